Context: an optimization exercise on an open-source flow, tuned for small area. The choices shown serve that exercise and are no tape-out recipe. In this exercise RTL edits were held to simulation tests only and were not proved equivalent to the original. The runs stand in the order in which they began. Some may have run side by side, so a run need not build on the results above it, and the first need not be the original design. The series may have gaps, and a smaller design here may also do less where the tests do not look.

==> design.v <==
`timescale 1ns / 1ps
module debouncer #(
    parameter HOLD_BITS = 20
)(
    input  clk,
    input  rst,
    input  raw,         
    output reg db       
);
    reg [HOLD_BITS-1:0] cnt;
    reg raw_prev;
    always @(posedge clk or posedge rst) begin
        if (rst) begin
            cnt <= 0; db <= 0; raw_prev <= 0;
        end else begin
            raw_prev <= raw;
            if (raw != raw_prev)
                cnt <= 0;                           
            else if (&cnt)                          
                db <= raw;                          
            else
                cnt <= cnt + 1;
        end
    end
endmodule
module debouncer_top (
    input        clk,
    input        rst_raw,         
    input        confirm_raw,     
    input  [3:0] key_in,          
    input        valid_in,
    output       db_reset,
    output       db_confirm,
    output [3:0] db_key,
    output       db_valid
);
    debouncer #(.HOLD_BITS(10)) u_rst (
        .clk(clk), .rst(1'b0), .raw(rst_raw), .db(db_reset)
    );
    debouncer #(.HOLD_BITS(10)) u_confirm (
        .clk(clk), .rst(rst_raw), .raw(confirm_raw), .db(db_confirm)
    );
    reg [3:0] db_key_r;
    reg       db_valid_r;
    always @(posedge clk or posedge rst_raw) begin
        if (rst_raw) begin
            db_key_r <= 0; db_valid_r <= 0;
        end else begin
            db_key_r   <= key_in;
            db_valid_r <= valid_in;
        end
    end
    assign db_key   = db_key_r;
    assign db_valid = db_valid_r;
endmodule
`timescale 1ns / 1ps
module hex_keypad_scanner (
    input        clk,
    input        rst,
    input  [3:0] col,         
    output reg [3:0] row,     
    output reg [3:0] key,     
    output reg       valid    
);
    reg [1:0] scan_row;
    reg [19:0] debounce_cnt;
    reg [3:0] col_stable;
    reg scanning;
    always @(*) begin
        case (scan_row)
            2'd0: row = 4'b1110;
            2'd1: row = 4'b1101;
            2'd2: row = 4'b1011;
            2'd3: row = 4'b0111;
        endcase
    end
    localparam [19:0] DB_MAX = 20'h003FF;
    wire key_hit = scanning && (col != 4'b1111) && !(debounce_cnt < DB_MAX);
    always @(posedge clk) begin
        if (!rst && key_hit) begin
            col_stable <= col;
            case ({scan_row, col})
                {2'd0,4'b1110}: key <= 4'h1;
                {2'd0,4'b1101}: key <= 4'h2;
                {2'd0,4'b1011}: key <= 4'h3;
                {2'd0,4'b0111}: key <= 4'hA;
                {2'd1,4'b1110}: key <= 4'h4;
                {2'd1,4'b1101}: key <= 4'h5;
                {2'd1,4'b1011}: key <= 4'h6;
                {2'd1,4'b0111}: key <= 4'hB;
                {2'd2,4'b1110}: key <= 4'h7;
                {2'd2,4'b1101}: key <= 4'h8;
                {2'd2,4'b1011}: key <= 4'h9;
                {2'd2,4'b0111}: key <= 4'hC;
                {2'd3,4'b1110}: key <= 4'hE;
                {2'd3,4'b1101}: key <= 4'h0;
                {2'd3,4'b1011}: key <= 4'hF;
                {2'd3,4'b0111}: key <= 4'hD;
                default:        key <= 4'h0;
            endcase
        end
    end
    always @(posedge clk or posedge rst) begin
        if (rst) begin
            scan_row <= 0; debounce_cnt <= 0;
            valid <= 0; scanning <= 1;
        end else begin
            valid <= 0;
            if (scanning) begin
                if (col != 4'b1111) begin
                    if (debounce_cnt < DB_MAX)
                        debounce_cnt <= debounce_cnt + 1;
                    else begin
                        debounce_cnt <= 0;
                        valid    <= 1;
                        scanning <= 0;  
                    end
                end else begin
                    debounce_cnt <= 0;
                    scan_row <= scan_row + 1;
                end
            end else begin
                if (col == 4'b1111)
                    scanning <= 1;
            end
        end
    end
endmodule
`timescale 1ns / 1ps
module input_buffer (
    input        clk,
    input        rst,            
    input  [3:0] db_key,         
    input        db_valid,       
    input        db_confirm,     
    output reg [7:0] snack_code,    
    output reg       snack_valid,   
    output reg [3:0] digit_l,
    output reg [3:0] digit_r
);
    localparam IDLE      = 3'd0,
               GOT_ONE   = 3'd1,
               GOT_TWO   = 3'd2,
               CONFIRMED = 3'd3,
               WAIT_RST  = 3'd4;
    reg [2:0] state;
    reg [3:0] buf_l, buf_r;
    localparam BLANK = 4'hF;  
    always @(posedge clk or posedge rst) begin
        if (rst) begin
            state       <= IDLE;
            buf_l       <= BLANK;
            buf_r       <= BLANK;
            snack_code  <= 8'h00;
            snack_valid <= 1'b0;
            digit_l     <= BLANK;
            digit_r     <= BLANK;
        end else begin
            snack_valid <= 1'b0;    
            case (state)
                IDLE: begin
                    buf_l <= BLANK;
                    buf_r <= BLANK;
                    if (db_valid) begin
                        buf_r  <= db_key;
                        state  <= GOT_ONE;
                    end
                end
                GOT_ONE: begin
                    digit_l <= BLANK;
                    digit_r <= buf_r;
                    if (db_valid) begin
                        buf_l  <= buf_r;      
                        buf_r  <= db_key;
                        state  <= GOT_TWO;
                    end
                end
                GOT_TWO: begin
                    digit_l <= buf_l;
                    digit_r <= buf_r;
                    if (db_valid) begin
                        buf_l <= buf_r;
                        buf_r <= db_key;
                    end else if (db_confirm) begin
                        snack_code  <= {buf_l, buf_r};
                        snack_valid <= 1'b1;
                        state       <= CONFIRMED;
                    end
                end
                CONFIRMED: begin
                    state <= WAIT_RST;
                end
                WAIT_RST: begin
                end
                default: state <= IDLE;
            endcase
        end
    end
endmodule
`timescale 1ns / 1ps
module cycle_2dig (
    input        clk,
    input        rst,
    input  [3:0] digit_l,     
    input  [3:0] digit_r,    
    output [6:0] seg,
    output reg   dig_sel,      
    output [1:0] anode
);
    reg [15:0] cnt;
    reg [3:0]  disp_val;
    always @(posedge clk or posedge rst) begin
        if (rst) cnt <= 0;
        else cnt <= cnt + 1;
    end
    always @(*) begin
        dig_sel  = cnt[15];
        disp_val = dig_sel ? digit_r : digit_l;
    end
    assign anode = dig_sel ? 2'b10 : 2'b01;
    seg7_encoder enc (.hex(disp_val), .seg(seg));
endmodule
module seg7_encoder (
    input  [3:0] hex,
    output reg [6:0] seg   
);
    always @(*) begin
        case (hex)
            4'h0: seg = 7'b0111111;
            4'h1: seg = 7'b0000110;
            4'h2: seg = 7'b1011011;
            4'h3: seg = 7'b1001111;
            4'h4: seg = 7'b1100110;
            4'h5: seg = 7'b1101101;
            4'h6: seg = 7'b1111101;
            4'h7: seg = 7'b0000111;
            4'h8: seg = 7'b1111111;
            4'h9: seg = 7'b1101111;
            4'hA: seg = 7'b1110111;
            4'hB: seg = 7'b1111100;
            4'hC: seg = 7'b0111001;
            4'hD: seg = 7'b1011110;
            4'hE: seg = 7'b1111001;
            4'hF: seg = 7'b1110001;
            default: seg = 7'b0000000;
        endcase
    end
endmodule
`timescale 1ns / 1ps
module keypad (
    input        clk,
    input        rst,
    input  [7:0] snack_code,     
    input        snack_valid,    
    output reg [5:0] ch0, ch1, ch2, ch3,   
    output reg       is_valid,
    output reg       is_invalid   
);
    localparam [5:0] A=0,B=1,C=2,D=3,E=4,F=5,G=6,H=7,I=8,J=9,
               K=10,L=11,M=12,N=13,O=14,P=15,Q=16,R=17,S=18,
               T=19,U=20,V=21,W=22,X=23,Y=24,Z=25,SPC=26;
    always @(posedge clk or posedge rst) begin
        if (rst) begin
            ch0 <= SPC; ch1 <= SPC; ch2 <= SPC; ch3 <= SPC;
            is_valid <= 0; is_invalid <= 0;
        end else begin
            is_valid   <= 1'b0;
            is_invalid <= 1'b0;
            if (snack_valid) begin
                case (snack_code)
                    8'h1A: begin {ch0,ch1,ch2,ch3} <= {C,H,I,P}; is_valid <= 1; end
                    8'h2A: begin {ch0,ch1,ch2,ch3} <= {B,A,R,SPC}; is_valid <= 1; end
                    8'h3A: begin {ch0,ch1,ch2,ch3} <= {C,H,O,C}; is_valid <= 1; end
                    8'h4B: begin {ch0,ch1,ch2,ch3} <= {N,U,T,S}; is_valid <= 1; end
                    8'h5B: begin {ch0,ch1,ch2,ch3} <= {C,A,K,E}; is_valid <= 1; end
                    8'h6B: begin {ch0,ch1,ch2,ch3} <= {O,R,E,O}; is_valid <= 1; end
                    8'h7C: begin {ch0,ch1,ch2,ch3} <= {C,A,F,E}; is_valid <= 1; end
                    8'h8C: begin {ch0,ch1,ch2,ch3} <= {A,C,A,I}; is_valid <= 1; end
                    8'h9C: begin {ch0,ch1,ch2,ch3} <= {R,A,N,D}; is_valid <= 1; end  
                    default: begin
                        {ch0,ch1,ch2,ch3} <= {SPC,SPC,SPC,SPC};
                        is_invalid <= 1;
                    end
                endcase
            end
        end
    end
endmodule
`timescale 1ns / 1ps
module cycle_4dig (
    input        clk,
    input        rst,
    input  [6:0] seg0,    
    input  [6:0] seg1,
    input  [6:0] seg2,
    input  [6:0] seg3,    
    output reg [6:0] seg,
    output reg [3:0] anode    
);
    reg [15:0] cnt;
    always @(posedge clk or posedge rst) begin
        if (rst) cnt <= 0;
        else     cnt <= cnt + 1;
    end
    always @(*) begin
        case (cnt[15:14])
            2'd0: begin seg = seg0; anode = 4'b1110; end
            2'd1: begin seg = seg1; anode = 4'b1101; end
            2'd2: begin seg = seg2; anode = 4'b1011; end
            2'd3: begin seg = seg3; anode = 4'b0111; end
        endcase
    end
endmodule
module letter_encoder (
    input  [5:0] ch,       
    output reg [6:0] seg
);
    always @(*) begin
        case (ch)
            6'd0:  seg = 7'b1110111;  
            6'd1:  seg = 7'b1111100;  
            6'd2:  seg = 7'b0111001;  
            6'd3:  seg = 7'b1011110;  
            6'd4:  seg = 7'b1111001;  
            6'd5:  seg = 7'b1110001;  
            6'd6:  seg = 7'b0111101;  
            6'd7:  seg = 7'b1110110;  
            6'd8:  seg = 7'b0000110;  
            6'd9:  seg = 7'b0011110;  
            6'd10: seg = 7'b1110101;  
            6'd11: seg = 7'b0111000;  
            6'd12: seg = 7'b0010101;  
            6'd13: seg = 7'b1010100;  
            6'd14: seg = 7'b0111111;  
            6'd15: seg = 7'b1110011;  
            6'd16: seg = 7'b1100111;  
            6'd17: seg = 7'b1010000;  
            6'd18: seg = 7'b1101101;  
            6'd19: seg = 7'b0000111;  
            6'd20: seg = 7'b0111110;  
            6'd21: seg = 7'b0111110;  
            6'd22: seg = 7'b0101010;  
            6'd23: seg = 7'b1110110;  
            6'd24: seg = 7'b1101110;  
            6'd25: seg = 7'b1011011;  
            6'd26: seg = 7'b0000000;  
            6'd27: seg = 7'b1000000;  
            default: seg = 7'b0000000;
        endcase
    end
endmodule
`timescale 1ns / 1ps
module dispenser #(
    parameter CLK_FREQ         = 50_000,
    parameter DISP_HOLD_CYCLES = 50_000,
    parameter SCROLL_STEP      = 12_500
)(
    input        clk,
    input        rst,
    input  [5:0] ch0_in, ch1_in, ch2_in, ch3_in,
    input        is_valid,       
    output [6:0] seg0, seg1, seg2, seg3,   
    output reg   done            
);
    localparam SPC = 26;
    reg [5:0] disp [0:3];    
    reg [5:0] ch0_r, ch1_r, ch2_r, ch3_r;
    wire [6:0] sego [0:3];
    letter_encoder le0 (.ch(disp[0]), .seg(sego[0]));
    letter_encoder le1 (.ch(disp[1]), .seg(sego[1]));
    letter_encoder le2 (.ch(disp[2]), .seg(sego[2]));
    letter_encoder le3 (.ch(disp[3]), .seg(sego[3]));
    assign seg0 = sego[0];
    assign seg1 = sego[1];
    assign seg2 = sego[2];
    assign seg3 = sego[3];
    localparam S_IDLE   = 2'd0,
               S_HOLD   = 2'd1,
               S_SCROLL = 2'd2,
               S_DONE   = 2'd3;
    reg [1:0] state;
    reg [25:0] timer;
    reg [1:0]  scroll_step;
    always @(posedge clk or posedge rst) begin
        if (rst) begin
            state       <= S_IDLE;
            timer       <= 0;
            scroll_step <= 0;
            done        <= 0;
            disp[0] <= SPC; disp[1] <= SPC;
            disp[2] <= SPC; disp[3] <= SPC;
        end else begin
            done <= 0;
            case (state)
                S_IDLE: begin
                    if (is_valid) begin
                        ch0_r <= ch0_in; ch1_r <= ch1_in;
                        ch2_r <= ch2_in; ch3_r <= ch3_in;
                        disp[0] <= ch0_in; disp[1] <= ch1_in;
                        disp[2] <= ch2_in; disp[3] <= ch3_in;
                        timer   <= 0;
                        state   <= S_HOLD;
                    end
                end
                S_HOLD: begin
                    if (timer == DISP_HOLD_CYCLES - 1) begin
                        timer       <= 0;
                        scroll_step <= 0;
                        state       <= S_SCROLL;
                    end else
                        timer <= timer + 1;
                end
                S_SCROLL: begin
                    if (timer == SCROLL_STEP - 1) begin
                        timer <= 0;
                        disp[0] <= disp[1];
                        disp[1] <= disp[2];
                        disp[2] <= disp[3];
                        disp[3] <= SPC;
                        if (scroll_step == 2'd3) begin
                            state <= S_DONE;
                        end else
                            scroll_step <= scroll_step + 1;
                    end else
                        timer <= timer + 1;
                end
                S_DONE: begin
                    disp[0] <= SPC; disp[1] <= SPC;
                    disp[2] <= SPC; disp[3] <= SPC;
                    done  <= 1;
                    state <= S_IDLE;
                end
            endcase
        end
    end
endmodule
module sfx #(
    parameter CLK_FREQ = 50_000
)(
    input  clk,
    input  rst,
    input  is_valid,       
    input  is_invalid,     
    output reg ain,        
    output     gain,       
    output     shutdown_n  
);
    assign gain       = 1'b0;    
    assign shutdown_n = ~rst;    
    reg [7:0] duty;
    reg       tone_active;
    always @(*) begin
        if (!tone_active)
            duty = 8'h80;                            
        else
            duty = phase_acc[23] ? 8'hC0 : 8'h40;   
    end
    reg [7:0] pwm_cnt;
    always @(posedge clk or posedge rst) begin
        if (rst) begin
            pwm_cnt <= 0;
            ain     <= 0;
        end else begin
            pwm_cnt <= pwm_cnt + 1;
            ain     <= (pwm_cnt < duty);
        end
    end
    reg [23:0] phase_acc;
    reg [23:0] phase_step;
    localparam STEP_C6 = 24'd352_187;    
    localparam STEP_G5 = 24'd263_314;    
    localparam STEP_A3 = 24'd73_819;     
    localparam STEP_E4 = 24'd110_728;    
    localparam DUR_SHORT  = CLK_FREQ / 4;    
    localparam DUR_MEDIUM = CLK_FREQ / 2;    
    localparam DUR_RATTLE = CLK_FREQ / 8;    
    localparam S_IDLE     = 3'd0,
               S_VALID_HI = 3'd1,
               S_VALID_LO = 3'd2,
               S_DISPENSE = 3'd3,
               S_INVALID  = 3'd4;
    reg [2:0]  state;
    reg [25:0] dur_cnt;
    reg [1:0]  rattle_cnt;
    always @(posedge clk or posedge rst) begin
        if (rst) begin
            state      <= S_IDLE;
            dur_cnt    <= 0;
            rattle_cnt <= 0;
            phase_step <= 0;
            tone_active <= 0;
            phase_acc  <= 0;
        end else begin
            phase_acc <= phase_acc + phase_step;
            case (state)
                S_IDLE: begin
                    tone_active <= 0;
                    phase_acc   <= 0;
                    dur_cnt     <= 0;
                    rattle_cnt  <= 0;
                    if (is_valid) begin
                        phase_step  <= STEP_C6;
                        tone_active <= 1;
                        state       <= S_VALID_HI;
                    end else if (is_invalid) begin
                        phase_step  <= STEP_E4;
                        tone_active <= 1;
                        state       <= S_INVALID;
                    end
                end
                S_VALID_HI: begin
                    if (dur_cnt == DUR_SHORT - 1) begin
                        dur_cnt     <= 0;
                        phase_step  <= STEP_G5;
                        phase_acc   <= 0;    
                        state       <= S_VALID_LO;
                    end else
                        dur_cnt <= dur_cnt + 1;
                end
                S_VALID_LO: begin
                    if (dur_cnt == DUR_SHORT - 1) begin
                        dur_cnt    <= 0;
                        phase_step <= STEP_A3;
                        phase_acc  <= 0;
                        rattle_cnt <= 0;
                        state      <= S_DISPENSE;
                    end else
                        dur_cnt <= dur_cnt + 1;
                end
                S_DISPENSE: begin
                    tone_active <= ~rattle_cnt[0];
                    if (dur_cnt == DUR_RATTLE - 1) begin
                        dur_cnt <= 0;
                        if (rattle_cnt == 2'd3) begin
                            tone_active <= 0;
                            state       <= S_IDLE;
                        end else begin
                            rattle_cnt <= rattle_cnt + 1;
                            phase_acc  <= 0;
                        end
                    end else
                        dur_cnt <= dur_cnt + 1;
                end
                S_INVALID: begin
                    if (dur_cnt[10:0] == 11'd0 && dur_cnt != 0)
                        phase_step <= phase_step - 24'd800;
                    if (dur_cnt == DUR_MEDIUM - 1) begin
                        tone_active <= 0;
                        state       <= S_IDLE;
                    end else
                        dur_cnt <= dur_cnt + 1;
                end
                default: state <= S_IDLE;
            endcase
        end
    end
endmodule
`timescale 1ns / 1ps
module top (
    input        clk,
    input        rst_raw,  
    input        confirm_raw,  
    input  [3:0] col,
    output [3:0] row,
    output [6:0] seg2,
    output [1:0] anode2,
    output [6:0] seg4,
    output [3:0] anode4,
    output       ain,
    output       gain,
    output       shutdown_n
);
    wire       db_reset, db_confirm;
    wire [3:0] db_key;
    wire       db_valid;
    wire [3:0] key_raw;
    wire       valid_raw;
    hex_keypad_scanner scanner (
        .clk(clk), .rst(db_reset),
        .col(col), .row(row),
        .key(key_raw), .valid(valid_raw)
    );
    debouncer_top deb (
        .clk(clk), .rst_raw(rst_raw), .confirm_raw(confirm_raw),
        .key_in(key_raw), .valid_in(valid_raw),
        .db_reset(db_reset), .db_confirm(db_confirm),
        .db_key(db_key), .db_valid(db_valid)
    );
    wire [7:0] snack_code;
    wire       snack_valid;
    wire [3:0] ibuf_digit_l, ibuf_digit_r;
    input_buffer ibuf (
        .clk(clk), .rst(db_reset),
        .db_key(db_key), .db_valid(db_valid),
        .db_confirm(db_confirm),
        .snack_code(snack_code), .snack_valid(snack_valid),
        .digit_l(ibuf_digit_l), .digit_r(ibuf_digit_r)
    );
    cycle_2dig c2d (
        .clk(clk), .rst(db_reset),
        .digit_l(ibuf_digit_l), .digit_r(ibuf_digit_r),
        .seg(seg2), .anode(anode2)
    );
    wire [5:0] ch0, ch1, ch2, ch3;
    wire       is_valid, is_invalid;
    keypad kp (
        .clk(clk), .rst(db_reset),
        .snack_code(snack_code), .snack_valid(snack_valid),
        .ch0(ch0), .ch1(ch1), .ch2(ch2), .ch3(ch3),
        .is_valid(is_valid), .is_invalid(is_invalid)
    );
    wire [6:0] dseg0, dseg1, dseg2, dseg3;
    wire       disp_done;
    dispenser disp (
        .clk(clk), .rst(db_reset),
        .ch0_in(ch0), .ch1_in(ch1), .ch2_in(ch2), .ch3_in(ch3),
        .is_valid(is_valid),
        .seg0(dseg0), .seg1(dseg1), .seg2(dseg2), .seg3(dseg3),
        .done(disp_done)
    );
    cycle_4dig c4d (
        .clk(clk), .rst(db_reset),
        .seg0(dseg0), .seg1(dseg1), .seg2(dseg2), .seg3(dseg3),
        .seg(seg4), .anode(anode4)
    );
    sfx sound (
        .clk(clk), .rst(db_reset),
        .is_valid(is_valid), .is_invalid(is_invalid),
        .ain(ain), .gain(gain), .shutdown_n(shutdown_n)
    );
endmodule
==> run.sh <==
#!/bin/bash
# synth_recipe.tcl (not shown) runs the flow's synth.tcl, then flattens the netlist and writes it again
# the make line also repeats each setting of config.mk as NAME=value (left out here)
make -C /OpenROAD-flow-scripts/flow DESIGN_CONFIG=/design/flow/config.mk WORK_HOME=/design/flow/orfs CLKGATE_MAP_FILE= SYNTH_SCRIPT=/design/flow/synth_recipe.tcl finish
==> config.mk <==
export PLATFORM = sky130hd
export DESIGN_NAME = top
export DESIGN_NICKNAME = top
export VERILOG_FILES = /design/flow/design.v
export SDC_FILE = /design/flow/constraint.sdc
export NUM_CORES = 4
export LEC_CHECK = 0
export CAP_MARGIN = 20
export CORE_MARGIN = 2
export CORE_UTILIZATION = 40
export SLEW_MARGIN = 20
==> constraint.sdc <==
create_clock -name core_clock -period 10.0 [get_ports {clk}]
set_input_delay 2.0000 -clock core_clock [delete_from_list [all_inputs] [get_ports {clk}]]
set_output_delay 2.0000 -clock core_clock [all_outputs]
set_load 0.01 [all_outputs]
==> flow_summary_export.csv, run 1 <==
group,metric,value,unit
die,pin_count,34,
logic_synthesis,ys.flop_type,"dfrtp_1",
routing,drc_errors,0,
critical_path,path_cells,"inv_1, ha_1, mux4_2, o21ai_0, mux4_2, clkdlybuf4s50_1",
die,fp.dieW,205.3,um
global_route,grt-busiest-layer,"met2",
cells_and_area,num-nets-final,1829,
min_path,hold_path.class,"register to register",
logic_synthesis,synth_nets,1838,
logic_synthesis,syn_avg_cell_area,9.317,sq um
die,core,0.03991,sq mm
die,start_util,0.4062,
critical_path,cp_max_fo,9,
critical_path,path_delay_family,"multiplexers",
timing,fmax,0.1966,GHz
logic_synthesis,synth-seq-cells,276,
logic_synthesis,synth_cell_types,87,
cells_and_area,final_area,0.01806,sq mm
routing,ant_nets,0,
timing,setup-violations-final,0,
logic_synthesis,ys_async_sr_fraction,0.9420,
clock_network,cts_inserted_buffers,34,
routing,vias_per_cell,5.511,
global_route,grt_max_degree,110,
clock_network,clk_latency,0.50,ns
critical_path,crit_path_frequent_cell,"mux4_2",
timing,holdWs,0.3491,ns
status,status,"finished clean",
clock_network,clock_tree.buffer_depth,3,
routing,firstDrtPassIters,5,
logic_synthesis,synth-edff-count,5,
logic_synthesis,yosysSeqAreaShare,0.4273,
clock_network,cts.repair.resized,0,
clock_network,htree_levels,2,
clock_network,path_clk_slew,0.06,ns
routing,routed_wirelength,33860,um
placement,dp.final_hpwl,23090,um
die,num_rows,73,
timing,slew_headroom,0.3525,
timing,slew_violations,0,
critical_path,arrival,3.09,ns
global_route,grt.total_usage,0.1652,
timing,worstMarginPinSlew,0.9442,ns
clock_network,root_buffer,"clkbuf_16",
placement,gp_congestion,0.8375,
global_route,grt_pass1_vias,12190,
die,die_h,205.3,um
placement,placedInstanceArea,0.01692,sq mm
critical_path,critPathLaunchType,"register",
timing,setup_tns,0,ns
timing,rsz0062_at_grt,"false",
clock_network,post-cts-setup-buffers,0,
logic_synthesis,yosys.area.top_type,"dfrtp_1",
critical_path,critPathBufInv,2,
timing,hold_violations,0,
clock_network,cts_sinks,276,
critical_path,crit_required,8.00,ns
logic_synthesis,ys_warn_count,13,
critical_path,cpPeakStageDelay,0.61,ns
clock_network,ctsHoldBuffers,0,
global_route,grt_pass1_wl,59130,um
critical_path,path_class,"register to output port",
logic_synthesis,synthCells,1740,
placement,portBuffers,32,
die,dieArea,0.04216,sq mm
global_route,grtUsageMet3,0.02502,
logic_synthesis,netlist_area,0.01621,sq mm
routing,via_count,12570,
flow_run,maxCapViolCount,0,
routing,drt-initial-drc-count,842,
clock_network,cts_tree,"done",
cells_and_area,final_cell_mix,"dfrtp_1, nor2_1, nand2_1, o21ai_0, a21oi_1",
critical_path,critical_path.slowest_cell,"dfstp_2",
global_route,antenna_found_initial,0,
cells_and_area,areaGrowthSynthToFinish,11.39,%
critical_path,worstSetupEndpointType,"output port",
timing,period_share,0.5085,
global_route,overflow,0,
timing,fin_crit,5.085,ns
cells_and_area,drive_above_1_share,0.08770,
logic_synthesis,yosys-top-cells-area,"dfrtp_1, ha_1, dfstp_2",
timing,skew,0.01877,ns
global_route,met2_usage,0.2630,
cells_and_area,layout_commonest_cell,"dfrtp_1",
routing,wl_per_cell,14.84,um
logic_synthesis,synth_top_cell_area_share,0.3380,
global_route,grt_util_met1,0.2357,
cells_and_area,diodes,0,
==> cells in the mapped netlist (all sizes together), types with 6 or more instances <==
| library cell | count |
|---|---|
| o22a | 22 |
| a21o | 15 |
| a21oi | 99 |
| nand4 | 41 |
| or2 | 6 |
| dfrtp | 219 |
| and3 | 29 |
| o21bai | 7 |
| clkbuf | 70 |
| inv | 71 |
| nand2b | 15 |
| nor3 | 37 |
| mux2i | 22 |
| buf | 16 |
| a31oi | 18 |
| a211oi | 37 |
| mux2 | 22 |
| o211ai | 8 |
| and2 | 10 |
| o22ai | 10 |
| nor2b | 45 |
| dfstp | 41 |
| mux4 | 6 |
| o31ai | 11 |
| o21ai | 111 |
| xnor2 | 69 |
| nand3 | 68 |
| nand2 | 130 |
| and4 | 8 |
| xor2 | 53 |
| nor3b | 9 |
| a221oi | 10 |
| nor4 | 15 |
| dfxtp | 11 |
| a2111oi | 6 |
| nor2 | 187 |
| or3 | 14 |
| ha | 90 |
==> final timing paths <==
path,cells past startpoint,start,endpoint,slack [ns]
max,6,disp.disp[3][1],seg4[0],4.91
min,0,scanner.valid,deb.db_valid_r,0.35
max reg2reg,7,sound.state[1],sound.phase_step[7],6.87
min reg2reg,0,scanner.valid,deb.db_valid_r,0.35
max in group asynchronous,3,deb.u_rst.db,sound.phase_acc[2],7.57
min in group asynchronous,1,deb.u_rst.db,scanner.scan_row[1],0.54
==> worst reg2reg max path, delay by kind of cell (launching register included) <==
| kind | cells | cell delay [ns] |
|---|---|---|
| compound gates | 3 | 0.61 |
| flops | 1 | 0.86 |
| simple gates | 4 | 1.58 |
==> logic make-up after synthesis <==
kind of cell	Yosys count	synth area share
AO/OA/AOI/OAI	407	0.1640
XOR/XNOR	122	0.06591
adder cells (fa/ha/maj)	92	0.07131
buffers and inverters	158	0.03766
flip-flops	276	0.4273
multiplexers	50	0.03743
other	1	0.0002313
AND/OR/NAND/NOR	634	0.1961
==> final cells by class <==
class / count / area (sq um)
clock buffers: 55 / 1074
clock inverters: 6 / 57.56
fillers: 3803 / 21860
inverters: 72 / 277.8
multi-input cells: 1306 / 8673
flip-flops and latches: 276 / 6928
well taps: 525 / 656.9
repair buffers: 41 / 391.6
==> sequential cells by signal, indices dropped and copies added (netlist names), 8 cells and up <==
| name | count |
|---|---|
| c2d.cnt | 16 |
| c4d.cnt | 16 |
| deb.u_confirm.cnt | 10 |
| deb.u_rst.cnt | 10 |
| disp.disp | 20 |
| disp.timer | 26 |
| ibuf.snack_code | 8 |
| scanner.debounce_cnt | 20 |
| sound.dur_cnt | 26 |
| sound.phase_acc | 24 |
| sound.phase_step | 22 |
| sound.pwm_cnt | 8 |
==> per-layer routing <==
layer	vias to the layer above	wire length, um
met5	-	0
met2	215	15350
met4	0	609
met3	48	1279
li1	6213	-
met1	6094	16620
==> stage by stage <==
stage                     std cells  setup slack, ns  utilization
after floorplan                1740            2.612            -
after global placement         2220            5.457       0.4240
after detailed placement       2220            5.424       0.4240
after CTS                      2281            4.894       0.4523
after global routing           2281            4.747       0.4524
final                          2281            4.915       0.4524
Power of run 1 is not shown: the default activity estimate is doubtful for this run.
==> inputs of run 2 (changes only) <==
==> design.v (replaced) <==
module top (
    input        clk,
    input        rst_raw,
    input        confirm_raw,
    input  [3:0] col,
    output [3:0] row,
    output [6:0] seg2,
    output [1:0] anode2,
    output [6:0] seg4,
    output [3:0] anode4,
    output       ain,
    output       gain,
    output       shutdown_n
);
    reg [9:0] rcnt;
    reg       rprev;
    reg       db_reset;
    always @(posedge clk) begin
        rprev <= rst_raw;
        if (rst_raw != rprev)
            rcnt <= 0;
        else if (&rcnt)
            db_reset <= rst_raw;
        else
            rcnt <= rcnt + 1;
    end
    reg [9:0] ccnt;
    reg       cprev;
    reg       db_confirm;
    always @(posedge clk or posedge rst_raw) begin
        if (rst_raw) begin
            ccnt <= 0; cprev <= 0; db_confirm <= 0;
        end else begin
            cprev <= confirm_raw;
            if (confirm_raw != cprev)
                ccnt <= 0;
            else if (&ccnt)
                db_confirm <= confirm_raw;
            else
                ccnt <= ccnt + 1;
        end
    end
    reg [15:0] cnt;
    always @(posedge clk or posedge db_reset) begin
        if (db_reset) cnt <= 0;
        else          cnt <= cnt + 1;
    end
    reg [1:0] scan_row;
    reg [9:0] dcnt;
    reg       scanning;
    wire dfull   = &dcnt;
    wire colany  = (col != 4'b1111);
    wire key_hit = scanning & colany & dfull;
    wire valid   = ~scanning & dfull;
    always @(posedge clk or posedge db_reset) begin
        if (db_reset) begin
            scan_row <= 0; dcnt <= 0; scanning <= 1;
        end else if (scanning) begin
            if (colany) begin
                if (dfull) scanning <= 0;
                else       dcnt <= dcnt + 1;
            end else begin
                dcnt <= 0;
                scan_row <= scan_row + 1;
            end
        end else begin
            dcnt <= 0;
            if (!colany) scanning <= 1;
        end
    end
    assign row = ~(4'b0001 << scan_row);
    reg [3:0] key;
    always @(posedge clk) begin
        if (key_hit) begin
            case ({scan_row, col})
                {2'd0,4'b1110}: key <= 4'h1;
                {2'd0,4'b1101}: key <= 4'h2;
                {2'd0,4'b1011}: key <= 4'h3;
                {2'd0,4'b0111}: key <= 4'hA;
                {2'd1,4'b1110}: key <= 4'h4;
                {2'd1,4'b1101}: key <= 4'h5;
                {2'd1,4'b1011}: key <= 4'h6;
                {2'd1,4'b0111}: key <= 4'hB;
                {2'd2,4'b1110}: key <= 4'h7;
                {2'd2,4'b1101}: key <= 4'h8;
                {2'd2,4'b1011}: key <= 4'h9;
                {2'd2,4'b0111}: key <= 4'hC;
                {2'd3,4'b1110}: key <= 4'hE;
                {2'd3,4'b1101}: key <= 4'h0;
                {2'd3,4'b1011}: key <= 4'hF;
                {2'd3,4'b0111}: key <= 4'hD;
                default:        key <= 4'h0;
            endcase
        end
    end
    reg db_valid;
    always @(posedge clk or posedge rst_raw) begin
        if (rst_raw) db_valid <= 0;
        else         db_valid <= valid;
    end
    reg [1:0] st;
    reg       pend;
    reg [3:0] dl, dr;
    wire post = (st == 2'd3);
    always @(posedge clk or posedge db_reset) begin
        if (db_reset) begin
            st <= 0; pend <= 0; dl <= 4'hF; dr <= 4'hF;
        end else begin
            pend <= db_valid & ~post;
            if (pend) begin
                dl <= dr; dr <= key;
            end
            if (!post) begin
                if (db_valid) begin
                    if (st != 2'd2) st <= st + 1;
                end else if (st == 2'd2 && db_confirm)
                    st <= 2'd3;
            end
        end
    end
    wire [7:0] code = {dl, dr};
    reg        vcode;
    always @(*) begin
        case (code)
            8'h1A, 8'h2A, 8'h3A, 8'h4B, 8'h5B, 8'h6B, 8'h7C, 8'h8C, 8'h9C: vcode = 1'b1;
            default: vcode = 1'b0;
        endcase
    end
    reg [4:0]  H;
    reg [12:0] L;
    wire term = (&L) | (vcode & (L == 13'd6249));
    always @(posedge clk) begin
        if (!post) begin
            H <= 5'd31; L <= 13'd8190;
        end else begin
            L <= term ? 13'd0 : L + 1;
            if (term & ~(H[4] & ~H[0])) H <= H + 1;
        end
    end
    wire [3:0] dsel = cnt[15] ? dr : dl;
    reg  [6:0] s2;
    always @(*) begin
        case (dsel)
            4'h0: s2 = 7'b0111111;
            4'h1: s2 = 7'b0000110;
            4'h2: s2 = 7'b1011011;
            4'h3: s2 = 7'b1001111;
            4'h4: s2 = 7'b1100110;
            4'h5: s2 = 7'b1101101;
            4'h6: s2 = 7'b1111101;
            4'h7: s2 = 7'b0000111;
            4'h8: s2 = 7'b1111111;
            4'h9: s2 = 7'b1101111;
            4'hA: s2 = 7'b1110111;
            4'hB: s2 = 7'b1111100;
            4'hC: s2 = 7'b0111001;
            4'hD: s2 = 7'b1011110;
            4'hE: s2 = 7'b1111001;
            default: s2 = 7'b1110001;
        endcase
    end
    assign seg2   = s2;
    assign anode2 = cnt[15] ? 2'b10 : 2'b01;
    localparam [6:0] LA = 7'b1110111, LB = 7'b1111100, LC = 7'b0111001,
                     LD = 7'b1011110, LE = 7'b1111001, LF = 7'b1110001,
                     LH = 7'b1110110, LI = 7'b0000110, LK = 7'b1110101,
                     LN = 7'b1010100, LO = 7'b0111111, LP = 7'b1110011,
                     LR = 7'b1010000, LS = 7'b1101101, LT = 7'b0000111,
                     LU = 7'b0111110, SP = 7'b0000000;
    wire [1:0] pos   = cnt[15:14];
    wire [1:0] shift = {H[3] & H[2], H[3] & H[1]};
    wire [2:0] idx   = {1'b0, pos} + {1'b0, shift};
    wire       dact  = post & vcode & ~H[4];
    reg  [27:0] name;
    always @(*) begin
        case (code)
            8'h1A: name = {LC, LH, LI, LP};
            8'h2A: name = {LB, LA, LR, SP};
            8'h3A: name = {LC, LH, LO, LC};
            8'h4B: name = {LN, LU, LT, LS};
            8'h5B: name = {LC, LA, LK, LE};
            8'h6B: name = {LO, LR, LE, LO};
            8'h7C: name = {LC, LA, LF, LE};
            8'h8C: name = {LA, LC, LA, LI};
            8'h9C: name = {LR, LA, LN, LD};
            default: name = {SP, SP, SP, SP};
        endcase
    end
    reg [6:0] s4;
    always @(*) begin
        case (idx)
            3'd0: s4 = name[27:21];
            3'd1: s4 = name[20:14];
            3'd2: s4 = name[13:7];
            3'd3: s4 = name[6:0];
            default: s4 = SP;
        endcase
    end
    assign seg4   = dact ? s4 : SP;
    assign anode4 = ~(4'b0001 << pos);
    localparam [23:0] STEP_C6 = 24'd352_187,
                      STEP_G5 = 24'd263_314,
                      STEP_A3 = 24'd73_819;
    wire [3:0] cbase = {H[1:0], L[12:11]};
    wire       bdec  = (L[10:0] == 11'd0) & (cbase != 4'd0);
    wire [3:0] chirp = cbase - {3'd0, bdec};
    reg  [23:0] istep;
    always @(*) begin
        case (chirp)
            4'd0:  istep = 24'd110728;
            4'd1:  istep = 24'd109928;
            4'd2:  istep = 24'd109128;
            4'd3:  istep = 24'd108328;
            4'd4:  istep = 24'd107528;
            4'd5:  istep = 24'd106728;
            4'd6:  istep = 24'd105928;
            4'd7:  istep = 24'd105128;
            4'd8:  istep = 24'd104328;
            4'd9:  istep = 24'd103528;
            4'd10: istep = 24'd102728;
            4'd11: istep = 24'd101928;
            default: istep = 24'd101128;
        endcase
    end
    wire [23:0] vstep = H[2] ? STEP_A3 : (H[1] ? STEP_G5 : STEP_C6);
    wire [23:0] step  = vcode ? vstep : istep;
    reg [23:0] acc;
    wire clr = term & ((H == 5'd31) |
                       (vcode & ((H == 5'd1) | (H == 5'd3) | (H == 5'd4) |
                                 (H == 5'd5) | (H == 5'd6))));
    always @(posedge clk)
        acc <= clr ? 24'd0 : acc + step;
    reg tone;
    wire tone_next = post & (((H == 5'd31) & L[0]) |
                             (vcode ? ((H <= 5'd4) | (H == 5'd6))
                                    : ((H <= 5'd2) | ((H == 5'd3) & (L < 13'd423)))));
    reg ain_r;
    always @(posedge clk or posedge db_reset) begin
        if (db_reset) begin
            tone <= 0; ain_r <= 0;
        end else begin
            tone  <= tone_next;
            ain_r <= tone ? (acc[23] ? ~(cnt[7] & cnt[6]) : ~(cnt[7] | cnt[6]))
                          : ~cnt[7];
        end
    end
    assign ain        = ain_r;
    assign gain       = 1'b0;
    assign shutdown_n = ~db_reset;
endmodule
==> run 2 against run 1 <==
Compared with the run above:
- wire length decreased by 56%
- still clean
- final cell count decreased by 51%
- sequential share of layout area decreased by 7.2 points
- critical path type unchanged
- register-to-register slack got worse by 1.5 ns
- first-iteration DRC count decreased by 61%
- critical path depth increased by 1
- clock-buffer cell count decreased by 36
==> flow_summary_export.csv, run 2 <==
group,metric,value,unit
critical_path,r2r_start,"L[0]",
clock_network,post-cts-setup-buffers,0,
critical_path,worstSetupEndpointType,"output port",
logic_synthesis,synth_nets,910,
cells_and_area,final_cell_mix,"nor2_1, nand2_1, ha_1, dfxtp_1, a21oi_1",
logic_synthesis,synth-edff-count,5,
logic_synthesis,synth_most_common_cell,"nor2_1",
logic_synthesis,ys.flop_type,"dfxtp_1",
status,status,"finished clean",
timing,rsz0062_at_grt,"false",
global_route,grt_max_degree,44,
global_route,grt_pass1_vias,5434,
clock_network,htree_levels,4,
min_path,hold_path.class,"register to async pin",
clock_network,clk_latency,0.42,ns
critical_path,critical_path.slowest_cell,"dfstp_2",
logic_synthesis,syn_avg_cell_area,8.538,sq um
cells_and_area,regMostFlops,"acc",
routing,vias_per_cell,5.263,
timing,period_share,0.5335,
timing,slew_violations,0,
critical_path,reg2reg_depth,18,
critical_path,cp_max_fo,14,
critical_path,critPathLaunchType,"register",
die,fp.dieW,138.5,um
cells_and_area,largest_reg_flops,24,
critical_path,r2r_setup_slack,5.38,ns
timing,skew,0.008901,ns
critical_path,path_cells,"and4bb_1, nand2_1, a21o_1, nand3_2, nand4b_1, a211oi_1, clkdlybuf4s50_1",
clock_network,path_clk_slew,0.05,ns
logic_synthesis,synthCells,847,
die,start_util,0.4054,
clock_network,cts.repair.resized,0,
timing,hold_violations,0,
critical_path,reg2reg_to,"acc[22]",
routing,ant_nets,0,
timing,slew_headroom,0.4024,
global_route,overflow,0,
flow_run,maxCapViolCount,0,
cells_and_area,areaGrowthSynthToFinish,15.14,%
routing,via_count,5842,
timing,fmax,0.1875,GHz
cells_and_area,drive_above_1_share,0.07719,
clock_network,cts_inserted_buffers,17,
logic_synthesis,synth-seq-cells,113,
logic_synthesis,ys_warn_count,1,
critical_path,cpPeakStageDelay,0.60,ns
global_route,antenna_found_initial,0,
routing,wl_per_cell,13.27,um
global_route,grt_pass1_wl,25700,um
die,num_rows,49,
clock_network,ctsHoldBuffers,0,
logic_synthesis,synth_commonest_cells,"nor2_1, nand2_1, ha_1",
timing,fin_crit,5.335,ns
clock_network,root_buffer,"clkbuf_16",
placement,gp_congestion,0.8899,
cells_and_area,num-nets-final,931,
clock_network,cts_tree,"done",
die,core,0.01784,sq mm
critical_path,crit_required,8.00,ns
timing,worstMarginPinSlew,0.8900,ns
logic_synthesis,yosysSeqAreaShare,0.3593,
global_route,grt.total_usage,0.1594,
die,dieArea,0.01917,sq mm
cells_and_area,top_regs,"acc: 24 flops, cnt: 16 flops, L: 13 flops",
logic_synthesis,ys_async_sr_fraction,0.4867,
placement,dp.final_hpwl,10380,um
routing,drc_errors,0,
cells_and_area,diodes,0,
placement,portBuffers,32,
logic_synthesis,synth_cell_types,77,
clock_network,clock_tree.buffer_depth,2,
die,die_h,138.5,um
routing,drt-initial-drc-count,328,
clock_network,cts_sinks,113,
critical_path,path_class,"register to output port",
logic_synthesis,synth_top_cell_area_share,0.1592,
logic_synthesis,netlist_area,0.007232,sq mm
timing,setup_tns,0,ns
routing,routed_wirelength,14730,um
routing,firstDrtPassIters,5,
logic_synthesis,yosys-top-cells-area,"dfrtp_1, dfxtp_1, ha_1",
timing,setup-violations-final,0,
cells_and_area,layout_commonest_cell,"nor2_1",
logic_synthesis,yosys.area.top_type,"dfrtp_1",
critical_path,arrival,3.33,ns
die,pin_count,34,
==> run 2: cell types whose count changed in the layout (fill, tap and decap cells not counted), moves of 31 or more <==
cell,previous run,this run
xnor2_1,69,38
dfxtp_1,11,53
o21ai_0,108,52
nor2b_1,45,8
a21oi_1,99,53
dfstp_2,41,9
nor2_1,187,99
nand2_1,129,89
ha_1,90,54
inv_1,70,39
dfrtp_1,219,46
nand3_1,68,32
==> run 2: worst max path at each step <==
stage | from | to | slack, ns | depth (start not counted)
floorplan | L[0] | acc[15] | 5.82 | 18
global placement | dr[3] | seg4[3] | 5.18 | 7
detailed placement | dr[3] | seg4[3] | 5.09 | 7
CTS | dr[3] | seg4[3] | 4.63 | 7
global route | dr[3] | seg4[3] | 4.35 | 7
finish | dr[3] | seg4[3] | 4.67 | 7
==> run 2: cells by family after synthesis <==
family	Yosys count	synth area share
flops	113	0.3593
buf+inv	74	0.04290
mux	19	0.02976
compound gates	187	0.1642
xor+xnor	67	0.08114
simple gates	330	0.2232
other cells	1	0.0005185
fa+ha+maj	56	0.09896
==> run 2: per-stage QoR <==
stage / instances / utilization / hold slack (ns) / setup slack (ns) / area (sq um)
floorplan: 847 / - / 0.4342 / 5.820 / 7232
global placement: 1078 / 0.4317 / 0.4480 / 5.182 / 7701
CTS: 1110 / 0.4664 / 0.4537 / 4.630 / 8322
global route: 1110 / 0.4667 / 0.4815 / 4.349 / 8327
detailed placement: 1078 / 0.4317 / 0.4511 / 5.090 / 7701
finish: 1110 / 0.4667 / 0.4158 / 4.665 / 8327
==> run 2: layer usage <==
layer  global-route usage  vias up  wire (um)  part of all wire
met3              0.03879       17        436             0.030
met2               0.2441       74       6481              0.44
met4              0.05371        0        199             0.014
met1               0.2209     2733       7613              0.52
met5                    0        -          0                 0
li1                     -     3018          -                 -
==> run 2: critical path: cells and delay by family (launching register included) <==
family / cells / cell delay (ns)
DFF: 1 / 0.60
AOI/OAI and AO/OA: 2 / 0.52
buffers and inverters: 1 / 0.57
and+or+nand+nor: 4 / 1.20
==> run 2: area by class of cell <==
class | instances | area, sq um
fillers | 1709 | 9514
multi-input cells | 660 | 4328
flip-flops and latches | 113 | 2599
clock buffers | 19 | 432.9
repair buffers | 34 | 335.3
well taps | 229 | 286.5
clock inverters | 13 | 187.7
inverters | 42 | 157.7
Power of run 2 is not shown: the default activity estimate is doubtful for this run.
==> inputs of run 3 (changes only) <==
--- a/config.mk
+++ b/config.mk
@@ -8,4 +8,7 @@
 export CAP_MARGIN = 20
 export CORE_MARGIN = 2
 export CORE_UTILIZATION = 40
+export CTS_BUF_LIST = sky130_fd_sc_hd__clkbuf_4 sky130_fd_sc_hd__clkbuf_8
+export CTS_CLUSTER_DIAMETER = 100
+export CTS_CLUSTER_SIZE = 30
 export SLEW_MARGIN = 20
==> run 3 against run 2 <==
Compared with the run above:
- still clean on timing, DRC and antenna
- critical path depth is the same
- sequential share of layout area up 0.70 points
- worst setup slack got worse by 0.029 ns
- critical path type unchanged
==> flow_summary_export.csv, run 3 <==
group,metric,value,unit
routing,routed_wirelength,14490,um
timing,slew_violations,0,
logic_synthesis,yosys.area.top_type,"dfrtp_1",
routing,ant_nets,0,
cells_and_area,finalNonFillerCells,1110,
logic_synthesis,synthCells,847,
cells_and_area,layout_commonest_cell,"nor2_1",
clock_network,cts_sinks,113,
logic_synthesis,ys.flop_type,"dfxtp_1",
routing,drc_errors,0,
placement,gp_congestion,0.8899,
critical_path,cp_max_fo,14,
die,core,0.01784,sq mm
timing,holdWs,0.4168,ns
logic_synthesis,syn_avg_cell_area,8.538,sq um
routing,wl_per_cell,13.05,um
cells_and_area,areaGrowthSynthToFinish,12.60,%
timing,skew,0.01480,ns
cells_and_area,final_cell_mix,"nor2_1, nand2_1, ha_1, dfxtp_1, a21oi_1",
timing,fin_crit,5.363,ns
routing,drt-initial-drc-count,323,
die,num_rows,49,
critical_path,path_class,"register to output port",
critical_path,path_cells,"and4bb_1, nand2_1, a21o_1, nand3_2, nand4b_1, a211oi_1, clkdlybuf4s50_1",
logic_synthesis,synth_cell_types,77,
critical_path,critical_path.slowest_cell,"dfstp_2",
cells_and_area,regMostFlops,"acc",
cells_and_area,top_regs,"acc: 24 flops, cnt: 16 flops, L: 13 flops",
status,status,"finished clean",
logic_synthesis,netlist_area,0.007232,sq mm
clock_network,ctsHoldBuffers,0,
routing,via_count,5829,
die,pin_count,34,
timing,layout_setup_ws,4.637,ns
placement,dp.final_hpwl,10380,um
timing,hold_violations,0,
routing,firstDrtPassIters,9,
critical_path,r2r_setup_slack,5.39,ns
global_route,grt.total_usage,0.1563,
timing,setup_tns,0,ns
die,dieArea,0.01917,sq mm
routing,vias_per_cell,5.251,
logic_synthesis,synth_most_common_cell,"nor2_1",
critical_path,critPathLaunchType,"register",
clock_network,clock_tree.buffer_depth,2,
timing,slew_headroom,0.4095,
logic_synthesis,synth_nets,910,
placement,portBuffers,32,
timing,setup-violations-final,0,
min_path,hold_path.class,"register to async pin",
critical_path,cpPeakStageDelay,0.61,ns
cells_and_area,largest_reg_flops,24,
timing,rsz0062_at_grt,"false",
timing,fmax,0.1864,GHz
cells_and_area,num-nets-final,931,
placement,pre_cts_ws,5.090,ns
logic_synthesis,yosysSeqAreaShare,0.3593,
logic_synthesis,ys_async_sr_fraction,0.4867,
logic_synthesis,synth-seq-cells,113,
logic_synthesis,synth-edff-count,5,
die,start_util,0.4054,
logic_synthesis,yosys-top-cells-area,"dfrtp_1, dfxtp_1, ha_1",
die,fp.dieW,138.5,um
cells_and_area,diodes,0,
critical_path,arrival,3.36,ns
timing,worstMarginPinSlew,0.8795,ns
global_route,overflow,0,
die,die_h,138.5,um
timing,period_share,0.5363,
logic_synthesis,synth_top_cell_area_share,0.1592,
global_route,grt_pass1_wl,25450,um
clock_network,cts_inserted_buffers,17,
critical_path,crit_required,8.00,ns
critical_path,worstSetupEndpointType,"output port",
logic_synthesis,synth_commonest_cells,"nor2_1, nand2_1, ha_1",
clock_network,cts.repair.resized,0,
logic_synthesis,ys_warn_count,1,
clock_network,path_clk_slew,0.07,ns
clock_network,post-cts-setup-buffers,0,
clock_network,clk_latency,0.43,ns
placement,dp_cells,1078,
flow_run,maxCapViolCount,0,
global_route,grt_max_degree,44,
global_route,grt_pass1_vias,5432,
clock_network,root_buffer,"clkbuf_8",
cells_and_area,drive_above_1_share,0.07946,
clock_network,htree_levels,4,
global_route,antenna_found_initial,0,
clock_network,cts_tree,"done",
[run 3: kinds of logic after synthesis]
family / count (synthesis) / share of synthesized area
other: 1 / 0.0005185
buffers and inverters: 74 / 0.04290
AND/OR/NAND/NOR: 330 / 0.2232
AO/OA/AOI/OAI: 187 / 0.1642
adder cells (fa/ha/maj): 56 / 0.09896
XOR/XNOR: 67 / 0.08114
multiplexers: 19 / 0.02976
flip-flops: 113 / 0.3593
[run 3: layer usage]
metal / share of wire / routed length (um) / vias to the layer above / GRT usage
met3: 0.027 / 395 / 15 / 0.03360
met5: 0 / 0 / - / 0
met2: 0.44 / 6335 / 73 / 0.2415
li1: - / - / 3018 / -
met4: 0.0092 / 134 / 0 / 0.04780
met1: 0.53 / 7626 / 2723 / 0.2198
[run 3: final timing paths]
path | start | end | depth (start not counted)
min in group core_clock | cnt[8] | cnt[8] | 1
setup / recovery | dr[3] | seg4[3] | 7
max in group asynchronous | rst_raw | ccnt[4] | 2
hold reg to reg | db_reset | ain_r | 2
setup reg to reg | L[0] | acc[22] | 18
hold / removal | db_reset | ain_r | 2
[run 3: per-stage QoR]
| step | area [sq um] | utilization |
|---|---|---|
| after floorplan | 7232 | - |
| after global placement | 7701 | 0.4317 |
| after detailed placement | 7701 | 0.4317 |
| after CTS | 8138 | 0.4561 |
| after global routing | 8143 | 0.4564 |
| final | 8143 | 0.4564 |
[run 3: critical path, delay by kind of cell (launching register included)]
| kind | cells | cell delay (ns) |
|---|---|---|
| AO/OA/AOI/OAI | 2 | 0.54 |
| buffers and inverters | 1 | 0.57 |
| flip-flops | 1 | 0.61 |
| AND/OR/NAND/NOR | 4 | 1.22 |
[run 3: final cells by class]
| cell class | count | area, sq um |
|---|---|---|
| Inverter | 42 | 157.7 |
| Sequential cell | 113 | 2599 |
| Clock buffer | 19 | 249.0 |
| Clock inverter | 13 | 187.7 |
| Timing Repair Buffer | 34 | 335.3 |
| Fill cell | 1744 | 9698 |
| Multi-Input combinational cell | 660 | 4328 |
| Tap cell | 229 | 286.5 |
Power of run 3 is not shown: the default activity estimate is doubtful for this run.
==> inputs of run 4 (changes only) <==
--- a/config.mk
+++ b/config.mk
@@ -8,7 +8,7 @@
 export CAP_MARGIN = 20
 export CORE_MARGIN = 2
 export CORE_UTILIZATION = 40
-export CTS_BUF_LIST = sky130_fd_sc_hd__clkbuf_4 sky130_fd_sc_hd__clkbuf_8
-export CTS_CLUSTER_DIAMETER = 100
-export CTS_CLUSTER_SIZE = 30
+export CTS_BUF_LIST = sky130_fd_sc_hd__clkbuf_2 sky130_fd_sc_hd__clkbuf_4
+export CTS_CLUSTER_DIAMETER = 60
+export CTS_CLUSTER_SIZE = 20
 export SLEW_MARGIN = 20
==> run 4 against run 3 <==
Compared with the run above:
- via count is essentially flat
- clock skew is 0.0082 ns higher
- critical endpoint unchanged
- global-route usage about the same
- non-clock buffer count unchanged
- worst hold slack worse by 0.0063 ns
- sequential share of layout area rose by 0.41 points
- register-to-register slack got worse by 0.02 ns
==> flow_summary_export.csv, run 4 <==
group,metric,value,unit
routing,routed_wirelength,14480,um
logic_synthesis,yosys-top-cells-area,"dfrtp_1, dfxtp_1, ha_1",
die,start_util,0.4054,
logic_synthesis,ys_async_sr_fraction,0.4867,
critical_path,worstSetupEndpointType,"output port",
routing,via_count,5827,
critical_path,path_class,"register to output port",
clock_network,clock_tree.buffer_depth,2,
timing,setup-violations-final,0,
timing,holdWs,0.4104,ns
critical_path,reg2reg_depth,18,
clock_network,cts_tree,"done",
clock_network,cts.repair.resized,0,
global_route,grt_pass1_wl,25360,um
clock_network,cts_sinks,113,
critical_path,arrival,3.48,ns
cells_and_area,final_area,0.008039,sq mm
critical_path,r2r_setup_slack,5.37,ns
timing,slew_violations,0,
logic_synthesis,netlist_area,0.007232,sq mm
clock_network,cts_inserted_buffers,17,
logic_synthesis,synth_top_cell_area_share,0.1592,
cells_and_area,areaGrowthSynthToFinish,11.16,%
cells_and_area,num-nets-final,931,
min_path,hold_path.class,"register to async pin",
routing,drc_errors,0,
cells_and_area,top_regs,"acc: 24 flops, cnt: 16 flops, L: 13 flops",
clock_network,ctsHoldBuffers,0,
timing,fmax,0.1824,GHz
routing,ant_nets,0,
die,pin_count,34,
die,dieArea,0.01917,sq mm
critical_path,crit_required,8.00,ns
timing,rsz0062_at_grt,"false",
flow_run,maxCapViolCount,0,
cells_and_area,drive_above_1_share,0.07946,
logic_synthesis,yosysSeqAreaShare,0.3593,
timing,worstMarginPinSlew,0.8990,ns
cells_and_area,layout_commonest_cell,"nor2_1",
cells_and_area,regMostFlops,"acc",
status,status,"finished clean",
placement,dp_cells,1078,
routing,wl_per_cell,13.03,um
logic_synthesis,synth_most_common_cell,"nor2_1",
placement,placedInstanceArea,0.007701,sq mm
die,fp.dieW,138.5,um
global_route,grt.total_usage,0.1566,
timing,fin_crit,5.482,ns
global_route,antenna_found_initial,1,
logic_synthesis,synth-edff-count,5,
clock_network,clk_latency,0.55,ns
placement,dp.final_hpwl,10380,um
cells_and_area,largest_reg_flops,24,
routing,drt-initial-drc-count,356,
clock_network,path_clk_slew,0.12,ns
cells_and_area,finalNonFillerCells,1111,
routing,firstDrtPassIters,5,
clock_network,htree_levels,4,
timing,skew,0.02303,ns
critical_path,cp_max_fo,14,
clock_network,root_buffer,"clkbuf_4",
routing,vias_per_cell,5.245,
logic_synthesis,synth_cell_types,77,
cells_and_area,final_cell_mix,"nor2_1, nand2_1, ha_1, dfxtp_1, a21oi_1",
logic_synthesis,synth_nets,910,
critical_path,reg2reg_to,"acc[22]",
global_route,overflow,0,
global_route,grt_pass1_vias,5407,
global_route,grt_max_degree,44,
logic_synthesis,yosys.area.top_type,"dfrtp_1",
placement,gp_congestion,0.8899,
critical_path,r2r_start,"L[0]",
critical_path,cp-startpoint,"dr[3]",
logic_synthesis,ys_warn_count,1,
critical_path,cp-endpoint,"seg4[3]",
timing,slew_headroom,0.3964,
die,core,0.01784,sq mm
logic_synthesis,synth_commonest_cells,"nor2_1, nand2_1, ha_1",
logic_synthesis,syn_avg_cell_area,8.538,sq um
clock_network,post-cts-setup-buffers,0,
placement,portBuffers,32,
die,die_h,138.5,um
logic_synthesis,synthCells,847,
die,num_rows,49,
logic_synthesis,ys.flop_type,"dfxtp_1",
logic_synthesis,synth-seq-cells,113,
timing,period_share,0.5482,
timing,hold_violations,0,
timing,setup_tns,0,ns
critical_path,critPathLaunchType,"register",
==> run 4: cell counts after synthesis <==
No cell type changed its count.
==> run 4: worst min path at each step <==
stage / end / slack, ns
final: cnt[1] / 0.41
after detailed placement: cnt[8] / 0.45
after floorplan: cnt[8] / 0.43
after global routing: cnt[1] / 0.47
after global placement: tone / 0.45
after CTS: dcnt[5] / 0.45
==> run 4: worst max-delay path: stages (launching register included) <==
cell and delay (ns):
dfstp_2 0.63, and4bb_1 0.42, nand2_1 0.19, a21o_1 0.26
nand3_2 0.28, nand4b_1 0.32, a211oi_1 0.28, clkdlybuf4s50_1 0.57
==> run 4: cell families after synthesis <==
| group | share of synthesized area |
|---|---|
| AO/OA/AOI/OAI | 0.1642 |
| multiplexers | 0.02976 |
| adder cells (fa/ha/maj) | 0.09896 |
| AND/OR/NAND/NOR | 0.2232 |
| other | 0.0005185 |
| buffers and inverters | 0.04290 |
| XOR/XNOR | 0.08114 |
| flip-flops | 0.3593 |
==> run 4: layout make-up <==
type                    instances  area (sq um)
fillers                      1749          9802
clock buffers                  19         142.6
well taps                     229         286.5
repair buffers                 34         335.3
multi-input cells             660          4328
flip-flops and latches        113          2599
inverters                      42         157.7
diodes                          1         2.502
clock inverters                13         187.7
==> run 4: layer usage <==
| layer | up-vias | routed length (um) | track usage |
|---|---|---|---|
| met5 | - | 0 | 0 |
| met4 | 0 | 170 | 0.04780 |
| met3 | 14 | 433 | 0.03879 |
| met2 | 73 | 6378 | 0.2410 |
| met1 | 2712 | 7493 | 0.2178 |
| li1 | 3028 | - | - |
==> run 4: metrics by stage <==
| stage | worst slack (ns) | utilization |
|---|---|---|
| after floorplan | 5.820 | - |
| after CTS | 4.464 | 0.4502 |
| final | 4.518 | 0.4506 |
| after global routing | 4.173 | 0.4506 |
| after detailed placement | 5.090 | 0.4317 |
| after global placement | 5.182 | 0.4317 |
Power of run 4 is not shown: the default activity estimate is doubtful for this run.
==> inputs of run 5 (changes only) <==
==> design.v (replaced) <==
module top (
    input        clk,
    input        rst_raw,
    input        confirm_raw,
    input  [3:0] col,
    output [3:0] row,
    output [6:0] seg2,
    output [1:0] anode2,
    output [6:0] seg4,
    output [3:0] anode4,
    output       ain,
    output       gain,
    output       shutdown_n
);
    function [9:0] lf10(input [9:0] q);
        lf10 = {q[8:0], (q[9] ^ q[2]) & (|q[8:0])};
    endfunction
    function [12:0] lf13(input [12:0] q);
        lf13 = {q[11:0], q[12] ^ q[2]};
    endfunction
    localparam [12:0] S_0    = 13'd1,
                      S_4202 = 13'd6930,
                      S_4625 = 13'd2502,
                      S_6248 = 13'd1377,
                      S_6249 = 13'd2754;
    reg [9:0] rcnt;
    reg       rprev;
    reg       db_reset;
    always @(posedge clk) begin
        rprev <= rst_raw;
        rcnt  <= (rst_raw != rprev) ? 10'd1 : lf10(rcnt);
        if (rst_raw == rprev && rcnt == 10'd0)
            db_reset <= rst_raw;
    end
    reg [9:0] ccnt;
    reg       cprev;
    reg       db_confirm;
    always @(posedge clk) begin
        cprev <= confirm_raw & ~rst_raw;
        ccnt  <= (rst_raw || confirm_raw != cprev) ? 10'd1 : lf10(ccnt);
    end
    always @(posedge clk or posedge rst_raw) begin
        if (rst_raw)
            db_confirm <= 0;
        else if (confirm_raw == cprev && ccnt == 10'd0)
            db_confirm <= confirm_raw;
    end
    reg [5:0] cnt_lo;
    reg [9:0] cnt_hi;
    always @(posedge clk or posedge db_reset) begin
        if (db_reset) begin
            cnt_lo <= 0; cnt_hi <= 0;
        end else begin
            cnt_lo <= {cnt_lo[4:0], cnt_lo[5] ^ cnt_lo[4] ^ (cnt_lo[4:0] == 5'd0)};
            cnt_hi <= cnt_hi + (cnt_lo == 6'b100000);
        end
    end
    reg [1:0] scan_row;
    reg [9:0] dcnt;        
    reg       scanning;
    wire dfull   = (dcnt == 10'd0);
    wire colany  = (col != 4'b1111);
    wire valid   = ~scanning & dfull;
    always @(posedge clk or posedge db_reset) begin
        if (db_reset)
            scan_row <= 0;
        else if (scanning & ~colany)
            scan_row <= scan_row + 1;
    end
    always @(posedge clk) begin
        dcnt     <= (db_reset | ~scanning | ~colany) ? 10'd1 : lf10(dcnt);
        scanning <= db_reset | (scanning ? ~(colany & dfull) : ~colany);
    end
    assign row = ~(4'b0001 << scan_row);
    reg [3:0] key;
    always @(posedge clk) begin
        if (scanning & dfull) begin
            case ({scan_row, col})
                {2'd0,4'b1110}: key <= 4'h1;
                {2'd0,4'b1101}: key <= 4'h2;
                {2'd0,4'b1011}: key <= 4'h3;
                {2'd0,4'b0111}: key <= 4'hA;
                {2'd1,4'b1110}: key <= 4'h4;
                {2'd1,4'b1101}: key <= 4'h5;
                {2'd1,4'b1011}: key <= 4'h6;
                {2'd1,4'b0111}: key <= 4'hB;
                {2'd2,4'b1110}: key <= 4'h7;
                {2'd2,4'b1101}: key <= 4'h8;
                {2'd2,4'b1011}: key <= 4'h9;
                {2'd2,4'b0111}: key <= 4'hC;
                {2'd3,4'b1110}: key <= 4'hE;
                {2'd3,4'b1101}: key <= 4'h0;
                {2'd3,4'b1011}: key <= 4'hF;
                {2'd3,4'b0111}: key <= 4'hD;
                default:        key <= 4'h0;
            endcase
        end
    end
    reg db_valid;
    always @(posedge clk or posedge rst_raw) begin
        if (rst_raw) db_valid <= 0;
        else         db_valid <= valid;
    end
    reg [1:0] st;
    reg       pend;
    reg [3:0] dl, dr;
    wire post = (st == 2'd3);
    always @(posedge clk)
        pend <= db_valid & ~post;
    always @(posedge clk or posedge db_reset) begin
        if (db_reset) begin
            st <= 0; dl <= 4'hF; dr <= 4'hF;
        end else begin
            if (pend) begin
                dl <= dr; dr <= key;
            end
            if (!post) begin
                if (db_valid) begin
                    if (st != 2'd2) st <= st + 1;
                end else if (st == 2'd2 && db_confirm)
                    st <= 2'd3;
            end
        end
    end
    wire [7:0] code = {dl, dr};
    reg        vcode;
    always @(*) begin
        case (code)
            8'h1A, 8'h2A, 8'h3A, 8'h4B, 8'h5B, 8'h6B, 8'h7C, 8'h8C, 8'h9C: vcode = 1'b1;
            default: vcode = 1'b0;
        endcase
    end
    reg [4:0]  H;
    reg [12:0] L;
    wire term = (L == S_6249);
    always @(posedge clk) begin
        if (!post) begin
            H <= 5'd31; L <= S_6248;
        end else begin
            L <= term ? (vcode ? S_0 : S_4202) : lf13(L);
            if (term & ~(H[4] & ~H[0])) H <= H + 1;
        end
    end
    wire [3:0] dsel = cnt_hi[9] ? dr : dl;
    reg  [6:0] s2;
    always @(*) begin
        case (dsel)
            4'h0: s2 = 7'b0111111;
            4'h1: s2 = 7'b0000110;
            4'h2: s2 = 7'b1011011;
            4'h3: s2 = 7'b1001111;
            4'h4: s2 = 7'b1100110;
            4'h5: s2 = 7'b1101101;
            4'h6: s2 = 7'b1111101;
            4'h7: s2 = 7'b0000111;
            4'h8: s2 = 7'b1111111;
            4'h9: s2 = 7'b1101111;
            4'hA: s2 = 7'b1110111;
            4'hB: s2 = 7'b1111100;
            4'hC: s2 = 7'b0111001;
            4'hD: s2 = 7'b1011110;
            4'hE: s2 = 7'b1111001;
            default: s2 = 7'b1110001;
        endcase
    end
    assign seg2   = s2;
    assign anode2 = cnt_hi[9] ? 2'b10 : 2'b01;
    localparam [6:0] LA = 7'b1110111, LB = 7'b1111100, LC = 7'b0111001,
                     LD = 7'b1011110, LE = 7'b1111001, LF = 7'b1110001,
                     LH = 7'b1110110, LI = 7'b0000110, LK = 7'b1110101,
                     LN = 7'b1010100, LO = 7'b0111111, LP = 7'b1110011,
                     LR = 7'b1010000, LS = 7'b1101101, LT = 7'b0000111,
                     LU = 7'b0111110, SP = 7'b0000000;
    wire [1:0] pos   = cnt_hi[9:8];
    wire [1:0] shift = {H[3] & H[2], H[3] & H[1]};
    wire [2:0] idx   = {1'b0, pos} + {1'b0, shift};
    wire       dact  = post & vcode & ~H[4];
    reg  [27:0] name;
    always @(*) begin
        case (code)
            8'h1A: name = {LC, LH, LI, LP};
            8'h2A: name = {LB, LA, LR, SP};
            8'h3A: name = {LC, LH, LO, LC};
            8'h4B: name = {LN, LU, LT, LS};
            8'h5B: name = {LC, LA, LK, LE};
            8'h6B: name = {LO, LR, LE, LO};
            8'h7C: name = {LC, LA, LF, LE};
            8'h8C: name = {LA, LC, LA, LI};
            8'h9C: name = {LR, LA, LN, LD};
            default: name = {SP, SP, SP, SP};
        endcase
    end
    reg [6:0] s4;
    always @(*) begin
        case (idx)
            3'd0: s4 = name[27:21];
            3'd1: s4 = name[20:14];
            3'd2: s4 = name[13:7];
            3'd3: s4 = name[6:0];
            default: s4 = SP;
        endcase
    end
    assign seg4   = dact ? s4 : SP;
    assign anode4 = ~(4'b0001 << pos);
    wire chirp_edge = (L == S_4202);
    reg [23:0] step;
    always @(*) begin
        case ({vcode, chirp_edge, H[3:0]})
            6'd0: step = 24'd110728;
            6'd1: step = 24'd109928;
            6'd2: step = 24'd109128;
            6'd3: step = 24'd108328;
            6'd4: step = 24'd107528;
            6'd5: step = 24'd106728;
            6'd6: step = 24'd105928;
            6'd7: step = 24'd105128;
            6'd8: step = 24'd104328;
            6'd9: step = 24'd103528;
            6'd10: step = 24'd102728;
            6'd11: step = 24'd101928;
            6'd12: step = 24'd101128;
            6'd13: step = 24'd101128;
            6'd14: step = 24'd101128;
            6'd15: step = 24'd101128;
            6'd16: step = 24'd110728;
            6'd17: step = 24'd110728;
            6'd18: step = 24'd109928;
            6'd19: step = 24'd109128;
            6'd20: step = 24'd108328;
            6'd21: step = 24'd107528;
            6'd22: step = 24'd106728;
            6'd23: step = 24'd105928;
            6'd24: step = 24'd105128;
            6'd25: step = 24'd104328;
            6'd26: step = 24'd103528;
            6'd27: step = 24'd102728;
            6'd28: step = 24'd101928;
            6'd29: step = 24'd101128;
            6'd30: step = 24'd101128;
            6'd31: step = 24'd101128;
            6'd32: step = 24'd352187;
            6'd33: step = 24'd352187;
            6'd34: step = 24'd263314;
            6'd35: step = 24'd263314;
            6'd36: step = 24'd73819;
            6'd37: step = 24'd73819;
            6'd38: step = 24'd73819;
            6'd39: step = 24'd73819;
            6'd40: step = 24'd73819;
            6'd41: step = 24'd73819;
            6'd42: step = 24'd73819;
            6'd43: step = 24'd73819;
            6'd44: step = 24'd73819;
            6'd45: step = 24'd73819;
            6'd46: step = 24'd73819;
            6'd47: step = 24'd73819;
            6'd48: step = 24'd352187;
            6'd49: step = 24'd352187;
            6'd50: step = 24'd263314;
            6'd51: step = 24'd263314;
            6'd52: step = 24'd73819;
            6'd53: step = 24'd73819;
            6'd54: step = 24'd73819;
            6'd55: step = 24'd73819;
            6'd56: step = 24'd73819;
            6'd57: step = 24'd73819;
            6'd58: step = 24'd73819;
            6'd59: step = 24'd73819;
            6'd60: step = 24'd73819;
            6'd61: step = 24'd73819;
            6'd62: step = 24'd73819;
            6'd63: step = 24'd73819;
            default: step = 24'd0;
        endcase
    end
    reg  [23:0] acc;
    wire [23:0] sum;
    wire [24:0] cy;
    assign cy[0] = 1'b0;
    genvar gi;
    generate
        for (gi = 0; gi < 24; gi = gi + 1) begin : g_add
            assign sum[gi]  = acc[gi] ^ step[gi] ^ cy[gi];
            assign cy[gi+1] = (acc[gi] & step[gi]) | (cy[gi] & (acc[gi] ^ step[gi]));
        end
    endgenerate
    wire clr = term & ((H == 5'd31) |
                       (vcode & ((H == 5'd1) | (H == 5'd3) | (H == 5'd4) |
                                 (H == 5'd5) | (H == 5'd6))));
    always @(posedge clk)
        acc <= clr ? 24'd0 : sum;
    reg tone;
    always @(posedge clk)
        tone <= post & (((H == 5'd31) & term) |
                        (vcode ? ((H <= 5'd4) | (H == 5'd6))
                               : ((H <= 5'd11) | ((H == 5'd12) & tone & (L != S_4625)))));
    reg ain_r;
    always @(posedge clk or posedge db_reset) begin
        if (db_reset)
            ain_r <= 0;
        else
            ain_r <= tone ? (acc[23] ? ~(cnt_hi[1] & cnt_hi[0]) : ~(cnt_hi[1] | cnt_hi[0]))
                          : ~cnt_hi[1];
    end
    assign ain        = ain_r;
    assign gain       = 1'b0;
    assign shutdown_n = ~db_reset;
endmodule
--- a/config.mk
+++ b/config.mk
@@ -8,7 +8,7 @@
 export CAP_MARGIN = 20
 export CORE_MARGIN = 2
 export CORE_UTILIZATION = 40
-export CTS_BUF_LIST = sky130_fd_sc_hd__clkbuf_2 sky130_fd_sc_hd__clkbuf_4
-export CTS_CLUSTER_DIAMETER = 60
-export CTS_CLUSTER_SIZE = 20
+export CTS_BUF_LIST = sky130_fd_sc_hd__clkbuf_4 sky130_fd_sc_hd__clkbuf_8
+export CTS_CLUSTER_DIAMETER = 100
+export CTS_CLUSTER_SIZE = 30
 export SLEW_MARGIN = 20
==> run 5 against run 4 <==
Compared with the run above:
- still clean on timing, DRC and antenna
- sequential share of layout area up 2.2 points
- worst setup slack worse by 3.6 ns
- worst hold slack worse by 0.034 ns
- global-route usage up 0.55 points
- sequential cell count unchanged
- critical endpoint is now acc[22]
- largest cell class unchanged
==> flow_summary_export.csv, run 5 <==
group,metric,value,unit
routing,via_count,4787,
critical_path,critPathLaunchType,"register",
die,die_h,129.4,um
min_path,holdCritStartpoint,"cnt_lo[3]",
clock_network,clk_latency,0.44,ns
critical_path,crit_required,10.30,ns
min_path,hold_path.class,"register to register",
logic_synthesis,synth-edff-count,5,
min_path,min_to,"cnt_lo[4]",
critical_path,critPathBufInv,7,
logic_synthesis,ys_async_sr_fraction,0.2743,
clock_network,ctsHoldBuffers,0,
timing,setup_tns,0,ns
die,core,0.01526,sq mm
min_path,whs_path_depth,0,
timing,period_share,0.9107,
critical_path,cp_max_fo,18,
timing,rsz0062_at_grt,"false",
logic_synthesis,yosysSeqAreaShare,0.3941,
critical_path,reg2reg_depth,36,
critical_path,reg2reg_to,"acc[22]",
cells_and_area,drive_above_1_share,0.09831,
flow_run,maxCapViolCount,0,
routing,firstDrtPassIters,4,
timing,hold_violations,0,
die,start_util,0.4120,
logic_synthesis,synth_most_common_cell,"dfxtp_1",
logic_synthesis,synth_cell_types,71,
cells_and_area,fin_util,0.4698,
global_route,antenna_found_initial,0,
cells_and_area,layout_commonest_cell,"dfxtp_1",
cells_and_area,num-nets-final,767,
critical_path,r2r_start,"dl[1]",
global_route,grt_pass1_vias,4674,
critical_path,r2r_setup_slack,0.89,ns
routing,drt-initial-drc-count,367,
critical_path,cpPeakStageDelay,0.71,ns
die,pin_count,34,
clock_network,path_clk_slew,0.07,ns
critical_path,critical_path.slowest_cell,"dfstp_2",
die,num_rows,45,
clock_network,cts.repair.resized,0,
routing,drc_errors,0,
logic_synthesis,netlist_area,0.006286,sq mm
cells_and_area,final_cell_mix,"dfxtp_1, nand2_1, nor2_1, inv_1, ha_1",
timing,worstMarginPinSlew,0.9084,ns
placement,gp_congestion,0.8921,
critical_path,worstSetupEndpointType,"register",
clock_network,root_buffer,"clkbuf_8",
critical_path,path_delay_family,"adder cells",
routing,vias_per_cell,5.186,
placement,portBuffers,32,
routing,ant_nets,0,
global_route,grt_pass1_wl,21860,um
placement,dp.final_hpwl,8881,um
logic_synthesis,yosys-top-cells-area,"dfxtp_1, dfrtp_1, ha_1",
logic_synthesis,synth_nets,746,
clock_network,cts_sinks,113,
logic_synthesis,synthCells,678,
clock_network,post-cts-setup-buffers,0,
logic_synthesis,synth-seq-cells,113,
global_route,grt_max_degree,31,
global_route,grt.total_usage,0.1621,
critical_path,arrival,9.40,ns
timing,skew,0.01467,ns
critical_path,path_class,"register to register",
logic_synthesis,ys.flop_type,"dfxtp_1",
logic_synthesis,synth_top_cell_area_share,0.2452,
routing,routed_wirelength,12580,um
logic_synthesis,synth_commonest_cells,"dfxtp_1, nand2_1, nor2_1",
timing,slew_headroom,0.3770,
status,status,"finished clean",
global_route,overflow,0,
die,fp.dieW,129.4,um
clock_network,cts_tree,"done",
clock_network,cts_inserted_buffers,17,
timing,slew_violations,0,
cells_and_area,fillCellCount,1468,
logic_synthesis,syn_avg_cell_area,9.271,sq um
clock_network,clock_tree.buffer_depth,2,
cells_and_area,regMostFlops,"acc",
critical_path,crit_path_frequent_cell,"fa_1",
timing,fmax,0.1098,GHz
cells_and_area,diodes,0,
clock_network,htree_levels,4,
logic_synthesis,yosys.area.top_type,"dfxtp_1",
logic_synthesis,ys_warn_count,1,
cells_and_area,multi_input_area,0.003476,sq mm
cells_and_area,areaGrowthSynthToFinish,14.03,%
routing,wl_per_cell,13.63,um
cells_and_area,top_regs,"acc: 24 flops, L: 13 flops",
timing,fin_crit,9.107,ns
cells_and_area,largest_reg_flops,24,
die,dieArea,0.01673,sq mm
cells_and_area,seqCellArea,0.002477,sq mm
timing,setup-violations-final,0,
==> run 5: cell type report <==
type / instances / area share
clock inverter: 12 / 0.02217
timing repair buffer: 35 / 0.04783
inverter: 49 / 0.02601
clock buffer: 20 / 0.03666
multi-input combinational: 483 / 0.4849
sequential: 113 / 0.3456
tap: 211 / 0.03683
==> run 5: worst max-delay path by stage <==
stage          startpoint  endpoint  cells past startpoint
4_1_cts             dl[1]   acc[22]                     36
2_1_floorplan       dr[1]   acc[22]                     38
3_3_place_gp        dl[1]   acc[22]                     36
6_report            dl[1]   acc[22]                     36
3_5_place_dp        dl[1]   acc[22]                     36
5_1_grt             dl[1]   acc[22]                     36
==> run 5: cell families (layout without fill, tap and decap cells) <==
group,count (synthesis),in the layout,synth area share
simple gates,242,242,0.2042
compound gates,141,141,0.1445
flops,113,113,0.3941
buf+inv,82,116,0.05414
fa+ha+maj,61,61,0.1417
mux,20,20,0.03563
xor+xnor,18,18,0.02508
other cells,1,1,0.0005966
==> run 5: layer usage <==
metal  GRT usage  up-vias  routed length [um]  part of all wire
li1            -     2381                   -                 -
met5           0        -                   0                 0
met3     0.04377       20                 455             0.036
met2      0.2628       86                5963              0.47
met4     0.05435        0                 184             0.015
met1      0.2102     2300                5976              0.48
==> run 5: metrics by stage <==
step                      hold slack (ns)  area, sq um  instances  worst slack (ns)
final                              0.3764         7168        923            0.8926
after global routing               0.3895         7168        923            0.4224
after CTS                          0.3780         7161        923            0.8432
after detailed placement           0.3619         6739        891            0.8966
after global placement             0.3590         6739        891             1.129
after floorplan                    0.3537         6286        678             1.331
Power of run 5 is not shown: the default activity estimate is doubtful for this run.
==> inputs of run 6 (changes only) <==
==> flow/run.sh (new file) <==
#!/bin/bash
# Standard layout, with plain buf_1 cells as port buffers and a clock tree
# without dummy loads. Each tool's output goes to its own log here.
set -euo pipefail
cat >> config.mk <<'EOC'
export BUFFER_PORTS_ARGS = -buffer_cell sky130_fd_sc_hd__buf_1
export CTS_ARGS = -sink_clustering_enable -repair_clock_nets -dont_use_dummy_load -buf_list {sky130_fd_sc_hd__clkbuf_4 sky130_fd_sc_hd__clkbuf_8}
EOC
bash standard.sh > make_flow.log 2>&1
==> standard.sh (new file) <==
#!/bin/bash
# synth_recipe.tcl (not shown) runs the flow's synth.tcl, then flattens the netlist and writes it again
# the make line also repeats each setting of config.mk as NAME=value (left out here)
make -C /OpenROAD-flow-scripts/flow DESIGN_CONFIG=/design/flow/config.mk WORK_HOME=/design/flow/orfs CLKGATE_MAP_FILE= SYNTH_SCRIPT=/design/flow/synth_recipe.tcl "${@:-finish}"
--- a/config.mk
+++ b/config.mk
@@ -12,3 +12,5 @@
 export CTS_CLUSTER_DIAMETER = 100
 export CTS_CLUSTER_SIZE = 30
 export SLEW_MARGIN = 20
+export BUFFER_PORTS_ARGS = -buffer_cell sky130_fd_sc_hd__buf_1
+export CTS_ARGS = -sink_clustering_enable -repair_clock_nets -dont_use_dummy_load -buf_list {sky130_fd_sc_hd__clkbuf_4 sky130_fd_sc_hd__clkbuf_8}
removed: run.sh
==> run 6 against run 5 <==
Compared with the run above:
- still clean
- first-iteration DRC count fell by 28%
- sequential cell count did not move
- non-clock buffer count did not move
- global-route usage fell by 0.15 points
- worst hold slack got worse by 0.0037 ns
- via count fell by 0.19%
- utilization fell by 2.5 points
- register-to-register slack improved by 0.05 ns
- die area did not move
- critical path depth did not move
- largest cell class unchanged
==> flow_summary_export.csv, run 6 <==
group,metric,value,unit
logic_synthesis,synth_most_common_cell,"dfxtp_1",
timing,setup_tns,0,ns
timing,worstMarginPinSlew,0.8968,ns
global_route,overflow,0,
critical_path,worstSetupEndpointType,"register",
global_route,grt.total_usage,0.1606,
timing,setup-violations-final,0,
cells_and_area,fillCellCount,1491,
timing,rsz0062_at_grt,"false",
critical_path,crit_required,10.26,ns
logic_synthesis,ys_async_sr_fraction,0.2743,
logic_synthesis,synth_top_cell_area_share,0.2452,
clock_network,ctsHoldBuffers,0,
die,dieArea,0.01673,sq mm
cells_and_area,drive_above_1_share,0.07891,
clock_network,cts_inserted_buffers,17,
routing,ant_nets,0,
cells_and_area,layout_commonest_cell,"dfxtp_1",
critical_path,cpPeakStageDelay,0.70,ns
routing,firstDrtPassIters,4,
cells_and_area,final_cell_mix,"dfxtp_1, nand2_1, nor2_1, inv_1, ha_1",
routing,drt-initial-drc-count,266,
logic_synthesis,yosys-top-cells-area,"dfxtp_1, dfrtp_1, ha_1",
timing,layout_setup_ws,0.9475,ns
routing,top_layer,"met4",
critical_path,critPathLaunchType,"register",
critical_path,arrival,9.31,ns
placement,dp.final_hpwl,9079,um
cells_and_area,regMostFlops,"acc",
routing,wl_per_cell,13.74,um
global_route,grt_max_degree,31,
die,fp.dieW,129.4,um
logic_synthesis,synth-edff-count,5,
clock_network,post-cts-setup-buffers,0,
cells_and_area,areaGrowthSynthToFinish,7.862,%
timing,hold_violations,0,
timing,slew_headroom,0.3851,
routing,met3_length,389,um
global_route,antenna_found_initial,0,
logic_synthesis,netlist_area,0.006286,sq mm
clock_network,cts_tree,"done",
cells_and_area,diodes,0,
critical_path,crit_path_frequent_cell,"fa_1",
die,start_util,0.4120,
timing,skew,0.03245,ns
logic_synthesis,ys_warn_count,1,
placement,pre_cts_ws,0.9079,ns
logic_synthesis,synth_commonest_cells,"dfxtp_1, nand2_1, nor2_1",
die,pin_count,34,
clock_network,clk_latency,0.43,ns
timing,fmax,0.1105,GHz
cells_and_area,top_regs,"acc: 24 flops, L: 13 flops",
clock_network,root_buffer,"clkbuf_8",
cells_and_area,largest_reg_flops,24,
logic_synthesis,synth_cell_types,71,
global_route,grt_pass1_wl,21470,um
critical_path,critical_path.slowest_cell,"dfstp_2",
clock_network,clock_tree.buffer_depth,2,
logic_synthesis,synth-seq-cells,113,
routing,drc_errors,0,
timing,slew_violations,0,
routing,drt-met1-wl,5926,um
logic_synthesis,synth_nets,746,
clock_network,htree_levels,4,
routing,wl_met2,5966,um
die,core,0.01526,sq mm
timing,fin_crit,9.052,ns
clock_network,cts.repair.resized,0,
global_route,grt_pass1_vias,4625,
cells_and_area,num-nets-final,767,
die,die_h,129.4,um
timing,holdWs,0.3727,ns
cells_and_area,fin_util,0.4444,
routing,routed_wirelength,12480,um
placement,portBuffers,32,
logic_synthesis,synthCells,678,
min_path,hold_path.class,"register to register",
logic_synthesis,yosys.area.top_type,"dfxtp_1",
logic_synthesis,yosysSeqAreaShare,0.3941,
clock_network,path_clk_slew,0.06,ns
routing,via_count,4778,
critical_path,path_class,"register to register",
logic_synthesis,syn_avg_cell_area,9.271,sq um
flow_run,maxCapViolCount,0,
critical_path,cp_max_fo,18,
logic_synthesis,ys.flop_type,"dfxtp_1",
clock_network,cts_sinks,113,
routing,vias_per_cell,5.262,
placement,gp_congestion,0.8669,
die,num_rows,45,
timing,period_share,0.9052,
status,status,"finished clean",
run 6: through the flow:
step | cells | cell area [sq um]
after global placement | 891 | 6539
after detailed placement | 891 | 6539
final | 908 | 6780
after floorplan | 678 | 6286
after CTS | 908 | 6773
after global routing | 908 | 6780
run 6: per-layer routing:
layer / vias to the layer above / track usage
met1: 2302 / 0.2097
li1: 2367 / -
met4: 0 / 0.06202
met3: 18 / 0.04005
met5: - / 0
met2: 91 / 0.2573
run 6: cells by family after synthesis:
| logic type | count (synthesis) | share of synthesized area |
|---|---|---|
| simple gates | 242 | 0.2042 |
| compound gates | 141 | 0.1445 |
| flops | 113 | 0.3941 |
| buf+inv | 82 | 0.05414 |
| fa+ha+maj | 61 | 0.1417 |
| mux | 20 | 0.03563 |
| xor+xnor | 18 | 0.02508 |
| other cells | 1 | 0.0005966 |
run 6: cell type report:
type	instances	area [sq um]	area share
multi-input combinational	483	3476	0.5126
sequential	113	2477	0.3654
tap	211	264.0	0.03894
clock buffer	17	234.0	0.03451
inverter	49	186.4	0.02750
timing repair buffer	35	142.6	0.02104
run 6: final timing paths:
path                       startpoint           to  slack (ns)  depth (start not counted)
setup / recovery                dl[1]      acc[22]        0.95                         36
hold / removal              cnt_lo[4]    cnt_lo[5]        0.37                          0
setup reg to reg                dl[1]      acc[22]        0.95                         36
hold reg to reg             cnt_lo[4]    cnt_lo[5]        0.37                          0
max in group asynchronous     rst_raw     db_valid        8.36                          2
min in group asynchronous    db_reset  scan_row[1]        0.41                          1
run 6: worst max-delay path: cells and delay by family (launching register included):
family,cells,cell delay [ns]
compound gates,2,0.32
flops,1,0.70
fa+ha+maj,23,6.51
buf+inv,7,0.46
simple gates,4,0.92
Power of run 6 is not shown: the default activity estimate is doubtful for this run.
==> inputs of run 7 (changes only) <==
--- a/design.v
+++ b/design.v
@@ -32,17 +32,16 @@
         if (rst_raw == rprev && rcnt == 10'd0)
             db_reset <= rst_raw;
     end
-    reg [9:0] ccnt;
-    reg       cprev;
-    reg       db_confirm;
-    always @(posedge clk) begin
+    reg        cprev;
+    reg        db_confirm;
+    reg [12:0] tl;
+    wire       csat = (tl[9:0] == 10'd0);
+    always @(posedge clk)
         cprev <= confirm_raw & ~rst_raw;
-        ccnt  <= (rst_raw || confirm_raw != cprev) ? 10'd1 : lf10(ccnt);
-    end
     always @(posedge clk or posedge rst_raw) begin
         if (rst_raw)
             db_confirm <= 0;
-        else if (confirm_raw == cprev && ccnt == 10'd0)
+        else if (confirm_raw == cprev && csat)
             db_confirm <= confirm_raw;
     end
     reg [5:0] cnt_lo;
@@ -103,21 +102,23 @@
     end
     reg [1:0] st;
     reg       pend;
-    reg [3:0] dl, dr;
+    reg [3:0] dln, drn;    
+    wire [3:0] dl = ~dln, dr = ~drn;
     wire post = (st == 2'd3);
+    wire confirm_ev = ~post & (st == 2'd2) & ~db_valid & db_confirm;
     always @(posedge clk)
         pend <= db_valid & ~post;
     always @(posedge clk or posedge db_reset) begin
         if (db_reset) begin
-            st <= 0; dl <= 4'hF; dr <= 4'hF;
+            st <= 0; dln <= 4'h0; drn <= 4'h0;
         end else begin
             if (pend) begin
-                dl <= dr; dr <= key;
+                dln <= drn; drn <= ~key;
             end
             if (!post) begin
                 if (db_valid) begin
                     if (st != 2'd2) st <= st + 1;
-                end else if (st == 2'd2 && db_confirm)
+                end else if (confirm_ev)
                     st <= 2'd3;
             end
         end
@@ -131,15 +132,27 @@
         endcase
     end
     reg [4:0]  H;
-    reg [12:0] L;
-    wire term = (L == S_6249);
+    wire [12:0] L = tl;
+    wire term    = (L == S_6249);
+    wire db_rise = rst_raw & rprev & (rcnt == 10'd0);
     always @(posedge clk) begin
-        if (!post) begin
-            H <= 5'd31; L <= S_6248;
-        end else begin
-            L <= term ? (vcode ? S_0 : S_4202) : lf13(L);
-            if (term & ~(H[4] & ~H[0])) H <= H + 1;
-        end
+        if (rst_raw & (~post | db_rise))
+            tl <= 13'd1;
+        else if (~post) begin
+            if (confirm_ev)
+                tl <= S_6248;
+            else if (confirm_raw != cprev)
+                tl <= 13'd1;
+            else
+                tl <= {tl[11:0], (tl[9] ^ tl[2]) & (|tl[8:0])};
+        end else
+            tl <= term ? (vcode ? S_0 : S_4202) : lf13(tl);
+    end
+    always @(posedge clk) begin
+        if (!post)
+            H <= 5'd31;
+        else if (term & ~(H[4] & ~H[0]))
+            H <= H + 1;
     end
     wire [3:0] dsel = cnt_hi[9] ? dr : dl;
     reg  [6:0] s2;
@@ -175,28 +188,45 @@
     wire [1:0] shift = {H[3] & H[2], H[3] & H[1]};
     wire [2:0] idx   = {1'b0, pos} + {1'b0, shift};
     wire       dact  = post & vcode & ~H[4];
-    reg  [27:0] name;
-    always @(*) begin
-        case (code)
-            8'h1A: name = {LC, LH, LI, LP};
-            8'h2A: name = {LB, LA, LR, SP};
-            8'h3A: name = {LC, LH, LO, LC};
-            8'h4B: name = {LN, LU, LT, LS};
-            8'h5B: name = {LC, LA, LK, LE};
-            8'h6B: name = {LO, LR, LE, LO};
-            8'h7C: name = {LC, LA, LF, LE};
-            8'h8C: name = {LA, LC, LA, LI};
-            8'h9C: name = {LR, LA, LN, LD};
-            default: name = {SP, SP, SP, SP};
-        endcase
-    end
     reg [6:0] s4;
     always @(*) begin
-        case (idx)
-            3'd0: s4 = name[27:21];
-            3'd1: s4 = name[20:14];
-            3'd2: s4 = name[13:7];
-            3'd3: s4 = name[6:0];
+        case ({code, idx})
+            {8'h1A, 3'd0}: s4 = LC;
+            {8'h1A, 3'd1}: s4 = LH;
+            {8'h1A, 3'd2}: s4 = LI;
+            {8'h1A, 3'd3}: s4 = LP;
+            {8'h2A, 3'd0}: s4 = LB;
+            {8'h2A, 3'd1}: s4 = LA;
+            {8'h2A, 3'd2}: s4 = LR;
+            {8'h2A, 3'd3}: s4 = SP;
+            {8'h3A, 3'd0}: s4 = LC;
+            {8'h3A, 3'd1}: s4 = LH;
+            {8'h3A, 3'd2}: s4 = LO;
+            {8'h3A, 3'd3}: s4 = LC;
+            {8'h4B, 3'd0}: s4 = LN;
+            {8'h4B, 3'd1}: s4 = LU;
+            {8'h4B, 3'd2}: s4 = LT;
+            {8'h4B, 3'd3}: s4 = LS;
+            {8'h5B, 3'd0}: s4 = LC;
+            {8'h5B, 3'd1}: s4 = LA;
+            {8'h5B, 3'd2}: s4 = LK;
+            {8'h5B, 3'd3}: s4 = LE;
+            {8'h6B, 3'd0}: s4 = LO;
+            {8'h6B, 3'd1}: s4 = LR;
+            {8'h6B, 3'd2}: s4 = LE;
+            {8'h6B, 3'd3}: s4 = LO;
+            {8'h7C, 3'd0}: s4 = LC;
+            {8'h7C, 3'd1}: s4 = LA;
+            {8'h7C, 3'd2}: s4 = LF;
+            {8'h7C, 3'd3}: s4 = LE;
+            {8'h8C, 3'd0}: s4 = LA;
+            {8'h8C, 3'd1}: s4 = LC;
+            {8'h8C, 3'd2}: s4 = LA;
+            {8'h8C, 3'd3}: s4 = LI;
+            {8'h9C, 3'd0}: s4 = LR;
+            {8'h9C, 3'd1}: s4 = LA;
+            {8'h9C, 3'd2}: s4 = LN;
+            {8'h9C, 3'd3}: s4 = LD;
             default: s4 = SP;
         endcase
     end
==> flow/run.sh (replaced) <==
#!/bin/bash
# Standard synthesis, then the combinational logic re-mapped for area by
# yosys/abc (registers untouched), then the standard layout with plain buf_1
# port buffers and a clock tree without dummy loads.
set -euo pipefail
HERE=$(pwd)
cat >> config.mk <<'EOC'
export BUFFER_PORTS_ARGS = -buffer_cell sky130_fd_sc_hd__buf_1
export CTS_ARGS = -sink_clustering_enable -repair_clock_nets -dont_use_dummy_load -buf_list {sky130_fd_sc_hd__clkbuf_4 sky130_fd_sc_hd__clkbuf_8}
EOC
bash standard.sh synth > make_synth.log 2>&1
R=$HERE/orfs/results/$FLOW_PLATFORM/top/base
cp $R/1_2_yosys.v $HERE/1_2_yosys_standard.v
export REOPT_LIB=$FLOW_HOME/platforms/sky130hd/lib/sky130_fd_sc_hd__tt_025C_1v80.lib
export REOPT_IN=$HERE/1_2_yosys_standard.v
export REOPT_OUT=$HERE/1_2_yosys_reopt.v
export REOPT_SCRIPT=$HERE/flow/reopt.abc
export REOPT_DONT_USE=$(sed -n '/DONT_USE_CELLS/,/^$/p' $FLOW_HOME/platforms/sky130hd/config.mk | grep -o "sky130_fd_sc_hd__[a-z0-9_]*" | sed 's/^/-dont_use /' | tr '\n' ' ')
yosys -c $HERE/flow/reopt.tcl > $HERE/reopt_yosys.log 2>&1
cp $REOPT_OUT $R/1_2_yosys.v
rm -f $R/1_synth.odb
bash standard.sh > make_finish.log 2>&1
==> flow/reopt.abc (new file) <==
strash
&get -n
&deepsyn -T 60
&put
dch
amap
==> flow/reopt.tcl (new file) <==
# Re-map the combinational logic of the standard synthesis for area.
# Registers and the tie cell are kept as they are (same cells, same names).
yosys read_liberty -ignore_miss_func $::env(REOPT_LIB)
yosys read_verilog $::env(REOPT_IN)
yosys hierarchy -top $::env(FLOW_TOP)
yosys setattr -mod -set keep_hierarchy 1 sky130_fd_sc_hd__df* sky130_fd_sc_hd__edf* sky130_fd_sc_hd__conb_*
yosys flatten
yosys opt_clean
yosys stat -liberty $::env(REOPT_LIB)
yosys abc -liberty $::env(REOPT_LIB) {*}$::env(REOPT_DONT_USE) -script $::env(REOPT_SCRIPT) $::env(FLOW_TOP)
yosys opt_clean -purge
yosys delete t:\$scopeinfo
yosys rename -enumerate -pattern reopt_%_
yosys stat -liberty $::env(REOPT_LIB)
yosys select $::env(FLOW_TOP)
yosys write_verilog -noattr -nohex -nodec -selected $::env(REOPT_OUT)
==> run 7 against run 6 <==
Compared with the run above:
- worst hold slack gained 0.018 ns
- largest cell class is now sequential cells
- synthesized cell count down 7.8%
- global-route usage is 0.55 points higher
- sequential cell count decreased by 10
- worst setup slack improved by 1.9 ns
- sequential share of layout area increased by 6.6 points
- non-clock buffer count decreased by 1
==> flow_summary_export.csv, run 7 <==
group,metric,value,unit
cells_and_area,diodes,0,
clock_network,post-cts-setup-buffers,0,
cells_and_area,top_regs,"acc: 24 flops, tl: 13 flops",
critical_path,crit_required,10.27,ns
placement,portBuffers,32,
global_route,overflow,0,
timing,skew,0.03824,ns
routing,drc_errors,0,
die,dieArea,0.01289,sq mm
global_route,grt_pass1_vias,3958,
routing,wl_per_cell,12.49,um
cells_and_area,regMostFlops,"acc",
placement,gp_congestion,0.9146,
cells_and_area,drive_above_1_share,0.01796,
clock_network,clk_latency,0.37,ns
cells_and_area,final_cell_mix,"nor2_1, clkinv_1, dfxtp_1, nand2_1, o21ai_0",
logic_synthesis,ys_warn_count,1,
timing,setup_tns,0,ns
min_path,hold_path.class,"register to register",
clock_network,htree_levels,3,
critical_path,crit_path_frequent_cell,"nor2_1",
die,core,0.01186,sq mm
timing,period_share,0.7127,
die,num_rows,40,
critical_path,critPathLaunchType,"register",
critical_path,arrival,7.40,ns
critical_path,critical_path.slowest_cell,"clkinv_1",
die,start_util,0.4046,
logic_synthesis,netlist_area,0.004800,sq mm
global_route,antenna_found_initial,0,
global_route,grt_max_degree,30,
die,die_h,113.5,um
critical_path,cpPeakStageDelay,0.42,ns
status,status,"finished clean",
timing,fin_crit,7.127,ns
logic_synthesis,syn_avg_cell_area,7.679,sq um
placement,dp.final_hpwl,7812,um
routing,via_count,4301,
cells_and_area,layout_commonest_cell,"nor2_1",
timing,setup-violations-final,0,
logic_synthesis,synthCells,625,
routing,routed_wirelength,10180,um
cells_and_area,areaGrowthSynthToFinish,9.385,%
routing,ant_nets,0,
clock_network,root_buffer,"clkbuf_8",
global_route,grt.total_usage,0.1661,
die,pin_count,34,
clock_network,ctsHoldBuffers,0,
global_route,grt_pass1_wl,17570,um
cells_and_area,largest_reg_flops,24,
routing,firstDrtPassIters,5,
timing,slew_headroom,0.5322,
timing,worstMarginPinSlew,0.6840,ns
clock_network,clock_tree.buffer_depth,2,
timing,fmax,0.1403,GHz
cells_and_area,num-nets-final,677,
clock_network,cts.repair.resized,0,
die,fp.dieW,113.5,um
logic_synthesis,synth_nets,632,
clock_network,path_clk_slew,0.11,ns
clock_network,cts_inserted_buffers,9,
critical_path,worstSetupEndpointType,"register",
timing,holdWs,0.3906,ns
critical_path,cp_max_fo,13,
routing,drt-initial-drc-count,226,
clock_network,cts_tree,"done",
timing,slew_violations,0,
timing,hold_violations,0,
critical_path,path_class,"register to register",
clock_network,cts_sinks,103,
routing,vias_per_cell,5.277,
flow_run,maxCapViolCount,0,
timing,rsz0062_at_grt,"false",
-- run 7: through the flow --
stage | cell area [sq um] | std cells | worst slack [ns] | util
final | 5250 | 815 | 2.873 | 0.4426
after global routing | 5250 | 815 | 1.781 | 0.4426
after CTS | 5250 | 815 | 2.875 | 0.4426
after detailed placement | 5126 | 806 | 2.933 | 0.4322
after global placement | 5126 | 806 | 3.237 | 0.4322
after floorplan | 4800 | 625 | 3.798 | -
-- run 7: final cells by class --
class | instances | area (sq um)
repair buffers | 34 | 135.1
well taps | 147 | 183.9
inverters | 76 | 285.3
flip-flops and latches | 103 | 2267
clock buffers | 9 | 123.9
fillers | 1227 | 6611
multi-input cells | 446 | 2255
-- run 7: final timing paths --
| check | from | to | slack [ns] | cells after the start |
|---|---|---|---|---|
| worst min register to register | cnt_lo[0] | cnt_lo[1] | 0.39 | 0 |
| worst min-delay path | cnt_lo[0] | cnt_lo[1] | 0.39 | 0 |
| worst max-delay path | dln[3] | acc[23] | 2.87 | 44 |
| worst max register to register | dln[3] | acc[23] | 2.87 | 44 |
| max in group asynchronous | rst_raw | db_valid | 8.35 | 2 |
| min in group asynchronous | db_reset | ain_r | 0.41 | 2 |
-- run 7: critical path, delay by kind of cell (launching register included) --
family	cells	cell delay (ns)
and+or+nand+nor	29	4.33
buffers and inverters	2	0.56
DFF	1	0.41
AOI/OAI and AO/OA	13	1.72
-- run 7: metal layers --
layer	vias to the layer above	GRT usage	share of wire
li1	2239	-	-
met1	1972	0.2221	0.49
met2	85	0.2667	0.46
met3	5	0.03932	0.040
met4	0	0.05528	0.0095
met5	-	0	0
Power of run 7 is not shown: the default activity estimate is doubtful for this run.
==> inputs of run 8 (changes only) <==
--- a/design.v
+++ b/design.v
@@ -20,7 +20,7 @@
     endfunction
     localparam [12:0] S_0    = 13'd1,
                       S_4202 = 13'd6930,
-                      S_4625 = 13'd2502,
+                      S_4624 = 13'd1251,
                       S_6248 = 13'd1377,
                       S_6249 = 13'd2754;
     reg [9:0] rcnt;
@@ -29,9 +29,10 @@
     always @(posedge clk) begin
         rprev <= rst_raw;
         rcnt  <= (rst_raw != rprev) ? 10'd1 : lf10(rcnt);
-        if (rst_raw == rprev && rcnt == 10'd0)
-            db_reset <= rst_raw;
+        db_reset <= db_reset_next;
     end
+    wire db_reset_next = (rst_raw == rprev && rcnt == 10'd0) ? rst_raw : db_reset;
+    wire srst = db_reset | db_reset_next;
     reg        cprev;
     reg        db_confirm;
     reg [12:0] tl;
@@ -46,8 +47,8 @@
     end
     reg [5:0] cnt_lo;
     reg [9:0] cnt_hi;
-    always @(posedge clk or posedge db_reset) begin
-        if (db_reset) begin
+    always @(posedge clk) begin
+        if (srst) begin
             cnt_lo <= 0; cnt_hi <= 0;
         end else begin
             cnt_lo <= {cnt_lo[4:0], cnt_lo[5] ^ cnt_lo[4] ^ (cnt_lo[4:0] == 5'd0)};
@@ -60,8 +61,8 @@
     wire dfull   = (dcnt == 10'd0);
     wire colany  = (col != 4'b1111);
     wire valid   = ~scanning & dfull;
-    always @(posedge clk or posedge db_reset) begin
-        if (db_reset)
+    always @(posedge clk) begin
+        if (srst)
             scan_row <= 0;
         else if (scanning & ~colany)
             scan_row <= scan_row + 1;
@@ -71,29 +72,27 @@
         scanning <= db_reset | (scanning ? ~(colany & dfull) : ~colany);
     end
     assign row = ~(4'b0001 << scan_row);
-    reg [3:0] key;
-    always @(posedge clk) begin
-        if (scanning & dfull) begin
+    reg [3:0] keydec;
+    always @(*) begin
             case ({scan_row, col})
-                {2'd0,4'b1110}: key <= 4'h1;
-                {2'd0,4'b1101}: key <= 4'h2;
-                {2'd0,4'b1011}: key <= 4'h3;
-                {2'd0,4'b0111}: key <= 4'hA;
-                {2'd1,4'b1110}: key <= 4'h4;
-                {2'd1,4'b1101}: key <= 4'h5;
-                {2'd1,4'b1011}: key <= 4'h6;
-                {2'd1,4'b0111}: key <= 4'hB;
-                {2'd2,4'b1110}: key <= 4'h7;
-                {2'd2,4'b1101}: key <= 4'h8;
-                {2'd2,4'b1011}: key <= 4'h9;
-                {2'd2,4'b0111}: key <= 4'hC;
-                {2'd3,4'b1110}: key <= 4'hE;
-                {2'd3,4'b1101}: key <= 4'h0;
-                {2'd3,4'b1011}: key <= 4'hF;
-                {2'd3,4'b0111}: key <= 4'hD;
-                default:        key <= 4'h0;
+                {2'd0,4'b1110}: keydec = 4'h1;
+                {2'd0,4'b1101}: keydec = 4'h2;
+                {2'd0,4'b1011}: keydec = 4'h3;
+                {2'd0,4'b0111}: keydec = 4'hA;
+                {2'd1,4'b1110}: keydec = 4'h4;
+                {2'd1,4'b1101}: keydec = 4'h5;
+                {2'd1,4'b1011}: keydec = 4'h6;
+                {2'd1,4'b0111}: keydec = 4'hB;
+                {2'd2,4'b1110}: keydec = 4'h7;
+                {2'd2,4'b1101}: keydec = 4'h8;
+                {2'd2,4'b1011}: keydec = 4'h9;
+                {2'd2,4'b0111}: keydec = 4'hC;
+                {2'd3,4'b1110}: keydec = 4'hE;
+                {2'd3,4'b1101}: keydec = 4'h0;
+                {2'd3,4'b1011}: keydec = 4'hF;
+                {2'd3,4'b0111}: keydec = 4'hD;
+                default:        keydec = 4'h0;
             endcase
-        end
     end
     reg db_valid;
     always @(posedge clk or posedge rst_raw) begin
@@ -108,8 +107,8 @@
     wire confirm_ev = ~post & (st == 2'd2) & ~db_valid & db_confirm;
     always @(posedge clk)
         pend <= db_valid & ~post;
-    always @(posedge clk or posedge db_reset) begin
-        if (db_reset) begin
+    always @(posedge clk) begin
+        if (srst) begin
             st <= 0; dln <= 4'h0; drn <= 4'h0;
         end else begin
             if (pend) begin
@@ -131,9 +130,13 @@
             default: vcode = 1'b0;
         endcase
     end
-    reg [4:0]  H;
+    reg [4:0]  hk;
+    wire [4:0] H = hk;
+    wire [3:0] key = hk[3:0];
+    reg        tone;
     wire [12:0] L = tl;
     wire term    = (L == S_6249);
+    wire hold    = term & (H == 5'd31) & ~tone & ~vcode;
     wire db_rise = rst_raw & rprev & (rcnt == 10'd0);
     always @(posedge clk) begin
         if (rst_raw & (~post | db_rise))
@@ -145,14 +148,19 @@
                 tl <= 13'd1;
             else
                 tl <= {tl[11:0], (tl[9] ^ tl[2]) & (|tl[8:0])};
-        end else
+        end else if (hold)
+            tl <= S_6249;
+        else
             tl <= term ? (vcode ? S_0 : S_4202) : lf13(tl);
     end
     always @(posedge clk) begin
-        if (!post)
-            H <= 5'd31;
-        else if (term & ~(H[4] & ~H[0]))
-            H <= H + 1;
+        if (post) begin
+            if (term & ~hold & ~(H[4] & ~H[0]))
+                hk <= hk + 1;
+        end else if (confirm_ev)
+            hk <= 5'd31;
+        else if (scanning & dfull)
+            hk[3:0] <= keydec;
     end
     wire [3:0] dsel = cnt_hi[9] ? dr : dl;
     reg  [6:0] s2;
@@ -232,74 +240,41 @@
     end
     assign seg4   = dact ? s4 : SP;
     assign anode4 = ~(4'b0001 << pos);
-    wire chirp_edge = (L == S_4202);
     reg [23:0] step;
     always @(*) begin
-        case ({vcode, chirp_edge, H[3:0]})
-            6'd0: step = 24'd110728;
-            6'd1: step = 24'd109928;
-            6'd2: step = 24'd109128;
-            6'd3: step = 24'd108328;
-            6'd4: step = 24'd107528;
-            6'd5: step = 24'd106728;
-            6'd6: step = 24'd105928;
-            6'd7: step = 24'd105128;
-            6'd8: step = 24'd104328;
-            6'd9: step = 24'd103528;
-            6'd10: step = 24'd102728;
-            6'd11: step = 24'd101928;
-            6'd12: step = 24'd101128;
-            6'd13: step = 24'd101128;
-            6'd14: step = 24'd101128;
-            6'd15: step = 24'd101128;
-            6'd16: step = 24'd110728;
-            6'd17: step = 24'd110728;
-            6'd18: step = 24'd109928;
-            6'd19: step = 24'd109128;
-            6'd20: step = 24'd108328;
-            6'd21: step = 24'd107528;
-            6'd22: step = 24'd106728;
-            6'd23: step = 24'd105928;
-            6'd24: step = 24'd105128;
-            6'd25: step = 24'd104328;
-            6'd26: step = 24'd103528;
-            6'd27: step = 24'd102728;
-            6'd28: step = 24'd101928;
-            6'd29: step = 24'd101128;
-            6'd30: step = 24'd101128;
-            6'd31: step = 24'd101128;
-            6'd32: step = 24'd352187;
-            6'd33: step = 24'd352187;
-            6'd34: step = 24'd263314;
-            6'd35: step = 24'd263314;
-            6'd36: step = 24'd73819;
-            6'd37: step = 24'd73819;
-            6'd38: step = 24'd73819;
-            6'd39: step = 24'd73819;
-            6'd40: step = 24'd73819;
-            6'd41: step = 24'd73819;
-            6'd42: step = 24'd73819;
-            6'd43: step = 24'd73819;
-            6'd44: step = 24'd73819;
-            6'd45: step = 24'd73819;
-            6'd46: step = 24'd73819;
-            6'd47: step = 24'd73819;
-            6'd48: step = 24'd352187;
-            6'd49: step = 24'd352187;
-            6'd50: step = 24'd263314;
-            6'd51: step = 24'd263314;
-            6'd52: step = 24'd73819;
-            6'd53: step = 24'd73819;
-            6'd54: step = 24'd73819;
-            6'd55: step = 24'd73819;
-            6'd56: step = 24'd73819;
-            6'd57: step = 24'd73819;
-            6'd58: step = 24'd73819;
-            6'd59: step = 24'd73819;
-            6'd60: step = 24'd73819;
-            6'd61: step = 24'd73819;
-            6'd62: step = 24'd73819;
-            6'd63: step = 24'd73819;
+        case ({vcode, H[3:0]})
+            5'd0: step = 24'd110728;
+            5'd1: step = 24'd109928;
+            5'd2: step = 24'd109128;
+            5'd3: step = 24'd108328;
+            5'd4: step = 24'd107528;
+            5'd5: step = 24'd106728;
+            5'd6: step = 24'd105928;
+            5'd7: step = 24'd105128;
+            5'd8: step = 24'd104328;
+            5'd9: step = 24'd103528;
+            5'd10: step = 24'd102728;
+            5'd11: step = 24'd101928;
+            5'd12: step = 24'd101128;
+            5'd13: step = 24'd101128;
+            5'd14: step = 24'd101128;
+            5'd15: step = 24'd110728;
+            5'd16: step = 24'd352187;
+            5'd17: step = 24'd352187;
+            5'd18: step = 24'd263314;
+            5'd19: step = 24'd263314;
+            5'd20: step = 24'd73819;
+            5'd21: step = 24'd73819;
+            5'd22: step = 24'd73819;
+            5'd23: step = 24'd73819;
+            5'd24: step = 24'd73819;
+            5'd25: step = 24'd73819;
+            5'd26: step = 24'd73819;
+            5'd27: step = 24'd73819;
+            5'd28: step = 24'd73819;
+            5'd29: step = 24'd73819;
+            5'd30: step = 24'd73819;
+            5'd31: step = 24'd73819;
             default: step = 24'd0;
         endcase
     end
@@ -314,19 +289,18 @@
             assign cy[gi+1] = (acc[gi] & step[gi]) | (cy[gi] & (acc[gi] ^ step[gi]));
         end
     endgenerate
-    wire clr = term & ((H == 5'd31) |
+    wire clr = term & (((H == 5'd31) & ~tone) |
                        (vcode & ((H == 5'd1) | (H == 5'd3) | (H == 5'd4) |
                                  (H == 5'd5) | (H == 5'd6))));
     always @(posedge clk)
         acc <= clr ? 24'd0 : sum;
-    reg tone;
     always @(posedge clk)
         tone <= post & (((H == 5'd31) & term) |
                         (vcode ? ((H <= 5'd4) | (H == 5'd6))
-                               : ((H <= 5'd11) | ((H == 5'd12) & tone & (L != S_4625)))));
+                               : ((H <= 5'd11) | ((H == 5'd12) & tone & (L != S_4624)))));
     reg ain_r;
-    always @(posedge clk or posedge db_reset) begin
-        if (db_reset)
+    always @(posedge clk) begin
+        if (srst)
             ain_r <= 0;
         else
             ain_r <= tone ? (acc[23] ? ~(cnt_hi[1] & cnt_hi[0]) : ~(cnt_hi[1] | cnt_hi[0]))
==> run 8 against run 7 <==
Compared with the run above:
- still clean
- cell area down 3.5%
- final cell count down 0.12%
- synthesized cell count up 0.48%
- area after synthesis down 3.6%
- maximum frequency up 7.4%
==> flow_summary_export.csv, run 8 <==
group,metric,value,unit
critical_path,r2r_setup_slack,3.42,ns
placement,portBuffers,32,
cells_and_area,final_cell_mix,"nor2_1, dfxtp_1, clkinv_1, nand2_1, a21oi_1",
global_route,grt_max_degree,25,
clock_network,ctsHoldBuffers,0,
cells_and_area,layout_commonest_cell,"nor2_1",
critical_path,r2r_start,"dln[0]",
cells_and_area,num-nets-final,680,
cells_and_area,top_regs,"acc: 24 flops, tl: 13 flops",
cells_and_area,areaGrowthSynthToFinish,9.575,%
global_route,antenna_found_initial,0,
cells_and_area,drive_above_1_share,0.01788,
critical_path,reg2reg_depth,42,
timing,setup_tns,0,ns
timing,hold_violations,0,
logic_synthesis,synthCells,628,
clock_network,path_clk_slew,0.10,ns
critical_path,path_cells,"clkinv_1, nor2_1, clkinv_1, nor2_1, clkinv_1, o21ai_0, or2_0, nor2_1, nor2_1, clkinv_1, or3_1, o22ai_1, nor2_1, a21oi_1, o21bai_1, nand3_1, o21bai_1, a21oi_1, clkinv_1, o221ai_1, nor2_1, nor2_1, buf_1",
critical_path,cpPeakStageDelay,0.48,ns
routing,wl_per_cell,12.22,um
clock_network,cts.repair.resized,0,
min_path,whs_path_depth,2,
placement,gp_congestion,0.8833,
clock_network,root_buffer,"clkbuf_8",
routing,routed_wirelength,9949,um
timing,period_share,0.6638,
logic_synthesis,synth_nets,635,
timing,skew,0.03053,ns
critical_path,worstSetupEndpointType,"output port",
cells_and_area,fillCellCount,1145,
die,die_h,111.5,um
critical_path,arrival,4.64,ns
critical_path,crit_required,8.00,ns
critical_path,crit_path_frequent_cell,"nor2_1",
placement,dp.final_hpwl,7581,um
critical_path,reg2reg_to,"acc[23]",
timing,slew_headroom,0.6004,
timing,rsz0062_at_grt,"false",
cells_and_area,seqCellArea,0.002042,sq mm
routing,drt-initial-drc-count,393,
global_route,grt.total_usage,0.1659,
clock_network,post-cts-setup-buffers,0,
routing,via_count,4303,
routing,firstDrtPassIters,5,
clock_network,htree_levels,3,
clock_network,clk_latency,0.37,ns
timing,slew_violations,0,
global_route,overflow,0,
timing,fmax,0.1506,GHz
clock_network,cts_tree,"done",
min_path,min_to,"tl[5]",
timing,fin_crit,6.638,ns
cells_and_area,regMostFlops,"acc",
logic_synthesis,ys_warn_count,1,
die,start_util,0.4068,
cells_and_area,multi_input_area,0.002285,sq mm
routing,ant_nets,0,
timing,setup-violations-final,0,
die,pin_count,34,
die,fp.dieW,111.5,um
status,status,"finished clean",
critical_path,path_class,"register to output port",
global_route,grt_pass1_vias,3903,
routing,drc_errors,0,
logic_synthesis,netlist_area,0.004626,sq mm
die,dieArea,0.01244,sq mm
flow_run,maxCapViolCount,0,
critical_path,cp_max_fo,6,
global_route,grt_pass1_wl,17190,um
cells_and_area,largest_reg_flops,24,
logic_synthesis,syn_avg_cell_area,7.366,sq um
die,num_rows,39,
routing,vias_per_cell,5.286,
min_path,hold_path.class,"register to register",
clock_network,clock_tree.buffer_depth,2,
cells_and_area,diodes,0,
min_path,holdCritStartpoint,"tl[4]",
critical_path,critical_path.slowest_cell,"edfxtp_1",
die,core,0.01137,sq mm
clock_network,cts_inserted_buffers,9,
critical_path,critPathLaunchType,"register",
clock_network,cts_sinks,99,
timing,worstMarginPinSlew,0.5843,ns
run 8: cell type report:
class                   count  area share
multi-input cells         448      0.4508
flip-flops and latches     99      0.4029
inverters                  81     0.05999
well taps                 143     0.03530
repair buffers             34     0.02666
clock buffers               9     0.02444
run 8: worst max-delay path, delay by kind of cell, from the launching register on:
kind | cells | cell delay (ns)
simple gates | 10 | 1.65
buf+inv | 6 | 0.79
compound gates | 7 | 1.39
flops | 1 | 0.48
run 8: worst max-delay path by stage:
stage	depth (start not counted)	end	startpoint	slack (ns)
CTS	42	acc[23]	dln[0]	3.41
global placement	42	acc[23]	dln[0]	3.62
finish	23	seg4[2]	hk[1]	3.36
global route	42	acc[23]	dln[0]	2.38
detailed placement	42	acc[23]	dln[0]	3.50
floorplan	42	acc[23]	dln[0]	3.74
run 8: through the flow:
step                      std cells  setup WS, ns  cell area, sq um    util  hold slack, ns
after floorplan                 628         3.740              4626       -          0.4030
after global placement          805         3.624              4945  0.4349          0.4107
after detailed placement        805         3.498              4945  0.4349          0.4114
after CTS                       814         3.415              5069  0.4458          0.4218
after global routing            814         2.377              5069  0.4458          0.4390
final                           814         3.362              5069  0.4458          0.4185
run 8: routing by layer:
layer | global-route usage | part of all wire | vias up
li1 | - | - | 2243
met1 | 0.2039 | 0.47 | 1908
met2 | 0.2695 | 0.44 | 127
met3 | 0.04518 | 0.055 | 25
met4 | 0.08148 | 0.034 | 0
met5 | 0 | 0 | -
Power of run 8 is not shown: the default activity estimate is doubtful for this run.
==> inputs of run 9 (changes only) <==
--- a/design.v
+++ b/design.v
@@ -72,27 +72,16 @@
         scanning <= db_reset | (scanning ? ~(colany & dfull) : ~colany);
     end
     assign row = ~(4'b0001 << scan_row);
+    localparam [3:0] POS_0 = 4'b1101, POS_F = 4'b1110;
     reg [3:0] keydec;
     always @(*) begin
-            case ({scan_row, col})
-                {2'd0,4'b1110}: keydec = 4'h1;
-                {2'd0,4'b1101}: keydec = 4'h2;
-                {2'd0,4'b1011}: keydec = 4'h3;
-                {2'd0,4'b0111}: keydec = 4'hA;
-                {2'd1,4'b1110}: keydec = 4'h4;
-                {2'd1,4'b1101}: keydec = 4'h5;
-                {2'd1,4'b1011}: keydec = 4'h6;
-                {2'd1,4'b0111}: keydec = 4'hB;
-                {2'd2,4'b1110}: keydec = 4'h7;
-                {2'd2,4'b1101}: keydec = 4'h8;
-                {2'd2,4'b1011}: keydec = 4'h9;
-                {2'd2,4'b0111}: keydec = 4'hC;
-                {2'd3,4'b1110}: keydec = 4'hE;
-                {2'd3,4'b1101}: keydec = 4'h0;
-                {2'd3,4'b1011}: keydec = 4'hF;
-                {2'd3,4'b0111}: keydec = 4'hD;
-                default:        keydec = 4'h0;
-            endcase
+        case (col)
+            4'b1110: keydec = {scan_row, 2'd0};
+            4'b1101: keydec = {scan_row, 2'd1};
+            4'b1011: keydec = {scan_row, 2'd2};
+            4'b0111: keydec = {scan_row, 2'd3};
+            default: keydec = POS_0;
+        endcase
     end
     reg db_valid;
     always @(posedge clk or posedge rst_raw) begin
@@ -101,18 +90,17 @@
     end
     reg [1:0] st;
     reg       pend;
-    reg [3:0] dln, drn;    
-    wire [3:0] dl = ~dln, dr = ~drn;
+    reg [3:0] dl, dr;      
     wire post = (st == 2'd3);
     wire confirm_ev = ~post & (st == 2'd2) & ~db_valid & db_confirm;
     always @(posedge clk)
         pend <= db_valid & ~post;
     always @(posedge clk) begin
         if (srst) begin
-            st <= 0; dln <= 4'h0; drn <= 4'h0;
+            st <= 0; dl <= POS_F; dr <= POS_F;
         end else begin
             if (pend) begin
-                dln <= drn; drn <= ~key;
+                dl <= dr; dr <= key;
             end
             if (!post) begin
                 if (db_valid) begin
@@ -122,14 +110,8 @@
             end
         end
     end
-    wire [7:0] code = {dl, dr};
-    reg        vcode;
-    always @(*) begin
-        case (code)
-            8'h1A, 8'h2A, 8'h3A, 8'h4B, 8'h5B, 8'h6B, 8'h7C, 8'h8C, 8'h9C: vcode = 1'b1;
-            default: vcode = 1'b0;
-        endcase
-    end
+    wire vcode = (dl[3:2] == dr[3:2]) & (dl[3:2] != 2'd3) &
+                 (dl[1:0] != 2'd3) & (dr[1:0] == 2'd3);
     reg [4:0]  hk;
     wire [4:0] H = hk;
     wire [3:0] key = hk[3:0];
@@ -166,22 +148,22 @@
     reg  [6:0] s2;
     always @(*) begin
         case (dsel)
-            4'h0: s2 = 7'b0111111;
-            4'h1: s2 = 7'b0000110;
-            4'h2: s2 = 7'b1011011;
-            4'h3: s2 = 7'b1001111;
-            4'h4: s2 = 7'b1100110;
-            4'h5: s2 = 7'b1101101;
-            4'h6: s2 = 7'b1111101;
-            4'h7: s2 = 7'b0000111;
-            4'h8: s2 = 7'b1111111;
-            4'h9: s2 = 7'b1101111;
-            4'hA: s2 = 7'b1110111;
-            4'hB: s2 = 7'b1111100;
-            4'hC: s2 = 7'b0111001;
-            4'hD: s2 = 7'b1011110;
-            4'hE: s2 = 7'b1111001;
-            default: s2 = 7'b1110001;
+            4'd0: s2 = 7'b0000110;  
+            4'd1: s2 = 7'b1011011;  
+            4'd2: s2 = 7'b1001111;  
+            4'd3: s2 = 7'b1110111;  
+            4'd4: s2 = 7'b1100110;  
+            4'd5: s2 = 7'b1101101;  
+            4'd6: s2 = 7'b1111101;  
+            4'd7: s2 = 7'b1111100;  
+            4'd8: s2 = 7'b0000111;  
+            4'd9: s2 = 7'b1111111;  
+            4'd10: s2 = 7'b1101111;  
+            4'd11: s2 = 7'b0111001;  
+            4'd12: s2 = 7'b1111001;  
+            4'd13: s2 = 7'b0111111;  
+            4'd14: s2 = 7'b1110001;  
+            4'd15: s2 = 7'b1011110;  
         endcase
     end
     assign seg2   = s2;
@@ -198,43 +180,43 @@
     wire       dact  = post & vcode & ~H[4];
     reg [6:0] s4;
     always @(*) begin
-        case ({code, idx})
-            {8'h1A, 3'd0}: s4 = LC;
-            {8'h1A, 3'd1}: s4 = LH;
-            {8'h1A, 3'd2}: s4 = LI;
-            {8'h1A, 3'd3}: s4 = LP;
-            {8'h2A, 3'd0}: s4 = LB;
-            {8'h2A, 3'd1}: s4 = LA;
-            {8'h2A, 3'd2}: s4 = LR;
-            {8'h2A, 3'd3}: s4 = SP;
-            {8'h3A, 3'd0}: s4 = LC;
-            {8'h3A, 3'd1}: s4 = LH;
-            {8'h3A, 3'd2}: s4 = LO;
-            {8'h3A, 3'd3}: s4 = LC;
-            {8'h4B, 3'd0}: s4 = LN;
-            {8'h4B, 3'd1}: s4 = LU;
-            {8'h4B, 3'd2}: s4 = LT;
-            {8'h4B, 3'd3}: s4 = LS;
-            {8'h5B, 3'd0}: s4 = LC;
-            {8'h5B, 3'd1}: s4 = LA;
-            {8'h5B, 3'd2}: s4 = LK;
-            {8'h5B, 3'd3}: s4 = LE;
-            {8'h6B, 3'd0}: s4 = LO;
-            {8'h6B, 3'd1}: s4 = LR;
-            {8'h6B, 3'd2}: s4 = LE;
-            {8'h6B, 3'd3}: s4 = LO;
-            {8'h7C, 3'd0}: s4 = LC;
-            {8'h7C, 3'd1}: s4 = LA;
-            {8'h7C, 3'd2}: s4 = LF;
-            {8'h7C, 3'd3}: s4 = LE;
-            {8'h8C, 3'd0}: s4 = LA;
-            {8'h8C, 3'd1}: s4 = LC;
-            {8'h8C, 3'd2}: s4 = LA;
-            {8'h8C, 3'd3}: s4 = LI;
-            {8'h9C, 3'd0}: s4 = LR;
-            {8'h9C, 3'd1}: s4 = LA;
-            {8'h9C, 3'd2}: s4 = LN;
-            {8'h9C, 3'd3}: s4 = LD;
+        case ({dl, idx})
+            {4'd0, 3'd0}: s4 = LC;
+            {4'd0, 3'd1}: s4 = LH;
+            {4'd0, 3'd2}: s4 = LI;
+            {4'd0, 3'd3}: s4 = LP;
+            {4'd1, 3'd0}: s4 = LB;
+            {4'd1, 3'd1}: s4 = LA;
+            {4'd1, 3'd2}: s4 = LR;
+            {4'd1, 3'd3}: s4 = SP;
+            {4'd2, 3'd0}: s4 = LC;
+            {4'd2, 3'd1}: s4 = LH;
+            {4'd2, 3'd2}: s4 = LO;
+            {4'd2, 3'd3}: s4 = LC;
+            {4'd4, 3'd0}: s4 = LN;
+            {4'd4, 3'd1}: s4 = LU;
+            {4'd4, 3'd2}: s4 = LT;
+            {4'd4, 3'd3}: s4 = LS;
+            {4'd5, 3'd0}: s4 = LC;
+            {4'd5, 3'd1}: s4 = LA;
+            {4'd5, 3'd2}: s4 = LK;
+            {4'd5, 3'd3}: s4 = LE;
+            {4'd6, 3'd0}: s4 = LO;
+            {4'd6, 3'd1}: s4 = LR;
+            {4'd6, 3'd2}: s4 = LE;
+            {4'd6, 3'd3}: s4 = LO;
+            {4'd8, 3'd0}: s4 = LC;
+            {4'd8, 3'd1}: s4 = LA;
+            {4'd8, 3'd2}: s4 = LF;
+            {4'd8, 3'd3}: s4 = LE;
+            {4'd9, 3'd0}: s4 = LA;
+            {4'd9, 3'd1}: s4 = LC;
+            {4'd9, 3'd2}: s4 = LA;
+            {4'd9, 3'd3}: s4 = LI;
+            {4'd10, 3'd0}: s4 = LR;
+            {4'd10, 3'd1}: s4 = LA;
+            {4'd10, 3'd2}: s4 = LN;
+            {4'd10, 3'd3}: s4 = LD;
             default: s4 = SP;
         endcase
     end
==> run 9 against run 8 <==
Compared with the run above:
- clock skew is 0.011 ns higher
- sequential share of layout area rose by 0.72 points
- sequential cell count unchanged
- first-iteration DRC count is 21% lower
- clock-buffer cell count is the same
- largest cell class unchanged
- critical path depth up 20
- global-route usage rose by 0.20 points
- cell area is 1.8% lower
- maximum frequency is 9.3% lower
- via count is 3.1% lower
- worst hold slack better by 0.0081 ns
- area after synthesis down 1.7%
==> flow_summary_export.csv, run 9 <==
group,metric,value,unit
routing,drt-initial-drc-count,309,
clock_network,post-cts-setup-buffers,0,
placement,dp.final_hpwl,7646,um
global_route,grt_pass1_wl,17330,um
cells_and_area,layout_commonest_cell,"nor2_1",
placement,dp_cells,792,
die,core,0.01098,sq mm
global_route,antenna_found_initial,0,
clock_network,clock_tree.buffer_depth,2,
status,status,"finished clean",
critical_path,r2r_start,"dl[3]",
cells_and_area,fin_util,0.4534,
critical_path,r2r_setup_slack,2.68,ns
timing,fmax,0.1367,GHz
logic_synthesis,ys_warn_count,1,
global_route,grt_max_degree,25,
global_route,grt_pass1_vias,3831,
clock_network,ctsHoldBuffers,0,
routing,drc_errors,0,
timing,slew_headroom,0.6388,
timing,setup_tns,0,ns
die,fp.dieW,110.6,um
routing,ant_nets,0,
clock_network,htree_levels,3,
logic_synthesis,synthCells,618,
routing,wl_per_cell,12.43,um
critical_path,path_delay_family,"compound AO/OA/AOI/OAI gates",
logic_synthesis,synth_nets,625,
routing,vias_per_cell,5.203,
cells_and_area,fillCellCount,1140,
critical_path,reg2reg_depth,43,
critical_path,path_class,"register to register",
clock_network,root_buffer,"clkbuf_8",
min_path,hold_path.class,"register to register",
clock_network,cts.repair.resized,0,
critical_path,cp_max_fo,12,
die,start_util,0.4139,
min_path,holdCritStartpoint,"rcnt[6]",
cells_and_area,top_regs,"acc: 24 flops, tl: 13 flops",
logic_synthesis,syn_avg_cell_area,7.355,sq um
cells_and_area,drive_above_1_share,0.01664,
routing,via_count,4168,
critical_path,crit_required,10.28,ns
clock_network,clk_latency,0.37,ns
clock_network,cts_sinks,99,
cells_and_area,diodes,0,
cells_and_area,regMostFlops,"acc",
die,num_rows,38,
timing,skew,0.04123,ns
global_route,overflow,0,
flow_run,maxCapViolCount,0,
clock_network,path_clk_slew,0.09,ns
die,die_h,110.6,um
cells_and_area,num-nets-final,670,
timing,setup-violations-final,0,
logic_synthesis,netlist_area,0.004546,sq mm
critical_path,crit_cells,43,
critical_path,cp-startpoint,"dl[3]",
timing,period_share,0.7316,
critical_path,cp-endpoint,"acc[23]",
cells_and_area,final_cell_mix,"nor2_1, dfxtp_1, clkinv_1, nand2_1, o21ai_0",
global_route,grt.total_usage,0.1679,
placement,gp_congestion,0.8429,
clock_network,cts_tree,"done",
critical_path,reg2reg_to,"acc[23]",
die,pin_count,34,
cells_and_area,largest_reg_flops,24,
cells_and_area,finalNonFillerCells,801,
critical_path,critical_path.slowest_cell,"dfxtp_1",
routing,routed_wirelength,9957,um
critical_path,critPathLaunchType,"register",
die,dieArea,0.01223,sq mm
critical_path,cpPeakStageDelay,0.45,ns
timing,rsz0062_at_grt,"false",
cells_and_area,areaGrowthSynthToFinish,9.551,%
critical_path,arrival,7.59,ns
timing,worstMarginPinSlew,0.5384,ns
clock_network,cts_inserted_buffers,9,
critical_path,critPathBufInv,5,
critical_path,worstSetupEndpointType,"register",
timing,holdWs,0.4266,ns
critical_path,crit_path_frequent_cell,"nand2_1",
timing,slew_violations,0,
timing,hold_violations,0,
routing,firstDrtPassIters,5,
placement,portBuffers,32,
timing,fin_crit,7.316,ns
## run 9: per-stage QoR
step	instance area (sq um)	setup slack (ns)
finish	4980	2.684
global route	4980	1.754
CTS	4980	2.737
detailed placement	4856	2.793
global placement	4856	3.021
floorplan	4546	3.008
## run 9: how the worst min path moves through the flow
stage,depth (start not counted),to,slack (ns)
final,2,rcnt[7],0.43
after detailed placement,2,rcnt[9],0.42
after CTS,2,rcnt[9],0.43
after floorplan,2,rcnt[7],0.40
after global placement,2,rcnt[8],0.41
after global routing,2,rcnt[4],0.45
## run 9: layout make-up
class                      count  area (sq um)  share of cell area
multi-input combinational    431          2173              0.4364
sequential                    99          2042              0.4101
inverter                      88         330.3             0.06633
tap                          140         175.2             0.03518
timing repair buffer          34         135.1             0.02714
clock buffer                   9         123.9             0.02487
## run 9: tightest hold or removal path, cell delays in order, from the launching register on
cell and delay, ns:
dfxtp_1 0.31, clkinv_1 0.05, nor2_1 0.04
## run 9: per-layer routing
layer | vias up | GRT usage | part of all wire
li1 | 2197 | - | -
met1 | 1859 | 0.2278 | 0.49
met2 | 103 | 0.2716 | 0.45
met3 | 9 | 0.04171 | 0.049
met4 | 0 | 0.03667 | 0.0085
met5 | - | 0 | 0
Power of run 9 is not shown: the default activity estimate is doubtful for this run.
==> inputs of run 10 (changes only) <==
--- a/flow/run.sh
+++ b/flow/run.sh
@@ -6,7 +6,7 @@
 HERE=$(pwd)
 cat >> config.mk <<'EOC'
 export BUFFER_PORTS_ARGS = -buffer_cell sky130_fd_sc_hd__buf_1
-export CTS_ARGS = -sink_clustering_enable -repair_clock_nets -dont_use_dummy_load -buf_list {sky130_fd_sc_hd__clkbuf_4 sky130_fd_sc_hd__clkbuf_8}
+export CTS_ARGS = -sink_clustering_enable -repair_clock_nets -dont_use_dummy_load -buf_list {sky130_fd_sc_hd__clkbuf_8 sky130_fd_sc_hd__clkbuf_16} -sink_clustering_size 50 -sink_clustering_max_diameter 200
 EOC
 bash standard.sh synth > make_synth.log 2>&1
 R=$HERE/orfs/results/$FLOW_PLATFORM/top/base
--- a/config.mk
+++ b/config.mk
@@ -13,4 +13,4 @@
 export CTS_CLUSTER_SIZE = 30
 export SLEW_MARGIN = 20
 export BUFFER_PORTS_ARGS = -buffer_cell sky130_fd_sc_hd__buf_1
-export CTS_ARGS = -sink_clustering_enable -repair_clock_nets -dont_use_dummy_load -buf_list {sky130_fd_sc_hd__clkbuf_4 sky130_fd_sc_hd__clkbuf_8}
+export CTS_ARGS = -sink_clustering_enable -repair_clock_nets -dont_use_dummy_load -buf_list {sky130_fd_sc_hd__clkbuf_8 sky130_fd_sc_hd__clkbuf_16} -sink_clustering_size 50 -sink_clustering_max_diameter 200
==> run 10 against run 9 <==
Compared with the run above:
- clock-buffer cell count unchanged
- sequential cell count unchanged
- via count increased by 1.6%
- synthesized cell count decreased by 2.9%
- still clean on timing, DRC and antenna
- critical path depth decreased by 2
- utilization increased by 0.94 points
- maximum frequency increased by 8.0%
- non-clock buffer count unchanged
- area after synthesis decreased by 0.58%
- first-iteration DRC count decreased by 1.9%
- clock skew decreased by 0.021 ns
- worst setup slack improved by 0.54 ns
- critical endpoint unchanged
==> flow_summary_export.csv, run 10 <==
group,metric,value,unit
status,status,"finished clean",
global_route,grt.total_usage,0.1850,
routing,wl_per_cell,13.22,um
logic_synthesis,synth_nets,607,
global_route,grt_pass1_wl,17510,um
critical_path,cp-startpoint,"dl[2]",
critical_path,cp_max_fo,15,
timing,skew,0.01987,ns
timing,hold_violations,0,
placement,dp.final_hpwl,7823,um
critical_path,worstSetupEndpointType,"register",
timing,rsz0062_at_grt,"false",
critical_path,critPathBufInv,4,
min_path,holdCritStartpoint,"rcnt[8]",
critical_path,arrival,7.02,ns
cells_and_area,largest_reg_flops,24,
clock_network,cts.repair.resized,0,
timing,period_share,0.6773,
routing,drc_errors,0,
min_path,hold_path.class,"register to register",
timing,setup-violations-final,0,
clock_network,cts_sinks,99,
routing,routed_wirelength,10350,um
routing,vias_per_cell,5.409,
routing,ant_nets,0,
clock_network,ctsHoldBuffers,0,
critical_path,crit_path_frequent_cell,"nand2_1",
global_route,grt_pass1_vias,3923,
critical_path,path_delay_family,"simple AND/OR/NAND/NOR gates",
global_route,grt_max_degree,25,
cells_and_area,areaGrowthSynthToFinish,11.99,%
clock_network,cts_tree,"done",
critical_path,cpPeakStageDelay,0.44,ns
critical_path,path_class,"register to register",
routing,drt-initial-drc-count,303,
clock_network,post-cts-setup-buffers,0,
critical_path,critical_path.slowest_cell,"dfxtp_1",
critical_path,r2r_start,"dl[2]",
logic_synthesis,netlist_area,0.004519,sq mm
timing,slew_headroom,0.3853,
die,core,0.01094,sq mm
clock_network,clk_latency,0.34,ns
cells_and_area,top_regs,"acc: 24 flops, tl: 13 flops",
timing,slew_violations,0,
critical_path,crit_required,10.25,ns
clock_network,path_clk_slew,0.06,ns
logic_synthesis,ys_warn_count,1,
flow_run,maxCapViolCount,0,
logic_synthesis,synthCells,600,
die,die_h,110.3,um
clock_network,root_buffer,"clkbuf_16",
placement,portBuffers,32,
timing,setup_tns,0,ns
timing,fin_crit,6.773,ns
cells_and_area,drive_above_1_share,0.01866,
cells_and_area,num-nets-final,652,
critical_path,critPathLaunchType,"register",
routing,via_count,4235,
cells_and_area,layout_commonest_cell,"nor2_1",
timing,fmax,0.1476,GHz
clock_network,cts_inserted_buffers,9,
timing,worstMarginPinSlew,0.9125,ns
global_route,overflow,0,
die,dieArea,0.01217,sq mm
cells_and_area,final_cell_mix,"nor2_1, dfxtp_1, clkinv_1, nand2_1, o21ai_0",
die,start_util,0.4133,
logic_synthesis,syn_avg_cell_area,7.532,sq um
die,pin_count,34,
placement,gp_congestion,0.8775,
global_route,antenna_found_initial,0,
routing,firstDrtPassIters,7,
clock_network,clock_tree.buffer_depth,2,
die,fp.dieW,110.3,um
cells_and_area,diodes,0,
cells_and_area,regMostFlops,"acc",
die,num_rows,38,
clock_network,htree_levels,3,
[run 10: cell count changes in the layout (fill, tap and decap cells not counted), moves of 5 or more]
cell	delta
nor2_1	-18
nand2_1	-7
clkbuf_8	-9
clkinv_1	-8
clkbuf_16	+9
nor3_1	+5
[run 10: final cells by class]
cell class / count / area (sq um)
repair buffers: 34 / 135.1
fillers: 1107 / 5874
clock buffers: 9 / 225.2
well taps: 140 / 175.2
multi-input cells: 421 / 2183
inverters: 80 / 300.3
flip-flops and latches: 99 / 2042
[run 10: tightest hold or removal path, stage by stage (launching register included)]
cell	delay [ns]
dfxtp_1	0.30
clkinv_1	0.04
nor2_1	0.03
[run 10: path summary, 6_finish.rpt]
path	slack, ns	to	depth (start not counted)
setup / recovery	3.23	acc[23]	41
hold / removal	0.42	rcnt[9]	2
setup reg to reg	3.23	acc[23]	41
hold reg to reg	0.42	rcnt[9]	2
max in group asynchronous	8.30	db_confirm	2
min in group asynchronous	1.59	db_valid	2
[run 10: routing by layer]
metal / wire (um) / global-route usage / vias to the layer above / share of wire
met3: 443 / 0.02998 / 15 / 0.043
li1: - / - / 2176 / -
met1: 4939 / 0.2359 / 1922 / 0.48
met2: 4802 / 0.3024 / 122 / 0.46
met5: 0 / 0 / - / 0
met4: 169 / 0.09375 / 0 / 0.016
[run 10: metrics by stage]
step	setup WS (ns)	utilization	cells	hold WS, ns	cell area, sq um
after detailed placement	3.254	0.4422	774	0.4124	4836
after CTS	3.260	0.4628	783	0.4209	5061
after global routing	2.222	0.4628	783	0.4442	5061
after global placement	3.635	0.4422	774	0.4099	4836
final	3.227	0.4628	783	0.4159	5061
after floorplan	2.198	-	600	0.4030	4519
Power of run 10 is not shown: the default activity estimate is doubtful for this run.
==> inputs of run 11 (changes only) <==
--- a/flow/run.sh
+++ b/flow/run.sh
@@ -6,7 +6,7 @@
 HERE=$(pwd)
 cat >> config.mk <<'EOC'
 export BUFFER_PORTS_ARGS = -buffer_cell sky130_fd_sc_hd__buf_1
-export CTS_ARGS = -sink_clustering_enable -repair_clock_nets -dont_use_dummy_load -buf_list {sky130_fd_sc_hd__clkbuf_8 sky130_fd_sc_hd__clkbuf_16} -sink_clustering_size 50 -sink_clustering_max_diameter 200
+export CTS_ARGS = -repair_clock_nets -dont_use_dummy_load -buf_list {sky130_fd_sc_hd__clkbuf_8 sky130_fd_sc_hd__clkbuf_16}
 EOC
 bash standard.sh synth > make_synth.log 2>&1
 R=$HERE/orfs/results/$FLOW_PLATFORM/top/base
--- a/config.mk
+++ b/config.mk
@@ -13,4 +13,4 @@
 export CTS_CLUSTER_SIZE = 30
 export SLEW_MARGIN = 20
 export BUFFER_PORTS_ARGS = -buffer_cell sky130_fd_sc_hd__buf_1
-export CTS_ARGS = -sink_clustering_enable -repair_clock_nets -dont_use_dummy_load -buf_list {sky130_fd_sc_hd__clkbuf_8 sky130_fd_sc_hd__clkbuf_16} -sink_clustering_size 50 -sink_clustering_max_diameter 200
+export CTS_ARGS = -repair_clock_nets -dont_use_dummy_load -buf_list {sky130_fd_sc_hd__clkbuf_8 sky130_fd_sc_hd__clkbuf_16}
==> run 11 against run 10 <==
Compared with the run above:
- synthesized cell count unchanged
- maximum frequency unchanged
- first-iteration DRC count unchanged
- register-to-register slack about the same
- worst hold slack unchanged
- via count unchanged
- sequential cell count unchanged
- non-clock buffer count unchanged
==> flow_summary_export.csv, run 11 <==
group,metric,value,unit
status,status,"finished clean",
clock_network,post-cts-setup-buffers,0,
min_path,hold_path.class,"register to register",
logic_synthesis,ys_warn_count,1,
critical_path,critical_path.slowest_cell,"dfxtp_1",
die,core,0.01094,sq mm
critical_path,r2r_start,"dl[2]",
critical_path,path_class,"register to register",
critical_path,r2r_setup_slack,3.23,ns
timing,slew_violations,0,
clock_network,clock_tree.buffer_depth,2,
clock_network,ctsHoldBuffers,0,
die,fp.dieW,110.3,um
die,pin_count,34,
die,die_h,110.3,um
timing,setup_tns,0,ns
cells_and_area,largest_reg_flops,24,
clock_network,cts_tree,"done",
clock_network,cts_inserted_buffers,9,
routing,routed_wirelength,10350,um
logic_synthesis,syn_avg_cell_area,7.532,sq um
timing,rsz0062_at_grt,"false",
critical_path,arrival,7.02,ns
critical_path,worstSetupEndpointType,"register",
routing,via_count,4235,
clock_network,root_buffer,"clkbuf_16",
min_path,holdCritStartpoint,"rcnt[8]",
critical_path,critPathLaunchType,"register",
timing,slew_headroom,0.3853,
timing,setup-violations-final,0,
timing,fmax,0.1476,GHz
clock_network,cts_sinks,99,
timing,fin_crit,6.773,ns
cells_and_area,num-nets-final,652,
timing,hold_violations,0,
logic_synthesis,synthCells,600,
cells_and_area,top_regs,"acc: 24 flops, tl: 13 flops",
clock_network,cts.repair.resized,0,
critical_path,crit_required,10.25,ns
critical_path,cp_max_fo,15,
cells_and_area,final_area,0.005061,sq mm
cells_and_area,regMostFlops,"acc",
cells_and_area,fillCellCount,1107,
placement,pre_cts_ws,3.254,ns
critical_path,reg2reg_to,"acc[23]",
min_path,whs_path_depth,2,
critical_path,path_delay_family,"simple AND/OR/NAND/NOR gates",
clock_network,path_clk_slew,0.06,ns
routing,vias_per_cell,5.409,
timing,skew,0.01987,ns
clock_network,htree_levels,3,
cells_and_area,final_cell_mix,"nor2_1, dfxtp_1, clkinv_1, nand2_1, o21ai_0",
critical_path,reg2reg_depth,41,
global_route,antenna_found_initial,0,
routing,drc_errors,0,
die,dieArea,0.01217,sq mm
cells_and_area,layout_commonest_cell,"nor2_1",
placement,portBuffers,32,
critical_path,critPathBufInv,4,
cells_and_area,drive_above_1_share,0.01866,
global_route,overflow,0,
timing,worstMarginPinSlew,0.9125,ns
routing,firstDrtPassIters,7,
timing,period_share,0.6773,
routing,drt-initial-drc-count,303,
critical_path,crit_path_frequent_cell,"nand2_1",
min_path,min_to,"rcnt[9]",
routing,ant_nets,0,
clock_network,clk_latency,0.34,ns
cells_and_area,diodes,0,
global_route,grt_max_degree,25,
logic_synthesis,synth_nets,607,
placement,gp_congestion,0.8775,
die,num_rows,38,
timing,layout_setup_ws,3.227,ns
critical_path,cpPeakStageDelay,0.44,ns
global_route,grt.total_usage,0.1850,
die,start_util,0.4133,
routing,wl_per_cell,13.22,um
cells_and_area,areaGrowthSynthToFinish,11.99,%
placement,placedInstanceArea,0.004836,sq mm
flow_run,maxCapViolCount,0,
placement,dp.final_hpwl,7823,um
global_route,grt_pass1_vias,3923,
global_route,grt_pass1_wl,17510,um
logic_synthesis,netlist_area,0.004519,sq mm
## run 11: layout make-up
cell class	instances	area, sq um	share of cell area
timing repair buffer	34	135.1	0.02670
inverter	80	300.3	0.05933
sequential	99	2042	0.4035
tap	140	175.2	0.03461
multi-input combinational	421	2183	0.4314
clock buffer	9	225.2	0.04450
## run 11: how the worst max path moves through the flow
| stage | startpoint | endpoint | slack (ns) | cells past startpoint |
|---|---|---|---|---|
| after floorplan | dl[2] | acc[23] | 2.20 | 40 |
| final | dl[2] | acc[23] | 3.23 | 41 |
| after CTS | dl[2] | acc[23] | 3.26 | 41 |
| after detailed placement | dl[2] | acc[23] | 3.25 | 41 |
| after global placement | dl[2] | acc[23] | 3.64 | 41 |
| after global routing | dl[2] | acc[23] | 2.22 | 41 |
## run 11: routing by layer
layer | vias up | part of all wire | track usage
met5 | - | 0 | 0
met4 | 0 | 0.016 | 0.09375
met3 | 15 | 0.043 | 0.02998
met2 | 122 | 0.46 | 0.3024
met1 | 1922 | 0.48 | 0.2359
li1 | 2176 | - | -
## run 11: through the flow
step	cells	hold WS [ns]	utilization
CTS	783	0.4209	0.4628
floorplan	600	0.4030	-
detailed placement	774	0.4124	0.4422
global route	783	0.4442	0.4628
finish	783	0.4159	0.4628
global placement	774	0.4099	0.4422
## run 11: worst register-to-register path: cells and delay by family, from the launching register on
family	cells	cell delay (ns)
flops	1	0.44
buf+inv	4	0.96
simple gates	20	2.67
compound gates	17	2.62
Power of run 11 is not shown: the default activity estimate is doubtful for this run.
==> inputs of run 12 (changes only) <==
==> flow/run.sh (replaced) <==
#!/bin/bash
# Standard synthesis, then the combinational logic re-mapped for area by
# yosys/abc (registers untouched: same cells, same names), then the standard
# layout with plain buf_1 port buffers and a clock tree without dummy loads.
# The re-mapping runs abc's deepsyn with four seeds in parallel and keeps the
# smallest result. Each tool writes its full output to its own log here.
set -uo pipefail
HERE=$(pwd)
cat >> config.mk <<'EOC'
export BUFFER_PORTS_ARGS = -buffer_cell sky130_fd_sc_hd__buf_1
export CTS_ARGS = -sink_clustering_enable -repair_clock_nets -dont_use_dummy_load -buf_list {sky130_fd_sc_hd__clkbuf_4 sky130_fd_sc_hd__clkbuf_8}
EOC
bash standard.sh synth > make_synth.log 2>&1 || exit 1
R=$HERE/orfs/results/$FLOW_PLATFORM/top/base
cp $R/1_2_yosys.v $HERE/1_2_yosys_standard.v
export REOPT_LIB=$FLOW_HOME/platforms/sky130hd/lib/sky130_fd_sc_hd__tt_025C_1v80.lib
export REOPT_IN=$HERE/1_2_yosys_standard.v
export REOPT_DONT_USE=$(sed -n '/DONT_USE_CELLS/,/^$/p' $FLOW_HOME/platforms/sky130hd/config.mk | grep -o "sky130_fd_sc_hd__[a-z0-9_]*" | sed 's/^/-dont_use /' | tr '\n' ' ')
pids=""
for S in 1 2 3 4; do
  printf 'strash\n&get -n\n&deepsyn -T 240 -S %s\n&put\ndch\namap\n' $S > $HERE/reopt_s$S.abc
  REOPT_SCRIPT=$HERE/reopt_s$S.abc REOPT_OUT=$HERE/reopt_s$S.v \
    yosys -c $HERE/flow/reopt.tcl > $HERE/reopt_s$S.log 2>&1 &
  pids="$pids $!"
done
for p in $pids; do wait $p; done
best=""; bestarea=""
for S in 1 2 3 4; do
  a=$(grep "Chip area for top module" $HERE/reopt_s$S.log 2>/dev/null | tail -1 | awk '{print $NF}')
  if [[ -n "$a" && -s $HERE/reopt_s$S.v ]]; then
    if [[ -z "$bestarea" ]] || awk "BEGIN{exit !($a < $bestarea)}"; then best=$S; bestarea=$a; fi
  fi
done
echo "re-mapped netlist: seed $best, area $bestarea" > $HERE/reopt_choice.log
if [[ -n "$best" ]]; then
  cp $HERE/reopt_s$best.v $R/1_2_yosys.v
  rm -f $R/1_synth.odb
fi
bash standard.sh > make_finish.log 2>&1
--- a/config.mk
+++ b/config.mk
@@ -13,4 +13,4 @@
 export CTS_CLUSTER_SIZE = 30
 export SLEW_MARGIN = 20
 export BUFFER_PORTS_ARGS = -buffer_cell sky130_fd_sc_hd__buf_1
-export CTS_ARGS = -repair_clock_nets -dont_use_dummy_load -buf_list {sky130_fd_sc_hd__clkbuf_8 sky130_fd_sc_hd__clkbuf_16}
+export CTS_ARGS = -sink_clustering_enable -repair_clock_nets -dont_use_dummy_load -buf_list {sky130_fd_sc_hd__clkbuf_4 sky130_fd_sc_hd__clkbuf_8}
removed: flow/reopt.abc
==> run 12 against run 11 <==
Compared with the run above:
- worst setup slack better by 0.093 ns
- utilization decreased by 1.0 points
- via count fell by 4.3%
- non-clock buffer count rose by 1
- first-iteration DRC count decreased by 27%
- global-route usage fell by 1.5 points
- area after synthesis shrank 1.4%
- worst hold slack gained 0.0094 ns
- final cell count fell by 0.38%
- sequential share of layout area grew 1.3 points
- synthesized cell count fell by 0.67%
- maximum frequency up 1.4%
- critical endpoint unchanged
==> flow_summary_export.csv, run 12 <==
group,metric,value,unit
status,status,"finished clean",
timing,holdWs,0.4253,ns
cells_and_area,num-nets-final,649,
timing,worstMarginPinSlew,0.6887,ns
global_route,grt.total_usage,0.1702,
critical_path,path_class,"register to register",
global_route,grt_pass1_vias,3681,
clock_network,clk_latency,0.36,ns
critical_path,arrival,6.94,ns
routing,firstDrtPassIters,4,
clock_network,root_buffer,"clkbuf_8",
cells_and_area,drive_above_1_share,0.02031,
cells_and_area,final_cell_mix,"nor2_1, dfxtp_1, clkinv_1, nand2_1, o21ai_0",
timing,fin_crit,6.680,ns
die,die_h,109.6,um
critical_path,crit_required,10.26,ns
die,pin_count,34,
routing,drc_errors,0,
placement,portBuffers,32,
cells_and_area,regMostFlops,"acc",
global_route,antenna_found_initial,0,
placement,gp_congestion,0.8775,
global_route,grt_pass1_wl,16200,um
cells_and_area,largest_reg_flops,24,
die,dieArea,0.01200,sq mm
routing,drt-initial-drc-count,220,
logic_synthesis,synth_nets,603,
routing,via_count,4052,
placement,pre_cts_ws,3.396,ns
timing,setup_tns,0,ns
critical_path,cpPeakStageDelay,0.46,ns
routing,routed_wirelength,9727,um
timing,period_share,0.6680,
min_path,hold_path.class,"register to register",
placement,dp.final_hpwl,7409,um
critical_path,crit_path_frequent_cell,"nand2_1",
global_route,grt-busiest-layer,"met2",
cells_and_area,layout_commonest_cell,"nor2_1",
routing,wl_per_cell,12.47,um
clock_network,ctsHoldBuffers,0,
cells_and_area,areaGrowthSynthToFinish,10.05,%
logic_synthesis,netlist_area,0.004457,sq mm
timing,rsz0062_at_grt,"false",
die,num_rows,38,
global_route,grt_max_degree,25,
die,start_util,0.4111,
cells_and_area,diodes,0,
routing,vias_per_cell,5.195,
logic_synthesis,synthCells,596,
flow_run,maxCapViolCount,0,
global_route,grt_util_met1,0.2236,
die,fp.dieW,109.6,um
clock_network,cts_tree,"done",
global_route,overflow,0,
critical_path,critPathLaunchType,"register",
clock_network,htree_levels,3,
global_route,grtUsageMet3,0.03082,
timing,skew,0.03008,ns
logic_synthesis,syn_avg_cell_area,7.478,sq um
timing,fmax,0.1497,GHz
timing,slew_headroom,0.5360,
critical_path,cp_max_fo,15,
critical_path,critical_path.slowest_cell,"dfxtp_1",
critical_path,worstSetupEndpointType,"register",
timing,hold_violations,0,
clock_network,post-cts-setup-buffers,0,
clock_network,path_clk_slew,0.10,ns
cells_and_area,final_area,0.004905,sq mm
die,core,0.01084,sq mm
clock_network,cts.repair.resized,0,
clock_network,cts_inserted_buffers,9,
placement,placedInstanceArea,0.004781,sq mm
timing,slew_violations,0,
global_route,met2_usage,0.2848,
logic_synthesis,ys_warn_count,1,
clock_network,cts_sinks,99,
timing,setup-violations-final,0,
cells_and_area,fillCellCount,1108,
cells_and_area,top_regs,"acc: 24 flops, tl: 13 flops",
routing,ant_nets,0,
clock_network,clock_tree.buffer_depth,2,
timing,layout_setup_ws,3.320,ns
-- run 12: changes by cell type in the layout (fill, tap and decap cells not counted), moves of 5 or more --
| cell | change |
|---|---|
| clkbuf_16 | -9 |
| nor3_1 | -5 |
| clkinv_1 | -7 |
| clkbuf_8 | +9 |
| nand2_1 | +7 |
| a21oi_1 | +5 |
| nor2_1 | +6 |
-- run 12: metal layers --
| layer | vias up | routed length (um) | part of all wire |
|---|---|---|---|
| met1 | 1799 | 4861 | 0.50 |
| met3 | 15 | 386 | 0.040 |
| met5 | - | 0 | 0 |
| met2 | 85 | 4330 | 0.45 |
| met4 | 0 | 148 | 0.015 |
| li1 | 2153 | - | - |
-- run 12: cell type report --
class | count | area (sq um) | area share
sequential | 99 | 2042 | 0.4163
clock buffer | 9 | 123.9 | 0.02526
inverter | 73 | 274.0 | 0.05587
tap | 140 | 175.2 | 0.03571
timing repair buffer | 35 | 142.6 | 0.02908
multi-input combinational | 424 | 2147 | 0.4378
-- run 12: final timing paths --
kind / endpoint / slack (ns) / cells after the start / start
min in group asynchronous: db_confirm / 1.58 / 2 / rst_raw
setup reg to reg: acc[23] / 3.32 / 45 / dl[2]
max in group asynchronous: db_valid / 8.27 / 2 / rst_raw
setup / recovery: acc[23] / 3.32 / 45 / dl[2]
hold reg to reg: rcnt[8] / 0.43 / 2 / rcnt[7]
hold / removal: rcnt[8] / 0.43 / 2 / rcnt[7]
-- run 12: stage by stage --
| step | std cells | utilization |
|---|---|---|
| finish | 780 | 0.4524 |
| global route | 780 | 0.4524 |
| CTS | 780 | 0.4524 |
| detailed placement | 771 | 0.4410 |
| global placement | 771 | 0.4410 |
| floorplan | 596 | - |
-- run 12: worst max-delay path: cells and delay by family, from the launching register on --
kind / cells / cell delay, ns
DFF: 1 / 0.46
AOI/OAI and AO/OA: 16 / 2.48
and+or+nand+nor: 26 / 2.97
buffers and inverters: 3 / 0.66
Power of run 12 is not shown: the default activity estimate is doubtful for this run.
==> inputs of run 13 (changes only) <==
--- a/design.v
+++ b/design.v
@@ -33,18 +33,10 @@
     end
     wire db_reset_next = (rst_raw == rprev && rcnt == 10'd0) ? rst_raw : db_reset;
     wire srst = db_reset | db_reset_next;
-    reg        cprev;
-    reg        db_confirm;
     reg [12:0] tl;
-    wire       csat = (tl[9:0] == 10'd0);
-    always @(posedge clk)
-        cprev <= confirm_raw & ~rst_raw;
-    always @(posedge clk or posedge rst_raw) begin
-        if (rst_raw)
-            db_confirm <= 0;
-        else if (confirm_raw == cprev && csat)
-            db_confirm <= confirm_raw;
-    end
+    wire       csat       = (tl[9:0] == 10'd0);
+    wire       cprev      = tl[11];
+    wire       db_confirm = tl[10] & ~rst_raw;
     reg [5:0] cnt_lo;
     reg [9:0] cnt_hi;
     always @(posedge clk) begin
@@ -83,18 +75,13 @@
             default: keydec = POS_0;
         endcase
     end
-    reg db_valid;
-    always @(posedge clk or posedge rst_raw) begin
-        if (rst_raw) db_valid <= 0;
-        else         db_valid <= valid;
-    end
     reg [1:0] st;
-    reg       pend;
     reg [3:0] dl, dr;      
-    wire post = (st == 2'd3);
+    reg [4:0] hk;
+    wire post       = (st == 2'd3);
+    wire db_valid   = hk[4] & ~rst_raw;
+    wire pend       = tl[12] & ~post;
     wire confirm_ev = ~post & (st == 2'd2) & ~db_valid & db_confirm;
-    always @(posedge clk)
-        pend <= db_valid & ~post;
     always @(posedge clk) begin
         if (srst) begin
             st <= 0; dl <= POS_F; dr <= POS_F;
@@ -112,7 +99,6 @@
     end
     wire vcode = (dl[3:2] == dr[3:2]) & (dl[3:2] != 2'd3) &
                  (dl[1:0] != 2'd3) & (dr[1:0] == 2'd3);
-    reg [4:0]  hk;
     wire [4:0] H = hk;
     wire [3:0] key = hk[3:0];
     reg        tone;
@@ -121,19 +107,24 @@
     wire hold    = term & (H == 5'd31) & ~tone & ~vcode;
     wire db_rise = rst_raw & rprev & (rcnt == 10'd0);
     always @(posedge clk) begin
-        if (rst_raw & (~post | db_rise))
+        if (post) begin
+            if (db_rise)
+                tl <= 13'd1;
+            else if (hold)
+                tl <= S_6249;
+            else
+                tl <= term ? (vcode ? S_0 : S_4202) : lf13(tl);
+        end else if (rst_raw)
             tl <= 13'd1;
-        else if (~post) begin
-            if (confirm_ev)
-                tl <= S_6248;
-            else if (confirm_raw != cprev)
-                tl <= 13'd1;
-            else
-                tl <= {tl[11:0], (tl[9] ^ tl[2]) & (|tl[8:0])};
-        end else if (hold)
-            tl <= S_6249;
-        else
-            tl <= term ? (vcode ? S_0 : S_4202) : lf13(tl);
+        else if (confirm_ev)
+            tl <= S_6248;
+        else begin
+            tl[9:0] <= (confirm_raw != cprev) ? 10'd1 : lf10(tl[9:0]);
+            if (confirm_raw == cprev && csat)
+                tl[10] <= confirm_raw;
+            tl[11] <= confirm_raw;
+            tl[12] <= db_valid;
+        end
     end
     always @(posedge clk) begin
         if (post) begin
@@ -141,8 +132,11 @@
                 hk <= hk + 1;
         end else if (confirm_ev)
             hk <= 5'd31;
-        else if (scanning & dfull)
-            hk[3:0] <= keydec;
+        else begin
+            hk[4] <= valid & ~rst_raw;
+            if (scanning & dfull)
+                hk[3:0] <= keydec;
+        end
     end
     wire [3:0] dsel = cnt_hi[9] ? dr : dl;
     reg  [6:0] s2;
==> run 13 against run 12 <==
Compared with the run above:
- worst setup slack improved by 0.017 ns
- area after synthesis fell by 2.3%
- register-to-register slack improved by 0.02 ns
- first-iteration DRC count fell by 4.1%
- clock-buffer cell count did not move
- sequential cell count fell by 4
- worst hold slack got worse by 0.0036 ns
- clock skew fell by 0.011 ns
- maximum frequency rose by 0.25%
- die area fell by 2.2%
==> flow_summary_export.csv, run 13 <==
group,metric,value,unit
logic_synthesis,ys_warn_count,1,
routing,via_count,4026,
cells_and_area,areaGrowthSynthToFinish,9.799,%
placement,gp_congestion,0.9128,
placement,portBuffers,32,
global_route,antenna_found_initial,0,
logic_synthesis,netlist_area,0.004354,sq mm
cells_and_area,diodes,0,
critical_path,worstSetupEndpointType,"register",
global_route,overflow,0,
clock_network,clock_tree.buffer_depth,2,
logic_synthesis,syn_avg_cell_area,7.355,sq um
timing,worstMarginPinSlew,0.9452,ns
routing,vias_per_cell,5.202,
timing,fin_crit,6.664,ns
critical_path,cp_max_fo,17,
routing,drc_errors,0,
timing,slew_violations,0,
cells_and_area,final_cell_mix,"nor2_1, dfxtp_1, clkinv_1, nand2_1, o21ai_0",
status,status,"finished clean",
timing,setup-violations-final,0,
placement,dp.final_hpwl,7255,um
global_route,grt_pass1_wl,16280,um
cells_and_area,regMostFlops,"acc",
critical_path,critical_path.slowest_cell,"dfxtp_1",
critical_path,reg2reg_depth,43,
routing,firstDrtPassIters,8,
clock_network,htree_levels,3,
clock_network,root_buffer,"clkbuf_8",
clock_network,ctsHoldBuffers,0,
critical_path,cpPeakStageDelay,0.47,ns
critical_path,arrival,6.91,ns
global_route,grt_max_degree,23,
critical_path,cp-startpoint,"dl[2]",
die,num_rows,38,
clock_network,cts_inserted_buffers,9,
critical_path,r2r_setup_slack,3.34,ns
routing,drt-initial-drc-count,211,
routing,wl_per_cell,12.30,um
global_route,grt_pass1_vias,3656,
timing,rsz0062_at_grt,"false",
cells_and_area,largest_reg_flops,24,
flow_run,maxCapViolCount,0,
cells_and_area,num-nets-final,643,
min_path,hold_path.class,"register to register",
timing,period_share,0.6664,
critical_path,crit_path_frequent_cell,"nor2_1",
timing,slew_headroom,0.3632,
critical_path,cp-endpoint,"acc[23]",
clock_network,clk_latency,0.36,ns
clock_network,post-cts-setup-buffers,0,
cells_and_area,fillCellCount,1118,
clock_network,path_clk_slew,0.09,ns
logic_synthesis,synthCells,592,
timing,hold_violations,0,
cells_and_area,seqCellArea,0.001962,sq mm
die,dieArea,0.01174,sq mm
clock_network,cts.repair.resized,0,
global_route,grt.total_usage,0.1742,
cells_and_area,top_regs,"acc: 24 flops, tl: 13 flops",
cells_and_area,drive_above_1_share,0.01577,
die,core,0.01075,sq mm
critical_path,critPathLaunchType,"register",
routing,routed_wirelength,9518,um
timing,setup_tns,0,ns
die,pin_count,34,
cells_and_area,layout_commonest_cell,"nor2_1",
clock_network,cts_tree,"done",
critical_path,reg2reg_to,"acc[23]",
clock_network,cts_sinks,95,
die,start_util,0.4052,
routing,ant_nets,0,
critical_path,path_class,"register to register",
logic_synthesis,synth_nets,599,
timing,skew,0.01929,ns
die,fp.dieW,108.3,um
critical_path,crit_required,10.25,ns
die,die_h,108.3,um
timing,fmax,0.1501,GHz
cells_and_area,multi_input_area,0.002100,sq mm
critical_path,r2r_start,"dl[2]",
run 13: cell count changes in the layout (fill, tap and decap cells not counted), sizes merged, moves of 3 or more:
cell / before / now
a21o: 0 / 3
a311oi: 3 / 0
clkinv: 73 / 78
dfxtp: 92 / 89
nand3: 3 / 10
nand4: 5 / 2
nor3: 29 / 26
o21a: 16 / 7
o21ai: 43 / 40
o22ai: 16 / 13
run 13: how the worst min path moves through the flow:
stage	startpoint	to	slack (ns)	cells past startpoint
after detailed placement	rcnt[7]	rcnt[8]	0.42	2
final	dcnt[4]	dcnt[5]	0.42	2
after CTS	dcnt[4]	dcnt[5]	0.42	2
after global placement	rcnt[7]	rcnt[8]	0.41	2
after global routing	rcnt[5]	rcnt[6]	0.45	2
after floorplan	dcnt[5]	dcnt[6]	0.40	2
run 13: layer usage:
| layer | global-route usage | share of wire |
|---|---|---|
| met4 | 0.07234 | 0.018 |
| met5 | 0 | 0 |
| met3 | 0.02351 | 0.039 |
| met1 | 0.2269 | 0.48 |
| met2 | 0.2911 | 0.46 |
run 13: per-stage QoR:
| stage | setup WS [ns] | hold WS [ns] | area (sq um) | cells | utilization |
|---|---|---|---|---|---|
| 2_1_floorplan | 3.816 | 0.4030 | 4354 | 592 | - |
| 3_3_place_gp | 3.677 | 0.4066 | 4657 | 765 | 0.4334 |
| 3_5_place_dp | 3.364 | 0.4185 | 4657 | 765 | 0.4334 |
| 4_1_cts | 3.323 | 0.4215 | 4781 | 774 | 0.4449 |
| 5_1_grt | 2.522 | 0.4507 | 4781 | 774 | 0.4449 |
| 6_report | 3.336 | 0.4216 | 4781 | 774 | 0.4449 |
run 13: cell type report:
| cell class | count | share of cell area |
|---|---|---|
| Multi-Input combinational cell | 419 | 0.4392 |
| Sequential cell | 95 | 0.4104 |
| Clock buffer | 9 | 0.02591 |
| Timing Repair Buffer | 33 | 0.02669 |
| Tap cell | 140 | 0.03664 |
| Inverter | 78 | 0.06124 |
run 13: critical path, delay by kind of cell, from the launching register on:
kind,cells,cell delay (ns)
flip-flops,1,0.47
buffers and inverters,3,0.50
AND/OR/NAND/NOR,30,4.02
AO/OA/AOI/OAI,10,1.55
Power of run 13 is not shown: the default activity estimate is doubtful for this run.

port drivers added, routing unchanged:
How much do the figures lean on ideal ports? The routed layouts below were timed once more, with nothing changed but the port constraints.
Step 1, drivers: a clkbuf_16 drives clk and a buf_2 each remaining input, both assumed.
Step 2 adds t to the input delays and takes it off the output delays; t is the mean of the earliest and latest rising clock arrival at the registers after step 1. Input paths then give back, and output paths get back, about the clock's delay inside the block.
Slacks: no drivers / after step 1 / after step 2; pairs: no drivers / after step 1.
run	t (ns)	setup slack, ns	worst register clock-pin slew, ns	worst slew at a driven data input, ns	cell pins on the clock port's net
run 1	0.543	4.915 / 4.863 / 5.406	0.06 / 0.06	0.04	1
run 2	0.460	4.665 / 4.621 / 5.081	0.06 / 0.06	0.03	1
run 3	0.464	4.637 / 4.601 / 5.065	0.08 / 0.08	0.03	1
run 4	0.569	4.518 / 4.483 / 5.052	0.12 / 0.12	0.03	1
run 5	0.462	0.893 / 0.893 / 0.893	0.08 / 0.08	0.04	1
run 6	0.450	0.948 / 0.948 / 0.948	0.08 / 0.08	0.03	1
run 7	0.390	2.873 / 2.873 / 2.873	0.11 / 0.11	0.03	1
run 8	0.393	3.362 / 3.328 / 3.417	0.10 / 0.10	0.04	1
run 9	0.379	2.684 / 2.684 / 2.684	0.10 / 0.10	0.03	1
run 10	0.369	3.227 / 3.227 / 3.227	0.07 / 0.07	0.04	1
run 11	0.369	3.227 / 3.227 / 3.227	0.07 / 0.07	0.04	1
run 12	0.380	3.320 / 3.320 / 3.320	0.10 / 0.10	0.03	1
run 13	0.379	3.336 / 3.336 / 3.336	0.09 / 0.09	0.03	1
After both steps setup and hold are still met in every run listed.
